Background: an optimization exercise with open tools, aiming at small area. Do not read the settings as production practice.
At most, simulation tests tie the RTL to the original design; equivalence was not proved.
Order is by start time. A run may have started before the one above it ended, and the first run may already hold edits.
Some runs may be left out. An edit can pass the tests and still lose a function that they never use.
For run 1, only the layout was checked, not whether the RTL still works.
In runs 15 to 19 the design's own scripts or RTL, not TritonCTS, make the clock network.
No driver is modelled on the clock port, so clock power and skew are understated where the tree is cut down; a real chip needs a root buffer or a tree.

==> run.sh <==
#!/bin/bash
# synth_recipe.tcl (not shown) runs the flow's synth.tcl, then flattens the netlist and writes it again
# the make line also repeats each setting of config.mk as NAME=value (left out here)
make -C /OpenROAD-flow-scripts/flow DESIGN_CONFIG=/design/flow/config.mk WORK_HOME=/design/flow/orfs CLKGATE_MAP_FILE= SYNTH_SCRIPT=/design/flow/synth_recipe.tcl finish
==> config.mk <==
export PLATFORM = sky130hd
export DESIGN_NAME = MusicBox
export DESIGN_NICKNAME = MusicBox
export VERILOG_FILES = /design/flow/design.v
export SDC_FILE = /design/flow/constraint.sdc
export NUM_CORES = 4
export LEC_CHECK = 0
export CAP_MARGIN = 20
export CORE_MARGIN = 2
export CORE_UTILIZATION = 40
export SLEW_MARGIN = 20
==> constraint.sdc <==
create_clock -name core_clock -period 10.0 [get_ports {clk}]
set_input_delay 2.0000 -clock core_clock [delete_from_list [all_inputs] [get_ports {clk}]]
set_output_delay 2.0000 -clock core_clock [all_outputs]
set_load 0.01 [all_outputs]
==> design.v <==
module MusicBox(clk,rst,out,debug,control);
input  clk,rst;
input  [7:0] control;
output out;
output [7:0] debug;
reg out;
reg [3:0]  clk_dur;
reg [2:0]  clk_tune;
reg [15:0] cnt;
reg [6:0]  pos;
reg [12:0] tune;
reg [3:0] dmax;
always @(*)
  case (control[7:4])
    4'b1110: dmax = 4'd3;
    4'b1101: dmax = 4'd4;
    4'b1011: dmax = 4'd6;
    4'b0111: dmax = 4'd12;
    default: dmax = 4'd4;
  endcase
reg [4:0] rom;
always @(*)
  case (pos)
      7'd0: rom = 5'd2;
      7'd1: rom = 5'd4;
      7'd2: rom = 5'd6;
      7'd3: rom = 5'd0;
      7'd4: rom = 5'd6;
      7'd5: rom = 5'd0;
      7'd6: rom = 5'd6;
      7'd7: rom = 5'd8;
      7'd8: rom = 5'd10;
      7'd9: rom = 5'd0;
      7'd10: rom = 5'd10;
      7'd11: rom = 5'd0;
      7'd12: rom = 5'd10;
      7'd13: rom = 5'd12;
      7'd14: rom = 5'd8;
      7'd15: rom = 5'd0;
      7'd16: rom = 5'd8;
      7'd17: rom = 5'd0;
      7'd18: rom = 5'd6;
      7'd19: rom = 5'd4;
      7'd20: rom = 5'd4;
      7'd21: rom = 5'd6;
      7'd22: rom = 5'd1;
      7'd23: rom = 5'd2;
      7'd24: rom = 5'd4;
      7'd25: rom = 5'd6;
      7'd26: rom = 5'd0;
      7'd27: rom = 5'd6;
      7'd28: rom = 5'd0;
      7'd29: rom = 5'd6;
      7'd30: rom = 5'd8;
      7'd31: rom = 5'd10;
      7'd32: rom = 5'd0;
      7'd33: rom = 5'd10;
      7'd34: rom = 5'd0;
      7'd35: rom = 5'd10;
      7'd36: rom = 5'd12;
      7'd37: rom = 5'd8;
      7'd38: rom = 5'd0;
      7'd39: rom = 5'd8;
      7'd40: rom = 5'd0;
      7'd41: rom = 5'd6;
      7'd42: rom = 5'd4;
      7'd43: rom = 5'd4;
      7'd44: rom = 5'd6;
      7'd45: rom = 5'd1;
      7'd46: rom = 5'd2;
      7'd47: rom = 5'd4;
      7'd48: rom = 5'd6;
      7'd49: rom = 5'd0;
      7'd50: rom = 5'd6;
      7'd51: rom = 5'd0;
      7'd52: rom = 5'd6;
      7'd53: rom = 5'd10;
      7'd54: rom = 5'd12;
      7'd55: rom = 5'd0;
      7'd56: rom = 5'd12;
      7'd57: rom = 5'd0;
      7'd58: rom = 5'd12;
      7'd59: rom = 5'd14;
      7'd60: rom = 5'd16;
      7'd61: rom = 5'd0;
      7'd62: rom = 5'd16;
      7'd63: rom = 5'd0;
      7'd64: rom = 5'd14;
      7'd65: rom = 5'd12;
      7'd66: rom = 5'd14;
      7'd67: rom = 5'd6;
      7'd68: rom = 5'd1;
      7'd69: rom = 5'd6;
      7'd70: rom = 5'd8;
      7'd71: rom = 5'd10;
      7'd72: rom = 5'd0;
      7'd73: rom = 5'd10;
      7'd74: rom = 5'd0;
      7'd75: rom = 5'd12;
      7'd76: rom = 5'd0;
      7'd77: rom = 5'd14;
      7'd78: rom = 5'd6;
      7'd79: rom = 5'd1;
      7'd80: rom = 5'd6;
      7'd81: rom = 5'd10;
      7'd82: rom = 5'd8;
      7'd83: rom = 5'd0;
      7'd84: rom = 5'd8;
      7'd85: rom = 5'd0;
      7'd86: rom = 5'd6;
      7'd87: rom = 5'd4;
      7'd88: rom = 5'd6;
    default: rom = 5'd0;
  endcase
wire [3:0] ti = rom[4:1];
wire long = rom[0];
wire fin = (pos == 7'd89);
wire rest = (ti == 4'd0);
reg [12:0] tone;
always @(*)
  case (ti)
      4'd1: tone = 13'd4584;
      4'd2: tone = 13'd3822;
      4'd3: tone = 13'd3405;
      4'd4: tone = 13'd3034;
      4'd5: tone = 13'd2865;
      4'd6: tone = 13'd2551;
      4'd7: tone = 13'd2273;
      4'd8: tone = 13'd2148;
    default: tone = 13'd0;
  endcase
assign debug = tone[7:0];
wire tick = (clk_dur >= dmax);
wire last = fin | (long ? (cnt[15] & cnt[14]) : (cnt[14] & cnt[13]));
always @(posedge clk or negedge rst)
  if (!rst) begin
    clk_dur <= 0; clk_tune <= 0;
  end else begin
    clk_dur <= tick ? 4'd0 : clk_dur + 4'd1;
    clk_tune <= (clk_tune == 3'd4) ? 3'd0 : clk_tune + 3'd1;
  end
always @(posedge clk or negedge rst)
  if (!rst) begin
    cnt <= 0; pos <= 0;
  end else if (tick) begin
    if (last) begin
      cnt <= 0;
      if (!fin) pos <= pos + 7'd1;
    end else
      cnt <= cnt + 16'd1;
  end
always @(posedge clk or negedge rst)
  if (!rst) begin
    tune <= 0; out <= 1'b1;
  end else if (rest) out <= 1'b1;
  else if (last) tune <= 0;
  else if (clk_tune == 3'd4) begin
    if (tune != tone) tune <= tune + 13'd1;
    else begin tune <= 0; out <= ~out; end
  end
endmodule
==> results of run 1 <==
[cell type report]
cell class                      instances  area share
Multi-Input combinational cell        340       0.592
Sequential cell                        44       0.288
Timing Repair Buffer                   15      0.0380
Tap cell                              108      0.0353
Clock buffer                            8      0.0236
Inverter                               23      0.0226
[logic make-up after synthesis]
group                    count (synthesis)
adder cells (fa/ha/maj)                 26
multiplexers                            11
AO/OA/AOI/OAI                           89
AND/OR/NAND/NOR                        190
buffers and inverters                   46
flip-flops                              44
XOR/XNOR                                24
[cells in the final DEF (no fill, tap or decap), drive strengths merged, types with 5 or more instances in the layout]
master / count
o21ai: 24
nand4: 6
nand2: 38
a21oi: 25
xor2: 13
dfrtp: 43
nor2: 39
nor3: 6
nand2b: 20
and2: 6
xnor2: 11
clkbuf: 8
nand3: 21
mux2i: 9
a31oi: 5
nor2b: 10
clkdlybuf4s50: 13
inv: 23
ha: 26
and3: 16
[how the worst min path moves through the flow]
stage	end	slack, ns
floorplan	clk_tune[0]	0.43
global placement	clk_tune[0]	0.46
detailed placement	clk_tune[0]	0.46
CTS	clk_tune[0]	0.47
global route	clk_tune[0]	0.52
finish	clk_tune[0]	0.47
[layer usage]
| metal | part of all wire | routed length [um] | GRT usage |
|---|---|---|---|
| met3 | 0.039 | 319 | 0.0248 |
| met5 | 0 | 0 | 0 |
| met1 | 0.50 | 4030 | 0.260 |
| met2 | 0.45 | 3650 | 0.269 |
| met4 | 0.013 | 102 | 0.0443 |
[per-stage QoR]
| stage | hold WS, ns | util | area [um2] | instances |
|---|---|---|---|---|
| detailed placement | 0.461 | 0.430 | 3730 | 530 |
| global placement | 0.456 | 0.430 | 3730 | 530 |
| global route | 0.515 | 0.441 | 3820 | 538 |
| CTS | 0.470 | 0.440 | 3820 | 538 |
| floorplan | 0.429 | - | 3570 | 430 |
| finish | 0.465 | 0.441 | 3820 | 538 |
[worst register-to-register path: cells and delay by family (launching register included)]
family	cells	cell delay (ns)
AOI/OAI and AO/OA	6	1.55
adders and majority gates	2	0.61
buffers and inverters	2	0.46
DFF	1	0.57
muxes	1	0.36
and+or+nand+nor	4	1.28
[registers in the layout, summed over array words and instances (netlist names)]
register  count
out           1
cnt          16
clk_dur       4
pos           7
clk_tune      3
tune         13
==> impl_results.rst, run 1 <==
.. list-table::
   :header-rows: 1

   * - Metric
     - Value
   * - Total of hold buffers inserted after clock tree synthesis
     - 0
   * - Via count
     - 3063
   * - Vias per cell
     - 5.69
   * - Number of diodes
     - 0
   * - Vias in the first global route
     - 2957
   * - Fill cells
     - 909
   * - Routed wire length per instance
     - 15.1 um
   * - Die outline area
     - 9710 um2
   * - Post-placement worst setup slack
     - 4.05 ns
   * - Result of the run
     - timing/DRC/antenna clean
   * - Startpoint kind of the worst setup timing path
     - flop
   * - Clock Tree Root
     - sky130_fd_sc_hd__clkbuf_8
   * - Setup slack on the worst flop-to-flop path
     - 5.06 ns
   * - Data required time at the worst endpoint
     - 8.00 ns
   * - Count of max-cap constraint violations
     - 0
   * - Overflow after GRT
     - 0
   * - Total number of yosys warnings
     - 1
   * - Worst-skew pair later-pin latency
     - 0.29 ns
   * - Resized cells post-CTS
     - 0
   * - Cell type with the largest total area after synthesis
     - sky130_fd_sc_hd__dfrtp_1
   * - Multiplexer share of the synthesized area
     - 0.0315
   * - Number of instances in the synthesized netlist
     - 430
   * - Starting DRT DRC Count
     - 123
   * - Count of pins on the block boundary
     - 19
   * - Area contributors post-synth
     - sky130_fd_sc_hd__dfrtp_1, sky130_fd_sc_hd__ha_1, sky130_fd_sc_hd__nand2_1, sky130_fd_sc_hd__nor2_1, sky130_fd_sc_hd__nand2b_1
   * - Count of cells along the worst hold path
     - 1
   * - Combinational family with the most area after synthesis
     - simple AND/OR/NAND/NOR gates
   * - Wire length after detailed routing
     - 8100 um
   * - Worst clock skew
     - 0.00608 ns
   * - Inserted Clock Buffers
     - 5
   * - WP data arrival
     - 4.28 ns
   * - Overall track demand over capacity in global routing
     - 0.175
   * - Count of endpoints failing hold in the final timing report
     - 0
   * - Number of nets still failing antenna checks after routing
     - 0
   * - Port bufs
     - 14
   * - Setup repair after global routing missed its margin
     - false
   * - Area fraction in compound gates after synthesis
     - 0.168
   * - Synthesized net count
     - 466
   * - Area inside the core boundary
     - 8680 um2
   * - Pin count of the biggest net entering global routing
     - 45
   * - Startpoint of the worst register-to-register path
     - pos[0]
   * - Worst Min Path Start
     - clk_tune[0]
   * - TritonRoute pass-1 iters
     - 4
   * - Vertical die dimension
     - 98.5 um
   * - Predominant post-synthesis flop cell
     - sky130_fd_sc_hd__dfrtp_1
   * - Critical path capture point type
     - output pin
   * - Total Nets Final
     - 465
   * - DR DRC count
     - 0
   * - Number of endpoints failing setup at the final stage
     - 0
   * - Hold/Removal Path Class
     - flop to flop
   * - Antenna violations before repair
     - 0
   * - Timing endpoint of the critical path
     - debug[7]
   * - Synthesized area per cell
     - 8.31 um2
   * - Fraction of registers with async set or reset after synthesis
     - 1.00
   * - Floorplan row count
     - 34
   * - Share of the synthesized area in the top cell type
     - 0.301
   * - Worst Reg2Reg Path Length in Cells
     - 15
   * - Start-to-end type of the worst setup path
     - flop to output pin
   * - Crit-path cells
     - inv_1 > ha_1 > or4bb_1 > o311a_1 > a32oi_1 > o21a_1 > inv_1 > ha_1 > a21boi_1 > nor3b_1 > clkdlybuf4s50_1
   * - Cell family contributing the most delay on the critical path
     - buffers and inverters
   * - Sequential area share after synthesis
     - 0.308
   * - Path length in cells of the critical path
     - 11
   * - Peak per-stage delay on the critical path
     - 0.63 ns
   * - Max-Slew Margin vs Limit
     - 0.351
   * - Timing startpoint of the critical path
     - pos[0]
   * - Most instantiated library cell after synthesis
     - sky130_fd_sc_hd__dfrtp_1
   * - Synth Area in Adders
     - 0.0910
   * - Share of layout cells above drive strength 1
     - 0.0488
   * - Sum of net half-perimeters after detailed placement
     - 5870 um
   * - Multi-input logic area
     - 2260 um2
   * - Post-synthesis cell area
     - 3570 um2
   * - Maximum buffer depth of the clock tree
     - 2
   * - Final period util
     - 0.628
   * - Last weighted congestion value of the routability-driven placer
     - 0.899
   * - Post-route minimum period
     - 6.28 ns
   * - Sum of negative setup slack
     - 0 ns
   * - Final number of max-transition violations
     - 0
   * - Unique masters post-synth
     - 65
   * - # Post-CTS Setup Buffers
     - 0
   * - Area added between synthesis and finish
     - 6.97%
   * - X dimension of the die
     - 98.5 um
   * - Post-synthesis register bit count
     - 44
   * - Sequential cell area
     - 1100 um2
   * - Starting density of the core
     - 0.412
   * - CTS H-Tree Depth
     - 2
   * - XOR/XNOR share of the synthesized area
     - 0.0588
   * - Max FO, Critical Path
     - 11
   * - EDFF count, synth
     - 0
   * - CTS clk-pin slew, worst paths
     - 0.08 ns
   * - Clock tree from TritonCTS
     - yes
   * - Worst-case setup margin in the final layout
     - 3.72 ns
   * - Clock Sink Count
     - 44
   * - Top post-synthesis cells by count
     - sky130_fd_sc_hd__dfrtp_1, sky130_fd_sc_hd__nand2_1, sky130_fd_sc_hd__nor2_1
   * - WP buf/inv
     - 3
   * - Highest attainable clock frequency
     - 0.159 GHz
   * - Wire length of the first global-routing pass
     - 14400 um
   * - Worst Max-Slew Pin Slew
     - 0.967 ns
   * - Terminus of the critical flop-to-flop path
     - tune[0]
   * - Simple logic cell fraction of the synthesized area
     - 0.285
   * - Cell with the largest stage delay on the worst path
     - sky130_fd_sc_hd__clkdlybuf4s50_1
Power of run 1 is not shown: the default activity estimate is doubtful for this run.
==> run 2, diff against run 1 <==
==> design.v (replaced) <==
module MusicBox(clk,rst,out,debug,control);
input  clk,rst;
input  [7:0] control;
output out;
output [7:0] debug;
reg out;
reg [3:0]  clk_dur;
reg [2:0]  clk_tune;
reg [14:0] cnt;
reg [6:0]  pos;
reg [12:0] tune;
function [2:0] inc3;
  input [2:0] x;
  integer i;
  reg c;
  begin
    c = 1'b1;
    for (i = 0; i < 3; i = i + 1) begin
      inc3[i] = x[i] ^ c;
      c = c & x[i];
    end
  end
endfunction
function [3:0] inc4;
  input [3:0] x;
  integer i;
  reg c;
  begin
    c = 1'b1;
    for (i = 0; i < 4; i = i + 1) begin
      inc4[i] = x[i] ^ c;
      c = c & x[i];
    end
  end
endfunction
function [6:0] inc7;
  input [6:0] x;
  integer i;
  reg c;
  begin
    c = 1'b1;
    for (i = 0; i < 7; i = i + 1) begin
      inc7[i] = x[i] ^ c;
      c = c & x[i];
    end
  end
endfunction
function [14:0] inc15;
  input [14:0] x;
  integer i;
  reg c;
  begin
    c = 1'b1;
    for (i = 0; i < 15; i = i + 1) begin
      inc15[i] = x[i] ^ c;
      c = c & x[i];
    end
  end
endfunction
function [12:0] inc13;
  input [12:0] x;
  integer i;
  reg c;
  begin
    c = 1'b1;
    for (i = 0; i < 13; i = i + 1) begin
      inc13[i] = x[i] ^ c;
      c = c & x[i];
    end
  end
endfunction
function [1:0] inc2;
  input [1:0] x;
  inc2 = {x[1] ^ x[0], ~x[0]};
endfunction
reg [3:0] ti;
always @(*)
  case (pos)
      7'd0: ti = 4'd1;
      7'd1: ti = 4'd2;
      7'd2: ti = 4'd3;
      7'd3: ti = 4'd0;
      7'd4: ti = 4'd3;
      7'd5: ti = 4'd0;
      7'd6: ti = 4'd3;
      7'd7: ti = 4'd4;
      7'd8: ti = 4'd5;
      7'd9: ti = 4'd0;
      7'd10: ti = 4'd5;
      7'd11: ti = 4'd0;
      7'd12: ti = 4'd5;
      7'd13: ti = 4'd6;
      7'd14: ti = 4'd4;
      7'd15: ti = 4'd0;
      7'd16: ti = 4'd4;
      7'd17: ti = 4'd0;
      7'd18: ti = 4'd3;
      7'd19: ti = 4'd2;
      7'd20: ti = 4'd2;
      7'd21: ti = 4'd3;
      7'd22: ti = 4'd0;
      7'd23: ti = 4'd0;
      7'd32: ti = 4'd1;
      7'd33: ti = 4'd2;
      7'd34: ti = 4'd3;
      7'd35: ti = 4'd0;
      7'd36: ti = 4'd3;
      7'd37: ti = 4'd0;
      7'd38: ti = 4'd3;
      7'd39: ti = 4'd4;
      7'd40: ti = 4'd5;
      7'd41: ti = 4'd0;
      7'd42: ti = 4'd5;
      7'd43: ti = 4'd0;
      7'd44: ti = 4'd5;
      7'd45: ti = 4'd6;
      7'd46: ti = 4'd4;
      7'd47: ti = 4'd0;
      7'd48: ti = 4'd4;
      7'd49: ti = 4'd0;
      7'd50: ti = 4'd3;
      7'd51: ti = 4'd2;
      7'd52: ti = 4'd2;
      7'd53: ti = 4'd3;
      7'd54: ti = 4'd0;
      7'd55: ti = 4'd0;
      7'd64: ti = 4'd1;
      7'd65: ti = 4'd2;
      7'd66: ti = 4'd3;
      7'd67: ti = 4'd0;
      7'd68: ti = 4'd3;
      7'd69: ti = 4'd0;
      7'd70: ti = 4'd3;
      7'd71: ti = 4'd5;
      7'd72: ti = 4'd6;
      7'd73: ti = 4'd0;
      7'd74: ti = 4'd6;
      7'd75: ti = 4'd0;
      7'd76: ti = 4'd6;
      7'd77: ti = 4'd7;
      7'd78: ti = 4'd8;
      7'd79: ti = 4'd0;
      7'd80: ti = 4'd8;
      7'd81: ti = 4'd0;
      7'd82: ti = 4'd7;
      7'd83: ti = 4'd6;
      7'd84: ti = 4'd7;
      7'd85: ti = 4'd3;
      7'd86: ti = 4'd0;
      7'd87: ti = 4'd0;
      7'd96: ti = 4'd3;
      7'd97: ti = 4'd4;
      7'd98: ti = 4'd5;
      7'd99: ti = 4'd0;
      7'd100: ti = 4'd5;
      7'd101: ti = 4'd0;
      7'd102: ti = 4'd6;
      7'd103: ti = 4'd0;
      7'd104: ti = 4'd7;
      7'd105: ti = 4'd3;
      7'd106: ti = 4'd0;
      7'd107: ti = 4'd0;
      7'd108: ti = 4'd3;
      7'd109: ti = 4'd5;
      7'd110: ti = 4'd4;
      7'd111: ti = 4'd0;
      7'd112: ti = 4'd4;
      7'd113: ti = 4'd0;
      7'd114: ti = 4'd3;
      7'd115: ti = 4'd2;
      7'd116: ti = 4'd3;
    default: ti = 4'd0;
  endcase
reg [12:0] tone;
always @(*)
  case (ti)
      4'd1: tone = 13'd4584;
      4'd2: tone = 13'd3822;
      4'd3: tone = 13'd3405;
      4'd4: tone = 13'd3034;
      4'd5: tone = 13'd2865;
      4'd6: tone = 13'd2551;
      4'd7: tone = 13'd2273;
      4'd8: tone = 13'd2148;
    default: tone = 13'd0;
  endcase
assign debug = tone[7:0];
wire fin   = (pos == 7'd117);
wire split = (pos == 7'd22) | (pos == 7'd54) | (pos == 7'd86) | (pos == 7'd106);
wire rest  = (ti == 4'd0);
wire ge3   = clk_dur[3] | clk_dur[2] | (clk_dur[1] & clk_dur[0]);
wire ge4   = clk_dur[3] | clk_dur[2];
wire ge6   = clk_dur[3] | (clk_dur[2] & clk_dur[1]);
wire ge12  = clk_dur[3] & clk_dur[2];
reg  tick;
always @(*)
  case (control[7:4])
    4'b1110: tick = ge3;
    4'b1101: tick = ge4;
    4'b1011: tick = ge6;
    4'b0111: tick = ge12;
    default: tick = ge4;
  endcase
wire ev    = (clk_tune == 3'd4);
wire last  = cnt[14] & cnt[13];
wire eq    = &(tune | ~tone);
always @(posedge clk or negedge rst)
  if (!rst) begin
    clk_dur <= 0; clk_tune <= 0;
  end else begin
    clk_dur <= tick ? 4'd0 : inc4(clk_dur);
    clk_tune <= ev ? 3'd0 : inc3(clk_tune);
  end
always @(posedge clk or negedge rst)
  if (!rst) begin
    cnt <= 0; pos <= 0;
  end else if (tick) begin
    cnt <= last ? {14'd0, split} : inc15(cnt);
    if (last) if (!fin) pos <= (pos[4:0] == 5'd23) ? {inc2(pos[6:5]), 5'd0} : inc7(pos);
  end
always @(posedge clk or negedge rst)
  if (!rst) begin
    tune <= 0; out <= 1'b1;
  end else begin
    if (last | (ev & eq)) tune <= 0;
    else if (ev) tune <= inc13(tune);
    if (rest) out <= 1'b1;
    else if (!last & ev & eq) out <= ~out;
  end
endmodule
==> run 2 against run 1 <==
Against the previous run: still clean on timing, DRC and antenna; fmax grew 4.7%; worst setup slack gained 0.28 ns; non-clock buffer count is the same; critical path depth is the same; flip-flop and latch count shrank 1; utilization shrank 0.074 points.
==> impl_results.rst, run 2 <==
.. list-table::
   :header-rows: 1

   * - Metric
     - Value
   * - Result of the run
     - timing/DRC/antenna clean
   * - Largest register FFs
     - 15
   * - WP data arrival
     - 4.00 ns
   * - Clock Sink Count
     - 43
   * - Final number of max-transition violations
     - 0
   * - Unique masters post-synth
     - 67
   * - Peak per-stage delay on the critical path
     - 0.78 ns
   * - Critical path capture point type
     - output pin
   * - Area inside the core boundary
     - 8090 um2
   * - Max FO, Critical Path
     - 22
   * - Total number of yosys warnings
     - 1
   * - Post-route insts no fill
     - 466
   * - Share of the synthesized area in the top cell type
     - 0.319
   * - Die outline area
     - 8970 um2
   * - Max-Slew Margin vs Limit
     - 0.358
   * - Worst clock skew
     - 0.0128 ns
   * - Final period util
     - 0.600
   * - Total of hold buffers inserted after clock tree synthesis
     - 0
   * - Cell type with the largest total area after synthesis
     - sky130_fd_sc_hd__dfrtp_1
   * - Port bufs
     - 14
   * - Setup repair after global routing missed its margin
     - false
   * - Cell family contributing the most delay on the critical path
     - buffers and inverters
   * - Start-to-end type of the worst setup path
     - flop to output pin
   * - Fraction of registers with async set or reset after synthesis
     - 1.00
   * - Share of layout cells above drive strength 1
     - 0.0776
   * - Worst Max-Slew Pin Slew
     - 0.963 ns
   * - Pin count of the biggest net entering global routing
     - 44
   * - Count of endpoints failing hold in the final timing report
     - 0
   * - Post-route minimum period
     - 6.00 ns
   * - Area added between synthesis and finish
     - 8.13%
   * - Crit-path cells
     - inv_1 > ha_1 > inv_1 > o21ai_0 > nand3_1 > a31oi_2 > inv_1 > ha_1 > or2b_1 > a21oi_1 > clkdlybuf4s50_1
   * - Path length in cells of the critical path
     - 11
   * - Count of max-cap constraint violations
     - 0
   * - Post-synthesis register bit count
     - 43
   * - CTS H-Tree Depth
     - 2
   * - X dimension of the die
     - 94.7 um
   * - Sequential area share after synthesis
     - 0.327
   * - DR DRC count
     - 0
   * - Overflow after GRT
     - 0
   * - Inserted Clock Buffers
     - 5
   * - Critical Path Most Common Cell
     - sky130_fd_sc_hd__inv_1
   * - Startpoint kind of the worst setup timing path
     - flop
   * - Wire length after detailed routing
     - 6490 um
   * - Vias in the first global route
     - 2373
   * - Data required time at the worst endpoint
     - 8.00 ns
   * - Predominant post-synthesis flop cell
     - sky130_fd_sc_hd__dfrtp_1
   * - Largest registers
     - cnt (15), tune (13), pos (7)
   * - Top library cells by usage in the layout, fill and taps aside
     - sky130_fd_sc_hd__nand2_1, sky130_fd_sc_hd__ha_1, sky130_fd_sc_hd__dfrtp_1, sky130_fd_sc_hd__o21ai_0, sky130_fd_sc_hd__inv_1
   * - Top post-synthesis cells by count
     - sky130_fd_sc_hd__nand2_1, sky130_fd_sc_hd__ha_1, sky130_fd_sc_hd__dfrtp_1
   * - Resized cells post-CTS
     - 0
   * - Count of pins on the block boundary
     - 19
   * - Fill cells
     - 814
   * - Antenna violations before repair
     - 0
   * - Most common cell after layout, fill and taps aside
     - sky130_fd_sc_hd__nand2_1
   * - EDFF count, synth
     - 0
   * - Sum of negative setup slack
     - 0 ns
   * - CTS clk-pin slew, worst paths
     - 0.08 ns
   * - Highest attainable clock frequency
     - 0.167 GHz
   * - Via count
     - 2516
   * - Floorplan row count
     - 33
   * - Most instantiated library cell after synthesis
     - sky130_fd_sc_hd__nand2_1
   * - Maximum buffer depth of the clock tree
     - 2
   * - Starting density of the core
     - 0.407
   * - WP buf/inv
     - 4
   * - Synthesized net count
     - 415
   * - DP Cell Count
     - 458
   * - Total Nets Final
     - 418
   * - Number of instances in the synthesized netlist
     - 357
   * - Overall track demand over capacity in global routing
     - 0.158
   * - Starting DRT DRC Count
     - 80
   * - TritonRoute pass-1 iters
     - 4
   * - Number of endpoints failing setup at the final stage
     - 0
   * - Clock tree from TritonCTS
     - yes
   * - # Post-CTS Setup Buffers
     - 0
   * - Worst Reg2Reg Path Length in Cells
     - 15
   * - Routed wire length per instance
     - 13.9 um
   * - Final Instance Area
     - 3560 um2
   * - Count of cells along the worst hold path
     - 1
   * - Area contributors post-synth
     - sky130_fd_sc_hd__dfrtp_1, sky130_fd_sc_hd__ha_1, sky130_fd_sc_hd__nand2_1, sky130_fd_sc_hd__o21ai_0, sky130_fd_sc_hd__a22o_1
   * - Worst-skew pair later-pin latency
     - 0.30 ns
   * - Vertical die dimension
     - 94.7 um
   * - Last weighted congestion value of the routability-driven placer
     - 0.848
   * - Hold/Removal Path Class
     - flop to flop
   * - Vias per cell
     - 5.40
   * - Clock Tree Root
     - sky130_fd_sc_hd__clkbuf_8
   * - Synthesized area per cell
     - 9.22 um2
   * - Post-placement cell area
     - 3420 um2
   * - Post-synthesis cell area
     - 3290 um2
   * - Wire length of the first global-routing pass
     - 11500 um
   * - Number of diodes
     - 0
   * - Cell with the largest stage delay on the worst path
     - sky130_fd_sc_hd__dfrtp_1
   * - Number of nets still failing antenna checks after routing
     - 0
   * - Biggest register
     - cnt
   * - Sum of net half-perimeters after detailed placement
     - 4630 um
-- run 2: layout make-up --
cell class / count / area (um2) / area share
Inverter: 15 / 56.3 / 0.0158
Clock buffer: 5 / 68.8 / 0.0193
Multi-Input combinational cell: 280 / 2020 / 0.566
Sequential cell: 43 / 1080 / 0.303
Clock inverter: 3 / 67.6 / 0.0190
Tap cell: 105 / 131 / 0.0369
Timing Repair Buffer: 15 / 143 / 0.0401
-- run 2: stage by stage --
| stage | worst slack (ns) | hold WS (ns) | util |
|---|---|---|---|
| 2_1_floorplan | 5.45 | 0.419 | - |
| 3_3_place_gp | 4.36 | 0.431 | 0.423 |
| 3_5_place_dp | 4.34 | 0.434 | 0.423 |
| 4_1_cts | 4.00 | 0.445 | 0.440 |
| 5_1_grt | 3.67 | 0.496 | 0.440 |
| 6_report | 4.00 | 0.441 | 0.440 |
-- run 2: final timing paths --
path / to / slack [ns] / startpoint
worst max-delay path: debug[3] / 4.00 / pos[2]
min in group asynchronous: cnt[10] / 1.84 / rst
max in group asynchronous: tune[1] / 7.55 / rst
worst min register to register: clk_dur[0] / 0.44 / clk_dur[0]
worst max register to register: tune[0] / 5.63 / pos[2]
worst min-delay path: clk_dur[0] / 0.44 / clk_dur[0]
-- run 2: kinds of logic after synthesis --
group / after synthesis / share of synthesized area
AO/OA/AOI/OAI: 93 / 0.195
XOR/XNOR: 3 / 0.00798
adder cells (fa/ha/maj): 48 / 0.182
buffers and inverters: 34 / 0.0604
flip-flops: 43 / 0.327
multiplexers: 10 / 0.0319
AND/OR/NAND/NOR: 126 / 0.195
-- run 2: metal layers --
metal / vias up / part of all wire / global-route usage
met4: 0 / 0.016 / 0.0447
met5: - / 0 / 0
met3: 9 / 0.030 / 0.0239
met1: 1188 / 0.51 / 0.231
li1: 1282 / - / -
met2: 37 / 0.44 / 0.241
Power of run 2 is not shown: the default activity estimate is doubtful for this run.
==> run 3, diff against run 2 <==
==> flow/run.sh (new file) <==
#!/bin/bash
# Own layout flow: the standard flow (standard.sh) with three changes:
#  - synthesis maps logic with an area-oriented ABC script (flow/synth.tcl, flow/area.abc);
#  - port buffers use the smallest buffer cell;
#  - the clock tree uses small clock buffers and no dummy loads.
set -euo pipefail
W=$(pwd)
sed "s#SYNTH_SCRIPT=[^ ]*#SYNTH_SCRIPT=$W/flow/synth.tcl#" standard.sh > own_standard.sh
bash own_standard.sh \
  "BUFFER_PORTS_ARGS=-buffer_cell sky130_fd_sc_hd__buf_1" \
  finish > own_flow.log 2>&1
==> flow/area.abc (new file) <==
strash
&get -n
&fraig -x
&put
scorr
dc2
strash
&get -n
&dch -f
&nf -R 1000
&put
==> flow/synth.tcl (new file) <==
# The standard synthesis (synth_recipe.tcl), except for the technology mapping:
# no half/full adder extraction, and ABC maps with the area-oriented script area.abc.
set own_dir [file dirname [file normalize [info script]]]
proc synth {args} { yosys synth -nofsm -noshare {*}$args }
proc abc {args} {
  set i [lsearch -exact $args -script]
  if {$i >= 0} { lset args [expr {$i + 1}] [file join $::own_dir area.abc] }
  yosys abc {*}$args
}
set ::env(ADDER_MAP_FILE) ""
source $::env(SCRIPTS_DIR)/synth.tcl
# left out here: clear keep_hierarchy, flatten, clean up, hide names made inside functions, write 1_2_yosys.v
==> standard.sh (new file) <==
#!/bin/bash
# synth_recipe.tcl (not shown) runs the flow's synth.tcl, then flattens the netlist and writes it again
# the make line also repeats each setting of config.mk as NAME=value (left out here)
make -C /OpenROAD-flow-scripts/flow DESIGN_CONFIG=/design/flow/config.mk WORK_HOME=/design/flow/orfs CLKGATE_MAP_FILE= SYNTH_SCRIPT=/design/flow/synth_recipe.tcl "${@:-finish}"
removed: run.sh
==> run 3 against run 2 <==
Against the previous run: still clean on timing, DRC and antenna; cell count shrank 23%; clock-buffer cell count up 1; synthesized cell count shrank 26%; critical path depth decreased by 2; critical path type unchanged; largest cell class unchanged; highest routed layer unchanged.
==> impl_results.rst, run 3 <==
.. list-table::
   :header-rows: 1

   * - Metric
     - Value
   * - Highest attainable clock frequency
     - 0.199 GHz
   * - Setup slack on the worst flop-to-flop path
     - 6.19 ns
   * - Max-Slew Margin vs Limit
     - 0.381
   * - Start-to-end type of the worst setup path
     - flop to output pin
   * - Multiplexer share of the synthesized area
     - 0.00932
   * - Vias in the first global route
     - 1804
   * - Combinational family with the most area after synthesis
     - simple AND/OR/NAND/NOR gates
   * - Predominant post-synthesis flop cell
     - sky130_fd_sc_hd__dfrtp_1
   * - Fraction of met1 tracks used by global routing
     - 0.226
   * - Sum of negative setup slack
     - 0 ns
   * - Worst clock skew
     - 0.00726 ns
   * - Routed wire length per instance
     - 13.0 um
   * - Most instantiated library cell after synthesis
     - sky130_fd_sc_hd__dfrtp_1
   * - Fraction of registers with async set or reset after synthesis
     - 1.00
   * - Terminus of the critical flop-to-flop path
     - cnt[14]
   * - XOR/XNOR share of the synthesized area
     - 0.0537
   * - TritonRoute pass-1 iters
     - 4
   * - Number of diodes
     - 0
   * - CTS H-Tree Depth
     - 2
   * - WP data arrival
     - 3.03 ns
   * - Share of layout cells above drive strength 1
     - 0.0315
   * - Largest register FFs
     - 15
   * - Worst-skew pair later-pin latency
     - 0.29 ns
   * - Cell type with the largest total area after synthesis
     - sky130_fd_sc_hd__dfrtp_1
   * - Post-synthesis cell area
     - 2280 um2
   * - Antenna violations before repair
     - 0
   * - Wire length after detailed routing
     - 4640 um
   * - Most used routing layer
     - met2
   * - Count of endpoints failing hold in the final timing report
     - 0
   * - Setup repair after global routing missed its margin
     - false
   * - Post-synthesis register bit count
     - 43
   * - Clock Sink Count
     - 43
   * - Hold/Removal Path Class
     - flop to flop
   * - CTS clk-pin slew, worst paths
     - 0.08 ns
   * - Count of cells along the worst hold path
     - 1
   * - Via count
     - 1936
   * - Clock tree from TritonCTS
     - yes
   * - Max FO, Critical Path
     - 13
   * - DR DRC count
     - 0
   * - Number of endpoints failing setup at the final stage
     - 0
   * - X dimension of the die
     - 79.5 um
   * - # Post-CTS Setup Buffers
     - 0
   * - Floorplan row count
     - 27
   * - Starting density of the core
     - 0.414
   * - Largest registers
     - cnt (15), tune (13), pos (7)
   * - Port bufs
     - 14
   * - Number of instances in the synthesized netlist
     - 264
   * - Total number of yosys warnings
     - 1
   * - Synthesized net count
     - 274
   * - Final number of max-transition violations
     - 0
   * - Data required time at the worst endpoint
     - 8.00 ns
   * - Worst Min Path Start
     - clk_dur[0]
   * - Clock Tree Root
     - sky130_fd_sc_hd__clkbuf_8
   * - Endpoint with the worst hold slack
     - clk_dur[0]
   * - Area contributors post-synth
     - sky130_fd_sc_hd__dfrtp_1, sky130_fd_sc_hd__nor2_1, sky130_fd_sc_hd__a21oi_1, sky130_fd_sc_hd__nor3_1, sky130_fd_sc_hd__xnor2_1
   * - Post-route minimum period
     - 5.03 ns
   * - Result of the run
     - timing/DRC/antenna clean
   * - Startpoint of the worst register-to-register path
     - clk_dur[1]
   * - Vias per cell
     - 5.41
   * - Number of nets still failing antenna checks after routing
     - 0
   * - Total of hold buffers inserted after clock tree synthesis
     - 0
   * - Total Nets Final
     - 296
   * - Sum of net half-perimeters after detailed placement
     - 3310 um
   * - Sequential area share after synthesis
     - 0.472
   * - EDFF count, synth
     - 0
   * - Vertical die dimension
     - 79.5 um
   * - Top post-synthesis cells by count
     - sky130_fd_sc_hd__dfrtp_1, sky130_fd_sc_hd__nor2_1, sky130_fd_sc_hd__a21oi_1
   * - Area added between synthesis and finish
     - 11.1%
   * - Overflow after GRT
     - 0
   * - Inserted Clock Buffers
     - 5
   * - Resized cells post-CTS
     - 0
   * - Top library cells by usage in the layout, fill and taps aside
     - sky130_fd_sc_hd__dfrtp_1, sky130_fd_sc_hd__nor2_1, sky130_fd_sc_hd__a21oi_1, sky130_fd_sc_hd__nand2_1, sky130_fd_sc_hd__nor3_1
   * - Most common cell after layout, fill and taps aside
     - sky130_fd_sc_hd__dfrtp_1
   * - Count of pins on the block boundary
     - 19
   * - Synth Area in Adders
     - 0
   * - Fill cells
     - 544
   * - Final period util
     - 0.503
   * - Synthesized area per cell
     - 8.64 um2
   * - Worst Reg2Reg Path Length in Cells
     - 16
   * - Met2 Usage GRT
     - 0.271
   * - Critical path capture point type
     - output pin
   * - Die outline area
     - 6330 um2
   * - Unique masters post-synth
     - 38
   * - Simple logic cell fraction of the synthesized area
     - 0.272
   * - Wire length of the first global-routing pass
     - 8450 um
   * - Pin count of the biggest net entering global routing
     - 44
   * - Worst Max-Slew Pin Slew
     - 0.928 ns
   * - Overall track demand over capacity in global routing
     - 0.168
   * - Starting DRT DRC Count
     - 133
   * - Met3 layer usage reported by global route
     - 0.0339
   * - Startpoint kind of the worst setup timing path
     - flop
   * - Share of the synthesized area in the top cell type
     - 0.461
   * - Area fraction in compound gates after synthesis
     - 0.176
   * - Last weighted congestion value of the routability-driven placer
     - 0.843
   * - Biggest register
     - cnt
   * - Area inside the core boundary
     - 5510 um2
   * - Count of max-cap constraint violations
     - 0
   * - Maximum buffer depth of the clock tree
     - 2
## run 3: how the worst max path moves through the flow
stage / startpoint / end / depth (start not counted)
detailed placement: control[6] / cnt[14] / 16
floorplan: control[7] / cnt[14] / 15
global placement: control[6] / cnt[14] / 16
CTS: control[6] / cnt[14] / 16
global route: control[6] / cnt[14] / 16
finish: pos[1] / debug[7] / 9
## run 3: worst max-delay path, stage by stage, from the launching register on
cell and delay, ns:
sky130_fd_sc_hd__dfrtp_1 0.60, sky130_fd_sc_hd__and2_0 0.43, sky130_fd_sc_hd__o21ai_0 0.20, sky130_fd_sc_hd__a21o_1 0.21, sky130_fd_sc_hd__a32oi_1 0.37, sky130_fd_sc_hd__and2_0 0.31, sky130_fd_sc_hd__nor2_1 0.10, sky130_fd_sc_hd__o21ai_0 0.28
sky130_fd_sc_hd__clkinv_1 0.11, sky130_fd_sc_hd__buf_1 0.14
## run 3: cell families (layout without fill, tap and decap cells)
family	count (synthesis)	after routing
muxes	2	2
DFF	43	43
and+or+nand+nor	129	129
buffers and inverters	10	32
AOI/OAI and AO/OA	66	66
xor gates and xnor gates	14	14
## run 3: metal layers
metal	share of wire	up-vias
met3	0.031	4
li1	-	996
met4	0.015	0
met1	0.49	910
met5	0	-
met2	0.47	26
## run 3: final cells by class
cell class / instances / area [um2] / share of cell area
Timing Repair Buffer: 15 / 61.3 / 0.0242
Clock buffer: 6 / 72.6 / 0.0286
Tap cell: 72 / 90.1 / 0.0355
Multi-Input combinational cell: 211 / 1170 / 0.460
Sequential cell: 43 / 1080 / 0.425
Inverter: 10 / 37.5 / 0.0148
Clock inverter: 1 / 30.0 / 0.0118
## run 3: per-stage QoR
| step | hold slack, ns | setup WS (ns) | utilization | instances | area, um2 |
|---|---|---|---|---|---|
| 2_1_floorplan | 0.420 | 5.29 | - | 264 | 2280 |
| 3_5_place_dp | 0.441 | 4.69 | 0.442 | 351 | 2430 |
| 6_report | 0.452 | 4.97 | 0.461 | 358 | 2540 |
| 3_3_place_gp | 0.432 | 4.73 | 0.442 | 351 | 2430 |
| 4_1_cts | 0.452 | 4.97 | 0.461 | 358 | 2540 |
| 5_1_grt | 0.485 | 4.48 | 0.461 | 358 | 2540 |
Power of run 3 is not shown: the default activity estimate is doubtful for this run.
==> run 4, diff against run 3 <==
--- a/flow/run.sh
+++ b/flow/run.sh
@@ -10,2 +10,3 @@
   "BUFFER_PORTS_ARGS=-buffer_cell sky130_fd_sc_hd__buf_1" \
+  "CTS_ARGS=-sink_clustering_enable -repair_clock_nets -dont_use_dummy_load -buf_list sky130_fd_sc_hd__clkbuf_4" \
   finish > own_flow.log 2>&1
==> run 4 against run 3 <==
Against the previous run: still clean on timing, DRC and antenna; first-iteration DRC count is 0.75% higher; final area shrank 2.6%; global-route usage fell by 0.14 points; cell count shrank 0.56%; flip-flop and latch count stayed put; non-clock buffer count unchanged; die area unchanged; sequential share of layout area increased by 1.1 points; area after synthesis did not move; worst hold slack better by 0.0038 ns; worst setup slack lost 0.056 ns; critical path type unchanged; largest cell class unchanged.
==> impl_results.rst, run 4 <==
.. list-table::
   :header-rows: 1

   * - Metric
     - Value
   * - Biggest register
     - cnt
   * - Worst Max-Slew Pin Slew
     - 0.935 ns
   * - Peak per-stage delay on the critical path
     - 0.54 ns
   * - Final period util
     - 0.509
   * - Number of nets still failing antenna checks after routing
     - 0
   * - Synth Area in Adders
     - 0
   * - # Post-CTS Setup Buffers
     - 0
   * - Pin count of the biggest net entering global routing
     - 44
   * - TritonRoute pass-1 iters
     - 4
   * - Die outline area
     - 6330 um2
   * - Most common cell after layout, fill and taps aside
     - sky130_fd_sc_hd__dfrtp_1
   * - Startpoint of the worst register-to-register path
     - clk_dur[1]
   * - Top library cells by usage in the layout, fill and taps aside
     - sky130_fd_sc_hd__dfrtp_1, sky130_fd_sc_hd__nor2_1, sky130_fd_sc_hd__a21oi_1, sky130_fd_sc_hd__nand2_1, sky130_fd_sc_hd__nor3_1
   * - Clock Tree Root
     - sky130_fd_sc_hd__clkbuf_4
   * - Antenna violations before repair
     - 0
   * - Final number of max-transition violations
     - 0
   * - Starting density of the core
     - 0.414
   * - Endpoint with the worst hold slack
     - clk_dur[0]
   * - Vias in the first global route
     - 1812
   * - Via count
     - 1940
   * - XOR/XNOR share of the synthesized area
     - 0.0537
   * - Synthesized area per cell
     - 8.64 um2
   * - Number of instances in the synthesized netlist
     - 264
   * - Wire length of the first global-routing pass
     - 8420 um
   * - Post-synthesis cell area
     - 2280 um2
   * - Port bufs
     - 14
   * - Post-synthesis register bit count
     - 43
   * - Final Instance Area
     - 2470 um2
   * - Starting DRT DRC Count
     - 134
   * - DR DRC count
     - 0
   * - Overflow after GRT
     - 0
   * - WP data arrival
     - 3.09 ns
   * - CTS H-Tree Depth
     - 2
   * - X dimension of the die
     - 79.5 um
   * - Cell type with the largest total area after synthesis
     - sky130_fd_sc_hd__dfrtp_1
   * - Share of layout cells above drive strength 1
     - 0.0282
   * - Vias per cell
     - 5.45
   * - Startpoint kind of the worst setup timing path
     - flop
   * - Unique masters post-synth
     - 38
   * - Count of max-cap constraint violations
     - 0
   * - Highest attainable clock frequency
     - 0.197 GHz
   * - Worst Reg2Reg Path Length in Cells
     - 16
   * - Result of the run
     - timing/DRC/antenna clean
   * - Overall track demand over capacity in global routing
     - 0.167
   * - Total of hold buffers inserted after clock tree synthesis
     - 0
   * - Sum of net half-perimeters after detailed placement
     - 3310 um
   * - Count of endpoints failing hold in the final timing report
     - 0
   * - Simple logic cell fraction of the synthesized area
     - 0.272
   * - Total Nets Final
     - 296
   * - Multiplexer share of the synthesized area
     - 0.00932
   * - Clock Sink Count
     - 43
   * - Count of cells along the worst hold path
     - 1
   * - Resized cells post-CTS
     - 0
   * - Hold/Removal Path Class
     - flop to flop
   * - Sequential area share after synthesis
     - 0.472
   * - Start-to-end type of the worst setup path
     - flop to output pin
   * - Area inside the core boundary
     - 5510 um2
   * - Sum of negative setup slack
     - 0 ns
   * - Vertical die dimension
     - 79.5 um
   * - Most instantiated library cell after synthesis
     - sky130_fd_sc_hd__dfrtp_1
   * - Max-Slew Margin vs Limit
     - 0.377
   * - Area contributors post-synth
     - sky130_fd_sc_hd__dfrtp_1, sky130_fd_sc_hd__nor2_1, sky130_fd_sc_hd__a21oi_1, sky130_fd_sc_hd__nor3_1, sky130_fd_sc_hd__xnor2_1
   * - Number of diodes
     - 0
   * - Wire length after detailed routing
     - 4620 um
   * - Critical path capture point type
     - output pin
   * - Largest register FFs
     - 15
   * - Total number of yosys warnings
     - 1
   * - Fill cells
     - 549
   * - Top post-synthesis cells by count
     - sky130_fd_sc_hd__dfrtp_1, sky130_fd_sc_hd__nor2_1, sky130_fd_sc_hd__a21oi_1
   * - Post-placement cell area
     - 2430 um2
   * - Crit-path cells
     - and2_0 > o31a_1 > a21oi_1 > nor2_1 > a21oi_1 > nand3_1 > and2_0 > nor2_1 > o21ai_0 > clkinv_1 > buf_1
   * - Area fraction in compound gates after synthesis
     - 0.176
   * - Data required time at the worst endpoint
     - 8.00 ns
   * - Number of endpoints failing setup at the final stage
     - 0
   * - Count of pins on the block boundary
     - 19
   * - Routed wire length per instance
     - 13.0 um
   * - Fraction of registers with async set or reset after synthesis
     - 1.00
   * - Setup repair after global routing missed its margin
     - false
   * - Clock tree from TritonCTS
     - yes
   * - CTS clk-pin slew, worst paths
     - 0.11 ns
   * - EDFF count, synth
     - 0
   * - Predominant post-synthesis flop cell
     - sky130_fd_sc_hd__dfrtp_1
   * - Terminus of the critical flop-to-flop path
     - cnt[14]
   * - Worst clock skew
     - 0.0162 ns
   * - Inserted Clock Buffers
     - 5
   * - Area added between synthesis and finish
     - 8.28%
   * - Cell with the largest stage delay on the worst path
     - sky130_fd_sc_hd__dfrtp_1
   * - Synthesized net count
     - 274
   * - Share of the synthesized area in the top cell type
     - 0.461
   * - Maximum buffer depth of the clock tree
     - 2
   * - Last weighted congestion value of the routability-driven placer
     - 0.843
   * - Worst-skew pair later-pin latency
     - 0.35 ns
   * - Worst Min Path Start
     - clk_dur[0]
   * - Largest registers
     - cnt (15), tune (13), pos (7)
   * - Max FO, Critical Path
     - 13
   * - Floorplan row count
     - 27
   * - Post-route minimum period
     - 5.09 ns
   * - Combinational family with the most area after synthesis
     - simple AND/OR/NAND/NOR gates
   * - Worst-case hold slack
     - 0.456 ns
   * - Setup slack on the worst flop-to-flop path
     - 6.20 ns
-- run 4: cell counts after synthesis --
No cell type changed its count.
-- run 4: final cells by class --
cell class / count / area, um2 / share of cell area
flip-flops and latches: 43 / 1080 / 0.436
well taps: 72 / 90.1 / 0.0365
repair buffers: 15 / 61.3 / 0.0248
clock buffers: 5 / 37.5 / 0.0152
multi-input cells: 211 / 1170 / 0.472
inverters: 10 / 37.5 / 0.0152
-- run 4: critical path: cells and delay by family, from the launching register on --
family                 cells  cell delay, ns
AO/OA/AOI/OAI              4            0.89
flip-flops                 1            0.54
AND/OR/NAND/NOR            5            1.08
buffers and inverters      2            0.22
-- run 4: stage by stage --
step / instances / setup WS, ns / utilization
floorplan: 264 / 5.29 / -
global placement: 351 / 4.73 / 0.442
detailed placement: 351 / 4.69 / 0.442
CTS: 356 / 4.94 / 0.449
global route: 356 / 4.57 / 0.449
finish: 356 / 4.91 / 0.449
-- run 4: worst max-delay path by stage --
stage | from | endpoint | slack, ns | depth (start not counted)
5_1_grt | pos[1] | debug[7] | 4.57 | 11
3_5_place_dp | control[6] | cnt[14] | 4.69 | 16
6_report | pos[1] | debug[7] | 4.91 | 11
2_1_floorplan | control[7] | cnt[14] | 5.29 | 15
3_3_place_gp | control[6] | cnt[14] | 4.73 | 16
4_1_cts | pos[1] | debug[7] | 4.94 | 9
-- run 4: layer usage --
metal,wire [um],track usage
met1,2310,0.223
met2,2140,0.269
met3,109,0.0339
met4,70,0.0569
met5,0,0
-- run 4: cell families (layout without fill, tap and decap cells) --
logic type / Yosys count / after routing
xor gates and xnor gates: 14 / 14
and+or+nand+nor: 129 / 129
AOI/OAI and AO/OA: 66 / 66
muxes: 2 / 2
buffers and inverters: 10 / 30
DFF: 43 / 43
Power of run 4 is not shown: the default activity estimate is doubtful for this run.
==> run 5, diff against run 4 <==
--- a/flow/run.sh
+++ b/flow/run.sh
@@ -10,3 +10,3 @@
   "BUFFER_PORTS_ARGS=-buffer_cell sky130_fd_sc_hd__buf_1" \
-  "CTS_ARGS=-sink_clustering_enable -repair_clock_nets -dont_use_dummy_load -buf_list sky130_fd_sc_hd__clkbuf_4" \
+  "CTS_ARGS=-sink_clustering_enable -repair_clock_nets -dont_use_dummy_load -buf_list sky130_fd_sc_hd__clkbuf_8 -sink_clustering_size 50 -sink_clustering_max_diameter 200" \
   finish > own_flow.log 2>&1
==> run 5 against run 4 <==
Against the previous run: critical path depth is 2 lower; worst setup slack better by 0.072 ns; sequential share of layout area is 0.54 points lower; non-clock buffer count stayed put; die area stayed put; register-to-register slack better by 0.02 ns; wire length is 0.32% lower; critical endpoint unchanged; synthesized cell count stayed put; final area is 1.3% higher.
==> impl_results.rst, run 5 <==
.. list-table::
   :header-rows: 1

   * - Metric
     - Value
   * - Highest attainable clock frequency
     - 0.199 GHz
   * - Resized cells post-CTS
     - 0
   * - Die outline area
     - 6330 um2
   * - Vertical die dimension
     - 79.5 um
   * - Worst-skew pair later-pin latency
     - 0.29 ns
   * - Vias per cell
     - 5.43
   * - Area added between synthesis and finish
     - 9.65%
   * - Sum of net half-perimeters after detailed placement
     - 3310 um
   * - Wire length of the first global-routing pass
     - 8340 um
   * - Overall track demand over capacity in global routing
     - 0.166
   * - Wire length after detailed routing
     - 4610 um
   * - EDFF count, synth
     - 0
   * - Cell type with the largest total area after synthesis
     - sky130_fd_sc_hd__dfrtp_1
   * - Final period util
     - 0.502
   * - Starting DRT DRC Count
     - 87
   * - Sequential area share after synthesis
     - 0.472
   * - Number of instances in the synthesized netlist
     - 264
   * - Startpoint of the worst register-to-register path
     - clk_dur[1]
   * - Result of the run
     - timing/DRC/antenna clean
   * - TritonRoute pass-1 iters
     - 4
   * - Total number of yosys warnings
     - 1
   * - Data required time at the worst endpoint
     - 8.00 ns
   * - Clock tree from TritonCTS
     - yes
   * - Timing startpoint of the critical path
     - pos[1]
   * - Predominant post-synthesis flop cell
     - sky130_fd_sc_hd__dfrtp_1
   * - Total Nets Final
     - 296
   * - Port bufs
     - 14
   * - Clock Tree Root
     - sky130_fd_sc_hd__clkbuf_8
   * - Synthesized area per cell
     - 8.64 um2
   * - Worst Min Path Start
     - clk_dur[0]
   * - Max FO, Critical Path
     - 13
   * - Number of endpoints failing setup at the final stage
     - 0
   * - Critical path capture point type
     - output pin
   * - Worst Max-Slew Pin Slew
     - 0.930 ns
   * - Startpoint kind of the worst setup timing path
     - flop
   * - Most instantiated library cell after synthesis
     - sky130_fd_sc_hd__dfrtp_1
   * - Largest register FFs
     - 15
   * - Area contributors post-synth
     - sky130_fd_sc_hd__dfrtp_1, sky130_fd_sc_hd__nor2_1, sky130_fd_sc_hd__a21oi_1, sky130_fd_sc_hd__nor3_1, sky130_fd_sc_hd__xnor2_1
   * - Start-to-end type of the worst setup path
     - flop to output pin
   * - Top library cells by usage in the layout, fill and taps aside
     - sky130_fd_sc_hd__dfrtp_1, sky130_fd_sc_hd__nor2_1, sky130_fd_sc_hd__a21oi_1, sky130_fd_sc_hd__nand2_1, sky130_fd_sc_hd__nor3_1
   * - Setup repair after global routing missed its margin
     - false
   * - Pin count of the biggest net entering global routing
     - 44
   * - Via count
     - 1933
   * - Max-Slew Margin vs Limit
     - 0.380
   * - Vias in the first global route
     - 1801
   * - Share of layout cells above drive strength 1
     - 0.0282
   * - Clock Sink Count
     - 43
   * - Share of the synthesized area in the top cell type
     - 0.461
   * - Count of max-cap constraint violations
     - 0
   * - Worst Reg2Reg Path Length in Cells
     - 16
   * - CTS H-Tree Depth
     - 2
   * - Final core utilization
     - 0.454
   * - Overflow after GRT
     - 0
   * - # Post-CTS Setup Buffers
     - 0
   * - Final number of max-transition violations
     - 0
   * - Hold/Removal Path Class
     - flop to flop
   * - Fraction of registers with async set or reset after synthesis
     - 1.00
   * - WP data arrival
     - 3.02 ns
   * - Count of pins on the block boundary
     - 19
   * - Count of cells along the worst hold path
     - 1
   * - Most common cell after layout, fill and taps aside
     - sky130_fd_sc_hd__dfrtp_1
   * - Post-route minimum period
     - 5.02 ns
   * - Count of endpoints failing hold in the final timing report
     - 0
   * - Maximum buffer depth of the clock tree
     - 2
   * - Last weighted congestion value of the routability-driven placer
     - 0.843
   * - Antenna violations before repair
     - 0
   * - Total of hold buffers inserted after clock tree synthesis
     - 0
   * - Synthesized net count
     - 274
   * - Area inside the core boundary
     - 5510 um2
   * - CTS clk-pin slew, worst paths
     - 0.07 ns
   * - Unique masters post-synth
     - 38
   * - Inserted Clock Buffers
     - 5
   * - DR DRC count
     - 0
   * - Routed wire length per instance
     - 12.9 um
   * - Floorplan row count
     - 27
   * - Post-synthesis cell area
     - 2280 um2
   * - Worst clock skew
     - 0.0132 ns
   * - X dimension of the die
     - 79.5 um
   * - Sum of negative setup slack
     - 0 ns
   * - Post-synthesis register bit count
     - 43
   * - Biggest register
     - cnt
   * - Starting density of the core
     - 0.414
   * - Number of nets still failing antenna checks after routing
     - 0
   * - Top post-synthesis cells by count
     - sky130_fd_sc_hd__dfrtp_1, sky130_fd_sc_hd__nor2_1, sky130_fd_sc_hd__a21oi_1
   * - Largest registers
     - cnt (15), tune (13), pos (7)
   * - Number of diodes
     - 0
## run 5: stage by stage
stage | hold slack [ns] | cells | cell area, um2 | setup slack (ns)
floorplan | 0.420 | 264 | 2280 | 5.29
global placement | 0.432 | 351 | 2430 | 4.73
detailed placement | 0.441 | 351 | 2430 | 4.69
CTS | 0.451 | 356 | 2500 | 4.98
global route | 0.483 | 356 | 2500 | 4.50
finish | 0.450 | 356 | 2500 | 4.98
## run 5: worst max-delay path, stage by stage, from the launching register on
cell	delay, ns
sky130_fd_sc_hd__dfrtp_1	0.59
sky130_fd_sc_hd__and2_0	0.42
sky130_fd_sc_hd__o21ai_0	0.20
sky130_fd_sc_hd__a21o_1	0.21
sky130_fd_sc_hd__a32oi_1	0.37
sky130_fd_sc_hd__and2_0	0.31
sky130_fd_sc_hd__nor2_1	0.10
sky130_fd_sc_hd__o21ai_0	0.28
sky130_fd_sc_hd__clkinv_1	0.11
sky130_fd_sc_hd__buf_1	0.14
## run 5: kinds of logic (layout without fill, tap and decap cells)
kind of cell	after synthesis	in the layout	share of synthesized area
AND/OR/NAND/NOR	129	129	0.272
AO/OA/AOI/OAI	66	66	0.176
flip-flops	43	43	0.472
XOR/XNOR	14	14	0.0537
buffers and inverters	10	30	0.0164
multiplexers	2	2	0.00932
## run 5: routing by layer
layer	share of wire	vias to the layer above	routed length [um]	track usage
li1	-	986	-	-
met1	0.49	920	2270	0.221
met2	0.47	23	2150	0.267
met3	0.025	4	115	0.0339
met4	0.014	0	66	0.0569
met5	0	-	0	0
## run 5: final cells by class
class                      count  area [um2]
clock buffer                   5        68.8
fill                         546        3000
inverter                      10        37.5
multi-input combinational    211        1170
sequential                    43        1080
tap                           72        90.1
timing repair buffer          15        61.3
## run 5: final timing paths
check	to	slack (ns)
worst max-delay path	debug[7]	4.98
worst min-delay path	clk_dur[0]	0.45
worst max register to register	cnt[14]	6.22
worst min register to register	clk_dur[0]	0.45
max in group asynchronous	pos[2]	7.57
min in group asynchronous	cnt[11]	1.85
Power of run 5 is not shown: the default activity estimate is doubtful for this run.
==> run 6, diff against run 5 <==
--- a/flow/run.sh
+++ b/flow/run.sh
@@ -10,3 +10,3 @@
   "BUFFER_PORTS_ARGS=-buffer_cell sky130_fd_sc_hd__buf_1" \
-  "CTS_ARGS=-sink_clustering_enable -repair_clock_nets -dont_use_dummy_load -buf_list sky130_fd_sc_hd__clkbuf_8 -sink_clustering_size 50 -sink_clustering_max_diameter 200" \
+  "CTS_ARGS=-sink_clustering_enable -repair_clock_nets -dont_use_dummy_load -root_buf sky130_fd_sc_hd__clkbuf_16 -buf_list sky130_fd_sc_hd__clkbuf_16 -sink_clustering_size 64 -sink_clustering_max_diameter 400 -sink_clustering_levels 1" \
   finish > own_flow.log 2>&1
==> run 6 against run 5 <==
Against the previous run: critical path type is now input port to flop; via count is 1.7% higher; first-iteration DRC count is 33% higher; non-clock buffer count stayed put; highest routed layer unchanged; flip-flop and latch count stayed put; register-to-register slack hardly changed; global-route usage hardly changed.
==> impl_results.rst, run 6 <==
.. list-table::
   :header-rows: 1

   * - Metric
     - Value
   * - Result of the run
     - timing/DRC/antenna clean
   * - Area added between synthesis and finish
     - 12.1%
   * - Via count
     - 1966
   * - Data required time at the worst endpoint
     - 10.20 ns
   * - Area fraction in compound gates after synthesis
     - 0.176
   * - # Post-CTS Setup Buffers
     - 0
   * - Vias in the first global route
     - 1830
   * - Crit-path cells
     - buf_1 > nand4_1 > nor2_1 > nor3_1 > a41oi_1 > and3_1 > and2_0 > and3_1 > and2_0 > and3_1 > and2_0 > and3_1 > and2_0 > and3_1 > nor2_1 > nor2_1
   * - Maximum buffer depth of the clock tree
     - 2
   * - Unique masters post-synth
     - 38
   * - Fraction of registers with async set or reset after synthesis
     - 1.00
   * - Largest register FFs
     - 15
   * - Wire length of the first global-routing pass
     - 8400 um
   * - Most instantiated library cell after synthesis
     - sky130_fd_sc_hd__dfrtp_1
   * - Terminus of the critical flop-to-flop path
     - cnt[14]
   * - Inserted Clock Buffers
     - 5
   * - Critical Path Most Common Cell
     - sky130_fd_sc_hd__and3_1
   * - EDFF count, synth
     - 0
   * - WP buf/inv
     - 1
   * - Predominant post-synthesis flop cell
     - sky130_fd_sc_hd__dfrtp_1
   * - Worst Max-Slew Pin Slew
     - 0.933 ns
   * - Worst Reg2Reg Path Length in Cells
     - 16
   * - Highest attainable clock frequency
     - 0.199 GHz
   * - Area contributors post-synth
     - sky130_fd_sc_hd__dfrtp_1, sky130_fd_sc_hd__nor2_1, sky130_fd_sc_hd__a21oi_1, sky130_fd_sc_hd__nor3_1, sky130_fd_sc_hd__xnor2_1
   * - Clock tree from TritonCTS
     - yes
   * - Worst clock skew
     - 0.00675 ns
   * - TritonRoute pass-1 iters
     - 4
   * - WP data arrival
     - 5.23 ns
   * - Clock Tree Root
     - sky130_fd_sc_hd__clkbuf_16
   * - Final core utilization
     - 0.465
   * - Setup slack on the worst flop-to-flop path
     - 6.21 ns
   * - Count of endpoints failing hold in the final timing report
     - 0
   * - Endpoint with the worst hold slack
     - clk_dur[0]
   * - Port bufs
     - 14
   * - Floorplan row count
     - 27
   * - Number of instances in the synthesized netlist
     - 264
   * - X dimension of the die
     - 79.5 um
   * - Starting density of the core
     - 0.414
   * - Starting DRT DRC Count
     - 116
   * - Total of hold buffers inserted after clock tree synthesis
     - 0
   * - Critical path capture point type
     - flop
   * - Startpoint of the worst register-to-register path
     - clk_dur[1]
   * - Most common cell after layout, fill and taps aside
     - sky130_fd_sc_hd__dfrtp_1
   * - Number of nets still failing antenna checks after routing
     - 0
   * - XOR/XNOR share of the synthesized area
     - 0.0537
   * - Simple logic cell fraction of the synthesized area
     - 0.272
   * - Overall track demand over capacity in global routing
     - 0.166
   * - Post-route minimum period
     - 5.03 ns
   * - Combinational family with the most area after synthesis
     - simple AND/OR/NAND/NOR gates
   * - Startpoint kind of the worst setup timing path
     - input port
   * - Synth Area in Adders
     - 0
   * - Cell family contributing the most delay on the critical path
     - simple AND/OR/NAND/NOR gates
   * - Die outline area
     - 6330 um2
   * - Cell type with the largest total area after synthesis
     - sky130_fd_sc_hd__dfrtp_1
   * - CTS H-Tree Depth
     - 2
   * - CTS clk-pin slew, worst paths
     - 0.05 ns
   * - Hold/Removal Path Class
     - flop to flop
   * - Sum of negative setup slack
     - 0 ns
   * - Worst-skew pair later-pin latency
     - 0.28 ns
   * - Post-synthesis register bit count
     - 43
   * - Sum of net half-perimeters after detailed placement
     - 3310 um
   * - Clock Sink Count
     - 43
   * - Peak per-stage delay on the critical path
     - 0.55 ns
   * - Max FO, Critical Path
     - 9
   * - Final period util
     - 0.503
   * - Wire length after detailed routing
     - 4620 um
   * - Area inside the core boundary
     - 5510 um2
   * - Count of cells along the worst hold path
     - 1
   * - Largest registers
     - cnt (15), tune (13), pos (7)
   * - Vertical die dimension
     - 79.5 um
   * - DR DRC count
     - 0
   * - Worst Min Path Start
     - clk_dur[0]
   * - Synthesized area per cell
     - 8.64 um2
   * - Cell with the largest stage delay on the worst path
     - sky130_fd_sc_hd__a41oi_1
   * - Count of max-cap constraint violations
     - 0
   * - Sequential area share after synthesis
     - 0.472
   * - Number of endpoints failing setup at the final stage
     - 0
   * - Synthesized net count
     - 274
   * - Top post-synthesis cells by count
     - sky130_fd_sc_hd__dfrtp_1, sky130_fd_sc_hd__nor2_1, sky130_fd_sc_hd__a21oi_1
   * - Count of pins on the block boundary
     - 19
   * - Total Nets Final
     - 296
   * - Overflow after GRT
     - 0
   * - Total number of yosys warnings
     - 1
   * - Last weighted congestion value of the routability-driven placer
     - 0.843
   * - Multiplexer share of the synthesized area
     - 0.00932
   * - Start-to-end type of the worst setup path
     - input port to flop
   * - Share of the synthesized area in the top cell type
     - 0.461
   * - Max-Slew Margin vs Limit
     - 0.378
   * - Setup repair after global routing missed its margin
     - false
   * - Post-synthesis cell area
     - 2280 um2
   * - Biggest register
     - cnt
   * - Pin count of the biggest net entering global routing
     - 44
   * - Antenna violations before repair
     - 0
   * - Top library cells by usage in the layout, fill and taps aside
     - sky130_fd_sc_hd__dfrtp_1, sky130_fd_sc_hd__nor2_1, sky130_fd_sc_hd__a21oi_1, sky130_fd_sc_hd__nand2_1, sky130_fd_sc_hd__nor3_1
   * - Vias per cell
     - 5.52
   * - Routed wire length per instance
     - 13.0 um
   * - Share of layout cells above drive strength 1
     - 0.0282
   * - Number of diodes
     - 0
   * - Final number of max-transition violations
     - 0
   * - Resized cells post-CTS
     - 0
-- run 6: worst reg2reg max path, delay by kind of cell (launching register included) --
| family | cells | cell delay, ns |
|---|---|---|
| compound gates | 1 | 0.55 |
| flops | 1 | 0.36 |
| simple gates | 15 | 2.79 |
-- run 6: worst max-delay path by stage --
| stage | slack [ns] | cells after the start | startpoint | end |
|---|---|---|---|---|
| final | 4.97 | 16 | control[6] | cnt[14] |
| after global routing | 4.49 | 16 | control[6] | cnt[14] |
| after CTS | 4.97 | 16 | control[6] | cnt[14] |
| after detailed placement | 4.69 | 16 | control[6] | cnt[14] |
| after global placement | 4.73 | 16 | control[6] | cnt[14] |
| after floorplan | 5.29 | 15 | control[7] | cnt[14] |
-- run 6: per-stage QoR --
stage                     cells  hold slack (ns)  setup WS (ns)  area [um2]
final                       356            0.447           4.97        2560
after detailed placement    351            0.441           4.69        2430
after global placement      351            0.432           4.73        2430
after CTS                   356            0.449           4.97        2560
after global routing        356            0.481           4.49        2560
after floorplan             264            0.420           5.29        2280
-- run 6: per-layer routing --
| layer | wire (um) | up-vias | GRT usage |
|---|---|---|---|
| li1 | - | 982 | - |
| met1 | 2270 | 946 | 0.222 |
| met2 | 2160 | 31 | 0.268 |
| met3 | 120 | 7 | 0.0339 |
| met4 | 68 | 0 | 0.0552 |
| met5 | 0 | - | 0 |
-- run 6: final cells by class --
| class | instances | area (um2) |
|---|---|---|
| fill | 542 | 2950 |
| multi-input combinational | 211 | 1170 |
| sequential | 43 | 1080 |
| clock buffer | 5 | 125 |
| tap | 72 | 90.1 |
| timing repair buffer | 15 | 61.3 |
| inverter | 10 | 37.5 |
-- run 6: cells by family after synthesis --
group	after synthesis
and+or+nand+nor	129
AOI/OAI and AO/OA	66
DFF	43
xor gates and xnor gates	14
buffers and inverters	10
muxes	2
Power of run 6 is not shown: the default activity estimate is doubtful for this run.
==> run 7, diff against run 6 <==
--- a/flow/run.sh
+++ b/flow/run.sh
@@ -10,3 +10,3 @@
   "BUFFER_PORTS_ARGS=-buffer_cell sky130_fd_sc_hd__buf_1" \
-  "CTS_ARGS=-sink_clustering_enable -repair_clock_nets -dont_use_dummy_load -root_buf sky130_fd_sc_hd__clkbuf_16 -buf_list sky130_fd_sc_hd__clkbuf_16 -sink_clustering_size 64 -sink_clustering_max_diameter 400 -sink_clustering_levels 1" \
+  "CTS_ARGS=-sink_clustering_enable -repair_clock_nets -dont_use_dummy_load -root_buf sky130_fd_sc_hd__clkbuf_8 -buf_list sky130_fd_sc_hd__clkbuf_4" \
   finish > own_flow.log 2>&1
==> run 7 against run 6 <==
Against the previous run: still clean; worst hold slack better by 0.0024 ns; utilization shrank 1.0 points; synthesized cell count is the same; wire length shrank 0.22%; area after synthesis unchanged; non-clock buffer count unchanged; clock skew rose by 0.0065 ns; final area is 2.2% lower; register-to-register slack about the same; first-iteration DRC count is 25% lower; via count fell by 1.7%; worst setup slack improved by 0.012 ns; largest cell class unchanged.
==> impl_results.rst, run 7 <==
.. list-table::
   :header-rows: 1

   * - Metric
     - Value
   * - Area added between synthesis and finish
     - 9.65%
   * - Max-Slew Margin vs Limit
     - 0.380
   * - Highest attainable clock frequency
     - 0.199 GHz
   * - Overflow after GRT
     - 0
   * - Port bufs
     - 14
   * - X dimension of the die
     - 79.5 um
   * - EDFF count, synth
     - 0
   * - Overall track demand over capacity in global routing
     - 0.166
   * - Biggest register
     - cnt
   * - DR DRC count
     - 0
   * - Timing endpoint of the critical path
     - debug[7]
   * - Maximum buffer depth of the clock tree
     - 2
   * - Top post-synthesis cells by count
     - sky130_fd_sc_hd__dfrtp_1, sky130_fd_sc_hd__nor2_1, sky130_fd_sc_hd__a21oi_1
   * - Sum of negative setup slack
     - 0 ns
   * - Terminus of the critical flop-to-flop path
     - cnt[14]
   * - Count of max-cap constraint violations
     - 0
   * - Via count
     - 1933
   * - Post-synthesis register bit count
     - 43
   * - Routed wire length per instance
     - 12.9 um
   * - CTS H-Tree Depth
     - 2
   * - Clock Sink Count
     - 43
   * - Vertical die dimension
     - 79.5 um
   * - Synthesized net count
     - 274
   * - Clock tree from TritonCTS
     - yes
   * - Post-route minimum period
     - 5.02 ns
   * - Number of nets still failing antenna checks after routing
     - 0
   * - Floorplan row count
     - 27
   * - Count of endpoints failing hold in the final timing report
     - 0
   * - Total Nets Final
     - 296
   * - Resized cells post-CTS
     - 0
   * - Hold/Removal Path Class
     - flop to flop
   * - Starting DRT DRC Count
     - 87
   * - Share of layout cells above drive strength 1
     - 0.0282
   * - WP data arrival
     - 3.02 ns
   * - Sequential area share after synthesis
     - 0.472
   * - Vias per cell
     - 5.43
   * - Die outline area
     - 6330 um2
   * - Pin count of the biggest net entering global routing
     - 44
   * - Startpoint kind of the worst setup timing path
     - flop
   * - Area inside the core boundary
     - 5510 um2
   * - Worst Max-Slew Pin Slew
     - 0.930 ns
   * - Most common cell after layout, fill and taps aside
     - sky130_fd_sc_hd__dfrtp_1
   * - Fraction of registers with async set or reset after synthesis
     - 1.00
   * - CTS clk-pin slew, worst paths
     - 0.07 ns
   * - Post-synthesis cell area
     - 2280 um2
   * - Number of endpoints failing setup at the final stage
     - 0
   * - Area contributors post-synth
     - sky130_fd_sc_hd__dfrtp_1, sky130_fd_sc_hd__nor2_1, sky130_fd_sc_hd__a21oi_1, sky130_fd_sc_hd__nor3_1, sky130_fd_sc_hd__xnor2_1
   * - Largest registers
     - cnt (15), tune (13), pos (7)
   * - Max FO, Critical Path
     - 13
   * - Antenna violations before repair
     - 0
   * - Worst-skew pair later-pin latency
     - 0.29 ns
   * - Synthesized area per cell
     - 8.64 um2
   * - Inserted Clock Buffers
     - 5
   * - Count of pins on the block boundary
     - 19
   * - Largest register FFs
     - 15
   * - Number of diodes
     - 0
   * - Start-to-end type of the worst setup path
     - flop to output pin
   * - Predominant post-synthesis flop cell
     - sky130_fd_sc_hd__dfrtp_1
   * - Fill cells
     - 546
   * - Setup slack on the worst flop-to-flop path
     - 6.22 ns
   * - TritonRoute pass-1 iters
     - 4
   * - Setup repair after global routing missed its margin
     - false
   * - Wire length of the first global-routing pass
     - 8340 um
   * - Timing startpoint of the critical path
     - pos[1]
   * - # Post-CTS Setup Buffers
     - 0
   * - Starting density of the core
     - 0.414
   * - Last weighted congestion value of the routability-driven placer
     - 0.843
   * - Most instantiated library cell after synthesis
     - sky130_fd_sc_hd__dfrtp_1
   * - Data required time at the worst endpoint
     - 8.00 ns
   * - Crit-path cells
     - and2_0 > o21ai_0 > a21o_1 > a32oi_1 > and2_0 > nor2_1 > o21ai_0 > clkinv_1 > buf_1
   * - Wire length after detailed routing
     - 4610 um
   * - Unique masters post-synth
     - 38
   * - Share of the synthesized area in the top cell type
     - 0.461
   * - Total of hold buffers inserted after clock tree synthesis
     - 0
   * - Result of the run
     - timing/DRC/antenna clean
   * - Worst Reg2Reg Path Length in Cells
     - 16
   * - Sum of net half-perimeters after detailed placement
     - 3310 um
   * - Final number of max-transition violations
     - 0
   * - Peak per-stage delay on the critical path
     - 0.59 ns
   * - Clock Tree Root
     - sky130_fd_sc_hd__clkbuf_8
   * - Top library cells by usage in the layout, fill and taps aside
     - sky130_fd_sc_hd__dfrtp_1, sky130_fd_sc_hd__nor2_1, sky130_fd_sc_hd__a21oi_1, sky130_fd_sc_hd__nand2_1, sky130_fd_sc_hd__nor3_1
   * - Total number of yosys warnings
     - 1
   * - Startpoint of the worst register-to-register path
     - clk_dur[1]
   * - Cell type with the largest total area after synthesis
     - sky130_fd_sc_hd__dfrtp_1
   * - Critical path capture point type
     - output pin
   * - Worst clock skew
     - 0.0132 ns
   * - Final period util
     - 0.502
   * - Final core utilization
     - 0.454
   * - Vias in the first global route
     - 1801
   * - Number of instances in the synthesized netlist
     - 264
   * - Cell with the largest stage delay on the worst path
     - sky130_fd_sc_hd__dfrtp_1
## run 7: changes by cell type in the layout (fill, tap and decap cells not counted)
| cell | before | now |
|---|---|---|
| sky130_fd_sc_hd__clkbuf_16 | 5 | 0 |
| sky130_fd_sc_hd__clkbuf_8 | 0 | 5 |
## run 7: final cells by class
cell class | count | area (um2) | share of cell area
sequential | 43 | 1080 | 0.430
clock buffer | 5 | 68.8 | 0.0275
timing repair buffer | 15 | 61.3 | 0.0245
multi-input combinational | 211 | 1170 | 0.467
inverter | 10 | 37.5 | 0.0150
tap | 72 | 90.1 | 0.0360
## run 7: routing by layer
metal  global-route usage  routed length [um]  up-vias
met5                    0                   0        -
met4               0.0569                  66        0
met3               0.0339                 115        4
met2                0.267                2150       23
met1                0.221                2270      920
li1                     -                   -      986
## run 7: worst min path at each step
stage	cells after the start	slack [ns]	end	startpoint
global route	1	0.48	clk_tune[0]	clk_tune[0]
finish	1	0.45	clk_dur[0]	clk_dur[0]
global placement	1	0.43	clk_dur[0]	clk_dur[0]
floorplan	1	0.42	clk_dur[0]	clk_dur[0]
detailed placement	1	0.44	clk_tune[0]	clk_tune[0]
CTS	1	0.45	clk_dur[0]	clk_dur[0]
## run 7: cell families (layout without fill, tap and decap cells)
kind of cell,Yosys count,count (layout),synth area share
simple gates,129,129,0.272
flops,43,43,0.472
buf+inv,10,30,0.0164
xor+xnor,14,14,0.0537
mux,2,2,0.00932
compound gates,66,66,0.176
## run 7: through the flow
step	setup slack [ns]	cells	instance area, um2	hold WS [ns]
floorplan	5.29	264	2280	0.420
global placement	4.73	351	2430	0.432
detailed placement	4.69	351	2430	0.441
CTS	4.98	356	2500	0.451
global route	4.50	356	2500	0.483
finish	4.98	356	2500	0.450
## run 7: critical path: cells and delay by family (launching register included)
kind / cells / cell delay, ns
compound gates: 4 / 1.06
buf+inv: 2 / 0.25
flops: 1 / 0.59
simple gates: 3 / 0.83
Power of run 7 is not shown: the default activity estimate is doubtful for this run.
==> run 8, diff against run 7 <==
--- a/flow/run.sh
+++ b/flow/run.sh
@@ -10,3 +10,3 @@
   "BUFFER_PORTS_ARGS=-buffer_cell sky130_fd_sc_hd__buf_1" \
-  "CTS_ARGS=-sink_clustering_enable -repair_clock_nets -dont_use_dummy_load -root_buf sky130_fd_sc_hd__clkbuf_8 -buf_list sky130_fd_sc_hd__clkbuf_4" \
+  "CTS_ARGS=-sink_clustering_enable -repair_clock_nets -dont_use_dummy_load -buf_list {sky130_fd_sc_hd__clkbuf_2 sky130_fd_sc_hd__clkbuf_4 sky130_fd_sc_hd__clkbuf_8}" \
   finish > own_flow.log 2>&1
==> run 8 against run 7 <==
Against the previous run: still clean; clock-buffer cell count is the same; flip-flop and latch count stayed put; non-clock buffer count stayed put; worst hold slack is the same; wire length did not move; clock skew stayed put; first-iteration DRC count unchanged; fmax unchanged; critical endpoint unchanged; worst setup slack did not move; sequential share of layout area unchanged.
==> impl_results.rst, run 8 <==
.. list-table::
   :header-rows: 1

   * - Metric
     - Value
   * - Result of the run
     - timing/DRC/antenna clean
   * - Data required time at the worst endpoint
     - 8.00 ns
   * - Starting density of the core
     - 0.414
   * - Most instantiated library cell after synthesis
     - sky130_fd_sc_hd__dfrtp_1
   * - Number of instances in the synthesized netlist
     - 264
   * - Area inside the core boundary
     - 5510 um2
   * - EDFF count, synth
     - 0
   * - Synthesized area per cell
     - 8.64 um2
   * - Total Nets Final
     - 296
   * - Vertical die dimension
     - 79.5 um
   * - Number of nets still failing antenna checks after routing
     - 0
   * - Cell with the largest stage delay on the worst path
     - sky130_fd_sc_hd__dfrtp_1
   * - Fraction of registers with async set or reset after synthesis
     - 1.00
   * - Clock Sink Count
     - 43
   * - Biggest register
     - cnt
   * - Routed wire length per instance
     - 12.9 um
   * - Worst clock skew
     - 0.0132 ns
   * - Via count
     - 1933
   * - Synthesized net count
     - 274
   * - Resized cells post-CTS
     - 0
   * - Sum of net half-perimeters after detailed placement
     - 3310 um
   * - Count of endpoints failing hold in the final timing report
     - 0
   * - Largest register FFs
     - 15
   * - Max FO, Critical Path
     - 13
   * - Area added between synthesis and finish
     - 9.65%
   * - Inserted Clock Buffers
     - 5
   * - Share of layout cells above drive strength 1
     - 0.0282
   * - Wire length of the first global-routing pass
     - 8340 um
   * - X dimension of the die
     - 79.5 um
   * - Peak per-stage delay on the critical path
     - 0.59 ns
   * - Post-route minimum period
     - 5.02 ns
   * - Last weighted congestion value of the routability-driven placer
     - 0.843
   * - Startpoint kind of the worst setup timing path
     - flop
   * - Clock tree from TritonCTS
     - yes
   * - Setup repair after global routing missed its margin
     - false
   * - Total of hold buffers inserted after clock tree synthesis
     - 0
   * - Floorplan row count
     - 27
   * - Final core utilization
     - 0.454
   * - Cell type with the largest total area after synthesis
     - sky130_fd_sc_hd__dfrtp_1
   * - Vias per cell
     - 5.43
   * - Worst-skew pair later-pin latency
     - 0.29 ns
   * - Count of max-cap constraint violations
     - 0
   * - Area contributors post-synth
     - sky130_fd_sc_hd__dfrtp_1, sky130_fd_sc_hd__nor2_1, sky130_fd_sc_hd__a21oi_1, sky130_fd_sc_hd__nor3_1, sky130_fd_sc_hd__xnor2_1
   * - Wire length after detailed routing
     - 4610 um
   * - Number of diodes
     - 0
   * - Starting DRT DRC Count
     - 87
   * - TritonRoute pass-1 iters
     - 4
   * - Clock Tree Root
     - sky130_fd_sc_hd__clkbuf_8
   * - Crit-path cells
     - and2_0 > o21ai_0 > a21o_1 > a32oi_1 > and2_0 > nor2_1 > o21ai_0 > clkinv_1 > buf_1
   * - Predominant post-synthesis flop cell
     - sky130_fd_sc_hd__dfrtp_1
   * - Final period util
     - 0.502
   * - Max-Slew Margin vs Limit
     - 0.380
   * - Die outline area
     - 6330 um2
   * - Top post-synthesis cells by count
     - sky130_fd_sc_hd__dfrtp_1, sky130_fd_sc_hd__nor2_1, sky130_fd_sc_hd__a21oi_1
   * - Port bufs
     - 14
   * - WP data arrival
     - 3.02 ns
   * - Top library cells by usage in the layout, fill and taps aside
     - sky130_fd_sc_hd__dfrtp_1, sky130_fd_sc_hd__nor2_1, sky130_fd_sc_hd__a21oi_1, sky130_fd_sc_hd__nand2_1, sky130_fd_sc_hd__nor3_1
   * - Sum of negative setup slack
     - 0 ns
   * - Critical path capture point type
     - output pin
   * - Overflow after GRT
     - 0
   * - CTS clk-pin slew, worst paths
     - 0.07 ns
   * - Number of endpoints failing setup at the final stage
     - 0
   * - Final number of max-transition violations
     - 0
   * - # Post-CTS Setup Buffers
     - 0
   * - Antenna violations before repair
     - 0
   * - Share of the synthesized area in the top cell type
     - 0.461
   * - Maximum buffer depth of the clock tree
     - 2
   * - DR DRC count
     - 0
   * - Vias in the first global route
     - 1801
   * - Post-synthesis register bit count
     - 43
   * - Worst Max-Slew Pin Slew
     - 0.930 ns
   * - CTS H-Tree Depth
     - 2
   * - Total number of yosys warnings
     - 1
   * - Most common cell after layout, fill and taps aside
     - sky130_fd_sc_hd__dfrtp_1
   * - Post-synthesis cell area
     - 2280 um2
   * - Unique masters post-synth
     - 38
   * - Largest registers
     - cnt (15), tune (13), pos (7)
   * - Start-to-end type of the worst setup path
     - flop to output pin
   * - Sequential area share after synthesis
     - 0.472
   * - Pin count of the biggest net entering global routing
     - 44
   * - Hold/Removal Path Class
     - flop to flop
   * - Count of pins on the block boundary
     - 19
   * - Highest attainable clock frequency
     - 0.199 GHz
   * - Overall track demand over capacity in global routing
     - 0.166
==> run 8: cell counts after synthesis <==
Identical to the previous run, type by type.
==> run 8: worst paths after layout <==
kind	from	to	slack, ns	cells after the start
min in group asynchronous	rst	cnt[11]	1.85	1
max in group asynchronous	rst	pos[2]	7.57	1
worst min-delay path	clk_dur[0]	clk_dur[0]	0.45	1
worst max-delay path	pos[1]	debug[7]	4.98	9
worst max register to register	clk_dur[1]	cnt[14]	6.22	16
worst min register to register	clk_dur[0]	clk_dur[0]	0.45	1
==> run 8: area by class of cell <==
| type | count | area, um2 |
|---|---|---|
| clock buffer | 5 | 68.8 |
| fill | 546 | 3000 |
| inverter | 10 | 37.5 |
| multi-input combinational | 211 | 1170 |
| sequential | 43 | 1080 |
| tap | 72 | 90.1 |
| timing repair buffer | 15 | 61.3 |
==> run 8: critical path: cells and delay by family, from the launching register on <==
kind	cells	cell delay (ns)
simple gates	3	0.83
buf+inv	2	0.25
flops	1	0.59
compound gates	4	1.06
==> run 8: through the flow <==
step | hold WS [ns] | std cells | worst slack [ns] | area, um2
detailed placement | 0.441 | 351 | 4.69 | 2430
global placement | 0.432 | 351 | 4.73 | 2430
finish | 0.450 | 356 | 4.98 | 2500
global route | 0.483 | 356 | 4.50 | 2500
CTS | 0.451 | 356 | 4.98 | 2500
floorplan | 0.420 | 264 | 5.29 | 2280
==> run 8: routing by layer <==
metal,up-vias,global-route usage,share of wire
met5,-,0,0
met4,0,0.0569,0.014
met3,4,0.0339,0.025
met2,23,0.267,0.47
met1,920,0.221,0.49
li1,986,-,-
==> run 8: kinds of logic after synthesis <==
logic type      synth area share
mux                      0.00932
compound gates             0.176
xor+xnor                  0.0537
simple gates               0.272
buf+inv                   0.0164
flops                      0.472
Power of run 8 is not shown: the default activity estimate is doubtful for this run.
==> run 9, diff against run 8 <==
--- a/flow/run.sh
+++ b/flow/run.sh
@@ -10,3 +10,3 @@
   "BUFFER_PORTS_ARGS=-buffer_cell sky130_fd_sc_hd__buf_1" \
-  "CTS_ARGS=-sink_clustering_enable -repair_clock_nets -dont_use_dummy_load -buf_list {sky130_fd_sc_hd__clkbuf_2 sky130_fd_sc_hd__clkbuf_4 sky130_fd_sc_hd__clkbuf_8}" \
+  "CTS_ARGS=-repair_clock_nets -dont_use_dummy_load -buf_list sky130_fd_sc_hd__clkbuf_8" \
   finish > own_flow.log 2>&1
==> run 9 against run 8 <==
Against the previous run: die area unchanged; clock-buffer cell count unchanged; flip-flop and latch count unchanged; area after synthesis unchanged; non-clock buffer count unchanged; global-route usage unchanged; cell count unchanged; fmax unchanged.
==> impl_results.rst, run 9 <==
.. list-table::
   :header-rows: 1

   * - Metric
     - Value
   * - Vias per cell
     - 5.43
   * - Hold/Removal Path Class
     - flop to flop
   * - Area inside the core boundary
     - 5510 um2
   * - Post-synthesis cell area
     - 2280 um2
   * - Vertical die dimension
     - 79.5 um
   * - Share of layout cells above drive strength 1
     - 0.0282
   * - Post-route insts no fill
     - 356
   * - EDFF count, synth
     - 0
   * - Met2 Usage GRT
     - 0.267
   * - Endpoint with the worst hold slack
     - clk_dur[0]
   * - Terminus of the critical flop-to-flop path
     - cnt[14]
   * - Setup slack on the worst flop-to-flop path
     - 6.22 ns
   * - Most instantiated library cell after synthesis
     - sky130_fd_sc_hd__dfrtp_1
   * - DR DRC count
     - 0
   * - Most used routing layer
     - met2
   * - Total Nets Final
     - 296
   * - Sequential cell area
     - 1080 um2
   * - Setup repair after global routing missed its margin
     - false
   * - Antenna violations before repair
     - 0
   * - Count of max-cap constraint violations
     - 0
   * - Data required time at the worst endpoint
     - 8.00 ns
   * - Multi-input logic area
     - 1170 um2
   * - Pin count of the biggest net entering global routing
     - 44
   * - Predominant post-synthesis flop cell
     - sky130_fd_sc_hd__dfrtp_1
   * - Worst clock skew
     - 0.0132 ns
   * - Number of nets still failing antenna checks after routing
     - 0
   * - Final period util
     - 0.502
   * - Total of hold buffers inserted after clock tree synthesis
     - 0
   * - Starting density of the core
     - 0.414
   * - TritonRoute pass-1 iters
     - 4
   * - Highest attainable clock frequency
     - 0.199 GHz
   * - Sum of net half-perimeters after detailed placement
     - 3310 um
   * - Port bufs
     - 14
   * - Sequential area share after synthesis
     - 0.472
   * - Met3 layer usage reported by global route
     - 0.0339
   * - Largest register FFs
     - 15
   * - Area added between synthesis and finish
     - 9.65%
   * - Resized cells post-CTS
     - 0
   * - Most common cell after layout, fill and taps aside
     - sky130_fd_sc_hd__dfrtp_1
   * - Sum of negative setup slack
     - 0 ns
   * - CTS H-Tree Depth
     - 2
   * - Count of endpoints failing hold in the final timing report
     - 0
   * - WP data arrival
     - 3.02 ns
   * - Overflow after GRT
     - 0
   * - Synthesized net count
     - 274
   * - Clock Sink Count
     - 43
   * - Number of instances in the synthesized netlist
     - 264
   * - Fill cells
     - 546
   * - Worst Reg2Reg Path Length in Cells
     - 16
   * - Max-Slew Margin vs Limit
     - 0.380
   * - Largest registers
     - cnt (15), tune (13), pos (7)
   * - Vias in the first global route
     - 1801
   * - Startpoint of the worst register-to-register path
     - clk_dur[1]
   * - Cell family contributing the most delay on the critical path
     - compound AO/OA/AOI/OAI gates
   * - Wire length of the first global-routing pass
     - 8340 um
   * - CTS clk-pin slew, worst paths
     - 0.07 ns
   * - Floorplan row count
     - 27
   * - Fraction of met1 tracks used by global routing
     - 0.221
   * - Number of endpoints failing setup at the final stage
     - 0
   * - Critical path capture point type
     - output pin
   * - Worst Max-Slew Pin Slew
     - 0.930 ns
   * - Cell type with the largest total area after synthesis
     - sky130_fd_sc_hd__dfrtp_1
   * - Top post-synthesis cells by count
     - sky130_fd_sc_hd__dfrtp_1, sky130_fd_sc_hd__nor2_1, sky130_fd_sc_hd__a21oi_1
   * - Number of diodes
     - 0
   * - Start-to-end type of the worst setup path
     - flop to output pin
   * - Clock Tree Root
     - sky130_fd_sc_hd__clkbuf_8
   * - Synthesized area per cell
     - 8.64 um2
   * - WP buf/inv
     - 2
   * - DP Cell Count
     - 351
   * - Post-route minimum period
     - 5.02 ns
   * - Unique masters post-synth
     - 38
   * - Cell with the largest stage delay on the worst path
     - sky130_fd_sc_hd__dfrtp_1
   * - Share of the synthesized area in the top cell type
     - 0.461
   * - Count of pins on the block boundary
     - 19
   * - Area contributors post-synth
     - sky130_fd_sc_hd__dfrtp_1, sky130_fd_sc_hd__nor2_1, sky130_fd_sc_hd__a21oi_1, sky130_fd_sc_hd__nor3_1, sky130_fd_sc_hd__xnor2_1
   * - Maximum buffer depth of the clock tree
     - 2
   * - Total number of yosys warnings
     - 1
   * - Worst Min Path Start
     - clk_dur[0]
   * - Count of cells along the worst hold path
     - 1
   * - Worst-skew pair later-pin latency
     - 0.29 ns
   * - Routed wire length per instance
     - 12.9 um
   * - # Post-CTS Setup Buffers
     - 0
   * - Starting DRT DRC Count
     - 87
   * - Clock tree from TritonCTS
     - yes
   * - Final number of max-transition violations
     - 0
   * - Die outline area
     - 6330 um2
   * - Biggest register
     - cnt
   * - Peak per-stage delay on the critical path
     - 0.59 ns
   * - Post-synthesis register bit count
     - 43
   * - X dimension of the die
     - 79.5 um
   * - Wire length after detailed routing
     - 4610 um
   * - Fraction of registers with async set or reset after synthesis
     - 1.00
   * - Via count
     - 1933
   * - Result of the run
     - timing/DRC/antenna clean
   * - Last weighted congestion value of the routability-driven placer
     - 0.843
   * - Max FO, Critical Path
     - 13
   * - Top library cells by usage in the layout, fill and taps aside
     - sky130_fd_sc_hd__dfrtp_1, sky130_fd_sc_hd__nor2_1, sky130_fd_sc_hd__a21oi_1, sky130_fd_sc_hd__nand2_1, sky130_fd_sc_hd__nor3_1
   * - Inserted Clock Buffers
     - 5
   * - Overall track demand over capacity in global routing
     - 0.166
   * - Startpoint kind of the worst setup timing path
     - flop
   * - Crit-path cells
     - and2_0 > o21ai_0 > a21o_1 > a32oi_1 > and2_0 > nor2_1 > o21ai_0 > clkinv_1 > buf_1
-- run 9: cell counts in the layout (fill, tap and decap cells not counted) --
Identical to the previous run, type by type.
-- run 9: kinds of logic after synthesis --
| kind of cell | share of synthesized area |
|---|---|
| buffers and inverters | 0.0164 |
| multiplexers | 0.00932 |
| AO/OA/AOI/OAI | 0.176 |
| flip-flops | 0.472 |
| AND/OR/NAND/NOR | 0.272 |
| XOR/XNOR | 0.0537 |
-- run 9: layout make-up --
class / instances / share of cell area
Inverter: 10 / 0.0150
Sequential cell: 43 / 0.430
Tap cell: 72 / 0.0360
Multi-Input combinational cell: 211 / 0.467
Clock buffer: 5 / 0.0275
Timing Repair Buffer: 15 / 0.0245
-- run 9: how the worst max path moves through the flow --
stage	start	to	slack, ns	cells past startpoint
final	pos[1]	debug[7]	4.98	9
after global routing	control[6]	cnt[14]	4.50	16
after CTS	control[6]	cnt[14]	4.98	16
after detailed placement	control[6]	cnt[14]	4.69	16
after global placement	control[6]	cnt[14]	4.73	16
after floorplan	control[7]	cnt[14]	5.29	15
-- run 9: routing by layer --
| layer | part of all wire | vias to the layer above |
|---|---|---|
| met5 | 0 | - |
| met4 | 0.014 | 0 |
| met3 | 0.025 | 4 |
| met2 | 0.47 | 23 |
| met1 | 0.49 | 920 |
| li1 | - | 986 |
-- run 9: through the flow --
stage               utilization  area, um2  setup WS (ns)  hold slack, ns
global route              0.454       2500           4.50           0.483
floorplan                     -       2280           5.29           0.420
finish                    0.454       2500           4.98           0.450
CTS                       0.454       2500           4.98           0.451
detailed placement        0.442       2430           4.69           0.441
global placement          0.442       2430           4.73           0.432
Power of run 9 is not shown: the default activity estimate is doubtful for this run.
==> run 10, diff against run 9 <==
==> flow/run.sh (replaced) <==
#!/bin/bash
# Own layout flow: the standard flow (standard.sh) with three changes:
#  - synthesis maps logic with an area-oriented ABC script (flow/synth.tcl, flow/area.abc)
#    and without the half/full adder extraction;
#  - port buffers use the smallest buffer cell;
#  - the clock tree has no dummy loads.
# make's full output goes to own_flow.log; each ORFS step keeps its own log under orfs/logs.
set -euo pipefail
W=$(pwd)
sed "s#SYNTH_SCRIPT=[^ ]*#SYNTH_SCRIPT=$W/flow/synth.tcl#" standard.sh > own_standard.sh
bash own_standard.sh \
  "BUFFER_PORTS_ARGS=-buffer_cell sky130_fd_sc_hd__buf_1" \
  "CTS_ARGS=-sink_clustering_enable -repair_clock_nets -dont_use_dummy_load -buf_list sky130_fd_sc_hd__clkbuf_8" \
  finish > own_flow.log 2>&1
==> flow/area.abc (replaced) <==
strash
&get -n
&deepsyn -T 60
&put
strash
&get -n
&dch -f
&nf -R 1000
&put
==> run 10 against run 9 <==
Against the previous run: still clean; clock skew grew 0.012 ns; flip-flop and latch count unchanged; clock-buffer cell count is the same; critical path depth rose by 4; global-route usage down 0.82 points; cell count decreased by 5.6%; critical path type unchanged.
==> impl_results.rst, run 10 <==
.. list-table::
   :header-rows: 1

   * - Metric
     - Value
   * - Sequential area share after synthesis
     - 0.494
   * - Routed wire length per instance
     - 12.7 um
   * - Number of nets still failing antenna checks after routing
     - 0
   * - XOR/XNOR share of the synthesized area
     - 0.0482
   * - Post-route minimum period
     - 5.43 ns
   * - Cell with the largest stage delay on the worst path
     - sky130_fd_sc_hd__dfrtp_1
   * - Crit-path cells
     - xor2_1 > nand2b_1 > o21ai_0 > a21oi_1 > a211o_1 > o21ai_0 > mux2_1 > nand3_1 > nand3b_1 > nand2_1 > and2_0 > o22ai_1 > buf_1
   * - Most common cell after layout, fill and taps aside
     - sky130_fd_sc_hd__dfrtp_1
   * - Via count
     - 1827
   * - Maximum buffer depth of the clock tree
     - 2
   * - Endpoint with the worst hold slack
     - clk_tune[2]
   * - Number of endpoints failing setup at the final stage
     - 0
   * - Inserted Clock Buffers
     - 5
   * - Overall track demand over capacity in global routing
     - 0.157
   * - Predominant post-synthesis flop cell
     - sky130_fd_sc_hd__dfrtp_1
   * - Number of diodes
     - 0
   * - X dimension of the die
     - 77.8 um
   * - Worst Max-Slew Pin Slew
     - 0.925 ns
   * - Number of instances in the synthesized netlist
     - 247
   * - Floorplan row count
     - 26
   * - Area added between synthesis and finish
     - 9.64%
   * - Combinational family with the most area after synthesis
     - simple AND/OR/NAND/NOR gates
   * - Share of layout cells above drive strength 1
     - 0.0263
   * - Post-synthesis register bit count
     - 43
   * - Area inside the core boundary
     - 5170 um2
   * - Count of pins on the block boundary
     - 19
   * - Top library cells by usage in the layout, fill and taps aside
     - sky130_fd_sc_hd__dfrtp_1, sky130_fd_sc_hd__nor2_1, sky130_fd_sc_hd__a21oi_1, sky130_fd_sc_hd__nand2_1, sky130_fd_sc_hd__nor3_1
   * - Largest register FFs
     - 15
   * - Starting density of the core
     - 0.422
   * - Startpoint of the worst register-to-register path
     - pos[2]
   * - Share of the synthesized area in the top cell type
     - 0.482
   * - Worst-skew pair later-pin latency
     - 0.30 ns
   * - Unique masters post-synth
     - 33
   * - Vias per cell
     - 5.44
   * - Count of max-cap constraint violations
     - 0
   * - Critical path capture point type
     - output pin
   * - Post-synthesis cell area
     - 2180 um2
   * - Biggest register
     - cnt
   * - Largest registers
     - cnt (15), tune (13), pos (7)
   * - Vias in the first global route
     - 1738
   * - Port bufs
     - 14
   * - CTS H-Tree Depth
     - 2
   * - Result of the run
     - timing/DRC/antenna clean
   * - WP data arrival
     - 3.43 ns
   * - Setup repair after global routing missed its margin
     - false
   * - TritonRoute pass-1 iters
     - 4
   * - Count of cells along the worst hold path
     - 1
   * - Last weighted congestion value of the routability-driven placer
     - 0.843
   * - Highest attainable clock frequency
     - 0.184 GHz
   * - Max FO, Critical Path
     - 13
   * - Max-Slew Margin vs Limit
     - 0.384
   * - Fraction of registers with async set or reset after synthesis
     - 1.00
   * - EDFF count, synth
     - 0
   * - Synthesized net count
     - 257
   * - Sum of negative setup slack
     - 0 ns
   * - Vertical die dimension
     - 77.8 um
   * - Synth Area in Adders
     - 0
   * - Clock Sink Count
     - 43
   * - CTS clk-pin slew, worst paths
     - 0.09 ns
   * - Clock tree from TritonCTS
     - yes
   * - Data required time at the worst endpoint
     - 8.00 ns
   * - Worst clock skew
     - 0.0254 ns
   * - Hold/Removal Path Class
     - flop to flop
   * - Final period util
     - 0.543
   * - Sum of net half-perimeters after detailed placement
     - 3110 um
   * - Area fraction in compound gates after synthesis
     - 0.177
   * - Wire length of the first global-routing pass
     - 7600 um
   * - Pin count of the biggest net entering global routing
     - 44
   * - Overflow after GRT
     - 0
   * - Total Nets Final
     - 278
   * - Cell type with the largest total area after synthesis
     - sky130_fd_sc_hd__dfrtp_1
   * - Worst Reg2Reg Path Length in Cells
     - 16
   * - Startpoint kind of the worst setup timing path
     - flop
   * - Die outline area
     - 6060 um2
   * - Count of endpoints failing hold in the final timing report
     - 0
   * - Top post-synthesis cells by count
     - sky130_fd_sc_hd__dfrtp_1, sky130_fd_sc_hd__nor2_1, sky130_fd_sc_hd__a21oi_1
   * - Starting DRT DRC Count
     - 51
   * - Worst Min Path Start
     - clk_tune[2]
   * - Clock Tree Root
     - sky130_fd_sc_hd__clkbuf_8
   * - Fill cells
     - 508
   * - Area contributors post-synth
     - sky130_fd_sc_hd__dfrtp_1, sky130_fd_sc_hd__a21oi_1, sky130_fd_sc_hd__nor2_1, sky130_fd_sc_hd__nand2_1, sky130_fd_sc_hd__nor3_1
   * - # Post-CTS Setup Buffers
     - 0
   * - DR DRC count
     - 0
   * - Total of hold buffers inserted after clock tree synthesis
     - 0
   * - Terminus of the critical flop-to-flop path
     - tune[3]
   * - Final number of max-transition violations
     - 0
   * - Most instantiated library cell after synthesis
     - sky130_fd_sc_hd__dfrtp_1
   * - Cell family contributing the most delay on the critical path
     - compound AO/OA/AOI/OAI gates
   * - Total number of yosys warnings
     - 1
   * - Multiplexer share of the synthesized area
     - 0.00516
   * - Antenna violations before repair
     - 0
   * - Wire length after detailed routing
     - 4280 um
   * - Simple logic cell fraction of the synthesized area
     - 0.265
   * - WP buf/inv
     - 1
   * - Peak per-stage delay on the critical path
     - 0.60 ns
   * - Setup slack on the worst flop-to-flop path
     - 5.85 ns
   * - Synthesized area per cell
     - 8.83 um2
   * - Start-to-end type of the worst setup path
     - flop to output pin
   * - Critical Path Most Common Cell
     - sky130_fd_sc_hd__o21ai_0
   * - Resized cells post-CTS
     - 0
## run 10: logic make-up (layout without fill, tap and decap cells)
logic type / count (synthesis) / in the layout
compound gates: 65 / 65
simple gates: 120 / 120
mux: 1 / 1
xor+xnor: 12 / 12
buf+inv: 6 / 25
flops: 43 / 43
## run 10: area by class of cell
cell class	count	area, um2	share of cell area
Clock buffer	5	68.8	0.0288
Inverter	6	22.5	0.00942
Multi-Input combinational cell	198	1080	0.452
Sequential cell	43	1080	0.451
Tap cell	70	87.6	0.0366
Timing Repair Buffer	14	53.8	0.0225
## run 10: metrics by stage
stage / area, um2 / hold slack, ns / cells / util / setup slack, ns
detailed placement: 2320 / 0.494 / 331 / 0.449 / 4.89
global placement: 2320 / 0.470 / 331 / 0.449 / 4.88
floorplan: 2180 / 0.449 / 247 / - / 5.35
finish: 2390 / 0.502 / 336 / 0.462 / 4.57
CTS: 2390 / 0.504 / 336 / 0.462 / 4.56
global route: 2390 / 0.531 / 336 / 0.462 / 4.25
## run 10: how the worst max path moves through the flow
| stage | start | endpoint | cells after the start |
|---|---|---|---|
| floorplan | pos[2] | debug[0] | 12 |
| global placement | pos[2] | debug[0] | 13 |
| detailed placement | pos[2] | debug[0] | 13 |
| CTS | pos[2] | debug[0] | 13 |
| global route | pos[2] | debug[0] | 13 |
| finish | pos[2] | debug[0] | 13 |
## run 10: metal layers
metal / global-route usage / up-vias / share of wire / wire [um]
met1: 0.195 / 859 / 0.48 / 2050
met5: 0 / - / 0 / 0
met2: 0.265 / 33 / 0.48 / 2050
li1: - / 930 / - / -
met3: 0.0419 / 5 / 0.030 / 130
met4: 0.0536 / 0 / 0.012 / 52
Power of run 10 is not shown: the default activity estimate is doubtful for this run.
==> run 11, diff against run 10 <==
==> flow/run.sh (replaced) <==
#!/bin/bash
# Own layout flow: the standard flow (standard.sh) with three changes:
#  - synthesis maps logic with an area-oriented ABC script (flow/synth.tcl, flow/area.abc);
#  - port buffers use the smallest buffer cell;
#  - the clock tree uses small clock buffers and no dummy loads.
set -euo pipefail
W=$(pwd)
sed "s#SYNTH_SCRIPT=[^ ]*#SYNTH_SCRIPT=$W/flow/synth.tcl#" standard.sh > own_standard.sh
bash own_standard.sh \
  "BUFFER_PORTS_ARGS=-buffer_cell sky130_fd_sc_hd__buf_1" \
  "CTS_ARGS=-sink_clustering_enable -repair_clock_nets -dont_use_dummy_load -buf_list sky130_fd_sc_hd__clkbuf_4" \
  finish > own_flow.log 2>&1
==> flow/area.abc (replaced) <==
strash
&get -n
&fraig -x
&put
scorr
dc2
strash
&get -n
&dch -f
&nf -R 1000
&put
--- a/config.mk
+++ b/config.mk
@@ -9,3 +9,3 @@
 export CORE_MARGIN = 2
-export CORE_UTILIZATION = 40
+export CORE_UTILIZATION = 60
 export SLEW_MARGIN = 20
==> run 11 against run 10 <==
Against the previous run: cell count decreased by 1.2%; still clean on timing, DRC and antenna; worst hold slack got worse by 0.047 ns; global-route usage increased by 7.0 points; sequential share of layout area decreased by 0.92 points.
==> impl_results.rst, run 11 <==
.. list-table::
   :header-rows: 1

   * - Metric
     - Value
   * - Crit-path cells
     - nor2b_1 > mux2i_1 > o21ai_0 > a31oi_1 > nor2_1 > o22ai_1 > a32oi_1 > and2_0 > nor2_1 > o21ai_0 > clkinv_1 > buf_1
   * - Worst clock skew
     - 0.0315 ns
   * - Port bufs
     - 14
   * - Predominant post-synthesis flop cell
     - sky130_fd_sc_hd__dfrtp_1
   * - Largest register FFs
     - 15
   * - Fraction of registers with async set or reset after synthesis
     - 1.00
   * - Most instantiated library cell after synthesis
     - sky130_fd_sc_hd__dfrtp_1
   * - Post-route minimum period
     - 5.11 ns
   * - Synth Area in Adders
     - 0
   * - Start-to-end type of the worst setup path
     - flop to output pin
   * - Number of diodes
     - 0
   * - Inserted Clock Buffers
     - 5
   * - Area contributors post-synth
     - sky130_fd_sc_hd__dfrtp_1, sky130_fd_sc_hd__nor2_1, sky130_fd_sc_hd__a21oi_1, sky130_fd_sc_hd__nor3_1, sky130_fd_sc_hd__xnor2_1
   * - Final period util
     - 0.511
   * - Total number of yosys warnings
     - 1
   * - Largest registers
     - cnt (15), tune (13), pos (7)
   * - Result of the run
     - timing/DRC/antenna clean
   * - Count of endpoints failing hold in the final timing report
     - 0
   * - Synthesized area per cell
     - 8.64 um2
   * - Multi-input logic area
     - 1170 um2
   * - Overall track demand over capacity in global routing
     - 0.228
   * - Max-Slew Margin vs Limit
     - 0.400
   * - Number of endpoints failing setup at the final stage
     - 0
   * - Simple logic cell fraction of the synthesized area
     - 0.272
   * - Wire length of the first global-routing pass
     - 7700 um
   * - # Post-CTS Setup Buffers
     - 0
   * - Routed wire length per instance
     - 12.9 um
   * - Cell type with the largest total area after synthesis
     - sky130_fd_sc_hd__dfrtp_1
   * - Sum of negative setup slack
     - 0 ns
   * - DR DRC count
     - 0
   * - Area inside the core boundary
     - 3660 um2
   * - Vias per cell
     - 5.63
   * - Antenna violations before repair
     - 0
   * - Share of the synthesized area in the top cell type
     - 0.461
   * - Sequential cell area
     - 1080 um2
   * - Unique masters post-synth
     - 38
   * - Setup repair after global routing missed its margin
     - false
   * - Vertical die dimension
     - 65.7 um
   * - Last weighted congestion value of the routability-driven placer
     - 0.839
   * - Starting DRT DRC Count
     - 194
   * - X dimension of the die
     - 65.7 um
   * - Sum of net half-perimeters after detailed placement
     - 3090 um
   * - Area fraction in compound gates after synthesis
     - 0.176
   * - Most common cell after layout, fill and taps aside
     - sky130_fd_sc_hd__dfrtp_1
   * - Area added between synthesis and finish
     - 6.96%
   * - CTS clk-pin slew, worst paths
     - 0.12 ns
   * - EDFF count, synth
     - 0
   * - Die outline area
     - 4310 um2
   * - Total Nets Final
     - 296
   * - Top post-synthesis cells by count
     - sky130_fd_sc_hd__dfrtp_1, sky130_fd_sc_hd__nor2_1, sky130_fd_sc_hd__a21oi_1
   * - Resized cells post-CTS
     - 0
   * - Synthesized net count
     - 274
   * - Biggest register
     - cnt
   * - Total of hold buffers inserted after clock tree synthesis
     - 0
   * - Data required time at the worst endpoint
     - 8.00 ns
   * - Share of layout cells above drive strength 1
     - 0.0282
   * - Top library cells by usage in the layout, fill and taps aside
     - sky130_fd_sc_hd__dfrtp_1, sky130_fd_sc_hd__nor2_1, sky130_fd_sc_hd__a21oi_1, sky130_fd_sc_hd__nand2_1, sky130_fd_sc_hd__nor3_1
   * - Pin count of the biggest net entering global routing
     - 44
   * - Starting density of the core
     - 0.623
   * - Clock Sink Count
     - 43
   * - Combinational family with the most area after synthesis
     - simple AND/OR/NAND/NOR gates
   * - Hold/Removal Path Class
     - flop to flop
   * - Via count
     - 1870
   * - Wire length after detailed routing
     - 4300 um
   * - Cell with the largest stage delay on the worst path
     - sky130_fd_sc_hd__dfrtp_1
   * - Floorplan row count
     - 22
   * - Number of instances in the synthesized netlist
     - 264
   * - Overflow after GRT
     - 0
   * - Worst-skew pair later-pin latency
     - 0.34 ns
   * - Startpoint kind of the worst setup timing path
     - flop
   * - XOR/XNOR share of the synthesized area
     - 0.0537
   * - Peak per-stage delay on the critical path
     - 0.65 ns
   * - Multiplexer share of the synthesized area
     - 0.00932
   * - Highest attainable clock frequency
     - 0.196 GHz
   * - Post-synthesis register bit count
     - 43
   * - WP data arrival
     - 3.11 ns
   * - Sequential area share after synthesis
     - 0.472
   * - Post-synthesis cell area
     - 2280 um2
   * - Max FO, Critical Path
     - 15
   * - CTS H-Tree Depth
     - 2
   * - Count of max-cap constraint violations
     - 0
   * - Final number of max-transition violations
     - 0
   * - Fill cells
     - 288
   * - Critical path capture point type
     - output pin
   * - Clock tree from TritonCTS
     - yes
   * - Vias in the first global route
     - 1791
   * - Number of nets still failing antenna checks after routing
     - 0
   * - TritonRoute pass-1 iters
     - 4
   * - Worst Max-Slew Pin Slew
     - 0.900 ns
   * - Count of pins on the block boundary
     - 19
   * - Clock Tree Root
     - sky130_fd_sc_hd__clkbuf_4
   * - Maximum buffer depth of the clock tree
     - 2
[run 11: metrics by stage]
step / util / cell area [um2] / setup WS (ns) / instances / hold slack [ns]
2_1_floorplan: - / 2280 / 5.29 / 264 / 0.420
3_3_place_gp: 0.657 / 2400 / 4.76 / 327 / 0.439
3_5_place_dp: 0.657 / 2400 / 4.68 / 327 / 0.442
4_1_cts: 0.667 / 2440 / 4.91 / 332 / 0.458
5_1_grt: 0.667 / 2440 / 4.59 / 332 / 0.474
6_report: 0.667 / 2440 / 4.89 / 332 / 0.454
[run 11: logic make-up (layout without fill, tap and decap cells)]
logic type,after synthesis,count (layout)
simple gates,129,129
compound gates,66,66
flops,43,43
xor+xnor,14,14
buf+inv,10,30
mux,2,2
[run 11: final cells by class]
| cell class | instances | share of cell area |
|---|---|---|
| well taps | 48 | 0.0246 |
| multi-input cells | 211 | 0.478 |
| clock buffers | 5 | 0.0154 |
| repair buffers | 15 | 0.0251 |
| flip-flops and latches | 43 | 0.441 |
| inverters | 10 | 0.0154 |
[run 11: final timing paths]
| kind | start | end | slack, ns | cells past startpoint |
|---|---|---|---|---|
| worst max register to register | pos[1] | tune[0] | 5.93 | 16 |
| worst max-delay path | pos[0] | debug[7] | 4.89 | 12 |
| min in group asynchronous | rst | cnt[2] | 1.77 | 1 |
| worst min-delay path | clk_tune[0] | clk_tune[0] | 0.45 | 1 |
| max in group asynchronous | rst | pos[6] | 7.63 | 1 |
| worst min register to register | clk_tune[0] | clk_tune[0] | 0.45 | 1 |
[run 11: critical path: cells and delay by family (launching register included)]
| kind | cells | cell delay [ns] |
|---|---|---|
| multiplexers | 1 | 0.14 |
| AO/OA/AOI/OAI | 5 | 0.95 |
| AND/OR/NAND/NOR | 4 | 0.77 |
| buffers and inverters | 2 | 0.27 |
| flip-flops | 1 | 0.65 |
[run 11: layer usage]
metal	track usage	up-vias	share of wire
met5	0	-	0
met4	0.0885	0	0.0058
met3	0.0497	2	0.031
met2	0.364	27	0.45
met1	0.302	861	0.51
li1	-	980	-
Power of run 11 is not shown: the default activity estimate is doubtful for this run.
==> run 12, diff against run 11 <==
--- a/config.mk
+++ b/config.mk
@@ -9,3 +9,3 @@
 export CORE_MARGIN = 2
-export CORE_UTILIZATION = 60
+export CORE_UTILIZATION = 75
 export SLEW_MARGIN = 20
==> run 12 against run 11 <==
Against the previous run: utilization rose by 15 points; sequential share of layout area is 0.34 points higher; global-route usage rose by 6.6 points; area after synthesis is the same; die area fell by 19%; register-to-register slack about the same; fmax grew 0.12%; final area fell by 0.77%; wire length is 3.1% higher; worst hold slack gained 0.020 ns; non-clock buffer count unchanged; largest cell class unchanged.
==> impl_results.rst, run 12 <==
.. list-table::
   :header-rows: 1

   * - Metric
     - Value
   * - Result of the run
     - timing/DRC/antenna clean
   * - Most common cell after layout, fill and taps aside
     - sky130_fd_sc_hd__dfrtp_1
   * - Via count
     - 1957
   * - Total of hold buffers inserted after clock tree synthesis
     - 0
   * - Max-Slew Margin vs Limit
     - 0.401
   * - Sum of negative setup slack
     - 0 ns
   * - CTS clk-pin slew, worst paths
     - 0.13 ns
   * - Vertical die dimension
     - 59.2 um
   * - Count of endpoints failing hold in the final timing report
     - 0
   * - Number of endpoints failing setup at the final stage
     - 0
   * - Post-synthesis register bit count
     - 43
   * - Clock Sink Count
     - 43
   * - Predominant post-synthesis flop cell
     - sky130_fd_sc_hd__dfrtp_1
   * - Unique masters post-synth
     - 38
   * - Total number of yosys warnings
     - 1
   * - TritonRoute pass-1 iters
     - 4
   * - Start-to-end type of the worst setup path
     - flop to output pin
   * - Wire length after detailed routing
     - 4430 um
   * - Post-route minimum period
     - 5.11 ns
   * - Critical path capture point type
     - output pin
   * - X dimension of the die
     - 59.2 um
   * - Hold/Removal Path Class
     - flop to flop
   * - Vias in the first global route
     - 1803
   * - Setup repair after global routing missed its margin
     - false
   * - Startpoint kind of the worst setup timing path
     - flop
   * - Total Nets Final
     - 296
   * - Multi-input logic area
     - 1170 um2
   * - Area contributors post-synth
     - sky130_fd_sc_hd__dfrtp_1, sky130_fd_sc_hd__nor2_1, sky130_fd_sc_hd__a21oi_1, sky130_fd_sc_hd__nor3_1, sky130_fd_sc_hd__xnor2_1
   * - Last weighted congestion value of the routability-driven placer
     - 0.915
   * - Number of nets still failing antenna checks after routing
     - 0
   * - Overflow after GRT
     - 0
   * - Largest registers
     - cnt (15), tune (13), pos (7)
   * - Biggest register
     - cnt
   * - Top library cells by usage in the layout, fill and taps aside
     - sky130_fd_sc_hd__dfrtp_1, sky130_fd_sc_hd__nor2_1, sky130_fd_sc_hd__a21oi_1, sky130_fd_sc_hd__nand2_1, sky130_fd_sc_hd__nor3_1
   * - Crit-path cells
     - nor2b_1 > mux2i_1 > o21ai_0 > a31oi_1 > nor2_1 > o22ai_1 > a32oi_1 > and2_0 > nand2_1 > a21oi_1 > clkinv_1 > buf_1
   * - Sequential cell area
     - 1080 um2
   * - Die outline area
     - 3500 um2
   * - Largest register FFs
     - 15
   * - Most instantiated library cell after synthesis
     - sky130_fd_sc_hd__dfrtp_1
   * - Final period util
     - 0.511
   * - Starting DRT DRC Count
     - 176
   * - Starting density of the core
     - 0.766
   * - Number of instances in the synthesized netlist
     - 264
   * - Post-synthesis cell area
     - 2280 um2
   * - # Post-CTS Setup Buffers
     - 0
   * - Wire length of the first global-routing pass
     - 7710 um
   * - WP data arrival
     - 3.11 ns
   * - Resized cells post-CTS
     - 0
   * - Worst Max-Slew Pin Slew
     - 0.899 ns
   * - Area inside the core boundary
     - 2980 um2
   * - Area added between synthesis and finish
     - 6.14%
   * - EDFF count, synth
     - 0
   * - Top post-synthesis cells by count
     - sky130_fd_sc_hd__dfrtp_1, sky130_fd_sc_hd__nor2_1, sky130_fd_sc_hd__a21oi_1
   * - Data required time at the worst endpoint
     - 8.00 ns
   * - Highest attainable clock frequency
     - 0.196 GHz
   * - Peak per-stage delay on the critical path
     - 0.66 ns
   * - Routed wire length per instance
     - 14.0 um
   * - Antenna violations before repair
     - 0
   * - Fill cells
     - 209
   * - Clock tree from TritonCTS
     - yes
   * - Cell with the largest stage delay on the worst path
     - sky130_fd_sc_hd__dfrtp_1
   * - Count of max-cap constraint violations
     - 0
   * - Vias per cell
     - 6.17
   * - Number of diodes
     - 0
   * - Worst-skew pair later-pin latency
     - 0.36 ns
   * - Sequential area share after synthesis
     - 0.472
   * - Clock Tree Root
     - sky130_fd_sc_hd__clkbuf_4
   * - Final number of max-transition violations
     - 0
   * - Fraction of registers with async set or reset after synthesis
     - 1.00
   * - Port bufs
     - 14
   * - Maximum buffer depth of the clock tree
     - 2
   * - Cell type with the largest total area after synthesis
     - sky130_fd_sc_hd__dfrtp_1
   * - Count of pins on the block boundary
     - 19
   * - Pin count of the biggest net entering global routing
     - 44
   * - Worst clock skew
     - 0.0297 ns
   * - Synthesized net count
     - 274
   * - DR DRC count
     - 0
   * - Floorplan row count
     - 20
   * - Overall track demand over capacity in global routing
     - 0.293
   * - Sum of net half-perimeters after detailed placement
     - 3280 um
   * - Share of layout cells above drive strength 1
     - 0.0282
   * - Max FO, Critical Path
     - 15
   * - Synthesized area per cell
     - 8.64 um2
   * - CTS H-Tree Depth
     - 2
   * - Share of the synthesized area in the top cell type
     - 0.461
   * - Inserted Clock Buffers
     - 5
run 12: stage by stage:
step           hold WS, ns  setup slack [ns]  area [um2]  instances  utilization
3_3_place_gp         0.431              4.78        2380        312        0.801
5_1_grt              0.509              4.56        2420        317        0.813
2_1_floorplan        0.420              5.29        2280        264            -
6_report             0.474              4.89        2420        317        0.813
3_5_place_dp         0.465              4.71        2380        312        0.801
4_1_cts              0.483              4.90        2420        317        0.813
run 12: critical path, delay by kind of cell (launching register included):
kind | cells | cell delay, ns
AOI/OAI and AO/OA | 5 | 0.94
and+or+nand+nor | 4 | 0.75
DFF | 1 | 0.66
buffers and inverters | 2 | 0.26
muxes | 1 | 0.14
run 12: path summary, 6_finish.rpt:
path	start	endpoint	slack, ns	cells past startpoint
max in group asynchronous	rst	cnt[6]	7.65	1
min	clk_dur[0]	clk_dur[0]	0.47	1
min reg2reg	clk_dur[0]	clk_dur[0]	0.47	1
min in group asynchronous	rst	clk_dur[1]	1.75	1
max reg2reg	pos[1]	tune[0]	5.94	16
max	pos[0]	debug[6]	4.89	12
run 12: logic make-up (layout without fill, tap and decap cells):
group           after synthesis  count (layout)  synth area share
simple gates                129             129             0.272
compound gates               66              66             0.176
flops                        43              43             0.472
xor+xnor                     14              14            0.0537
buf+inv                      10              30            0.0164
mux                           2               2           0.00932
run 12: cell type report:
| class | instances | share of cell area |
|---|---|---|
| inverter | 10 | 0.0155 |
| tap | 33 | 0.0170 |
| clock buffer | 5 | 0.0155 |
| multi-input combinational | 211 | 0.482 |
| sequential | 43 | 0.445 |
| timing repair buffer | 15 | 0.0253 |
run 12: per-layer routing:
layer / routed length (um) / global-route usage / up-vias / part of all wire
met5: 0 / 0 / - / 0
met4: 68 / 0.101 / 0 / 0.015
met3: 174 / 0.0677 / 7 / 0.039
met2: 2110 / 0.467 / 42 / 0.48
met1: 2080 / 0.399 / 922 / 0.47
li1: - / - / 986 / -
Power of run 12 is not shown: the default activity estimate is doubtful for this run.
==> run 13, diff against run 12 <==
==> flow/run.sh (replaced) <==
#!/bin/bash
# Own layout flow: the standard flow (standard.sh) with three changes:
#  - synthesis maps logic with an area-oriented ABC script (flow/synth.tcl, flow/area.abc)
#    and without the half/full adder extraction;
#  - port buffers use the smallest buffer cell;
#  - the clock tree has no dummy loads, and after CTS flow/post_cts.tcl feeds the leaf clock
#    buffers straight from the clock port and sizes them down where slew allows.
# make's full output goes to own_flow.log; each ORFS step keeps its own log under orfs/logs.
set -euo pipefail
W=$(pwd)
sed "s#SYNTH_SCRIPT=[^ ]*#SYNTH_SCRIPT=$W/flow/synth.tcl#" standard.sh > own_standard.sh
bash own_standard.sh \
  "BUFFER_PORTS_ARGS=-buffer_cell sky130_fd_sc_hd__buf_1" \
  "CTS_ARGS=-sink_clustering_enable -repair_clock_nets -dont_use_dummy_load -buf_list sky130_fd_sc_hd__clkbuf_8" \
  "POST_CTS_TCL=$W/flow/post_cts.tcl" \
  finish > own_flow.log 2>&1
==> flow/area.abc (replaced) <==
strash
&get -n
&deepsyn -T 60
&put
strash
&get -n
&dch -f
&nf -R 1000
&put
==> flow/post_cts.tcl (new file) <==
set root [get_cells -quiet clkbuf_0_clk]
if {[llength $root] == 1} {
  set in_net [get_nets -of_objects [get_pins clkbuf_0_clk/A]]
  set out_net [get_nets -of_objects [get_pins clkbuf_0_clk/X]]
  set loads [get_pins -quiet -of_objects $out_net -filter "direction==input"]
  set leaves_only 1
  foreach pin $loads {
    if {![string match clkbuf_* [get_name [get_cells -of_objects $pin]]]} { set leaves_only 0 }
  }
  if {[llength $loads] <= 4 && $leaves_only} {
    foreach pin $loads {
      disconnect_pin $out_net $pin
      connect_pin $in_net $pin
    }
    disconnect_pin $in_net [get_pins clkbuf_0_clk/A]
    delete_instance $root
    delete_net $out_net
  }
}

proc leaf_slew {leaf} {
  set net [get_nets -of_objects [get_pins [get_name $leaf]/X]]
  set worst 0.0
  foreach p [get_pins -of_objects $net -filter "direction==input"] {
    set s [get_property $p slew_max]
    if {$s > $worst} { set worst $s }
  }
  return $worst
}

set slew_target 0.095
estimate_parasitics -placement
foreach leaf [get_cells -quiet clkbuf_*] {
  set orig [get_property $leaf ref_name]
  foreach size {sky130_fd_sc_hd__clkbuf_2 sky130_fd_sc_hd__clkbuf_4} {
    replace_cell $leaf $size
    estimate_parasitics -placement
    if {[leaf_slew $leaf] <= $slew_target} { break }
    replace_cell $leaf $orig
    estimate_parasitics -placement
  }
  puts "clock leaf [get_name $leaf]: [get_property $leaf ref_name], slew [leaf_slew $leaf]"
}
--- a/config.mk
+++ b/config.mk
@@ -9,3 +9,3 @@
 export CORE_MARGIN = 2
-export CORE_UTILIZATION = 75
+export CORE_UTILIZATION = 60
 export SLEW_MARGIN = 20
==> run 13 against run 12 <==
Against the previous run: clock skew shrank 0.012 ns; final area shrank 3.4%; synthesized cell count shrank 6.4%; first-iteration DRC count grew 11%; clock-buffer cell count shrank 1; wire length shrank 2.4%; fmax shrank 4.6%; register-to-register slack lost 0.14 ns; die area grew 18%; critical path depth grew 1; sequential share of layout area grew 1.5 points; utilization shrank 13 points; critical path type unchanged; critical endpoint is now debug[0]; largest cell class unchanged.
==> impl_results.rst, run 13 <==
.. list-table::
   :header-rows: 1

   * - Metric
     - Value
   * - Vertical die dimension
     - 64.3 um
   * - Number of endpoints failing setup at the final stage
     - 0
   * - Setup slack on the worst flop-to-flop path
     - 5.80 ns
   * - Count of endpoints failing hold in the final timing report
     - 0
   * - Post-route minimum period
     - 5.35 ns
   * - Routed wire length per instance
     - 13.9 um
   * - Total number of yosys warnings
     - 1
   * - Sequential area share after synthesis
     - 0.494
   * - Die outline area
     - 4130 um2
   * - Highest attainable clock frequency
     - 0.187 GHz
   * - Overall track demand over capacity in global routing
     - 0.240
   * - Data required time at the worst endpoint
     - 8.00 ns
   * - Via count
     - 1839
   * - Post-synthesis cell area
     - 2180 um2
   * - Largest registers
     - cnt (15), tune (13), pos (7)
   * - X dimension of the die
     - 64.3 um
   * - DR DRC count
     - 0
   * - Largest register FFs
     - 15
   * - Vias in the first global route
     - 1795
   * - Number of nets still failing antenna checks after routing
     - 0
   * - Top library cells by usage in the layout, fill and taps aside
     - sky130_fd_sc_hd__dfrtp_1, sky130_fd_sc_hd__nor2_1, sky130_fd_sc_hd__a21oi_1, sky130_fd_sc_hd__nand2_1, sky130_fd_sc_hd__nor3_1
   * - Overflow after GRT
     - 0
   * - Clock Sink Count
     - 43
   * - Max FO, Critical Path
     - 13
   * - WP data arrival
     - 3.35 ns
   * - CTS clk-pin slew, worst paths
     - 0.08 ns
   * - Critical path capture point type
     - output pin
   * - Final core utilization
     - 0.685
   * - Port bufs
     - 14
   * - Count of max-cap constraint violations
     - 0
   * - Area added between synthesis and finish
     - 7.34%
   * - EDFF count, synth
     - 0
   * - Number of diodes
     - 0
   * - Final period util
     - 0.535
   * - Starting DRT DRC Count
     - 195
   * - Max-Slew Margin vs Limit
     - 0.393
   * - Most instantiated library cell after synthesis
     - sky130_fd_sc_hd__dfrtp_1
   * - Area inside the core boundary
     - 3420 um2
   * - Synthesized area per cell
     - 8.83 um2
   * - Wire length of the first global-routing pass
     - 7870 um
   * - Setup repair after global routing missed its margin
     - false
   * - Sum of net half-perimeters after detailed placement
     - 3050 um
   * - Biggest register
     - cnt
   * - Wire length after detailed routing
     - 4330 um
   * - Top post-synthesis cells by count
     - sky130_fd_sc_hd__dfrtp_1, sky130_fd_sc_hd__nor2_1, sky130_fd_sc_hd__a21oi_1
   * - Final number of max-transition violations
     - 0
   * - Total Nets Final
     - 277
   * - Number of instances in the synthesized netlist
     - 247
   * - Antenna violations before repair
     - 0
   * - Floorplan row count
     - 21
   * - Start-to-end type of the worst setup path
     - flop to output pin
   * - Synthesized net count
     - 257
   * - Sum of negative setup slack
     - 0 ns
   * - Startpoint kind of the worst setup timing path
     - flop
   * - Count of pins on the block boundary
     - 19
   * - Worst clock skew
     - 0.0180 ns
   * - Pin count of the biggest net entering global routing
     - 44
   * - Post-synthesis register bit count
     - 43
   * - Sequential cell area
     - 1080 um2
   * - Fraction of registers with async set or reset after synthesis
     - 1.00
   * - Starting density of the core
     - 0.638
   * - Share of the synthesized area in the top cell type
     - 0.482
   * - Share of layout cells above drive strength 1
     - 0.0226
   * - Multi-input logic area
     - 1080 um2
   * - Most common cell after layout, fill and taps aside
     - sky130_fd_sc_hd__dfrtp_1
   * - Unique masters post-synth
     - 33
   * - Hold/Removal Path Class
     - flop to flop
   * - Vias per cell
     - 5.91
   * - Fill cells
     - 282
   * - Last weighted congestion value of the routability-driven placer
     - 0.805
   * - Worst-skew pair later-pin latency
     - 0.15 ns
   * - Worst Max-Slew Pin Slew
     - 0.911 ns
   * - Predominant post-synthesis flop cell
     - sky130_fd_sc_hd__dfrtp_1
   * - Area contributors post-synth
     - sky130_fd_sc_hd__dfrtp_1, sky130_fd_sc_hd__a21oi_1, sky130_fd_sc_hd__nor2_1, sky130_fd_sc_hd__nand2_1, sky130_fd_sc_hd__nor3_1
   * - Result of the run
     - timing/DRC/antenna clean
   * - TritonRoute pass-1 iters
     - 5
   * - Cell type with the largest total area after synthesis
     - sky130_fd_sc_hd__dfrtp_1
==> run 13: cell types whose count changed after synthesis, moves of 4 or more <==
cell	previous run	this run
sky130_fd_sc_hd__a21oi_1	26	32
sky130_fd_sc_hd__and2_0	11	7
sky130_fd_sc_hd__and3_1	10	14
sky130_fd_sc_hd__clkinv_1	10	6
sky130_fd_sc_hd__nand2_1	22	27
sky130_fd_sc_hd__nor2_1	41	33
sky130_fd_sc_hd__nor2b_1	8	2
sky130_fd_sc_hd__xnor2_1	12	8
==> run 13: worst paths after layout <==
path | cells after the start | start | end
min in group asynchronous | 1 | rst | pos[3]
worst min-delay path | 1 | clk_tune[2] | clk_tune[2]
worst max-delay path | 13 | pos[2] | debug[0]
max in group asynchronous | 1 | rst | tune[10]
worst max register to register | 17 | pos[2] | tune[1]
worst min register to register | 1 | clk_tune[2] | clk_tune[2]
==> run 13: logic make-up (layout without fill, tap and decap cells) <==
logic type                after synthesis  in the layout  synth area share
AOI/OAI and AO/OA                      65             65             0.177
xor gates and xnor gates               12             12            0.0482
buffers and inverters                   6             24            0.0103
DFF                                    43             43             0.494
muxes                                   1              1           0.00516
and+or+nand+nor                       120            120             0.265
==> run 13: final cells by class <==
type	instances	area share
clock buffer	4	0.0208
inverter	6	0.00962
multi-input combinational	198	0.462
sequential	43	0.460
tap	46	0.0246
timing repair buffer	14	0.0230
==> run 13: through the flow <==
stage	worst slack, ns	area (um2)	instances	hold slack [ns]
after floorplan	5.35	2180	247	0.449
after global placement	4.94	2290	307	0.481
after detailed placement	4.84	2290	307	0.486
after global routing	4.30	2340	311	0.525
final	4.65	2340	311	0.491
==> run 13: worst max-delay path: stages, from the launching register on <==
cell and delay [ns]:
sky130_fd_sc_hd__dfrtp_1 0.62, sky130_fd_sc_hd__xor2_1 0.26, sky130_fd_sc_hd__nand2b_1 0.11, sky130_fd_sc_hd__o21ai_0 0.12, sky130_fd_sc_hd__a21oi_1 0.07, sky130_fd_sc_hd__a211o_1 0.32
sky130_fd_sc_hd__o21ai_0 0.20, sky130_fd_sc_hd__mux2_1 0.43, sky130_fd_sc_hd__nand3_1 0.17, sky130_fd_sc_hd__nand3b_1 0.16, sky130_fd_sc_hd__nand2_1 0.15, sky130_fd_sc_hd__and2_0 0.23
sky130_fd_sc_hd__o22ai_1 0.19, sky130_fd_sc_hd__buf_1 0.18
==> run 13: layer usage <==
| layer | GRT usage | wire length (um) | vias to the layer above |
|---|---|---|---|
| met5 | 0 | 0 | - |
| met4 | 0.0559 | 40 | 0 |
| met3 | 0.0493 | 193 | 3 |
| met2 | 0.419 | 2080 | 38 |
| met1 | 0.307 | 2010 | 869 |
| li1 | - | - | 929 |
Power of run 13 is not shown: the default activity estimate is doubtful for this run.
==> run 14, diff against run 13 <==
--- a/design.v
+++ b/design.v
@@ -10,2 +10,3 @@
 reg [6:0]  pos;
+localparam [6:0] POS0 = 7'd8;
 reg [12:0] tune;
@@ -70,6 +71,2 @@
   end
-endfunction
-function [1:0] inc2;
-  input [1:0] x;
-  inc2 = {x[1] ^ x[0], ~x[0]};
 endfunction
@@ -86,18 +83,26 @@
       7'd7: ti = 4'd4;
-      7'd8: ti = 4'd5;
-      7'd9: ti = 4'd0;
-      7'd10: ti = 4'd5;
+      7'd8: ti = 4'd1;
+      7'd9: ti = 4'd2;
+      7'd10: ti = 4'd3;
       7'd11: ti = 4'd0;
-      7'd12: ti = 4'd5;
-      7'd13: ti = 4'd6;
-      7'd14: ti = 4'd4;
-      7'd15: ti = 4'd0;
-      7'd16: ti = 4'd4;
+      7'd12: ti = 4'd3;
+      7'd13: ti = 4'd0;
+      7'd14: ti = 4'd3;
+      7'd15: ti = 4'd4;
+      7'd16: ti = 4'd5;
       7'd17: ti = 4'd0;
-      7'd18: ti = 4'd3;
-      7'd19: ti = 4'd2;
-      7'd20: ti = 4'd2;
-      7'd21: ti = 4'd3;
-      7'd22: ti = 4'd0;
+      7'd18: ti = 4'd5;
+      7'd19: ti = 4'd0;
+      7'd20: ti = 4'd5;
+      7'd21: ti = 4'd6;
+      7'd22: ti = 4'd4;
       7'd23: ti = 4'd0;
+      7'd24: ti = 4'd4;
+      7'd25: ti = 4'd0;
+      7'd26: ti = 4'd3;
+      7'd27: ti = 4'd2;
+      7'd28: ti = 4'd2;
+      7'd29: ti = 4'd3;
+      7'd30: ti = 4'd0;
+      7'd31: ti = 4'd0;
       7'd32: ti = 4'd1;
@@ -110,18 +115,26 @@
       7'd39: ti = 4'd4;
-      7'd40: ti = 4'd5;
-      7'd41: ti = 4'd0;
-      7'd42: ti = 4'd5;
+      7'd40: ti = 4'd1;
+      7'd41: ti = 4'd2;
+      7'd42: ti = 4'd3;
       7'd43: ti = 4'd0;
-      7'd44: ti = 4'd5;
-      7'd45: ti = 4'd6;
-      7'd46: ti = 4'd4;
-      7'd47: ti = 4'd0;
-      7'd48: ti = 4'd4;
+      7'd44: ti = 4'd3;
+      7'd45: ti = 4'd0;
+      7'd46: ti = 4'd3;
+      7'd47: ti = 4'd4;
+      7'd48: ti = 4'd5;
       7'd49: ti = 4'd0;
-      7'd50: ti = 4'd3;
-      7'd51: ti = 4'd2;
-      7'd52: ti = 4'd2;
-      7'd53: ti = 4'd3;
-      7'd54: ti = 4'd0;
+      7'd50: ti = 4'd5;
+      7'd51: ti = 4'd0;
+      7'd52: ti = 4'd5;
+      7'd53: ti = 4'd6;
+      7'd54: ti = 4'd4;
       7'd55: ti = 4'd0;
+      7'd56: ti = 4'd4;
+      7'd57: ti = 4'd0;
+      7'd58: ti = 4'd3;
+      7'd59: ti = 4'd2;
+      7'd60: ti = 4'd2;
+      7'd61: ti = 4'd3;
+      7'd62: ti = 4'd0;
+      7'd63: ti = 4'd0;
       7'd64: ti = 4'd1;
@@ -134,18 +147,26 @@
       7'd71: ti = 4'd5;
-      7'd72: ti = 4'd6;
-      7'd73: ti = 4'd0;
-      7'd74: ti = 4'd6;
+      7'd72: ti = 4'd1;
+      7'd73: ti = 4'd2;
+      7'd74: ti = 4'd3;
       7'd75: ti = 4'd0;
-      7'd76: ti = 4'd6;
-      7'd77: ti = 4'd7;
-      7'd78: ti = 4'd8;
-      7'd79: ti = 4'd0;
-      7'd80: ti = 4'd8;
+      7'd76: ti = 4'd3;
+      7'd77: ti = 4'd0;
+      7'd78: ti = 4'd3;
+      7'd79: ti = 4'd5;
+      7'd80: ti = 4'd6;
       7'd81: ti = 4'd0;
-      7'd82: ti = 4'd7;
-      7'd83: ti = 4'd6;
-      7'd84: ti = 4'd7;
-      7'd85: ti = 4'd3;
-      7'd86: ti = 4'd0;
+      7'd82: ti = 4'd6;
+      7'd83: ti = 4'd0;
+      7'd84: ti = 4'd6;
+      7'd85: ti = 4'd7;
+      7'd86: ti = 4'd8;
       7'd87: ti = 4'd0;
+      7'd88: ti = 4'd8;
+      7'd89: ti = 4'd0;
+      7'd90: ti = 4'd7;
+      7'd91: ti = 4'd6;
+      7'd92: ti = 4'd7;
+      7'd93: ti = 4'd3;
+      7'd94: ti = 4'd0;
+      7'd95: ti = 4'd0;
       7'd96: ti = 4'd3;
@@ -158,16 +179,26 @@
       7'd103: ti = 4'd0;
-      7'd104: ti = 4'd7;
-      7'd105: ti = 4'd3;
-      7'd106: ti = 4'd0;
+      7'd104: ti = 4'd3;
+      7'd105: ti = 4'd4;
+      7'd106: ti = 4'd5;
       7'd107: ti = 4'd0;
-      7'd108: ti = 4'd3;
-      7'd109: ti = 4'd5;
-      7'd110: ti = 4'd4;
+      7'd108: ti = 4'd5;
+      7'd109: ti = 4'd0;
+      7'd110: ti = 4'd6;
       7'd111: ti = 4'd0;
-      7'd112: ti = 4'd4;
-      7'd113: ti = 4'd0;
-      7'd114: ti = 4'd3;
-      7'd115: ti = 4'd2;
+      7'd112: ti = 4'd7;
+      7'd113: ti = 4'd3;
+      7'd114: ti = 4'd0;
+      7'd115: ti = 4'd0;
       7'd116: ti = 4'd3;
-    default: ti = 4'd0;
+      7'd117: ti = 4'd5;
+      7'd118: ti = 4'd4;
+      7'd119: ti = 4'd0;
+      7'd120: ti = 4'd4;
+      7'd121: ti = 4'd0;
+      7'd122: ti = 4'd3;
+      7'd123: ti = 4'd2;
+      7'd124: ti = 4'd3;
+      7'd125: ti = 4'd0;
+      7'd126: ti = 4'd3;
+      7'd127: ti = 4'd0;
   endcase
@@ -176,15 +207,24 @@
   case (ti)
-      4'd1: tone = 13'd4584;
-      4'd2: tone = 13'd3822;
-      4'd3: tone = 13'd3405;
-      4'd4: tone = 13'd3034;
-      4'd5: tone = 13'd2865;
-      4'd6: tone = 13'd2551;
-      4'd7: tone = 13'd2273;
-      4'd8: tone = 13'd2148;
-    default: tone = 13'd0;
+    4'd0: tone = 13'd0;
+    4'd1: tone = 13'd4584;
+    4'd2: tone = 13'd3822;
+    4'd3: tone = 13'd3405;
+    4'd4: tone = 13'd3034;
+    4'd5: tone = 13'd2865;
+    4'd6: tone = 13'd2551;
+    4'd7: tone = 13'd2273;
+    4'd8: tone = 13'd2148;
+    4'd9: tone = 13'd2148;
+    4'd10: tone = 13'd2148;
+    4'd11: tone = 13'd2148;
+    4'd12: tone = 13'd2148;
+    4'd13: tone = 13'd2148;
+    4'd14: tone = 13'd2148;
+    4'd15: tone = 13'd2148;
   endcase
 assign debug = tone[7:0];
-wire fin   = (pos == 7'd117);
-wire split = (pos == 7'd22) | (pos == 7'd54) | (pos == 7'd86) | (pos == 7'd106);
+wire [14:0] cinc = inc15(cnt);    
+wire [6:0] pinc = inc7(pos);
+wire fin   = pos[0] & pos[2] & pos[3] & pos[4] & pos[5] & pos[6];    
+wire split = (pos == 7'd30) | (pos == 7'd62) | (pos == 7'd94) | (pos == 7'd114);
 wire rest  = (ti == 4'd0);
@@ -215,6 +255,6 @@
   if (!rst) begin
-    cnt <= 0; pos <= 0;
+    cnt <= 0; pos <= POS0;
   end else if (tick) begin
-    cnt <= last ? {14'd0, split} : inc15(cnt);
-    if (last) if (!fin) pos <= (pos[4:0] == 5'd23) ? {inc2(pos[6:5]), 5'd0} : inc7(pos);
+    cnt <= {last ? 2'b00 : cinc[14:13], cinc[12:1], last ? split : cinc[0]};
+    if (last) if (!fin) pos <= {pinc[6:4], pinc[3] | (&pos[4:0]), pinc[2:0]};
   end
--- a/flow/run.sh
+++ b/flow/run.sh
@@ -2,3 +2,3 @@
 # Own layout flow: the standard flow (standard.sh) with three changes:
-#  - synthesis maps logic with an area-oriented ABC script (flow/synth.tcl, flow/area.abc)
+#  - synthesis maps logic with an area-oriented ABC script (flow/synth.tcl)
 #    and without the half/full adder extraction;
==> flow/synth.tcl (replaced) <==
# The standard synthesis (synth_recipe.tcl), except for the technology mapping: no
# half/full adder extraction, and ABC maps the logic after &deepsyn (AIG optimisation).
# &deepsyn is tried with several random seeds; the mapping with the least cell area is kept.
proc synth {args} { yosys synth -nofsm -noshare {*}$args }
set ::own_seeds {1 2 3 4}
set ::own_deepsyn_s 45
proc abc {args} {
  set i [lsearch -exact $args -script]
  set best_area ""
  set best_seed ""
  yosys design -save own_pre_abc
  foreach seed $::own_seeds {
    set script [file join $::env(OBJECTS_DIR) own_abc_$seed.script]
    set f [open $script w]
    puts $f "strash\n&get -n\n&deepsyn -T $::own_deepsyn_s -S $seed\n&put\nstrash\n&get -n\n&dch -f\n&nf -R 1000\n&put"
    close $f
    yosys design -load own_pre_abc
    if {$i >= 0} { lset args [expr {$i + 1}] $script }
    yosys abc {*}$args
    set st [tee -q -s result.string stat {*}$::lib_args]
    if {[regexp {Chip area for module '[^']*': ([0-9.]+)} $st -> area]} {
      puts "own synthesis: deepsyn seed $seed gives cell area $area"
      if {$best_area eq "" || $area < $best_area} {
        set best_area $area
        set best_seed $seed
        yosys design -save own_best
      }
    }
  }
  puts "own synthesis: keeping deepsyn seed $best_seed (cell area $best_area)"
  yosys design -load own_best
}
set ::env(ADDER_MAP_FILE) ""
source $::env(SCRIPTS_DIR)/synth.tcl
# left out here: clear keep_hierarchy, flatten, clean up, hide names made inside functions, write 1_2_yosys.v
removed: flow/area.abc
==> run 14 against run 13 <==
Against the previous run: via count down 6.9%; utilization shrank 0.57 points; first-iteration DRC count is 46% lower; final area fell by 2.4%; clock skew down 0.0069 ns; worst setup slack got worse by 0.69 ns; clock-buffer cell count unchanged; flip-flop and latch count is the same; worst hold slack got worse by 0.015 ns; critical path depth stayed put; critical path type unchanged; critical endpoint is now debug[5].
==> impl_results.rst, run 14 <==
.. list-table::
   :header-rows: 1

   * - Metric
     - Value
   * - Result of the run
     - timing/DRC/antenna clean
   * - Count of cells along the worst hold path
     - 1
   * - Vias per cell
     - 5.78
   * - Worst Max-Slew Pin Slew
     - 0.918 ns
   * - Biggest register
     - cnt
   * - Unique masters post-synth
     - 32
   * - Final period util
     - 0.604
   * - Routed wire length per instance
     - 13.5 um
   * - EDFF count, synth
     - 0
   * - Largest register FFs
     - 15
   * - Wire length after detailed routing
     - 4000 um
   * - Peak per-stage delay on the critical path
     - 0.60 ns
   * - Sequential area share after synthesis
     - 0.510
   * - WP data arrival
     - 4.04 ns
   * - Synthesized net count
     - 242
   * - Number of nets still failing antenna checks after routing
     - 0
   * - Starting density of the core
     - 0.628
   * - DR DRC count
     - 0
   * - Max-Slew Margin vs Limit
     - 0.388
   * - Share of layout cells above drive strength 1
     - 0.0320
   * - Worst Reg2Reg Path Length in Cells
     - 15
   * - CTS clk-pin slew, worst paths
     - 0.08 ns
   * - Sequential cell area
     - 1080 um2
   * - Post-route minimum period
     - 6.04 ns
   * - Fill cells
     - 287
   * - Cell type with the largest total area after synthesis
     - sky130_fd_sc_hd__dfrtp_1
   * - Multi-input logic area
     - 1020 um2
   * - Vias in the first global route
     - 1552
   * - Number of diodes
     - 0
   * - Fraction of registers with async set or reset after synthesis
     - 1.00
   * - Max FO, Critical Path
     - 11
   * - Number of instances in the synthesized netlist
     - 232
   * - Sum of negative setup slack
     - 0 ns
   * - Path length in cells of the critical path
     - 13
   * - Sum of net half-perimeters after detailed placement
     - 2830 um
   * - Vertical die dimension
     - 63.3 um
   * - Total Nets Final
     - 262
   * - Post-synthesis cell area
     - 2110 um2
   * - Via count
     - 1712
   * - Critical path capture point type
     - output pin
   * - Final number of max-transition violations
     - 0
   * - Top library cells by usage in the layout, fill and taps aside
     - sky130_fd_sc_hd__dfrtp_1, sky130_fd_sc_hd__nor2_1, sky130_fd_sc_hd__nand2_1, sky130_fd_sc_hd__a21oi_1
   * - Most instantiated library cell after synthesis
     - sky130_fd_sc_hd__dfrtp_1
   * - Count of max-cap constraint violations
     - 0
   * - Worst clock skew
     - 0.0111 ns
   * - Wire length of the first global-routing pass
     - 6880 um
   * - Worst-skew pair later-pin latency
     - 0.14 ns
   * - Post-synthesis register bit count
     - 43
   * - Share of the synthesized area in the top cell type
     - 0.485
   * - Largest registers
     - cnt (15), tune (13), pos (7)
   * - Data required time at the worst endpoint
     - 8.00 ns
   * - Overall track demand over capacity in global routing
     - 0.214
   * - Overflow after GRT
     - 0
   * - Area inside the core boundary
     - 3360 um2
   * - Count of endpoints failing hold in the final timing report
     - 0
   * - Crit-path cells
     - and2_0 > nor2_1 > o311ai_0 > a21oi_1 > a21oi_1 > a32oi_1 > nor4b_2 > nor2b_1 > a22oi_1 > a21oi_1 > o21ai_0 > xor2_1 > buf_1
   * - Critical Path Most Common Cell
     - sky130_fd_sc_hd__a21oi_1
   * - Total number of yosys warnings
     - 1
   * - Antenna violations before repair
     - 0
   * - Clock Sink Count
     - 43
   * - Highest attainable clock frequency
     - 0.166 GHz
   * - Start-to-end type of the worst setup path
     - flop to output pin
   * - Synthesized area per cell
     - 9.11 um2
   * - Startpoint kind of the worst setup timing path
     - flop
   * - Number of endpoints failing setup at the final stage
     - 0
   * - Hold/Removal Path Class
     - flop to flop
   * - TritonRoute pass-1 iters
     - 4
   * - Cell family contributing the most delay on the critical path
     - compound AO/OA/AOI/OAI gates
   * - WP buf/inv
     - 1
   * - Top post-synthesis cells by count
     - sky130_fd_sc_hd__dfrtp_1, sky130_fd_sc_hd__nor2_1, sky130_fd_sc_hd__nand2_1
   * - Cell with the largest stage delay on the worst path
     - sky130_fd_sc_hd__nor4b_2
   * - Most common cell after layout, fill and taps aside
     - sky130_fd_sc_hd__dfrtp_1
   * - Die outline area
     - 4010 um2
   * - Setup repair after global routing missed its margin
     - false
   * - Predominant post-synthesis flop cell
     - sky130_fd_sc_hd__dfrtp_1
   * - Area contributors post-synth
     - sky130_fd_sc_hd__dfrtp_1, sky130_fd_sc_hd__nor2_1, sky130_fd_sc_hd__a21oi_1, sky130_fd_sc_hd__xnor2_1, sky130_fd_sc_hd__nand2_1
   * - Port bufs
     - 14
   * - Pin count of the biggest net entering global routing
     - 44
   * - Worst-case hold slack
     - 0.476 ns
   * - Starting DRT DRC Count
     - 106
   * - Last weighted congestion value of the routability-driven placer
     - 0.958
   * - Floorplan row count
     - 21
   * - Area added between synthesis and finish
     - 8.17%
   * - X dimension of the die
     - 63.3 um
   * - Count of pins on the block boundary
     - 19
[run 14: changes by cell type after synthesis, sizes merged, moves of 3 or more]
cell	previous run	this run
a21oi	32	23
a31oi	2	5
and2	7	4
and3	14	6
nor2b	2	5
nor3	18	10
o21a	4	1
o22ai	3	0
xnor2	8	13
xor2	4	8
[run 14: metal layers]
metal,part of all wire,global-route usage
met2,0.47,0.332
met5,0,0
met4,0.016,0.0652
met1,0.47,0.311
met3,0.044,0.0339
[run 14: area by class of cell]
cell class / instances / share of cell area
Clock buffer: 4 / 0.0241
Inverter: 6 / 0.00985
Multi-Input combinational cell: 183 / 0.446
Sequential cell: 43 / 0.472
Tap cell: 46 / 0.0252
Timing Repair Buffer: 14 / 0.0235
[run 14: through the flow]
stage | std cells | worst slack, ns | util | instance area, um2
after detailed placement | 292 | 3.86 | 0.661 | 2220
after global routing | 296 | 3.51 | 0.680 | 2290
after global placement | 292 | 3.84 | 0.661 | 2220
final | 296 | 3.96 | 0.680 | 2290
after floorplan | 232 | 4.49 | - | 2110
[run 14: cell families (layout without fill, tap and decap cells)]
| group | after synthesis | after routing | synth area share |
|---|---|---|---|
| and+or+nand+nor | 109 | 109 | 0.242 |
| xor gates and xnor gates | 21 | 21 | 0.0870 |
| buffers and inverters | 6 | 24 | 0.0107 |
| DFF | 43 | 43 | 0.510 |
| AOI/OAI and AO/OA | 53 | 53 | 0.150 |
[run 14: worst paths after layout]
check | startpoint | to | slack (ns)
min in group asynchronous | rst | clk_dur[1] | 1.99
min | cnt[7] | cnt[7] | 0.48
max | pos[1] | debug[5] | 3.96
max in group asynchronous | rst | pos[5] | 7.43
min reg2reg | cnt[7] | cnt[7] | 0.48
max reg2reg | pos[1] | tune[3] | 5.36
Power of run 14 is not shown: the default activity estimate is doubtful for this run.
==> run 15, diff against run 14 <==
==> flow/run.sh (replaced) <==
#!/bin/bash
set -euo pipefail
W=$(pwd)
sed "s#SYNTH_SCRIPT=[^ ]*#SYNTH_SCRIPT=$W/flow/synth.tcl#" standard.sh > own_standard.sh
bash own_standard.sh \
  "BUFFER_PORTS_ARGS=-buffer_cell sky130_fd_sc_hd__buf_1" \
  "CTS_ARGS=-sink_clustering_enable -repair_clock_nets -dont_use_dummy_load -buf_list sky130_fd_sc_hd__clkbuf_8" \
  "POST_CTS_TCL=$W/flow/post_cts.tcl" \
  finish > own_flow.log 2>&1
==> flow/post_cts.tcl (replaced) <==
set own_slew_target 0.105
set own_bufs {sky130_fd_sc_hd__clkbuf_2 sky130_fd_sc_hd__clkbuf_4 sky130_fd_sc_hd__clkbuf_8 sky130_fd_sc_hd__clkbuf_16}
set block [ord::get_db_block]
set db [ord::get_db]
set port_net [$block findNet clk]

# 1. take apart the tree: walk the clock net from the port through the buffers CTS made;
#    every buffer on it goes, and the registers' clock pins are left unconnected
set sinks {}
set todo [list $port_net]
while {[llength $todo]} {
  set net [lindex $todo 0]
  set todo [lrange $todo 1 end]
  foreach it [$net getITerms] {
    set inst [$it getInst]
    set m [[$inst getMaster] getName]
    if {[string match sky130_fd_sc_hd__clkbuf_* $m] && [[$it getMTerm] getName] eq "A"} {
      set out [[$inst findITerm X] getNet]
      $it disconnect
      if {$out ne "NULL"} {
        [$inst findITerm X] disconnect
        lappend todo $out
      }
      odb::dbInst_destroy $inst
    } else {
      $it disconnect
      lappend sinks $it
    }
  }
  if {$net ne $port_net} { odb::dbNet_destroy $net }
}
puts "recluster: [llength $sinks] clock sinks"

proc sink_xy {it} {
  set b [[$it getInst] getBBox]
  return [list [expr {([$b xMin] + [$b xMax]) / 2.0}] [expr {([$b yMin] + [$b yMax]) / 2.0}]]
}

# 2. k-means on the register locations (deterministic start: sinks sorted by x+y)
proc kmeans {pts k} {
  set n [llength $pts]
  set order [lsort -real -index 0 [lmap p $pts {list [expr {[lindex $p 0] + [lindex $p 1]}] $p}]]
  set cent {}
  for {set j 0} {$j < $k} {incr j} {
    lappend cent [lindex $order [expr {int(($j + 0.5) * $n / $k)}] 1]
  }
  for {set iter 0} {$iter < 50} {incr iter} {
    set assign {}
    foreach p $pts {
      set best 0; set bd 1e30
      for {set j 0} {$j < $k} {incr j} {
        set c [lindex $cent $j]
        set d [expr {abs([lindex $p 0] - [lindex $c 0]) + abs([lindex $p 1] - [lindex $c 1])}]
        if {$d < $bd} { set bd $d; set best $j }
      }
      lappend assign $best
    }
    set newc {}
    for {set j 0} {$j < $k} {incr j} {
      set sx 0.0; set sy 0.0; set cnt 0
      foreach p $pts a $assign {
        if {$a == $j} { set sx [expr {$sx + [lindex $p 0]}]; set sy [expr {$sy + [lindex $p 1]}]; incr cnt }
      }
      if {$cnt > 0} { lappend newc [list [expr {$sx / $cnt}] [expr {$sy / $cnt}]] } else { lappend newc [lindex $cent $j] }
    }
    set cent $newc
  }
  return [list $assign $cent]
}

set pts [lmap it $sinks {sink_xy $it}]
set k [expr {min(4, [llength $sinks])}]
lassign [kmeans $pts $k] assign cent

# 3. one buffer per group, at the group's centre, fed by the port
for {set j 0} {$j < $k} {incr j} {
  set master [$db findMaster sky130_fd_sc_hd__clkbuf_8]
  set inst [odb::dbInst_create $block $master clkbuf_own_$j]
  set net [odb::dbNet_create $block clknet_own_$j]
  $net setSigType CLOCK
  [$inst findITerm A] connect $port_net
  [$inst findITerm X] connect $net
  set c [lindex $cent $j]
  $inst setLocation [expr {int([lindex $c 0])}] [expr {int([lindex $c 1])}]
  $inst setPlacementStatus PLACED
  foreach it $sinks a $assign {
    if {$a == $j} { $it connect $net }
  }
}
detailed_placement
estimate_parasitics -placement

proc leaf_slew {name} {
  set worst 0.0
  foreach p [get_pins -of_objects [get_nets -of_objects [get_pins $name/X]] -filter "direction==input"] {
    set s [get_property $p slew_max]
    if {$s > $worst} { set worst $s }
  }
  return $worst
}
# 4. smallest buffer per group that meets the slew target
for {set j 0} {$j < $k} {incr j} {
  set name clkbuf_own_$j
  foreach size $own_bufs {
    replace_cell [get_cells $name] $size
    estimate_parasitics -placement
    if {[leaf_slew $name] <= $own_slew_target} { break }
  }
  puts "recluster: $name [get_property [get_cells $name] ref_name], slew [leaf_slew $name]"
}
detailed_placement
==> run 15 against run 14 <==
Against the previous run: still clean on timing, DRC and antenna; final area is 0.55% lower; clock skew grew 0.0028 ns; wire length fell by 1.5%; flip-flop and latch count unchanged; worst hold slack about the same; die area stayed put; global-route usage hardly changed; sequential share of layout area increased by 0.26 points; fmax hardly changed; highest routed layer unchanged; worst setup slack lost 0.0058 ns.
==> impl_results.rst, run 15 <==
.. list-table::
   :header-rows: 1

   * - Metric
     - Value
   * - Result of the run
     - timing/DRC/antenna clean
   * - Area added between synthesis and finish
     - 7.58%
   * - Fraction of registers with async set or reset after synthesis
     - 1.00
   * - Critical path capture point type
     - output pin
   * - Starting DRT DRC Count
     - 110
   * - Final period util
     - 0.605
   * - Hold/Removal Path Class
     - flop to flop
   * - Simple logic cell fraction of the synthesized area
     - 0.242
   * - Sum of net half-perimeters after detailed placement
     - 2830 um
   * - Port bufs
     - 14
   * - Max-Slew Margin vs Limit
     - 0.391
   * - Synthesized area per cell
     - 9.11 um2
   * - CTS clk-pin slew, worst paths
     - 0.09 ns
   * - Starting density of the core
     - 0.628
   * - WP data arrival
     - 4.05 ns
   * - Area contributors post-synth
     - sky130_fd_sc_hd__dfrtp_1, sky130_fd_sc_hd__nor2_1, sky130_fd_sc_hd__a21oi_1, sky130_fd_sc_hd__xnor2_1, sky130_fd_sc_hd__nand2_1
   * - Via count
     - 1706
   * - Met2 Usage GRT
     - 0.332
   * - Most instantiated library cell after synthesis
     - sky130_fd_sc_hd__dfrtp_1
   * - Worst Reg2Reg Path Length in Cells
     - 15
   * - Startpoint of the worst register-to-register path
     - pos[1]
   * - Cell family contributing the most delay on the critical path
     - compound AO/OA/AOI/OAI gates
   * - Post-placement worst setup slack
     - 3.86 ns
   * - X dimension of the die
     - 63.3 um
   * - EDFF count, synth
     - 0
   * - Timing endpoint of the critical path
     - debug[5]
   * - Number of endpoints failing setup at the final stage
     - 0
   * - Path length in cells of the critical path
     - 13
   * - Post-route minimum period
     - 6.05 ns
   * - Number of diodes
     - 0
   * - Count of endpoints failing hold in the final timing report
     - 0
   * - Share of layout cells above drive strength 1
     - 0.0320
   * - Max FO, Critical Path
     - 11
   * - Start-to-end type of the worst setup path
     - flop to output pin
   * - Biggest register
     - cnt
   * - Post-synthesis register bit count
     - 43
   * - Count of pins on the block boundary
     - 19
   * - Met3 layer usage reported by global route
     - 0.0339
   * - Area inside the core boundary
     - 3360 um2
   * - Pin count of the biggest net entering global routing
     - 44
   * - Total Nets Final
     - 262
   * - Cell type with the largest total area after synthesis
     - sky130_fd_sc_hd__dfrtp_1
   * - Antenna violations before repair
     - 0
   * - Combinational family with the most area after synthesis
     - simple AND/OR/NAND/NOR gates
   * - Number of instances in the synthesized netlist
     - 232
   * - Post-placement cell area
     - 2220 um2
   * - Count of max-cap constraint violations
     - 0
   * - Fraction of met1 tracks used by global routing
     - 0.313
   * - Worst clock skew
     - 0.0139 ns
   * - Area fraction in compound gates after synthesis
     - 0.150
   * - DR DRC count
     - 0
   * - TritonRoute pass-1 iters
     - 4
   * - Post-synthesis cell area
     - 2110 um2
   * - Multiplexer share of the synthesized area
     - 0
   * - Total number of yosys warnings
     - 1
   * - Number of nets still failing antenna checks after routing
     - 0
   * - Final number of max-transition violations
     - 0
   * - Overall track demand over capacity in global routing
     - 0.214
   * - Top library cells by usage in the layout, fill and taps aside
     - sky130_fd_sc_hd__dfrtp_1, sky130_fd_sc_hd__nor2_1, sky130_fd_sc_hd__nand2_1, sky130_fd_sc_hd__a21oi_1
   * - Synth Area in Adders
     - 0
   * - Timing startpoint of the critical path
     - pos[1]
   * - Largest register FFs
     - 15
   * - Sequential area share after synthesis
     - 0.510
   * - Peak per-stage delay on the critical path
     - 0.59 ns
   * - Worst-case hold slack
     - 0.476 ns
   * - Sum of negative setup slack
     - 0 ns
   * - XOR/XNOR share of the synthesized area
     - 0.0870
   * - Predominant post-synthesis flop cell
     - sky130_fd_sc_hd__dfrtp_1
   * - Data required time at the worst endpoint
     - 8.00 ns
   * - Setup repair after global routing missed its margin
     - false
   * - Worst-skew pair later-pin latency
     - 0.15 ns
   * - Crit-path cells
     - and2_0 > nor2_1 > o311ai_0 > a21oi_1 > a21oi_1 > a32oi_1 > nor4b_2 > nor2b_1 > a22oi_1 > a21oi_1 > o21ai_0 > xor2_1 > buf_1
   * - Startpoint kind of the worst setup timing path
     - flop
   * - WP buf/inv
     - 1
   * - Die outline area
     - 4010 um2
   * - Critical Path Most Common Cell
     - sky130_fd_sc_hd__a21oi_1
   * - Worst-case setup margin in the final layout
     - 3.95 ns
   * - Synthesized net count
     - 242
   * - Vias per cell
     - 5.76
   * - Vertical die dimension
     - 63.3 um
   * - Share of the synthesized area in the top cell type
     - 0.485
   * - Most used routing layer
     - met2
   * - Setup slack on the worst flop-to-flop path
     - 5.36 ns
   * - Final Instance Area
     - 2270 um2
   * - Largest registers
     - cnt (15), tune (13), pos (7)
   * - Top post-synthesis cells by count
     - sky130_fd_sc_hd__dfrtp_1, sky130_fd_sc_hd__nor2_1, sky130_fd_sc_hd__nand2_1
   * - Clock Sink Count
     - 43
   * - Floorplan row count
     - 21
   * - Cell with the largest stage delay on the worst path
     - sky130_fd_sc_hd__nor4b_2
   * - Wire length after detailed routing
     - 3950 um
   * - Vias in the first global route
     - 1557
   * - Last weighted congestion value of the routability-driven placer
     - 0.958
   * - Routed wire length per instance
     - 13.3 um
   * - Highest attainable clock frequency
     - 0.165 GHz
   * - Overflow after GRT
     - 0
   * - Wire length of the first global-routing pass
     - 6870 um
   * - Unique masters post-synth
     - 32
   * - Worst Max-Slew Pin Slew
     - 0.914 ns
   * - Most common cell after layout, fill and taps aside
     - sky130_fd_sc_hd__dfrtp_1
   * - Terminus of the critical flop-to-flop path
     - tune[9]
-- run 15: worst min-delay path by stage --
stage | slack, ns | startpoint | cells past startpoint | to
6_report | 0.48 | cnt[7] | 1 | cnt[7]
5_1_grt | 0.51 | cnt[7] | 1 | cnt[7]
3_5_place_dp | 0.47 | cnt[7] | 1 | cnt[7]
3_3_place_gp | 0.46 | cnt[7] | 1 | cnt[7]
2_1_floorplan | 0.45 | cnt[10] | 1 | cnt[10]
-- run 15: kinds of logic (layout without fill, tap and decap cells) --
group	after synthesis	count (layout)
buf+inv	6	24
xor+xnor	21	21
compound gates	53	53
simple gates	109	109
flops	43	43
-- run 15: routing by layer --
| layer | part of all wire | vias to the layer above | wire length [um] |
|---|---|---|---|
| met5 | 0 | - | 0 |
| met3 | 0.049 | 3 | 192 |
| met2 | 0.47 | 45 | 1850 |
| li1 | - | 856 | - |
| met4 | 0.0063 | 0 | 25 |
| met1 | 0.47 | 802 | 1870 |
-- run 15: final cells by class --
class,instances,area (um2)
repair buffers,14,53.8
multi-input cells,183,1020
plain buffers,4,42.5
fillers,290,1090
inverters,6,22.5
flip-flops and latches,43,1080
well taps,46,57.6
-- run 15: stage by stage --
step           utilization  std cells
3_3_place_gp         0.661        292
3_5_place_dp         0.661        292
6_report             0.676        296
5_1_grt              0.676        296
2_1_floorplan            -        232
Power of run 15 is not shown: the default activity estimate is doubtful for this run.
==> run 16, diff against run 15 <==
--- a/design.v
+++ b/design.v
@@ -264,3 +264,3 @@
   end else begin
-    if (last | (ev & eq)) tune <= 0;
+    if (last | rest | (ev & eq)) tune <= 0;    
     else if (ev) tune <= inc13(tune);
--- a/flow/synth.tcl
+++ b/flow/synth.tcl
@@ -4,3 +4,3 @@
 proc synth {args} { yosys synth -nofsm -noshare {*}$args }
-set ::own_seeds {1 2 3 4}
+set ::own_seeds {1 2 3 4 5 6 7 8}
 set ::own_deepsyn_s 45
==> run 16 against run 15 <==
Against the previous run: critical path type unchanged; die area down 1.9%; clock skew increased by 0.0026 ns; area after synthesis is 2.0% lower; flip-flop and latch count stayed put; final area is 2.1% lower; critical path depth shrank 1; first-iteration DRC count is 77% higher; fmax up 20%; sequential share of layout area is 1.0 points higher.
==> impl_results.rst, run 16 <==
.. list-table::
   :header-rows: 1

   * - Metric
     - Value
   * - Largest registers
     - cnt (15), tune (13), pos (7)
   * - Die outline area
     - 3940 um2
   * - TritonRoute pass-1 iters
     - 5
   * - Number of instances in the synthesized netlist
     - 225
   * - Cell type with the largest total area after synthesis
     - sky130_fd_sc_hd__dfrtp_1
   * - Post-placement worst setup slack
     - 5.21 ns
   * - Overflow after GRT
     - 0
   * - X dimension of the die
     - 62.7 um
   * - Routed wire length per instance
     - 14.0 um
   * - Total Nets Final
     - 255
   * - Floorplan row count
     - 21
   * - Worst Max-Slew Pin Slew
     - 0.923 ns
   * - Last weighted congestion value of the routability-driven placer
     - 0.839
   * - Top post-synthesis cells by count
     - sky130_fd_sc_hd__dfrtp_1, sky130_fd_sc_hd__nor2_1, sky130_fd_sc_hd__nand2_1
   * - Vias per cell
     - 5.81
   * - Predominant post-synthesis flop cell
     - sky130_fd_sc_hd__dfrtp_1
   * - Sum of net half-perimeters after detailed placement
     - 2970 um
   * - Total number of yosys warnings
     - 1
   * - Critical path capture point type
     - output pin
   * - WP buf/inv
     - 2
   * - Wire length after detailed routing
     - 4040 um
   * - Synthesized net count
     - 235
   * - Data required time at the worst endpoint
     - 8.00 ns
   * - Sequential cell area
     - 1080 um2
   * - Start-to-end type of the worst setup path
     - flop to output pin
   * - Most used routing layer
     - met2
   * - Count of pins on the block boundary
     - 19
   * - Share of the synthesized area in the top cell type
     - 0.495
   * - Startpoint kind of the worst setup timing path
     - flop
   * - Share of layout cells above drive strength 1
     - 0.0288
   * - Sequential area share after synthesis
     - 0.521
   * - Post-route minimum period
     - 5.04 ns
   * - Cell with the largest stage delay on the worst path
     - sky130_fd_sc_hd__dfrtp_1
   * - Number of diodes
     - 0
   * - Overall track demand over capacity in global routing
     - 0.230
   * - Clock Sink Count
     - 43
   * - Count of max-cap constraint violations
     - 0
   * - Starting DRT DRC Count
     - 195
   * - Pin count of the biggest net entering global routing
     - 44
   * - Met2 Usage GRT
     - 0.391
   * - Area contributors post-synth
     - sky130_fd_sc_hd__dfrtp_1, sky130_fd_sc_hd__nor2_1, sky130_fd_sc_hd__xnor2_1, sky130_fd_sc_hd__nand2_1, sky130_fd_sc_hd__a21oi_1
   * - Setup repair after global routing missed its margin
     - false
   * - Cell family contributing the most delay on the critical path
     - simple AND/OR/NAND/NOR gates
   * - Wire length of the first global-routing pass
     - 7230 um
   * - Sum of negative setup slack
     - 0 ns
   * - Max FO, Critical Path
     - 10
   * - Unique masters post-synth
     - 34
   * - CTS clk-pin slew, worst paths
     - 0.09 ns
   * - Starting density of the core
     - 0.621
   * - Crit-path cells
     - nor2_1 > nor3_1 > nor4_1 > nor4_1 > a21oi_1 > a21boi_0 > o21ai_0 > nand2b_1 > nor2_1 > o21ai_0 > clkinv_1 > buf_1
   * - Multi-input logic area
     - 970 um2
   * - Fraction of registers with async set or reset after synthesis
     - 1.00
   * - Max-Slew Margin vs Limit
     - 0.385
   * - Result of the run
     - timing/DRC/antenna clean
   * - Top library cells by usage in the layout, fill and taps aside
     - sky130_fd_sc_hd__dfrtp_1, sky130_fd_sc_hd__nor2_1, sky130_fd_sc_hd__nand2_1, sky130_fd_sc_hd__nor3_1, sky130_fd_sc_hd__a21oi_1
   * - Hold/Removal Path Class
     - flop to flop
   * - Count of endpoints failing hold in the final timing report
     - 0
   * - Fill cells
     - 269
   * - Post-synthesis register bit count
     - 43
   * - Synthesized area per cell
     - 9.20 um2
   * - Biggest register
     - cnt
   * - Area inside the core boundary
     - 3340 um2
   * - Vertical die dimension
     - 62.7 um
   * - Port bufs
     - 14
   * - Number of endpoints failing setup at the final stage
     - 0
   * - Post-synthesis cell area
     - 2070 um2
   * - Vias in the first global route
     - 1634
   * - Most instantiated library cell after synthesis
     - sky130_fd_sc_hd__dfrtp_1
   * - Final period util
     - 0.504
   * - Largest register FFs
     - 15
   * - WP data arrival
     - 3.04 ns
   * - EDFF count, synth
     - 0
   * - Worst-case setup margin in the final layout
     - 4.96 ns
   * - Area added between synthesis and finish
     - 7.43%
   * - Highest attainable clock frequency
     - 0.198 GHz
   * - DR DRC count
     - 0
   * - Met3 layer usage reported by global route
     - 0.0450
   * - Via count
     - 1678
   * - Peak per-stage delay on the critical path
     - 0.49 ns
   * - Worst clock skew
     - 0.0165 ns
   * - Fraction of met1 tracks used by global routing
     - 0.292
   * - Final number of max-transition violations
     - 0
   * - Number of nets still failing antenna checks after routing
     - 0
   * - Worst-skew pair later-pin latency
     - 0.15 ns
   * - Most common cell after layout, fill and taps aside
     - sky130_fd_sc_hd__dfrtp_1
   * - Antenna violations before repair
     - 0
run 16: area by class of cell:
class,count,share of cell area
Sequential cell,43,0.485
Tap cell,46,0.0259
Inverter,6,0.0101
Timing Repair Buffer,14,0.0242
Buffer,4,0.0191
Multi-Input combinational cell,176,0.436
run 16: layer usage:
| metal | part of all wire | wire, um |
|---|---|---|
| met1 | 0.45 | 1820 |
| met4 | 0.0089 | 36 |
| met3 | 0.028 | 114 |
| met2 | 0.51 | 2070 |
| met5 | 0 | 0 |
run 16: kinds of logic (layout without fill, tap and decap cells):
kind of cell,count (synthesis),count (layout),synth area share
xor+xnor,20,20,0.0846
flops,43,43,0.521
buf+inv,6,24,0.0109
simple gates,110,110,0.245
compound gates,46,46,0.138
run 16: stage by stage:
step,util,instances,cell area [um2],hold slack (ns)
finish,0.667,289,2220,0.483
global route,0.667,289,2220,0.518
detailed placement,0.654,285,2180,0.471
global placement,0.654,285,2180,0.459
floorplan,-,225,2070,0.446
run 16: final timing paths:
check / start / to / slack, ns / depth (start not counted)
setup reg to reg: pos[1] / tune[9] / 5.69 / 16
hold / removal: cnt[11] / cnt[11] / 0.48 / 1
min in group asynchronous: rst / pos[1] / 1.97 / 1
max in group asynchronous: rst / clk_tune[0] / 7.44 / 1
hold reg to reg: cnt[11] / cnt[11] / 0.48 / 1
setup / recovery: pos[1] / debug[2] / 4.96 / 12
Power of run 16 is not shown: the default activity estimate is doubtful for this run.
==> run 17, diff against run 16 <==
--- a/config.mk
+++ b/config.mk
@@ -7,5 +7,5 @@
 export LEC_CHECK = 0
-export CAP_MARGIN = 20
+export CAP_MARGIN = 5
 export CORE_MARGIN = 2
 export CORE_UTILIZATION = 60
-export SLEW_MARGIN = 20
+export SLEW_MARGIN = 5
==> run 17 against run 16 <==
Against the previous run: worst setup slack did not move; wire length about the same; global-route usage unchanged; first-iteration DRC count did not move; flip-flop and latch count stayed put; largest cell class unchanged; worst hold slack unchanged; cell count did not move; critical endpoint unchanged; final area unchanged.
==> impl_results.rst, run 17 <==
.. list-table::
   :header-rows: 1

   * - Metric
     - Value
   * - Clock Sink Count
     - 43
   * - Count of cells along the worst hold path
     - 1
   * - Top post-synthesis cells by count
     - sky130_fd_sc_hd__dfrtp_1, sky130_fd_sc_hd__nor2_1, sky130_fd_sc_hd__nand2_1
   * - Die outline area
     - 3940 um2
   * - Number of endpoints failing setup at the final stage
     - 0
   * - Wire length of the first global-routing pass
     - 7230 um
   * - Count of pins on the block boundary
     - 19
   * - Largest registers
     - cnt (15), tune (13), pos (7)
   * - Overall track demand over capacity in global routing
     - 0.230
   * - Sum of negative setup slack
     - 0 ns
   * - Setup repair after global routing missed its margin
     - false
   * - CTS clk-pin slew, worst paths
     - 0.09 ns
   * - Count of endpoints failing hold in the final timing report
     - 0
   * - Port bufs
     - 14
   * - Fill cells
     - 269
   * - Crit-path cells
     - nor2_1 > nor3_1 > nor4_1 > nor4_1 > a21oi_1 > a21boi_0 > o21ai_0 > nand2b_1 > nor2_1 > o21ai_0 > clkinv_1 > buf_1
   * - Starting DRT DRC Count
     - 195
   * - Post-route minimum period
     - 5.04 ns
   * - Sum of net half-perimeters after detailed placement
     - 2970 um
   * - Worst Min Path Start
     - cnt[11]
   * - Most instantiated library cell after synthesis
     - sky130_fd_sc_hd__dfrtp_1
   * - Vias per cell
     - 5.81
   * - Worst Max-Slew Pin Slew
     - 1.03 ns
   * - Sequential area share after synthesis
     - 0.521
   * - Wire length after detailed routing
     - 4040 um
   * - Critical path capture point type
     - output pin
   * - Share of the synthesized area in the top cell type
     - 0.495
   * - Biggest register
     - cnt
   * - EDFF count, synth
     - 0
   * - Vertical die dimension
     - 62.7 um
   * - Max-Slew Margin vs Limit
     - 0.311
   * - Starting density of the core
     - 0.621
   * - Total number of yosys warnings
     - 1
   * - Floorplan row count
     - 21
   * - Start-to-end type of the worst setup path
     - flop to output pin
   * - WP data arrival
     - 3.04 ns
   * - Post-placement cell area
     - 2180 um2
   * - Max FO, Critical Path
     - 10
   * - Top library cells by usage in the layout, fill and taps aside
     - sky130_fd_sc_hd__dfrtp_1, sky130_fd_sc_hd__nor2_1, sky130_fd_sc_hd__nand2_1, sky130_fd_sc_hd__nor3_1, sky130_fd_sc_hd__a21oi_1
   * - Largest register FFs
     - 15
   * - Last weighted congestion value of the routability-driven placer
     - 0.839
   * - Unique masters post-synth
     - 34
   * - Post-synthesis register bit count
     - 43
   * - Predominant post-synthesis flop cell
     - sky130_fd_sc_hd__dfrtp_1
   * - Synthesized net count
     - 235
   * - Number of instances in the synthesized netlist
     - 225
   * - Data required time at the worst endpoint
     - 8.00 ns
   * - Number of diodes
     - 0
   * - DR DRC count
     - 0
   * - Final Instance Area
     - 2220 um2
   * - Synthesized area per cell
     - 9.20 um2
   * - Pin count of the biggest net entering global routing
     - 44
   * - Most common cell after layout, fill and taps aside
     - sky130_fd_sc_hd__dfrtp_1
   * - Worst Reg2Reg Path Length in Cells
     - 16
   * - Area inside the core boundary
     - 3340 um2
   * - Share of layout cells above drive strength 1
     - 0.0288
   * - Worst-skew pair later-pin latency
     - 0.15 ns
   * - TritonRoute pass-1 iters
     - 5
   * - Routed wire length per instance
     - 14.0 um
   * - Area added between synthesis and finish
     - 7.43%
   * - Final number of max-transition violations
     - 0
   * - Number of nets still failing antenna checks after routing
     - 0
   * - Via count
     - 1678
   * - Vias in the first global route
     - 1634
   * - Hold/Removal Path Class
     - flop to flop
   * - Peak per-stage delay on the critical path
     - 0.49 ns
   * - Startpoint kind of the worst setup timing path
     - flop
   * - Overflow after GRT
     - 0
   * - Timing startpoint of the critical path
     - pos[1]
   * - Worst clock skew
     - 0.0165 ns
   * - Cell type with the largest total area after synthesis
     - sky130_fd_sc_hd__dfrtp_1
   * - Area contributors post-synth
     - sky130_fd_sc_hd__dfrtp_1, sky130_fd_sc_hd__nor2_1, sky130_fd_sc_hd__xnor2_1, sky130_fd_sc_hd__nand2_1, sky130_fd_sc_hd__a21oi_1
   * - Fraction of registers with async set or reset after synthesis
     - 1.00
   * - Post-synthesis cell area
     - 2070 um2
   * - Antenna violations before repair
     - 0
   * - Total Nets Final
     - 255
   * - Highest attainable clock frequency
     - 0.198 GHz
   * - Result of the run
     - timing/DRC/antenna clean
   * - Final period util
     - 0.504
   * - Startpoint of the worst register-to-register path
     - pos[1]
   * - Count of max-cap constraint violations
     - 0
   * - Cell with the largest stage delay on the worst path
     - sky130_fd_sc_hd__dfrtp_1
   * - X dimension of the die
     - 62.7 um
run 17: cell counts after synthesis:
Identical to the previous run, type by type.
run 17: per-stage QoR:
stage               hold slack [ns]  std cells   util  setup slack [ns]
finish                        0.483        289  0.667              4.96
detailed placement            0.471        285  0.654              5.21
floorplan                     0.446        225      -              5.63
global route                  0.518        289  0.667              4.55
global placement              0.459        285  0.654              5.23
run 17: cells by family (layout without fill, tap and decap cells):
logic type	after synthesis	after routing	share of synthesized area
DFF	43	43	0.521
buffers and inverters	6	24	0.0109
AOI/OAI and AO/OA	46	46	0.138
xor gates and xnor gates	20	20	0.0846
and+or+nand+nor	110	110	0.245
run 17: path summary, 6_finish.rpt:
path                                     to  slack (ns)
worst max register to register      tune[9]        5.69
worst min-delay path                cnt[11]        0.48
max in group asynchronous       clk_tune[0]        7.35
worst max-delay path               debug[2]        4.96
min in group asynchronous            pos[1]        2.01
worst min register to register      cnt[11]        0.48
run 17: critical path, delay by kind of cell, from the launching register on:
kind | cells | cell delay [ns]
AO/OA/AOI/OAI | 4 | 1.05
buffers and inverters | 2 | 0.29
AND/OR/NAND/NOR | 6 | 1.05
flip-flops | 1 | 0.49
run 17: layer usage:
| metal | track usage | up-vias | share of wire |
|---|---|---|---|
| li1 | - | 825 | - |
| met1 | 0.292 | 809 | 0.45 |
| met2 | 0.391 | 40 | 0.51 |
| met3 | 0.0450 | 4 | 0.028 |
| met4 | 0.0889 | 0 | 0.0089 |
| met5 | 0 | - | 0 |
run 17: area by class of cell:
class	count	area, um2	share of cell area
Buffer	4	42.5	0.0191
Inverter	6	22.5	0.0101
Multi-Input combinational cell	176	970	0.436
Sequential cell	43	1080	0.485
Tap cell	46	57.6	0.0259
Timing Repair Buffer	14	53.8	0.0242
Power of run 17 is not shown: the default activity estimate is doubtful for this run.
==> run 18, diff against run 17 <==
==> flow/synth.tcl (replaced) <==
# The standard synthesis (synth_recipe.tcl), except for the technology mapping: no
# half/full adder extraction, and ABC maps the logic after &deepsyn (AIG optimisation).
# The search keeps the smallest mapping: round 1 runs &deepsyn with several random seeds;
# each later round starts from the best AIG so far and runs &deepsyn again with each seed,
# until a round finds nothing smaller.
proc synth {args} { yosys synth -nofsm -noshare {*}$args }
set ::own_seeds {1 2 3 4 5 6 7 8}
set ::own_rounds 3
set ::own_deepsyn_s 45
proc own_area {} {
  set st [tee -q -s result.string stat {*}$::lib_args]
  if {[regexp {Chip area for module '[^']*': ([0-9.]+)} $st -> area]} { return $area }
  return ""
}
proc abc {args} {
  set i [lsearch -exact $args -script]
  set dir $::env(OBJECTS_DIR)
  set best_area ""
  set best_aig ""
  yosys design -save own_pre_abc
  for {set round 1} {$round <= $::own_rounds} {incr round} {
    set start_aig $best_aig
    set improved 0
    foreach seed $::own_seeds {
      set aig [file join $dir own_r${round}_s${seed}.aig]
      set script [file join $dir own_r${round}_s${seed}.script]
      set f [open $script w]
      puts $f "strash\n&get -n"
      # ABC names the network after the file it reads; Yosys wants it named "netlist",
      # so the best AIG is read back through a copy of that name in the current folder
      if {$start_aig ne ""} { puts $f "&r $start_aig\n&w netlist.aig\n&r netlist.aig" }
      puts $f "&deepsyn -T $::own_deepsyn_s -S $seed\n&w $aig\n&put\nstrash\n&get -n\n&dch -f\n&nf -R 1000\n&put"
      close $f
      yosys design -load own_pre_abc
      set old_dir [pwd]
      cd $dir
      if {$i >= 0} { lset args [expr {$i + 1}] $script }
      yosys abc {*}$args
      cd $old_dir
      set area [own_area]
      puts "own synthesis: round $round seed $seed gives cell area $area"
      if {$area ne "" && ($best_area eq "" || $area < $best_area)} {
        set best_area $area
        set best_aig $aig
        set improved 1
        yosys design -save own_best
      }
    }
    if {!$improved} { break }
  }
  puts "own synthesis: keeping $best_aig (cell area $best_area)"
  yosys design -load own_best
}
set ::env(ADDER_MAP_FILE) ""
source $::env(SCRIPTS_DIR)/synth.tcl
# left out here: clear keep_hierarchy, flatten, clean up, hide names made inside functions, write 1_2_yosys.v
--- a/config.mk
+++ b/config.mk
@@ -7,5 +7,5 @@
 export LEC_CHECK = 0
-export CAP_MARGIN = 5
+export CAP_MARGIN = 20
 export CORE_MARGIN = 2
 export CORE_UTILIZATION = 60
-export SLEW_MARGIN = 5
+export SLEW_MARGIN = 20
==> run 18 against run 17 <==
Against the previous run: worst setup slack got worse by 0.35 ns; flip-flop and latch count did not move; global-route usage fell by 0.51 points; wire length fell by 3.9%; fmax fell by 6.5%; still clean; clock skew rose by 0.0079 ns; via count fell by 1.7%.
==> impl_results.rst, run 18 <==
.. list-table::
   :header-rows: 1

   * - Metric
     - Value
   * - Result of the run
     - timing/DRC/antenna clean
   * - DR DRC count
     - 0
   * - Sum of negative setup slack
     - 0 ns
   * - Startpoint kind of the worst setup timing path
     - flop
   * - Count of endpoints failing hold in the final timing report
     - 0
   * - Area added between synthesis and finish
     - 7.50%
   * - Total number of yosys warnings
     - 1
   * - Biggest register
     - cnt
   * - EDFF count, synth
     - 0
   * - Synthesized area per cell
     - 9.41 um2
   * - Most common cell after layout, fill and taps aside
     - sky130_fd_sc_hd__dfrtp_1
   * - Cell type with the largest total area after synthesis
     - sky130_fd_sc_hd__dfrtp_1
   * - Share of the synthesized area in the top cell type
     - 0.500
   * - Max FO, Critical Path
     - 7
   * - Most instantiated library cell after synthesis
     - sky130_fd_sc_hd__dfrtp_1
   * - Vertical die dimension
     - 62.5 um
   * - Area inside the core boundary
     - 3310 um2
   * - Number of endpoints failing setup at the final stage
     - 0
   * - Area contributors post-synth
     - sky130_fd_sc_hd__dfrtp_1, sky130_fd_sc_hd__xnor2_1, sky130_fd_sc_hd__nor2_1, sky130_fd_sc_hd__nand2_1, sky130_fd_sc_hd__a21oi_1
   * - Number of nets still failing antenna checks after routing
     - 0
   * - Most used routing layer
     - met2
   * - Largest register FFs
     - 15
   * - Clock Sink Count
     - 43
   * - Post-synthesis cell area
     - 2050 um2
   * - Final Instance Area
     - 2210 um2
   * - Critical path capture point type
     - output pin
   * - Die outline area
     - 3900 um2
   * - Post-placement cell area
     - 2160 um2
   * - Count of max-cap constraint violations
     - 0
   * - Worst Reg2Reg Path Length in Cells
     - 15
   * - Hold/Removal Path Class
     - flop to flop
   * - Floorplan row count
     - 21
   * - Post-synthesis register bit count
     - 43
   * - CTS clk-pin slew, worst paths
     - 0.08 ns
   * - Predominant post-synthesis flop cell
     - sky130_fd_sc_hd__dfrtp_1
   * - TritonRoute pass-1 iters
     - 4
   * - Count of cells along the worst hold path
     - 1
   * - Vias in the first global route
     - 1621
   * - Largest registers
     - cnt (15), tune (13), pos (7)
   * - Overall track demand over capacity in global routing
     - 0.225
   * - DP Cell Count
     - 278
   * - Max-Slew Margin vs Limit
     - 0.384
   * - Number of instances in the synthesized netlist
     - 218
   * - Worst Max-Slew Pin Slew
     - 0.924 ns
   * - Wire length of the first global-routing pass
     - 6960 um
   * - Final number of max-transition violations
     - 0
   * - Data required time at the worst endpoint
     - 8.00 ns
   * - Start-to-end type of the worst setup path
     - flop to output pin
   * - Vias per cell
     - 5.85
   * - Share of layout cells above drive strength 1
     - 0.0297
   * - Sequential area share after synthesis
     - 0.526
   * - Met3 layer usage reported by global route
     - 0.0721
   * - Last weighted congestion value of the routability-driven placer
     - 0.886
   * - Total Nets Final
     - 248
   * - Via count
     - 1649
   * - Setup repair after global routing missed its margin
     - false
   * - Worst clock skew
     - 0.0244 ns
   * - Post-route minimum period
     - 5.39 ns
   * - Antenna violations before repair
     - 0
   * - Worst-skew pair later-pin latency
     - 0.16 ns
   * - Sum of net half-perimeters after detailed placement
     - 2850 um
   * - Top post-synthesis cells by count
     - sky130_fd_sc_hd__dfrtp_1, sky130_fd_sc_hd__nor2_1, sky130_fd_sc_hd__nand2_1
   * - WP data arrival
     - 3.39 ns
   * - Final core utilization
     - 0.666
   * - Fraction of registers with async set or reset after synthesis
     - 1.00
   * - Port bufs
     - 14
   * - Met2 Usage GRT
     - 0.367
   * - Highest attainable clock frequency
     - 0.185 GHz
   * - Starting density of the core
     - 0.620
   * - Post-route insts no fill
     - 282
   * - Pin count of the biggest net entering global routing
     - 44
   * - Starting DRT DRC Count
     - 98
   * - Final period util
     - 0.539
   * - Routed wire length per instance
     - 13.8 um
   * - Count of pins on the block boundary
     - 19
   * - Fraction of met1 tracks used by global routing
     - 0.283
   * - Number of diodes
     - 0
   * - Unique masters post-synth
     - 35
   * - Synthesized net count
     - 228
   * - Wire length after detailed routing
     - 3880 um
   * - Top library cells by usage in the layout, fill and taps aside
     - sky130_fd_sc_hd__dfrtp_1, sky130_fd_sc_hd__nor2_1, sky130_fd_sc_hd__nand2_1, sky130_fd_sc_hd__a21oi_1
   * - Overflow after GRT
     - 0
   * - X dimension of the die
     - 62.5 um
run 18: worst max-delay path, cell delays in order (launching register included):
cell and delay (ns):
sky130_fd_sc_hd__dfrtp_1 0.46, sky130_fd_sc_hd__mux2_1 0.34, sky130_fd_sc_hd__o21ai_0 0.24, sky130_fd_sc_hd__a21oi_1 0.15
sky130_fd_sc_hd__o21ai_0 0.60, sky130_fd_sc_hd__o211ai_1 0.32, sky130_fd_sc_hd__nand2b_1 0.21, sky130_fd_sc_hd__a21oi_1 0.09
sky130_fd_sc_hd__nor2_1 0.30, sky130_fd_sc_hd__nor3_1 0.16, sky130_fd_sc_hd__nor2_1 0.20, sky130_fd_sc_hd__buf_1 0.18
run 18: cells by family (layout without fill, tap and decap cells):
| family | after synthesis | in the layout | share of synthesized area |
|---|---|---|---|
| simple gates | 94 | 94 | 0.209 |
| flops | 43 | 43 | 0.526 |
| mux | 1 | 1 | 0.00549 |
| xor+xnor | 20 | 20 | 0.0854 |
| compound gates | 52 | 52 | 0.160 |
| buf+inv | 8 | 26 | 0.0146 |
run 18: routing by layer:
metal / vias to the layer above / part of all wire
li1: 815 / -
met5: - / 0
met4: 0 / 0.016
met1: 802 / 0.45
met3: 8 / 0.037
met2: 24 / 0.50
run 18: final timing paths:
path	startpoint	to	slack [ns]
max in group asynchronous	rst	cnt[9]	7.43
worst max-delay path	pos[0]	debug[2]	4.61
min in group asynchronous	rst	tune[11]	1.97
worst min-delay path	cnt[10]	cnt[10]	0.48
worst max register to register	pos[0]	tune[8]	5.27
worst min register to register	cnt[10]	cnt[10]	0.48
run 18: layout make-up:
| type | count | area (um2) |
|---|---|---|
| fillers | 299 | 1100 |
| multi-input cells | 167 | 943 |
| flip-flops and latches | 43 | 1080 |
| repair buffers | 14 | 53.8 |
| inverters | 8 | 30.0 |
| well taps | 46 | 57.6 |
| plain buffers | 4 | 42.5 |
run 18: per-stage QoR:
stage               hold slack, ns  worst slack (ns)
finish                       0.475              4.61
global route                 0.493              4.29
detailed placement           0.466              4.82
global placement             0.460              4.96
floorplan                    0.446              5.42
Power of run 18 is not shown: the default activity estimate is doubtful for this run.
==> run 19, diff against run 18 <==
--- a/flow/post_cts.tcl
+++ b/flow/post_cts.tcl
@@ -1,2 +1,2 @@
-set own_slew_target 0.105
+set own_slew_target 0.112
 set own_bufs {sky130_fd_sc_hd__clkbuf_2 sky130_fd_sc_hd__clkbuf_4 sky130_fd_sc_hd__clkbuf_8 sky130_fd_sc_hd__clkbuf_16}
@@ -40,3 +40,6 @@
 proc kmeans {pts k} {
+  # k-means with balanced groups: each round assigns the registers to the group centres in
+  # order of distance, at most ceil(n/k) registers per group.
   set n [llength $pts]
+  set cap [expr {($n + $k - 1) / $k}]
   set order [lsort -real -index 0 [lmap p $pts {list [expr {[lindex $p 0] + [lindex $p 1]}] $p}]]
@@ -47,11 +50,18 @@
   for {set iter 0} {$iter < 50} {incr iter} {
-    set assign {}
+    set pairs {}
+    set i 0
     foreach p $pts {
-      set best 0; set bd 1e30
       for {set j 0} {$j < $k} {incr j} {
         set c [lindex $cent $j]
-        set d [expr {abs([lindex $p 0] - [lindex $c 0]) + abs([lindex $p 1] - [lindex $c 1])}]
-        if {$d < $bd} { set bd $d; set best $j }
+        lappend pairs [list [expr {abs([lindex $p 0] - [lindex $c 0]) + abs([lindex $p 1] - [lindex $c 1])}] $i $j]
       }
-      lappend assign $best
+      incr i
+    }
+    set assign [lrepeat $n -1]
+    set fill [lrepeat $k 0]
+    foreach pr [lsort -real -index 0 $pairs] {
+      lassign $pr d i j
+      if {[lindex $assign $i] >= 0 || [lindex $fill $j] >= $cap} { continue }
+      lset assign $i $j
+      lset fill $j [expr {[lindex $fill $j] + 1}]
     }
==> run 19 against run 18 <==
Against the previous run: register-to-register slack got worse by 0.06 ns; clock skew fell by 0.0032 ns; area after synthesis did not move; cell count did not move; via count did not move; die area did not move; fmax fell by 0.71%; flip-flop and latch count did not move; sequential share of layout area rose by 0.14 points; critical path depth did not move; largest cell class unchanged.
==> impl_results.rst, run 19 <==
.. list-table::
   :header-rows: 1

   * - Metric
     - Value
   * - Result of the run
     - timing/DRC/antenna clean
   * - Final period util
     - 0.543
   * - Vias per cell
     - 5.85
   * - Multi-input logic area
     - 943 um2
   * - Wire length of the first global-routing pass
     - 6960 um
   * - Die outline area
     - 3900 um2
   * - Timing startpoint of the critical path
     - pos[0]
   * - Post-route minimum period
     - 5.43 ns
   * - EDFF count, synth
     - 0
   * - Fill cells
     - 301
   * - Max-Slew Margin vs Limit
     - 0.381
   * - Terminus of the critical flop-to-flop path
     - tune[8]
   * - Area contributors post-synth
     - sky130_fd_sc_hd__dfrtp_1, sky130_fd_sc_hd__xnor2_1, sky130_fd_sc_hd__nor2_1, sky130_fd_sc_hd__nand2_1, sky130_fd_sc_hd__a21oi_1
   * - Vertical die dimension
     - 62.5 um
   * - Sum of net half-perimeters after detailed placement
     - 2850 um
   * - Count of max-cap constraint violations
     - 0
   * - Cell type with the largest total area after synthesis
     - sky130_fd_sc_hd__dfrtp_1
   * - Post-synthesis cell area
     - 2050 um2
   * - Data required time at the worst endpoint
     - 8.00 ns
   * - Count of endpoints failing hold in the final timing report
     - 0
   * - Start-to-end type of the worst setup path
     - flop to output pin
   * - Largest register FFs
     - 15
   * - Top post-synthesis cells by count
     - sky130_fd_sc_hd__dfrtp_1, sky130_fd_sc_hd__nor2_1, sky130_fd_sc_hd__nand2_1
   * - Port bufs
     - 14
   * - Unique masters post-synth
     - 35
   * - TritonRoute pass-1 iters
     - 4
   * - Worst-skew pair later-pin latency
     - 0.16 ns
   * - Share of the synthesized area in the top cell type
     - 0.500
   * - Routed wire length per instance
     - 13.7 um
   * - Critical path capture point type
     - output pin
   * - CTS clk-pin slew, worst paths
     - 0.10 ns
   * - Starting DRT DRC Count
     - 117
   * - Sequential area share after synthesis
     - 0.526
   * - Antenna violations before repair
     - 0
   * - Sum of negative setup slack
     - 0 ns
   * - Number of nets still failing antenna checks after routing
     - 0
   * - Largest registers
     - cnt (15), tune (13), pos (7)
   * - Startpoint of the worst register-to-register path
     - pos[0]
   * - Clock Sink Count
     - 43
   * - Setup repair after global routing missed its margin
     - false
   * - Final number of max-transition violations
     - 0
   * - Total number of yosys warnings
     - 1
   * - Area added between synthesis and finish
     - 7.20%
   * - Floorplan row count
     - 21
   * - Share of layout cells above drive strength 1
     - 0.0297
   * - Most instantiated library cell after synthesis
     - sky130_fd_sc_hd__dfrtp_1
   * - Overflow after GRT
     - 0
   * - Synthesized net count
     - 228
   * - Number of endpoints failing setup at the final stage
     - 0
   * - WP data arrival
     - 3.43 ns
   * - Top library cells by usage in the layout, fill and taps aside
     - sky130_fd_sc_hd__dfrtp_1, sky130_fd_sc_hd__nor2_1, sky130_fd_sc_hd__nand2_1, sky130_fd_sc_hd__a21oi_1
   * - Hold/Removal Path Class
     - flop to flop
   * - Number of instances in the synthesized netlist
     - 218
   * - Area inside the core boundary
     - 3310 um2
   * - Vias in the first global route
     - 1607
   * - Fraction of registers with async set or reset after synthesis
     - 1.00
   * - Most common cell after layout, fill and taps aside
     - sky130_fd_sc_hd__dfrtp_1
   * - Worst clock skew
     - 0.0212 ns
   * - Startpoint kind of the worst setup timing path
     - flop
   * - Highest attainable clock frequency
     - 0.184 GHz
   * - Count of pins on the block boundary
     - 19
   * - Pin count of the biggest net entering global routing
     - 44
   * - Synthesized area per cell
     - 9.41 um2
   * - Max FO, Critical Path
     - 7
   * - Via count
     - 1649
   * - Total Nets Final
     - 248
   * - Timing endpoint of the critical path
     - debug[2]
   * - Worst Max-Slew Pin Slew
     - 0.929 ns
   * - Number of diodes
     - 0
   * - Predominant post-synthesis flop cell
     - sky130_fd_sc_hd__dfrtp_1
   * - DR DRC count
     - 0
   * - Last weighted congestion value of the routability-driven placer
     - 0.886
   * - Biggest register
     - cnt
   * - Post-synthesis register bit count
     - 43
   * - Overall track demand over capacity in global routing
     - 0.224
   * - Worst Reg2Reg Path Length in Cells
     - 15
   * - Setup slack on the worst flop-to-flop path
     - 5.21 ns
   * - X dimension of the die
     - 62.5 um
   * - Sequential cell area
     - 1080 um2
   * - Starting density of the core
     - 0.620
   * - Wire length after detailed routing
     - 3870 um
==> run 19: cell counts after synthesis <==
No cell type changed its count.
==> run 19: worst min path at each step <==
stage | from | endpoint | slack, ns | cells past startpoint
2_1_floorplan | cnt[10] | cnt[10] | 0.45 | 1
3_3_place_gp | cnt[10] | cnt[10] | 0.46 | 1
3_5_place_dp | cnt[7] | cnt[7] | 0.47 | 1
5_1_grt | cnt[7] | cnt[7] | 0.51 | 1
6_report | cnt[7] | cnt[7] | 0.48 | 1
==> run 19: logic make-up (layout without fill, tap and decap cells) <==
family | Yosys count | after routing | share of synthesized area
buf+inv | 8 | 26 | 0.0146
xor+xnor | 20 | 20 | 0.0854
compound gates | 52 | 52 | 0.160
mux | 1 | 1 | 0.00549
flops | 43 | 43 | 0.526
simple gates | 94 | 94 | 0.209
==> run 19: critical path: stages (launching register included) <==
cell and delay [ns]:
sky130_fd_sc_hd__dfrtp_1 0.47, sky130_fd_sc_hd__mux2_1 0.34, sky130_fd_sc_hd__o21ai_0 0.24, sky130_fd_sc_hd__a21oi_1 0.15, sky130_fd_sc_hd__o21ai_0 0.61, sky130_fd_sc_hd__o211ai_1 0.32
sky130_fd_sc_hd__nand2b_1 0.22, sky130_fd_sc_hd__a21oi_1 0.09, sky130_fd_sc_hd__nor2_1 0.30, sky130_fd_sc_hd__nor3_1 0.16, sky130_fd_sc_hd__nor2_1 0.20, sky130_fd_sc_hd__buf_1 0.18
==> run 19: final cells by class <==
cell class | count | area share
Sequential cell | 43 | 0.490
Buffer | 4 | 0.0165
Tap cell | 46 | 0.0262
Timing Repair Buffer | 14 | 0.0245
Multi-Input combinational cell | 167 | 0.429
Inverter | 8 | 0.0137
==> run 19: layer usage <==
metal  track usage  vias to the layer above  wire length, um
met5             0                        -                0
met4        0.0778                        0               55
met3        0.0595                        7              146
met2         0.366                       35             1880
met1         0.289                      791             1800
li1              -                      816                -
==> run 19: metrics by stage <==
step / hold WS (ns) / area (um2) / instances / worst slack [ns] / utilization
3_5_place_dp: 0.466 / 2160 / 278 / 4.82 / 0.653
6_report: 0.483 / 2200 / 282 / 4.57 / 0.664
3_3_place_gp: 0.460 / 2160 / 278 / 4.96 / 0.653
5_1_grt: 0.506 / 2200 / 282 / 4.26 / 0.664
2_1_floorplan: 0.446 / 2050 / 218 / 5.42 / -
Power of run 19 is not shown: the default activity estimate is doubtful for this run.

what the ideal ports hide:
The flow's constraints put no driver on any port. The routed layouts listed below were extracted and timed again, unchanged, in two steps.
Step 1 (the two cells are an assumption about what drives the block):
set clk [get_ports {clk}]
set_driving_cell -lib_cell sky130_fd_sc_hd__clkbuf_16 $clk
set_driving_cell -lib_cell sky130_fd_sc_hd__buf_2 [delete_from_list [all_inputs] $clk]
Step 2 times the ports against the registers' clock, not the clock port: input delays grow and output delays shrink by t, the midpoint of the rising clock arrivals with the driver on.
Three values: ideal, step 1, step 2; two values: the first two.
run	t (ns)	slack for setup (ns)	worst setup path after step 2	slew at the worst register clock pin (ns)	worst slew at a driven data input, ns
run 1	0.318	3.716 / 3.688 / 4.006	register to output	0.08 / 0.08	0.03
run 2	0.323	4.000 / 3.970 / 4.293	register to output	0.09 / 0.09	0.04
run 3	0.315	4.969 / 4.941 / 4.658	input to register	0.08 / 0.08	0.03
run 4	0.366	4.913 / 4.886 / 4.682	input to register	0.12 / 0.12	0.03
run 5	0.311	4.985 / 4.956 / 4.682	input to register	0.08 / 0.08	0.03
run 6	0.308	4.973 / 4.966 / 4.670	input to register	0.06 / 0.06	0.03
run 7	0.311	4.985 / 4.956 / 4.682	input to register	0.08 / 0.08	0.03
run 8	0.311	4.985 / 4.956 / 4.682	input to register	0.08 / 0.08	0.03
run 9	0.311	4.985 / 4.956 / 4.682	input to register	0.08 / 0.08	0.03
run 10	0.314	4.572 / 4.547 / 4.861	register to output	0.09 / 0.09	0.03
run 11	0.346	4.888 / 4.864 / 4.637	input to register	0.12 / 0.12	0.03
run 12	0.363	4.894 / 4.871 / 4.661	input to register	0.13 / 0.13	0.03
run 13	0.193	4.646 / 4.597 / 4.789	register to output	0.09 / 0.09	0.03
run 14	0.183	3.961 / 3.910 / 4.094	register to output	0.08 / 0.08	0.03
run 15	0.192	3.955 / 3.909 / 4.101	register to output	0.09 / 0.09	0.03
run 16	0.191	4.957 / 4.913 / 5.103	register to output	0.09 / 0.09	0.03
run 17	0.191	4.957 / 4.913 / 5.103	register to output	0.09 / 0.09	0.03
run 18	0.198	4.606 / 4.554 / 4.751	register to output	0.10 / 0.10	0.03
run 19	0.202	4.567 / 4.519 / 4.721	register to output	0.10 / 0.10	0.03
After both steps every run listed still meets setup and hold. The setup slack of run 3, which loses most, moves by -0.028 ns with the drivers and by -0.311 ns with both steps.
